What follows belongs to an exercise in optimizing a design on an open flow for small area and a short achievable clock period; a production flow would make more cautious choices. At most, simulation tests tie the RTL to the original design; equivalence was not proved. Order is by start time. A run may have started before the one above it ended, and the first run may already hold edits. Not every run is shown, and edits may drop behaviour that the tests do not exercise. For runs 2, 3, 5 and 6, only the layout was checked, not whether the RTL still works.

[flow/config.mk]
export PLATFORM = sky130hd
export DESIGN_NAME = vga_top
export DESIGN_NICKNAME = vga_top
export VERILOG_FILES = /design/flow/design.v
export SDC_FILE = /design/flow/constraint.sdc
export NUM_CORES = 4
export LEC_CHECK = 0
export CAP_MARGIN = 20
export CORE_MARGIN = 2
export CORE_UTILIZATION = 40
export SLEW_MARGIN = 20
[flow/constraint.sdc]
create_clock -name core_clock -period 30.0 [get_ports {ClkPort}]
set_input_delay 6.0000 -clock core_clock [delete_from_list [all_inputs] [get_ports {ClkPort}]]
set_output_delay 6.0000 -clock core_clock [all_outputs]
set_load 0.01 [all_outputs]
[flow/design.v]
module ee201_debouncer(CLK, RESET, PB, DPB, SCEN, MCEN, CCEN);
input	CLK, RESET;
input PB;
output DPB;
output SCEN, MCEN, CCEN;
parameter N_dc = 5;
(* fsm_encoding = "user" *)
reg [5:0] state;
reg [N_dc-1:0] debounce_count;
reg [3:0] MCEN_count;
assign {DPB, SCEN, MCEN, CCEN} = state[5:2];
localparam
 INI        = 6'b000000,
 WQ         = 6'b000001,
 SCEN_st    = 6'b111100,
 WH         = 6'b100000,
 MCEN_st    = 6'b101100,
 CCEN_st    = 6'b100100,
 MCEN_cont  = 6'b101101,
 CCR        = 6'b100001,
 WFCR       = 6'b100010;
always @ (posedge CLK)
	begin : State_Machine
		if (RESET)
		   begin
		      state <= INI;
		      debounce_count <= 0;
		      MCEN_count <= 4'd0;
		   end
		else 
		   begin
			   case (state)
				   INI: begin					
					     debounce_count <= 0;
					     MCEN_count <= 0;  
					     if (PB)
						   begin
							   state <= WQ;
						   end
			            end
			       WQ: begin
					   debounce_count <= debounce_count + 1;
			           if (!PB)
			             begin
			                state <= INI;
			             end
				       else if (debounce_count[N_dc-2])  
				         begin
				             state <= SCEN_st;
				         end
				      end
				   SCEN_st: begin
					  debounce_count <= 0;
				      MCEN_count <= MCEN_count + 1;
				      state <= WH;
				      end
				   WH: begin
					  debounce_count <= debounce_count + 1;
				      if (!PB)
				         begin
								state <= CCR;
							end	
				      else if (debounce_count[N_dc-1])  
				         begin
								state <= MCEN_st;
							end
				      end
				   MCEN_st: begin
					  debounce_count <= 0;
				      MCEN_count <= MCEN_count + 1;
				      state <= CCEN_st;
				      end
				   CCEN_st: begin
					  debounce_count <= debounce_count + 1;
				      if (!PB)
				        begin
							state <= CCR;
						end
				      else if (debounce_count[N_dc-2])  
				        begin
				            if (MCEN_count == 50'd100000000)
				                begin
									state <= MCEN_cont;
								end
				            else
				                begin
									state <= MCEN_st;
								end
				        end
				      end
				   MCEN_cont: begin  
					  if (!PB)
				         begin
								state <= CCR;
						 end
				      end
				   CCR: begin
					  debounce_count <= 0;
				      MCEN_count <= 0;
				      state <= WFCR;
				      end
				   WFCR: begin
					  debounce_count <= debounce_count + 1;
				      if (PB)
				         begin
								state <= WH;
							end
				      else if (debounce_count[N_dc-2]) 
				         begin
								state <= INI;
							end
				      end
				endcase		    
	      end
	end  
endmodule  
`timescale 1ns / 1ps
module game_logic (
    input clk,
	input BtnR,
	input BtnL,
	input BtnC,
    input Reset,
    input rst,
	output reg[9:0]x_position_player,
	output reg[9:0]ben_v,
	output reg[9:0]ben_x,
	output reg collision,
	output reg [9:0] enemy1_x,
	output reg [9:0] enemy1_y,
	output reg [9:0] enemy1_bx,
	output reg [9:0] enemy1_by,
	output reg       enemy1_d,
	output reg       enemy1_c,
	output reg game_over,
    output reg [9:0] enemy2_by,
    output reg [9:0] enemy2_bx,
    output reg [9:0] enemy3_by,
    output reg [9:0] enemy3_bx,
    output reg [9:0] enemy4_by,
    output reg [9:0] enemy4_bx,
    output reg [9:0] enemy5_by,
    output reg [9:0] enemy5_bx,
    output reg [9:0] enemy6_by,
    output reg [9:0] enemy6_bx,
    output reg [9:0] enemy7_by,
    output reg [9:0] enemy7_bx,
    output reg [9:0] enemy8_by,
    output reg [9:0] enemy8_bx,
    output reg [9:0] enemy9_by,
    output reg [9:0] enemy9_bx,
    output reg       enemy_BL,
    output reg       enemy_BR,
    output reg       enemy_MM,
    output reg       enemy_ML,
    output reg       enemy_MR,
    output reg       enemy_TM,
    output reg       enemy_TL,
    output reg       enemy_TR,
    output reg       splash_screen);
    wire o_CCEN;
    wire L_MCEN;
    wire C_MCEN;
    reg[49:0] div_clk;  
    reg[49:0] div_clk2;  
    reg[49:0] div_clk3;  
    reg[49:0] div_clk4;  
    reg[49:0] div_clk5;  
    reg[49:0] movement_speed_wave_input;  
    reg[49:0] bullet_speed_wave_input;
    reg[4:0] enemy_movement_clock;
    reg ben;
    reg bounce;
    reg boundary;
    reg enable_enemybullet;
    reg enable_enemybullet2;
    reg enable_enemybullet3;
    reg enable_enemybullet4;
    reg enable_enemybullet5;
    reg enable_enemybullet6;
    reg enable_enemybullet7;
    reg enable_enemybullet8;
    reg enable_enemybullet9;
    reg[2:0] random_number;
    reg benflag;
ee201_debouncer #(.N_dc(12)) ee201_debouncer_1 
        (.CLK(clk), .RESET(Reset | rst), .PB(BtnR), .DPB( ), .SCEN( ), .MCEN(o_CCEN), .CCEN());
ee201_debouncer #(.N_dc(12)) ffee201_debouncer_2 
        (.CLK(clk), .RESET(Reset | rst), .PB(BtnL), .DPB( ), .SCEN( ), .MCEN(L_MCEN), .CCEN());
ee201_debouncer #(.N_dc(12)) ggee201_debouncer_3 
        (.CLK(clk), .RESET(Reset | rst), .PB(BtnC), .DPB( ), .SCEN( ), .MCEN(C_MCEN), .CCEN());
    always@ (posedge clk) begin
      if (rst) begin
		x_position_player = 10'd340;
		ben_v = 10'd0;
		ben_x = 10'd0;
		collision = 0;
		enemy1_x = 10'd340;
		enemy1_y = 10'd84;
		enemy1_bx = 10'd0;
		enemy1_by = 10'd0;
		enemy1_d = 0;
		enemy1_c = 0;
		game_over = 0;
		enemy2_bx = 10'd0; enemy2_by = 10'd0;
		enemy3_bx = 10'd0; enemy3_by = 10'd0;
		enemy4_bx = 10'd0; enemy4_by = 10'd0;
		enemy5_bx = 10'd0; enemy5_by = 10'd0;
		enemy6_bx = 10'd0; enemy6_by = 10'd0;
		enemy7_bx = 10'd0; enemy7_by = 10'd0;
		enemy8_bx = 10'd0; enemy8_by = 10'd0;
		enemy9_bx = 10'd0; enemy9_by = 10'd0;
		enemy_BL = 0;
		enemy_BR = 0;
		enemy_MM = 0;
		enemy_ML = 0;
		enemy_MR = 0;
		enemy_TM = 0;
		enemy_TL = 0;
		enemy_TR = 0;
		splash_screen = 0;
		div_clk = 50'd0;
		div_clk2 = 50'd0;
		div_clk3 = 50'd0;
		div_clk4 = 50'd0;
		div_clk5 = 50'd0;
		bullet_speed_wave_input = 50'd200000;     
		movement_speed_wave_input = 50'd200;      
		enemy_movement_clock = 5'd0;
		ben = 0;
		bounce = 1;
		boundary = 0;
		enable_enemybullet = 0;
		enable_enemybullet2 = 0;
		enable_enemybullet3 = 0;
		enable_enemybullet4 = 0;
		enable_enemybullet5 = 0;
		enable_enemybullet6 = 0;
		enable_enemybullet7 = 0;
		enable_enemybullet8 = 0;
		enable_enemybullet9 = 0;
		random_number = 1;
		benflag = 0;
      end
      else begin
        if (o_CCEN)begin
            if (x_position_player >= 10'd744)begin
                x_position_player = x_position_player; end
            else begin
                x_position_player = x_position_player + 10'd10; end
        end
        else if (L_MCEN)begin
            if (x_position_player <= 10'd144)begin                 
                x_position_player = x_position_player; end         
            else begin                                             
                x_position_player = x_position_player - 10'd10; end
        end
        else if (C_MCEN && (benflag == 0))begin
            ben = 1;
            benflag = 1;
            ben_v = 10'd400;
            ben_x = x_position_player + 10'd15;
        end           
        if (ben)begin
            div_clk = div_clk + 50'd1;
                if (div_clk >= 50'd50)begin
                    div_clk = 50'd0;
                    ben_v = ben_v - 10'd1; end
                if (ben_v <= 10'd34)begin
                    ben_v = 10'd400;
                    ben = 0;
                    benflag = 0;
                end
        end
        if ((ben_x >= enemy1_x) & (ben_x <= enemy1_x+ 10'd20) & (ben_v == enemy1_y + 10'd20) & ~enemy1_c)begin
            enemy1_c = 1;
            ben = 0;
            benflag = 0;
            ben_v = 10'd400;
            ben_x = x_position_player + 10'd15;
            end
            if ((ben_x >= enemy1_x -10'd25) & (ben_x <= enemy1_x - 10'd5) & (ben_v == enemy1_y + 10'd20) & ~enemy_BL)begin
            enemy_BL = 1;
            ben = 0;
            benflag = 0;
            ben_v = 10'd400;
            ben_x = x_position_player + 10'd15;
            end
            if ((ben_x >= enemy1_x + 10'd25) & (ben_x <= enemy1_x + 10'd45) & (ben_v == enemy1_y + 10'd20) & ~enemy_BR)begin
            enemy_BR = 1;
            ben = 0;
            benflag = 0;
            ben_v = 10'd400;
            ben_x = x_position_player + 10'd15;
            end
        if ((ben_x >= enemy1_x) & (ben_x <= enemy1_x+ 10'd20) & (ben_v == enemy1_y - 10'd25) & ~enemy_MM)begin
            enemy_MM = 1;
            ben = 0;
            benflag = 0;
            ben_v = 10'd400;
            ben_x = x_position_player + 10'd15;
            end
            if ((ben_x >= enemy1_x -10'd25) & (ben_x <= enemy1_x - 10'd5) & (ben_v == enemy1_y - 10'd25) & ~enemy_ML)begin
            enemy_ML = 1;
            ben = 0;
            benflag = 0;
            ben_v = 10'd400;
            ben_x = x_position_player + 10'd15;
            end
            if ((ben_x >= enemy1_x + 10'd25) & (ben_x <= enemy1_x + 10'd45) & (ben_v == enemy1_y - 10'd25) & ~enemy_MR)begin
            enemy_MR = 1;
            ben = 0;
            benflag = 0;
            ben_v = 10'd400;
            ben_x = x_position_player + 10'd15;
            end
        if ((ben_x >= enemy1_x) & (ben_x <= enemy1_x+ 10'd20) & (ben_v == enemy1_y - 10'd50) & ~enemy_TM)begin
            enemy_TM = 1;
            ben = 0;
            benflag = 0;
            ben_v = 10'd400;
            ben_x = x_position_player + 10'd15;
            end
            if ((ben_x >= enemy1_x -10'd25) & (ben_x <= enemy1_x - 10'd5) & (ben_v == enemy1_y - 10'd50) & ~enemy_TL)begin
            enemy_TL = 1;
            ben = 0;
            benflag = 0;
            ben_v = 10'd400;
            ben_x = x_position_player + 10'd15;
            end
            if ((ben_x >= enemy1_x + 10'd25) & (ben_x <= enemy1_x + 10'd45) & (ben_v == enemy1_y - 10'd50) & ~enemy_TR)begin
            enemy_TR = 1;
            ben = 0;
            benflag = 0;
            ben_v = 10'd400;
            ben_x = x_position_player + 10'd15;
            end
            div_clk2 = div_clk2+ 50'd1;
        if (div_clk2 >= movement_speed_wave_input)begin
            div_clk2 = 50'd0;
            enemy_movement_clock = enemy_movement_clock + 5'd1;
            if (bounce)begin
                enemy1_y = enemy1_y + 10'd10;
                bounce = 0;
                boundary = ~boundary;
                end
            if (boundary)begin
                enemy1_x = enemy1_x + 10'd1;
                if (enemy1_x >= 10'd764)begin
                    bounce = 1;
                    enemy1_x = enemy1_x;
                    end                    
            end
            if (boundary == 0)begin
                enemy1_x = enemy1_x - 10'd1;
                if (enemy1_x <= 10'd144)begin
                    bounce = 1;
                    enemy1_x = enemy1_x;
                    end
            end   
        end
    div_clk3 = div_clk3 + 50'd1;
    if (div_clk3 >= 50'd75)begin
        div_clk3 =0;
        if (enable_enemybullet) begin
            if(enemy1_by >=516)begin
                enemy1_by = enemy1_by;
                enable_enemybullet = 0;
            end
            else
                enemy1_by = enemy1_by + 10'd1;
        end
        if (enable_enemybullet2) begin
            if(enemy2_by >=516)begin
                enemy2_by = enemy2_by;
                enable_enemybullet2 = 0;
            end
            else
                enemy2_by = enemy2_by + 10'd1;
        end
        if (enable_enemybullet3) begin
            if(enemy3_by >=516)begin
                enemy3_by = enemy3_by;
                enable_enemybullet3 = 0;
            end
            else
                enemy3_by = enemy3_by + 10'd1;
        end
        if (enable_enemybullet4) begin
            if(enemy4_by >=516)begin
                enemy4_by = enemy4_by;
                enable_enemybullet4 = 0;
            end
            else
                enemy4_by = enemy4_by + 10'd1;
        end
        if (enable_enemybullet5) begin
            if(enemy5_by >=516)begin
                enemy5_by = enemy5_by;
                enable_enemybullet5 = 0;
            end
            else
                enemy5_by = enemy5_by + 10'd1;
        end
        if (enable_enemybullet6) begin
            if(enemy6_by >=516)begin
                enemy6_by = enemy6_by;
                enable_enemybullet6 = 0;
            end
            else
                enemy6_by = enemy6_by + 10'd1;
        end
        if (enable_enemybullet7) begin
            if(enemy7_by >=516)begin
                enemy7_by = enemy7_by;
                enable_enemybullet7 = 0;
            end
            else
                enemy7_by = enemy7_by + 10'd1;
        end
        if (enable_enemybullet8) begin
            if(enemy8_by >=516)begin
                enemy8_by = enemy8_by;
                enable_enemybullet8 = 0;
            end
            else
                enemy8_by = enemy8_by + 10'd1;
        end
        if (enable_enemybullet9) begin
            if(enemy9_by >=516)begin
                enemy9_by = enemy9_by;
                enable_enemybullet9 = 0;
            end
            else
                enemy9_by = enemy9_by + 10'd1;
        end
    end  
    div_clk4 = div_clk4 + 50'd1;
    if (div_clk4 >= bullet_speed_wave_input)begin
    random_number = {random_number[1:0], random_number[2] ^ random_number[1]};
    div_clk4 = 0;  
    if (~enemy1_c & (random_number == 1))begin
    enable_enemybullet = 1;
    enemy1_bx = enemy1_x + 10'd8;
    enemy1_by = enemy1_y;
    end
    if (~enemy_BL & (random_number == 1))begin
    enable_enemybullet2 = 1;
    enemy2_bx = enemy1_x -10'd13;
    enemy2_by = enemy1_y;
    end
    if (~enemy_BR & (random_number == 2))begin
    enable_enemybullet3 = 1;
    enemy3_bx = enemy1_x + 10'd33;
    enemy3_by = enemy1_y;
    end
    if (~enemy_MM & (random_number == 3))begin
    enable_enemybullet4 = 1;
    enemy4_bx = enemy1_x + 10'd8;
    enemy4_by = enemy1_y - 10'd25;
    end    
    if (~enemy_ML & (random_number == 4))begin
    enable_enemybullet5 = 1;
    enemy5_bx = enemy1_x - 10'd13;
    enemy5_by = enemy1_y - 10'd25;
    end
    if (~enemy_MR & (random_number == 5))begin
    enable_enemybullet6 = 1;
    enemy6_bx = enemy1_x + 10'd33;
    enemy6_by = enemy1_y - 10'd25;
    end
    if (~enemy_TM & (random_number == 6))begin
    enable_enemybullet7 = 1;
    enemy7_bx = enemy1_x + 10'd8;
    enemy7_by = enemy1_y - 10'd50;
    end   
    if (~enemy_TL & (random_number == 7))begin
    enable_enemybullet8 = 1;
    enemy8_bx = enemy1_x - 10'd13;
    enemy8_by = enemy1_y - 10'd50;
    end   
    if (~enemy_TR & (random_number == 7))begin
    enable_enemybullet9 = 1;
    enemy9_bx = enemy1_x + 10'd33;  
    enemy9_by = enemy1_y - 10'd50;
    end   
    end  
    if ((enemy1_bx >= x_position_player - 10'd5) & (enemy1_bx <= x_position_player + 10'd40) & (enemy1_by >= 10'd390) & (enemy1_by <= 10'd440)) begin
        game_over =1;
        enable_enemybullet = 0;
        end
    if ((enemy2_bx >= x_position_player - 10'd5) & (enemy2_bx <= x_position_player + 10'd40) & (enemy2_by >= 10'd390) & (enemy2_by <= 10'd440)) begin
        game_over =1;
        enable_enemybullet2 = 0;
        end
    if ((enemy3_bx >= x_position_player - 10'd5) & (enemy3_bx <= x_position_player + 10'd40) & (enemy3_by >= 10'd390) & (enemy3_by <= 10'd440)) begin
        game_over =1;
        enable_enemybullet3 = 0;
        end
    if ((enemy4_bx >= x_position_player - 10'd5) & (enemy4_bx <= x_position_player + 10'd40) & (enemy4_by >= 10'd390) & (enemy4_by <= 10'd440)) begin
        game_over =1;
        enable_enemybullet4 = 0;
        end
    if ((enemy5_bx >= x_position_player - 10'd5) & (enemy5_bx <= x_position_player + 10'd40) & (enemy5_by >= 10'd390) & (enemy5_by <= 10'd440)) begin
        game_over =1;
        enable_enemybullet5 = 0;
        end
    if ((enemy6_bx >= x_position_player - 10'd5) & (enemy6_bx <= x_position_player + 10'd40) & (enemy6_by >= 10'd390) & (enemy6_by <= 10'd440)) begin
        game_over =1;
        enable_enemybullet6 = 0;
        end    
    if ((enemy7_bx >= x_position_player - 10'd5) & (enemy7_bx <= x_position_player + 10'd40) & (enemy7_by >= 10'd390) & (enemy7_by <= 10'd440)) begin
        game_over =1;
        enable_enemybullet7 = 0;
        end
    if ((enemy8_bx >= x_position_player - 10'd5) & (enemy8_bx <= x_position_player + 10'd40) & (enemy8_by >= 10'd390) & (enemy8_by <= 10'd440)) begin
        game_over =1;
        enable_enemybullet8 = 0;
        end
    if ((enemy9_bx >= x_position_player - 10'd5) & (enemy9_bx <= x_position_player + 10'd40) & (enemy9_by >= 10'd390) & (enemy9_by <= 10'd440)) begin
        game_over =1;
        enable_enemybullet9 = 0;
        end    
if (enemy1_c & enemy_BL & enemy_BR & enemy_MM & enemy_ML & enemy_MR & enemy_TR & enemy_TM & enemy_TL)begin
    splash_screen =1;
    div_clk5 = div_clk5 + 50'd1;
    if (div_clk5 >= 5000)begin
    splash_screen =0;
    div_clk5 = 0;
    movement_speed_wave_input = movement_speed_wave_input - 50'd25;
    bullet_speed_wave_input = bullet_speed_wave_input - 50'd50000;
    enemy1_c = 0;
    enemy_BL = 0;
    enemy_BR = 0;
    enemy_MM = 0;
    enemy_ML = 0;
    enemy_MR = 0;
    enemy_TR = 0;
    enemy_TM = 0;
    enemy_TL = 0;
    x_position_player = 10'd340;
	enemy1_x = 10'd340;
	enemy1_y = 10'd84;
	bounce = 1;
	end 
    end  
    end  
    end  
endmodule
`timescale 1ns / 1ps
module display_controller(
	input clk,
	input rst,
	output hSync, vSync,
	output reg bright,
	output reg[9:0] hCount, 
	output reg [9:0] vCount  
	);
	reg [1:0] div;
	wire clk25_en = (div == 2'd0);
	always @(posedge clk)
		if (rst)
			div <= 2'd0;
		else
			div <= div + 2'd1;
	always @ (posedge clk)
		if (rst)
			begin
			hCount <= 0;
			vCount <= 0;
			end
		else if (clk25_en)
		begin
		if (hCount < 10'd799)
			begin
			hCount <= hCount + 1;
			end
		else if (vCount < 10'd524)
			begin
			hCount <= 0;
			vCount <= vCount + 1;
			end
		else
			begin
			hCount <= 0;
			vCount <= 0;
			end
		end
	assign hSync = (hCount < 96) ? 1:0;
	assign vSync = (vCount < 2) ? 1:0;
	always @(posedge clk)
		if (rst)
			bright <= 0;
		else if (clk25_en)
		begin
		if(hCount > 10'd143 && hCount < 10'd784 && vCount > 10'd34 && vCount < 10'd516)
			bright <= 1;
		else
			bright <= 0;
		end	
endmodule
`timescale 1ns / 1ps
module vga_bitchange(
	input clk,
	input rst,
	input bright,
	input BtnC,
	input button,
	input BtnR,
	input BtnL,
	input [9:0] hCount, vCount,
	output reg [11:0] rgb,
	output [15:0] score
   );
	parameter BLACK = 12'b0000_0000_0000;
	parameter WHITE = 12'b1111_1111_1111;
	parameter RED   = 12'b1111_0000_0000;
	parameter GREEN = 12'b0000_1111_0000;
	parameter BLUE = 12'b0000_0000_1111;
	parameter PINK = 12'b1111_1100_1101;
	wire whiteZone;
	reg reset;
    reg[9:0] ox_position_player;
    wire player;
    reg[49:0] x_clk;
    wire fenemy;
	wire [9:0] x_position_player;
	wire [9:0] ben_v;
    wire [9:0] ben_x;
    wire bullet;
    wire collision;
    wire stars;
    wire [9:0] enemy1_x;
    wire [9:0] enemy1_y;
    wire [9:0] enemy1_bx;
    wire [9:0] enemy1_by;
    wire       enemy1_d;
    wire       enemy1_c;
    wire game_over;
    wire enemy1bullet;  
	wire enemy2bullet;
	wire enemy3bullet;
	wire enemy4bullet;
	wire enemy5bullet;
	wire enemy6bullet;
	wire enemy7bullet;
	wire enemy8bullet;
	wire enemy9bullet;
	wire [9:0] enemy2_bx;
    wire [9:0] enemy2_by;
	wire [9:0] enemy3_bx;
    wire [9:0] enemy3_by;
	wire [9:0] enemy4_bx;
    wire [9:0] enemy4_by;
	wire [9:0] enemy5_bx;
    wire [9:0] enemy5_by;
	wire [9:0] enemy6_bx;
    wire [9:0] enemy6_by;		
	wire [9:0] enemy7_bx;
    wire [9:0] enemy7_by;
	wire [9:0] enemy8_bx;
    wire [9:0] enemy8_by;
	wire [9:0] enemy9_bx;
    wire [9:0] enemy9_by;
	wire enemy_BL;  
	wire enemy_BR;
	wire enemy2_d;  
	wire enemy3_d;
	wire enemy4_d;
	wire enemy5_d;
	wire enemy6_d;
	wire enemy7_d;
	wire enemy8_d;
	wire enemy9_d;
	wire splash_screen;
	wire enemy_MM, enemy_ML, enemy_MR, enemy_TM, enemy_TL, enemy_TR;
	assign score = 16'd0;
	game_logic gl(.clk(clk), .rst(rst), .BtnR(BtnR), .BtnL(BtnL), .BtnC(BtnC), .Reset(button), .x_position_player(x_position_player), .ben_v(ben_v), .ben_x(ben_x), .collision(collision),
	 .enemy1_x(enemy1_x), .enemy1_y(enemy1_y),
	  .enemy1_bx(enemy1_bx), .enemy1_by(enemy1_by),
	   .enemy1_d(), .enemy1_c(enemy1_c),
	    .game_over(game_over),
	 .enemy2_by(enemy2_by), .enemy2_bx(enemy2_bx),
	  .enemy3_by(enemy3_by), .enemy3_bx(enemy3_bx),
	  .enemy4_by(enemy4_by), .enemy4_bx(enemy4_bx),
	  .enemy5_by(enemy5_by), .enemy5_bx(enemy5_bx),
	  .enemy6_by(enemy6_by), .enemy6_bx(enemy6_bx),
	  .enemy7_by(enemy7_by), .enemy7_bx(enemy7_bx),
	  .enemy8_by(enemy8_by), .enemy8_bx(enemy8_bx),
	  .enemy9_by(enemy9_by), .enemy9_bx(enemy9_bx),
	   .enemy_BL(enemy_BL), .enemy_BR(enemy_BR),
	   .enemy_MM(enemy_MM), .enemy_ML(enemy_ML), .enemy_MR(enemy_MR),
	   .enemy_TM(enemy_TM), .enemy_TL(enemy_TL), .enemy_TR(enemy_TR), .splash_screen(splash_screen));
	always@ (*) begin 
    	if (~bright)
		rgb = BLACK;  
	 else if (game_over ==1)
	       rgb = PINK;
	 else if (splash_screen == 1)
	   rgb = GREEN;
	  else if (player == 1)
	   rgb = BLUE;
	 else if (bullet ==1)begin
	 	if (ben_v >=10'd399)
			rgb = BLACK;
	   	else
			rgb = RED;
	end
	else if (enemy1_d == 1)begin
	   if (enemy1_c)
	       rgb = BLACK;
	   else
	       rgb = GREEN;
	end
	else if (enemy2_d ==1)begin
		if (enemy_BL ==1)
			rgb = BLACK;
		else
			rgb = WHITE;
	end
	else if (enemy3_d ==1)begin
		if (enemy_BR ==1)
			rgb = BLACK;
		else
			rgb = WHITE;
	end
	else if (enemy4_d ==1)begin
		if (enemy_MM ==1)
			rgb = BLACK;
		else
			rgb = WHITE;
	end
	else if (enemy5_d ==1)begin
		if (enemy_ML ==1)
			rgb = BLACK;
		else
			rgb = WHITE;
	end
	else if (enemy6_d ==1)begin
		if (enemy_MR ==1)
			rgb = BLACK;
		else
			rgb = WHITE;
	end
	else if (enemy7_d ==1)begin
		if (enemy_TM ==1)
			rgb = BLACK;
		else
			rgb = WHITE;
	end
	else if (enemy8_d ==1)begin
		if (enemy_TL ==1)
			rgb = BLACK;
		else
			rgb = WHITE;
	end
	else if(enemy9_d ==1)begin
		if (enemy_TR ==1)
			rgb = BLACK;
		else
			rgb = WHITE;
	end
	else if (enemy1bullet == 1)begin
		if (enemy1_c)
			rgb = BLACK;
		else
			rgb = WHITE;
	end
	else if (enemy2bullet == 1)begin
		if(enemy_BL)
			rgb = BLACK;
		else
			rgb = WHITE;
	end
	else if (enemy3bullet == 1)begin
		if(enemy_BR)
			rgb =BLACK;
		else
			rgb = WHITE;
	end
	else if (enemy4bullet == 1)begin
		if(enemy_MM)
			rgb = BLACK;
		else
			rgb = WHITE;
	end
	else if (enemy5bullet == 1)begin
		if(enemy_ML)
			rgb = BLACK;
		else
			rgb = WHITE;
	end
	else if (enemy6bullet == 1)begin
		if(enemy_MR)
			rgb = BLACK;
		else
			rgb = WHITE;
	end
	else if (enemy7bullet == 1)begin
		if(enemy_TM)
			rgb = BLACK;
		else
			rgb = WHITE;
	end
	else if (enemy8bullet == 1)begin
		if(enemy_TL)
			rgb = BLACK;
		else
			rgb = WHITE;
	end
	else if (enemy9bullet == 1)begin
		if(enemy_TR)
			rgb = BLACK;
		else
			rgb = WHITE;
	end
    else if (stars == 1)
	   rgb = WHITE;
	 else if (whiteZone == 1)
		rgb = BLACK;  
	 else
		rgb = BLACK;  
	end
	assign whiteZone = ((hCount >= 10'd144) && (hCount <= 10'd784)) && ((vCount >= 10'd400) && (vCount <= 10'd475)) ? 1 : 0;
    assign stars = ((hCount + vCount)%17 == 0) && (vCount%13 == 0)? 1 : 0;
    assign player = (
                   ((hCount >= x_position_player) && (hCount < x_position_player + 10'd40)) &&
				   ((vCount >= 10'd420) && (vCount <= 10'd440)) 
				   || 
				   ((hCount >= x_position_player + + 10'd10) && (hCount < x_position_player + 10'd30)) &&
				   ((vCount >= 10'd400) && (vCount <= 10'd410))
				   ||
				   ((hCount >= x_position_player + + 10'd15) && (hCount < x_position_player + 10'd25)) &&
				   ((vCount >= 10'd410) && (vCount <= 10'd420))
				   )? 1 : 0;
	assign bullet = (
	               ((hCount >= ben_x + 10'd4) && (hCount < ben_x + 10'd6)) &&
				   ((vCount >= ben_v +10'd12) && (vCount <= ben_v + 10'd20))
				   ||
				   ((hCount >= ben_x + 10'd2) && (hCount < ben_x + 10'd8)) &&
				   ((vCount >= ben_v +10'd6) && (vCount <= ben_v + 10'd12))
				   ||
				   ((hCount >= ben_x) && (hCount < ben_x + 10'd10)) &&
				   ((vCount >= ben_v) && (vCount <= ben_v + 10'd6))
				   ||
				   ((hCount >= ben_x + 10'd2) && (hCount < ben_x + 10'd8)) &&
				   ((vCount >= ben_v - 10'd2) && (vCount <= ben_v))
				   )
				    ? 1 : 0;
	assign enemy1_d = (
	                  (((hCount >= enemy1_x) && (hCount <= enemy1_x + 10'd20)) &&
				      ((vCount >= enemy1_y) && (vCount <= enemy1_y + 10'd20)))
				   )
				    ? 1 : 0;
	assign enemy2_d = ((hCount >= (enemy1_x -10'd25)) && (hCount <= enemy1_x - 10'd5)) &&
				   ((vCount >= enemy1_y) && (vCount <= enemy1_y + 10'd20)) ? 1 : 0;
	assign enemy3_d = ((hCount >= (enemy1_x + 10'd25)) && (hCount <= enemy1_x + 10'd45)) &&
				   ((vCount >= enemy1_y) && (vCount <= enemy1_y + 10'd20)) ? 1 : 0;
	assign enemy4_d = ((hCount >= enemy1_x) && (hCount <= enemy1_x + 10'd20)) &&
				   ((vCount >= enemy1_y - 10'd25) && (vCount <= enemy1_y - 10'd5)) ? 1 : 0;
	assign enemy5_d = ((hCount >= (enemy1_x -10'd25)) && (hCount <= enemy1_x - 10'd5)) &&
				   ((vCount >= enemy1_y - 10'd25) && (vCount <= enemy1_y - 10'd5)) ? 1 : 0;
	assign enemy6_d = ((hCount >= (enemy1_x + 10'd25)) && (hCount <= enemy1_x + 10'd45)) &&
				   ((vCount >= enemy1_y - 10'd25) && (vCount <= enemy1_y - 10'd5)) ? 1 : 0;
	assign enemy7_d = ((hCount >= enemy1_x) && (hCount <= enemy1_x + 10'd20)) &&
				   ((vCount >= enemy1_y - 10'd50) && (vCount <= enemy1_y - 10'd30)) ? 1 : 0;
	assign enemy8_d = ((hCount >= (enemy1_x -10'd25)) && (hCount <= enemy1_x - 10'd5)) &&
				   ((vCount >= enemy1_y - 10'd50) && (vCount <= enemy1_y - 10'd30)) ? 1 : 0;
	assign enemy9_d = ((hCount >= (enemy1_x + 10'd25)) && (hCount <= enemy1_x + 10'd45)) &&
				   ((vCount >= enemy1_y - 10'd50) && (vCount <= enemy1_y - 10'd30)) ? 1 : 0;
	assign enemy1bullet = ((hCount >= enemy1_bx) && (hCount <= enemy1_bx + 10'd5)) &&
				   ((vCount >= enemy1_by) && (vCount <= enemy1_by + 10'd5)) ? 1 : 0;
	assign enemy2bullet = ((hCount >= enemy2_bx) && (hCount <= enemy2_bx + 10'd5)) &&
				   ((vCount >= enemy2_by) && (vCount <= enemy2_by + 10'd5)) ? 1 : 0;
	assign enemy3bullet = ((hCount >= enemy3_bx) && (hCount <= enemy3_bx + 10'd5)) &&
				   ((vCount >= enemy3_by) && (vCount <= enemy3_by + 10'd5)) ? 1 : 0;
	assign enemy4bullet = ((hCount >= enemy4_bx) && (hCount <= enemy4_bx + 10'd5)) &&
				   ((vCount >= enemy4_by) && (vCount <= enemy4_by + 10'd5)) ? 1 : 0;
	assign enemy5bullet = ((hCount >= enemy5_bx) && (hCount <= enemy5_bx + 10'd5)) &&
				   ((vCount >= enemy5_by) && (vCount <= enemy5_by + 10'd5)) ? 1 : 0;
	assign enemy6bullet = ((hCount >= enemy6_bx) && (hCount <= enemy6_bx + 10'd5)) &&
				   ((vCount >= enemy6_by) && (vCount <= enemy6_by + 10'd5)) ? 1 : 0;
	assign enemy7bullet = ((hCount >= enemy7_bx) && (hCount <= enemy7_bx + 10'd5)) &&
				   ((vCount >= enemy7_by) && (vCount <= enemy7_by + 10'd5)) ? 1 : 0;
	assign enemy8bullet = ((hCount >= enemy8_bx) && (hCount <= enemy8_bx + 10'd5)) &&
				   ((vCount >= enemy8_by) && (vCount <= enemy8_by + 10'd5)) ? 1 : 0;
	assign enemy9bullet = ((hCount >= enemy9_bx) && (hCount <= enemy9_bx + 10'd5)) &&
				   ((vCount >= enemy9_by) && (vCount <= enemy9_by + 10'd5)) ? 1 : 0;
endmodule
`timescale 1ns / 1ps
module counter(
	input clk,
	input rst,
	input[15:0] displayNumber,
	output reg [3:0] anode,
	output reg [6:0] ssdOut	
    );
	reg [10:0] refresh;  
	reg [3:0] LEDNumber;
	wire [1:0] LEDCounter;
	always @ (posedge clk)
	begin
		if (rst)
			refresh <= 11'd0;
		else
			refresh <= refresh + 11'd1;
	end
	assign LEDCounter = refresh[10:9];
	always @ (*)
	 begin
		case (LEDCounter)
		2'b00: begin
			anode = 4'b0111;
			LEDNumber = displayNumber/1000;
				end
		2'b01: begin
			anode = 4'b1011;
			LEDNumber = (displayNumber % 1000)/100;
				end
		2'b10: begin
			anode = 4'b1101;
			LEDNumber = ((displayNumber % 1000)%100)/10;
				end
		2'b11: begin
			anode = 4'b1110;
			LEDNumber = ((displayNumber % 1000)%100)%10;
				end		
		endcase
	end
	always @ (*)
    begin
        case (LEDNumber)
        4'b0000: ssdOut = 7'b0000001;     
        4'b0001: ssdOut = 7'b1001111; 
        4'b0010: ssdOut = 7'b0010010; 
        4'b0011: ssdOut = 7'b0000110;  
        4'b0100: ssdOut = 7'b1001100;  
        4'b0101: ssdOut = 7'b0100100; 
        4'b0110: ssdOut = 7'b0100000;  
        4'b0111: ssdOut = 7'b0001111;  
        4'b1000: ssdOut = 7'b0000000;     
        4'b1001: ssdOut = 7'b0000100; 
        default: ssdOut = 7'b0000001; 
        endcase
    end
endmodule
`timescale 1ns / 1ps
module vga_top(
	input ClkPort,
	input Reset,
	input BtnC,
	input BtnU,
	input BtnR,
	input BtnL,
	output hSync, vSync,
	output [3:0] vgaR, vgaG, vgaB,
	output An0, An1, An2, An3, An4, An5, An6, An7,
	output Ca, Cb, Cc, Cd, Ce, Cf, Cg, Dp,
	output QuadSpiFlashCS
	);
	wire bright;
	wire[9:0] hc, vc;
	wire[15:0] score;
	wire [6:0] ssdOut;
	wire [3:0] anode;
	wire [11:0] rgb;
	display_controller dc(.clk(ClkPort), .rst(Reset), .hSync(hSync), .vSync(vSync), .bright(bright), .hCount(hc), .vCount(vc));
	vga_bitchange vbc(.clk(ClkPort), .rst(Reset), .bright(bright), .BtnC(BtnC), .button(BtnU), .BtnR(BtnR), .BtnL(BtnL), .hCount(hc), .vCount(vc), .rgb(rgb), .score(score));
	counter cnt(.clk(ClkPort), .rst(Reset), .displayNumber(score), .anode(anode), .ssdOut(ssdOut));
	assign Dp = 1;
	assign {Ca, Cb, Cc, Cd, Ce, Cf, Cg} = ssdOut[6 : 0];
    assign {An7, An6, An5, An4, An3, An2, An1, An0} = {4'b1111, anode};
	assign vgaR = rgb[11 : 8];
	assign vgaG = rgb[7  : 4];
	assign vgaB = rgb[3  : 0];
	assign {QuadSpiFlashCS} = 1'b1;
endmodule
[flow/run.sh]
#!/bin/bash
# synth_recipe.tcl (not shown) runs the flow's synth.tcl, then flattens the netlist and writes it again
# the make line also repeats each setting of config.mk as NAME=value (left out here)
make -C /OpenROAD-flow-scripts/flow DESIGN_CONFIG=/design/flow/config.mk WORK_HOME=/design/flow/orfs CLKGATE_MAP_FILE= SYNTH_SCRIPT=/design/flow/synth_recipe.tcl finish
==> results.py, run 1 <==
metrics = {
    "clocking": {
        "clk_pin_slew_ns": 0.06,
        "clkSinkCount": 689,
        "clk_latency_ns": 0.73,
        "clock_path_buffers": 3,
        "h-tree-depth": 3,
        "ctsHoldBuffers": 0,
        "cts_tree": "done",
        "cts_buffers": 86,
        "cts_root_buffer": "clkbuf_16",
    },
    "placed_design": {
        "dp_hpwl_mm": 175,
        "gp_congestion": 0.995,
        "placed_cells": 11300,
        "post-place-ws_ns": -0.119,
        "io_buffer_count": 23,
    },
    "global_routing": {
        "antenna_found_initial": 5,
        "first_global_vias": 62200,
        "top_usage_layer": "met2",
        "grt_util_met2_pct": 41.7,
        "use_met1_pct": 34.9,
        "grtUsageMet3_pct": 3.40,
        "grt_pass1_wl_mm": 360,
        "grt_max_degree": 205,
        "grt_overflow": 0,
        "grt.total_usage_pct": 25.6,
    },
    "timing": {
        "drv_slew": 0,
        "relSlewSlack_pct": 25.4,
        "period_needed_ns": 28.29,
        "setup_ws_ns": 1.71,
        "setup_viol": 0,
        "fmax_mhz": 35.4,
        "finalHoldViolCount": 0,
        "fin_skew_ns": 0.0342,
        "tightest_slew_ns": 1.12,
        "finalCritPeriodShare_pct": 94.3,
    },
    "synth": {
        "ys_seq_elements": 689,
        "ys_warn_count": 5,
        "ys.flop_type": "dfxtp_1",
        "synth_seq_area_share_pct": 19.9,
        "synthArstFlopShare_pct": 0,
        "avgSynthCellArea_um2": 7.75,
        "syn_area_um2": 69500,
        "synth_edf_count": 0,
        "synth.distinct_cells": 111,
        "netlist_instances": 8965,
    },
    "routing": {
        "routed_via_density": 5.80,
        "dr.pass1.iters": 6,
        "wire_per_inst_um": 20.5,
        "drtIter0Drc": 5422,
        "drc": 0,
        "vias": 66500,
        "ant_nets": 0,
        "drt_wl_total_mm": 235,
    },
    "worst_setup_path": {
        "critPathSlowestCell": "or4_1",
        "path_class": "flip-flop to flip-flop",
        "arrival_ns": 28.92,
        "crit_path_end_kind": "flip-flop",
        "cp_slowest_stage_delay_ns": 0.57,
        "crit_required_ns": 30.63,
        "path_buf_inv": 9,
        "cp_max_fo": 15,
        "worstSetupStartpointType": "flip-flop",
        "worst_path_dominant_cell_family": "compound AO/OA/AOI/OAI gates",
        "crit_top_cell": "a21oi_1",
        "r2r_slack_ns": 1.71,
    },
    "finish": {
        "fin_util_pct": 44.8,
        "final_cell_mix": "1,139 x ha_1, 824 x nor2_1, 657 x a21oi_1",
        "drive_above_1_share_pct": 7.65,
        "fin_cells": 11500,
        "fillers": 17200,
        "area_delta_synth_final_pct": 11.0,
        "nNetsFinal": 10200,
        "final_common_cell": "ha_1",
    },
    "die": {
        "dieArea_um2": 177000,
        "start_util_pct": 40.4,
        "die_w_um": 421,
        "io_pins": 37,
        "core-area_um2": 172000,
        "rows": 152,
        "chipHeight_um": 421,
    },
    "hold_path": {
        "hold_class": "flip-flop to flip-flop",
    },
    "status": {
        "status": "complete, no violations",
    },
    "job": {
        "drv_cap": 0,
    },
}
## logic make-up (layout without fill, tap and decap cells)
family	after synthesis	in the layout	share of synthesized area (%)
xor+xnor	735	735	9.27
other cells	2	58	0.0108
flops	689	689	19.9
simple gates	3382	3383	25.2
mux	144	144	2.22
compound gates	2018	2018	18.1
fa+ha+maj	1146	1146	20.6
buf+inv	849	970	4.75
## layer usage
metal	vias up	wire [um]
met2	2049	105000
met5	-	27
li1	32400	-
met3	409	15500
met1	31600	107000
met4	4	7460
## final cells by class
type / instances / area, um^2 / share of cell area, %
Sequential cell: 689 / 13800 / 18.0
Clock buffer: 114 / 2370 / 3.07
Tap cell: 2310 / 2890 / 3.75
Clock inverter: 43 / 612 / 0.793
Timing Repair Buffer: 300 / 2370 / 3.07
Multi-Input combinational cell: 7482 / 53100 / 68.9
Antenna cell: 2 / 5.00 / 0.00649
Inverter: 513 / 1930 / 2.50
## synthesized netlist by cell type, types with 80 or more instances
library cell  count  area (um^2)
nor2_1          828         3110
inv_1           491         1840
a21o_1          182         1370
dfxtp_1         689        13800
nand4_1         274         1710
nand2_1         577         2170
xor2_1          138         1210
xnor2_1         597         5230
a21oi_1         665         3330
nor3_1          207         1040
nand2b_1        201         1260
o21ai_0         489         2450
ha_1           1141        14300
a31oi_1          80          500
nand3_1         262         1310
and2_1          142          888
and3_1          266         1660
or3_1            89          557
nor4_1           99          619
nor2b_1         227         1420
mux2_2           81          912
clkbuf_1        280         1050
## what timing repair did
| item | 4_1_cts | 5_1_grt |
|---|---|---|
| gates resized for setup | 7 | 111 |
| gates cloned | 0 | 2 |
| endpoints found under the setup margin | 2 | 229 |
| setup buffers | 0 | 31 |
| pin swaps | 1 | 28 |
## registers in the layout, summed over array words and instances, names as in the netlist, 11 cells and up
register,flops
vbc.gl.ee201_debouncer_1.debounce_count,12
vbc.gl.div_clk4,50
vbc.gl.ffee201_debouncer_2.debounce_count,12
vbc.gl.div_clk2,50
vbc.gl.movement_speed_wave_input,50
vbc.gl.div_clk3,50
vbc.gl.ggee201_debouncer_3.debounce_count,12
cnt.refresh,11
vbc.gl.bullet_speed_wave_input,46
vbc.gl.div_clk5,50
vbc.gl.div_clk,50
## worst paths after layout
kind / start / endpoint / depth (start not counted)
max: vbc.gl.div_clk[9]$_SDFFE_PP0N_ / vbc.gl.game_over$_SDFFE_PP0P_ / 158
min: dc.div[0]$_SDFF_PP0_ / dc.div[0]$_SDFF_PP0_ / 1
max reg2reg: vbc.gl.div_clk[9]$_SDFFE_PP0N_ / vbc.gl.game_over$_SDFFE_PP0P_ / 158
min reg2reg: dc.div[0]$_SDFF_PP0_ / dc.div[0]$_SDFF_PP0_ / 1
## stage by stage
stage	TNS, ns	cell area, um^2	hold WS, ns
floorplan	0	69700	0.393
global placement	0	73400	0.400
detailed placement	-0.218	73400	0.413
CTS	0	76400	0.421
global route	-0.318	77100	0.442
finish	0	77100	0.419
Power of run 1 is not shown: the default activity estimate is doubtful for this run.
==> inputs of run 2 (changes only) <==
==> flow/design.v (replaced) <==
module ee201_debouncer(CLK, RESET, PB, MCEN);
input CLK, RESET;
input PB;
output MCEN;
parameter N_dc = 5;
localparam
 INI     = 3'd0,
 WQ      = 3'd1,
 WH      = 3'd2,
 CCEN_st = 3'd3,
 CCR     = 3'd4,
 WFCR    = 3'd5,
 SCEN_st = 3'd6,
 MCEN_st = 3'd7;
reg [2:0] state;
reg [N_dc-1:0] debounce_count;
assign MCEN = state[2] & state[1];
always @(posedge CLK) begin
	case (state)
	INI, SCEN_st, MCEN_st, CCR: debounce_count <= 0;
	default: debounce_count <= debounce_count + 1;
	endcase
	if (RESET)
		state <= INI;
	else
		case (state)
		INI:     if (PB) state <= WQ;
		WQ:      if (!PB) state <= INI;
		         else if (debounce_count[N_dc-2]) state <= SCEN_st;
		SCEN_st: state <= WH;
		WH:      if (!PB) state <= CCR;
		         else if (debounce_count[N_dc-1]) state <= MCEN_st;
		MCEN_st: state <= CCEN_st;
		CCEN_st: if (!PB) state <= CCR;
		         else if (debounce_count[N_dc-2]) state <= MCEN_st;
		CCR:     state <= WFCR;
		WFCR:    if (PB) state <= WH;
		         else if (debounce_count[N_dc-2]) state <= INI;
		endcase
end
endmodule
`timescale 1ns / 1ps
module game_logic (
	input clk,
	input BtnR,
	input BtnL,
	input BtnC,
	input Reset,
	input rst,
	output reg [9:0] x_position_player,
	output reg [9:0] ben_v,
	output reg [9:0] ben_x,
	output reg [9:0] enemy1_x,
	output reg [9:0] enemy1_y,
	output reg [9:0] enemy1_bx, output reg [9:0] enemy1_by,
	output reg [9:0] enemy2_bx, output reg [9:0] enemy2_by,
	output reg [9:0] enemy3_bx, output reg [9:0] enemy3_by,
	output reg [9:0] enemy4_bx, output reg [9:0] enemy4_by,
	output reg [9:0] enemy5_bx, output reg [9:0] enemy5_by,
	output reg [9:0] enemy6_bx, output reg [9:0] enemy6_by,
	output reg [9:0] enemy7_bx, output reg [9:0] enemy7_by,
	output reg [9:0] enemy8_bx, output reg [9:0] enemy8_by,
	output reg [9:0] enemy9_bx, output reg [9:0] enemy9_by,
	output reg       enemy1_c,
	output reg       enemy_BL,
	output reg       enemy_BR,
	output reg       enemy_MM,
	output reg       enemy_ML,
	output reg       enemy_MR,
	output reg       enemy_TM,
	output reg       enemy_TL,
	output reg       enemy_TR,
	output reg       game_over,
	output reg       splash_screen);
	wire o_CCEN, L_MCEN, C_MCEN;
	reg [5:0]  div_clk;    
	reg [7:0]  div_clk2;   
	reg [6:0]  div_clk3;   
	reg [17:0] div_clk4;   
	reg [12:0] div_clk5;   
	reg [3:0]  wave;       
	reg ben;               
	reg bounce;
	reg boundary;
	reg [9:1] en;          
	reg [2:0] random_number;
	ee201_debouncer #(.N_dc(12)) ee201_debouncer_1
		(.CLK(clk), .RESET(Reset | rst), .PB(BtnR), .MCEN(o_CCEN));
	ee201_debouncer #(.N_dc(12)) ffee201_debouncer_2
		(.CLK(clk), .RESET(Reset | rst), .PB(BtnL), .MCEN(L_MCEN));
	ee201_debouncer #(.N_dc(12)) ggee201_debouncer_3
		(.CLK(clk), .RESET(Reset | rst), .PB(BtnC), .MCEN(C_MCEN));
	reg [7:0]  move_period;
	reg [17:0] fire_period;
	always @(*) begin
		case (wave)
		4'd0: move_period = 8'd200;
		4'd1: move_period = 8'd175;
		4'd2: move_period = 8'd150;
		4'd3: move_period = 8'd125;
		4'd4: move_period = 8'd100;
		4'd5: move_period = 8'd75;
		4'd6: move_period = 8'd50;
		4'd7: move_period = 8'd25;
		default: move_period = 8'd0;
		endcase
		case (wave)
		4'd0: fire_period = 18'd200000;
		4'd1: fire_period = 18'd150000;
		4'd2: fire_period = 18'd100000;
		4'd3: fire_period = 18'd50000;
		default: fire_period = 18'd0;
		endcase
	end
	wire move_live = (wave <= 4'd8);
	wire fire_live = (wave <= 4'd4);
	wire [7:0]  div_clk2_inc = div_clk2 + 8'd1;
	wire [17:0] div_clk4_inc = div_clk4 + 18'd1;
	reg [9:0] n_x_position_player;
	reg [9:0] n_ben_v;
	reg [9:0] n_ben_x;
	reg [9:0] n_enemy1_x;
	reg [9:0] n_enemy1_y;
	reg [9:0] n_enemy1_bx;
	reg [9:0] n_enemy1_by;
	reg [9:0] n_enemy2_bx;
	reg [9:0] n_enemy2_by;
	reg [9:0] n_enemy3_bx;
	reg [9:0] n_enemy3_by;
	reg [9:0] n_enemy4_bx;
	reg [9:0] n_enemy4_by;
	reg [9:0] n_enemy5_bx;
	reg [9:0] n_enemy5_by;
	reg [9:0] n_enemy6_bx;
	reg [9:0] n_enemy6_by;
	reg [9:0] n_enemy7_bx;
	reg [9:0] n_enemy7_by;
	reg [9:0] n_enemy8_bx;
	reg [9:0] n_enemy8_by;
	reg [9:0] n_enemy9_bx;
	reg [9:0] n_enemy9_by;
	reg n_enemy1_c;
	reg n_enemy_BL;
	reg n_enemy_BR;
	reg n_enemy_MM;
	reg n_enemy_ML;
	reg n_enemy_MR;
	reg n_enemy_TM;
	reg n_enemy_TL;
	reg n_enemy_TR;
	reg n_game_over;
	reg n_splash_screen;
	reg n_ben;
	reg n_bounce;
	reg n_boundary;
	reg [5:0] n_div_clk;
	reg [7:0] n_div_clk2;
	reg [6:0] n_div_clk3;
	reg [17:0] n_div_clk4;
	reg [12:0] n_div_clk5;
	reg [3:0] n_wave;
	reg [9:1] n_en;
	reg [2:0] n_random_number;
	always @(*) begin
		n_x_position_player = x_position_player;
		n_ben_v = ben_v;
		n_ben_x = ben_x;
		n_enemy1_x = enemy1_x;
		n_enemy1_y = enemy1_y;
		n_enemy1_bx = enemy1_bx;
		n_enemy1_by = enemy1_by;
		n_enemy2_bx = enemy2_bx;
		n_enemy2_by = enemy2_by;
		n_enemy3_bx = enemy3_bx;
		n_enemy3_by = enemy3_by;
		n_enemy4_bx = enemy4_bx;
		n_enemy4_by = enemy4_by;
		n_enemy5_bx = enemy5_bx;
		n_enemy5_by = enemy5_by;
		n_enemy6_bx = enemy6_bx;
		n_enemy6_by = enemy6_by;
		n_enemy7_bx = enemy7_bx;
		n_enemy7_by = enemy7_by;
		n_enemy8_bx = enemy8_bx;
		n_enemy8_by = enemy8_by;
		n_enemy9_bx = enemy9_bx;
		n_enemy9_by = enemy9_by;
		n_enemy1_c = enemy1_c;
		n_enemy_BL = enemy_BL;
		n_enemy_BR = enemy_BR;
		n_enemy_MM = enemy_MM;
		n_enemy_ML = enemy_ML;
		n_enemy_MR = enemy_MR;
		n_enemy_TM = enemy_TM;
		n_enemy_TL = enemy_TL;
		n_enemy_TR = enemy_TR;
		n_game_over = game_over;
		n_splash_screen = splash_screen;
		n_ben = ben;
		n_bounce = bounce;
		n_boundary = boundary;
		n_div_clk = div_clk;
		n_div_clk2 = div_clk2;
		n_div_clk3 = div_clk3;
		n_div_clk4 = div_clk4;
		n_div_clk5 = div_clk5;
		n_wave = wave;
		n_en = en;
		n_random_number = random_number;
			if (o_CCEN) begin
				if (n_x_position_player < 10'd744)
					n_x_position_player = n_x_position_player + 10'd10;
			end else if (L_MCEN) begin
				if (n_x_position_player > 10'd144)
					n_x_position_player = n_x_position_player - 10'd10;
			end else if (C_MCEN && !n_ben) begin
				n_ben = 1;
				n_ben_v = 10'd400;
				n_ben_x = n_x_position_player + 10'd15;
			end
			if (n_ben) begin
				n_div_clk = n_div_clk + 6'd1;
				if (n_div_clk >= 6'd50) begin
					n_div_clk = 0;
					n_ben_v = n_ben_v - 10'd1;
				end
				if (n_ben_v <= 10'd34) begin
					n_ben_v = 10'd400;
					n_ben = 0;
				end
			end
			if ((n_ben_x >= n_enemy1_x) & (n_ben_x <= n_enemy1_x + 10'd20) & (n_ben_v == n_enemy1_y + 10'd20) & ~n_enemy1_c) begin
				n_enemy1_c = 1; n_ben = 0; n_ben_v = 10'd400; n_ben_x = n_x_position_player + 10'd15;
			end
			if ((n_ben_x >= n_enemy1_x - 10'd25) & (n_ben_x <= n_enemy1_x - 10'd5) & (n_ben_v == n_enemy1_y + 10'd20) & ~n_enemy_BL) begin
				n_enemy_BL = 1; n_ben = 0; n_ben_v = 10'd400; n_ben_x = n_x_position_player + 10'd15;
			end
			if ((n_ben_x >= n_enemy1_x + 10'd25) & (n_ben_x <= n_enemy1_x + 10'd45) & (n_ben_v == n_enemy1_y + 10'd20) & ~n_enemy_BR) begin
				n_enemy_BR = 1; n_ben = 0; n_ben_v = 10'd400; n_ben_x = n_x_position_player + 10'd15;
			end
			if ((n_ben_x >= n_enemy1_x) & (n_ben_x <= n_enemy1_x + 10'd20) & (n_ben_v == n_enemy1_y - 10'd25) & ~n_enemy_MM) begin
				n_enemy_MM = 1; n_ben = 0; n_ben_v = 10'd400; n_ben_x = n_x_position_player + 10'd15;
			end
			if ((n_ben_x >= n_enemy1_x - 10'd25) & (n_ben_x <= n_enemy1_x - 10'd5) & (n_ben_v == n_enemy1_y - 10'd25) & ~n_enemy_ML) begin
				n_enemy_ML = 1; n_ben = 0; n_ben_v = 10'd400; n_ben_x = n_x_position_player + 10'd15;
			end
			if ((n_ben_x >= n_enemy1_x + 10'd25) & (n_ben_x <= n_enemy1_x + 10'd45) & (n_ben_v == n_enemy1_y - 10'd25) & ~n_enemy_MR) begin
				n_enemy_MR = 1; n_ben = 0; n_ben_v = 10'd400; n_ben_x = n_x_position_player + 10'd15;
			end
			if ((n_ben_x >= n_enemy1_x) & (n_ben_x <= n_enemy1_x + 10'd20) & (n_ben_v == n_enemy1_y - 10'd50) & ~n_enemy_TM) begin
				n_enemy_TM = 1; n_ben = 0; n_ben_v = 10'd400; n_ben_x = n_x_position_player + 10'd15;
			end
			if ((n_ben_x >= n_enemy1_x - 10'd25) & (n_ben_x <= n_enemy1_x - 10'd5) & (n_ben_v == n_enemy1_y - 10'd50) & ~n_enemy_TL) begin
				n_enemy_TL = 1; n_ben = 0; n_ben_v = 10'd400; n_ben_x = n_x_position_player + 10'd15;
			end
			if ((n_ben_x >= n_enemy1_x + 10'd25) & (n_ben_x <= n_enemy1_x + 10'd45) & (n_ben_v == n_enemy1_y - 10'd50) & ~n_enemy_TR) begin
				n_enemy_TR = 1; n_ben = 0; n_ben_v = 10'd400; n_ben_x = n_x_position_player + 10'd15;
			end
			if (move_live && div_clk2_inc >= move_period) begin
				n_div_clk2 = 0;
				if (n_bounce) begin
					n_enemy1_y = n_enemy1_y + 10'd10;
					n_bounce = 0;
					n_boundary = ~n_boundary;
				end
				if (n_boundary) begin
					n_enemy1_x = n_enemy1_x + 10'd1;
					if (n_enemy1_x >= 10'd764) n_bounce = 1;
				end else begin
					n_enemy1_x = n_enemy1_x - 10'd1;
					if (n_enemy1_x <= 10'd144) n_bounce = 1;
				end
			end else
				n_div_clk2 = div_clk2_inc;
			if (n_div_clk3 >= 7'd74) begin
				n_div_clk3 = 0;
				if (n_en[1]) begin if (n_enemy1_by >= 10'd516) n_en[1] = 0; else n_enemy1_by = n_enemy1_by + 10'd1; end
				if (n_en[2]) begin if (n_enemy2_by >= 10'd516) n_en[2] = 0; else n_enemy2_by = n_enemy2_by + 10'd1; end
				if (n_en[3]) begin if (n_enemy3_by >= 10'd516) n_en[3] = 0; else n_enemy3_by = n_enemy3_by + 10'd1; end
				if (n_en[4]) begin if (n_enemy4_by >= 10'd516) n_en[4] = 0; else n_enemy4_by = n_enemy4_by + 10'd1; end
				if (n_en[5]) begin if (n_enemy5_by >= 10'd516) n_en[5] = 0; else n_enemy5_by = n_enemy5_by + 10'd1; end
				if (n_en[6]) begin if (n_enemy6_by >= 10'd516) n_en[6] = 0; else n_enemy6_by = n_enemy6_by + 10'd1; end
				if (n_en[7]) begin if (n_enemy7_by >= 10'd516) n_en[7] = 0; else n_enemy7_by = n_enemy7_by + 10'd1; end
				if (n_en[8]) begin if (n_enemy8_by >= 10'd516) n_en[8] = 0; else n_enemy8_by = n_enemy8_by + 10'd1; end
				if (n_en[9]) begin if (n_enemy9_by >= 10'd516) n_en[9] = 0; else n_enemy9_by = n_enemy9_by + 10'd1; end
			end else
				n_div_clk3 = n_div_clk3 + 7'd1;
			if (fire_live && div_clk4_inc >= fire_period) begin
				n_div_clk4 = 0;
				n_random_number = {n_random_number[1:0], n_random_number[2] ^ n_random_number[1]};
				if (~n_enemy1_c & (n_random_number == 3'd1)) begin n_en[1] = 1; n_enemy1_bx = n_enemy1_x + 10'd8;  n_enemy1_by = n_enemy1_y; end
				if (~n_enemy_BL & (n_random_number == 3'd1)) begin n_en[2] = 1; n_enemy2_bx = n_enemy1_x - 10'd13; n_enemy2_by = n_enemy1_y; end
				if (~n_enemy_BR & (n_random_number == 3'd2)) begin n_en[3] = 1; n_enemy3_bx = n_enemy1_x + 10'd33; n_enemy3_by = n_enemy1_y; end
				if (~n_enemy_MM & (n_random_number == 3'd3)) begin n_en[4] = 1; n_enemy4_bx = n_enemy1_x + 10'd8;  n_enemy4_by = n_enemy1_y - 10'd25; end
				if (~n_enemy_ML & (n_random_number == 3'd4)) begin n_en[5] = 1; n_enemy5_bx = n_enemy1_x - 10'd13; n_enemy5_by = n_enemy1_y - 10'd25; end
				if (~n_enemy_MR & (n_random_number == 3'd5)) begin n_en[6] = 1; n_enemy6_bx = n_enemy1_x + 10'd33; n_enemy6_by = n_enemy1_y - 10'd25; end
				if (~n_enemy_TM & (n_random_number == 3'd6)) begin n_en[7] = 1; n_enemy7_bx = n_enemy1_x + 10'd8;  n_enemy7_by = n_enemy1_y - 10'd50; end
				if (~n_enemy_TL & (n_random_number == 3'd7)) begin n_en[8] = 1; n_enemy8_bx = n_enemy1_x - 10'd13; n_enemy8_by = n_enemy1_y - 10'd50; end
				if (~n_enemy_TR & (n_random_number == 3'd7)) begin n_en[9] = 1; n_enemy9_bx = n_enemy1_x + 10'd33; n_enemy9_by = n_enemy1_y - 10'd50; end
			end else
				n_div_clk4 = div_clk4_inc;
			if ((n_enemy1_bx >= n_x_position_player - 10'd5) & (n_enemy1_bx <= n_x_position_player + 10'd40) & (n_enemy1_by >= 10'd390) & (n_enemy1_by <= 10'd440)) n_game_over = 1;
			if ((n_enemy2_bx >= n_x_position_player - 10'd5) & (n_enemy2_bx <= n_x_position_player + 10'd40) & (n_enemy2_by >= 10'd390) & (n_enemy2_by <= 10'd440)) n_game_over = 1;
			if ((n_enemy3_bx >= n_x_position_player - 10'd5) & (n_enemy3_bx <= n_x_position_player + 10'd40) & (n_enemy3_by >= 10'd390) & (n_enemy3_by <= 10'd440)) n_game_over = 1;
			if ((n_enemy4_bx >= n_x_position_player - 10'd5) & (n_enemy4_bx <= n_x_position_player + 10'd40) & (n_enemy4_by >= 10'd390) & (n_enemy4_by <= 10'd440)) n_game_over = 1;
			if ((n_enemy5_bx >= n_x_position_player - 10'd5) & (n_enemy5_bx <= n_x_position_player + 10'd40) & (n_enemy5_by >= 10'd390) & (n_enemy5_by <= 10'd440)) n_game_over = 1;
			if ((n_enemy6_bx >= n_x_position_player - 10'd5) & (n_enemy6_bx <= n_x_position_player + 10'd40) & (n_enemy6_by >= 10'd390) & (n_enemy6_by <= 10'd440)) n_game_over = 1;
			if ((n_enemy7_bx >= n_x_position_player - 10'd5) & (n_enemy7_bx <= n_x_position_player + 10'd40) & (n_enemy7_by >= 10'd390) & (n_enemy7_by <= 10'd440)) n_game_over = 1;
			if ((n_enemy8_bx >= n_x_position_player - 10'd5) & (n_enemy8_bx <= n_x_position_player + 10'd40) & (n_enemy8_by >= 10'd390) & (n_enemy8_by <= 10'd440)) n_game_over = 1;
			if ((n_enemy9_bx >= n_x_position_player - 10'd5) & (n_enemy9_bx <= n_x_position_player + 10'd40) & (n_enemy9_by >= 10'd390) & (n_enemy9_by <= 10'd440)) n_game_over = 1;
			if (n_enemy1_c & n_enemy_BL & n_enemy_BR & n_enemy_MM & n_enemy_ML & n_enemy_MR & n_enemy_TR & n_enemy_TM & n_enemy_TL) begin
				n_splash_screen = 1;
				if (n_div_clk5 >= 13'd4999) begin
					n_splash_screen = 0;
					n_div_clk5 = 0;
					if (n_wave != 4'd9) n_wave = n_wave + 4'd1;
					n_enemy1_c = 0;
					n_enemy_BL = 0; n_enemy_BR = 0;
					n_enemy_MM = 0; n_enemy_ML = 0; n_enemy_MR = 0;
					n_enemy_TR = 0; n_enemy_TM = 0; n_enemy_TL = 0;
					n_x_position_player = 10'd340;
					n_enemy1_x = 10'd340;
					n_enemy1_y = 10'd84;
					n_bounce = 1;
				end else
					n_div_clk5 = n_div_clk5 + 13'd1;
			end
	end
	always @(posedge clk) begin
		if (rst) begin
			x_position_player <= 10'd340;
			ben_v <= 10'd0;
			ben_x <= 10'd0;
			enemy1_x <= 10'd340;
			enemy1_y <= 10'd84;
			enemy1_bx <= 10'd0; enemy1_by <= 10'd0;
			enemy2_bx <= 10'd0; enemy2_by <= 10'd0;
			enemy3_bx <= 10'd0; enemy3_by <= 10'd0;
			enemy4_bx <= 10'd0; enemy4_by <= 10'd0;
			enemy5_bx <= 10'd0; enemy5_by <= 10'd0;
			enemy6_bx <= 10'd0; enemy6_by <= 10'd0;
			enemy7_bx <= 10'd0; enemy7_by <= 10'd0;
			enemy8_bx <= 10'd0; enemy8_by <= 10'd0;
			enemy9_bx <= 10'd0; enemy9_by <= 10'd0;
			enemy1_c <= 0;
			enemy_BL <= 0; enemy_BR <= 0;
			enemy_MM <= 0; enemy_ML <= 0; enemy_MR <= 0;
			enemy_TM <= 0; enemy_TL <= 0; enemy_TR <= 0;
			game_over <= 0;
			splash_screen <= 0;
			div_clk <= 0;
			div_clk2 <= 0;
			div_clk3 <= 0;
			div_clk4 <= 0;
			div_clk5 <= 0;
			wave <= 0;
			ben <= 0;
			bounce <= 1;
			boundary <= 0;
			en <= 9'd0;
			random_number <= 3'd1;
		end else begin
			x_position_player <= n_x_position_player;
			ben_v <= n_ben_v;
			ben_x <= n_ben_x;
			enemy1_x <= n_enemy1_x;
			enemy1_y <= n_enemy1_y;
			enemy1_bx <= n_enemy1_bx;
			enemy1_by <= n_enemy1_by;
			enemy2_bx <= n_enemy2_bx;
			enemy2_by <= n_enemy2_by;
			enemy3_bx <= n_enemy3_bx;
			enemy3_by <= n_enemy3_by;
			enemy4_bx <= n_enemy4_bx;
			enemy4_by <= n_enemy4_by;
			enemy5_bx <= n_enemy5_bx;
			enemy5_by <= n_enemy5_by;
			enemy6_bx <= n_enemy6_bx;
			enemy6_by <= n_enemy6_by;
			enemy7_bx <= n_enemy7_bx;
			enemy7_by <= n_enemy7_by;
			enemy8_bx <= n_enemy8_bx;
			enemy8_by <= n_enemy8_by;
			enemy9_bx <= n_enemy9_bx;
			enemy9_by <= n_enemy9_by;
			enemy1_c <= n_enemy1_c;
			enemy_BL <= n_enemy_BL;
			enemy_BR <= n_enemy_BR;
			enemy_MM <= n_enemy_MM;
			enemy_ML <= n_enemy_ML;
			enemy_MR <= n_enemy_MR;
			enemy_TM <= n_enemy_TM;
			enemy_TL <= n_enemy_TL;
			enemy_TR <= n_enemy_TR;
			game_over <= n_game_over;
			splash_screen <= n_splash_screen;
			ben <= n_ben;
			bounce <= n_bounce;
			boundary <= n_boundary;
			div_clk <= n_div_clk;
			div_clk2 <= n_div_clk2;
			div_clk3 <= n_div_clk3;
			div_clk4 <= n_div_clk4;
			div_clk5 <= n_div_clk5;
			wave <= n_wave;
			en <= n_en;
			random_number <= n_random_number;
		end
	end
endmodule
module display_controller(
	input clk,
	input rst,
	output hSync, vSync,
	output reg bright,
	output reg [9:0] hCount,
	output reg [9:0] vCount,
	output [1:0] div_out,
	output stars
	);
	reg [1:0] div;
	wire clk25_en = (div == 2'd0);
	assign div_out = div;
	reg [4:0] s17, v17;
	reg [3:0] v13;
	always @(posedge clk)
		if (rst)
			div <= 2'd0;
		else
			div <= div + 2'd1;
	wire [4:0] v17_inc = (v17 == 5'd16) ? 5'd0 : v17 + 5'd1;
	always @(posedge clk)
		if (rst) begin
			hCount <= 0;
			vCount <= 0;
			s17 <= 0;
			v17 <= 0;
			v13 <= 0;
		end else if (clk25_en) begin
			if (hCount < 10'd799) begin
				hCount <= hCount + 1;
				s17 <= (s17 == 5'd16) ? 5'd0 : s17 + 5'd1;
			end else if (vCount < 10'd524) begin
				hCount <= 0;
				vCount <= vCount + 1;
				v17 <= v17_inc;
				s17 <= v17_inc;
				v13 <= (v13 == 4'd12) ? 4'd0 : v13 + 4'd1;
			end else begin
				hCount <= 0;
				vCount <= 0;
				s17 <= 0;
				v17 <= 0;
				v13 <= 0;
			end
		end
	assign hSync = (hCount < 96) ? 1 : 0;
	assign vSync = (vCount < 2) ? 1 : 0;
	assign stars = (s17 == 5'd0) && (v13 == 4'd0);
	always @(posedge clk)
		if (rst)
			bright <= 0;
		else if (clk25_en)
			bright <= (hCount > 10'd143 && hCount < 10'd784 && vCount > 10'd34 && vCount < 10'd516);
endmodule
`timescale 1ns / 1ps
module vga_bitchange(
	input clk,
	input rst,
	input bright,
	input BtnC,
	input button,
	input BtnR,
	input BtnL,
	input [9:0] hCount, vCount,
	input stars,
	output reg [11:0] rgb,
	output [15:0] score
	);
	parameter BLACK = 12'b0000_0000_0000;
	parameter WHITE = 12'b1111_1111_1111;
	parameter RED   = 12'b1111_0000_0000;
	parameter GREEN = 12'b0000_1111_0000;
	parameter BLUE  = 12'b0000_0000_1111;
	parameter PINK  = 12'b1111_1100_1101;
	wire [9:0] x_position_player, ben_v, ben_x, enemy1_x, enemy1_y;
	wire [9:0] enemy1_bx, enemy1_by, enemy2_bx, enemy2_by, enemy3_bx, enemy3_by;
	wire [9:0] enemy4_bx, enemy4_by, enemy5_bx, enemy5_by, enemy6_bx, enemy6_by;
	wire [9:0] enemy7_bx, enemy7_by, enemy8_bx, enemy8_by, enemy9_bx, enemy9_by;
	wire enemy1_c, enemy_BL, enemy_BR, enemy_MM, enemy_ML, enemy_MR, enemy_TM, enemy_TL, enemy_TR;
	wire game_over, splash_screen;
	assign score = 16'd0;
	game_logic gl(.clk(clk), .rst(rst), .BtnR(BtnR), .BtnL(BtnL), .BtnC(BtnC), .Reset(button),
		.x_position_player(x_position_player), .ben_v(ben_v), .ben_x(ben_x),
		.enemy1_x(enemy1_x), .enemy1_y(enemy1_y),
		.enemy1_bx(enemy1_bx), .enemy1_by(enemy1_by),
		.enemy2_bx(enemy2_bx), .enemy2_by(enemy2_by),
		.enemy3_bx(enemy3_bx), .enemy3_by(enemy3_by),
		.enemy4_bx(enemy4_bx), .enemy4_by(enemy4_by),
		.enemy5_bx(enemy5_bx), .enemy5_by(enemy5_by),
		.enemy6_bx(enemy6_bx), .enemy6_by(enemy6_by),
		.enemy7_bx(enemy7_bx), .enemy7_by(enemy7_by),
		.enemy8_bx(enemy8_bx), .enemy8_by(enemy8_by),
		.enemy9_bx(enemy9_bx), .enemy9_by(enemy9_by),
		.enemy1_c(enemy1_c), .enemy_BL(enemy_BL), .enemy_BR(enemy_BR),
		.enemy_MM(enemy_MM), .enemy_ML(enemy_ML), .enemy_MR(enemy_MR),
		.enemy_TM(enemy_TM), .enemy_TL(enemy_TL), .enemy_TR(enemy_TR),
		.game_over(game_over), .splash_screen(splash_screen));
	function inbox;
		input [9:0] pix, p;
		input [9:0] c;
		reg [10:0] d;
		begin
			d = {1'b0, pix} - {1'b0, p};
			inbox = ~d[10] & (d[9:0] <= c);
		end
	endfunction
	wire player =
		(inbox(hCount, x_position_player, 10'd39) && vCount >= 10'd420 && vCount <= 10'd440) ||
		(inbox(hCount, x_position_player + 10'd10, 10'd19) && vCount >= 10'd400 && vCount <= 10'd410) ||
		(inbox(hCount, x_position_player + 10'd15, 10'd9) && vCount >= 10'd410 && vCount <= 10'd420);
	wire bullet =
		((hCount >= ben_x + 10'd4) && (hCount < ben_x + 10'd6) && (vCount >= ben_v + 10'd12) && (vCount <= ben_v + 10'd20)) ||
		((hCount >= ben_x + 10'd2) && (hCount < ben_x + 10'd8) && (vCount >= ben_v + 10'd6) && (vCount <= ben_v + 10'd12)) ||
		((hCount >= ben_x) && (hCount < ben_x + 10'd10) && (vCount >= ben_v) && (vCount <= ben_v + 10'd6)) ||
		((hCount >= ben_x + 10'd2) && (hCount < ben_x + 10'd8) && (vCount >= ben_v - 10'd2) && (vCount <= ben_v));
	wire colL = inbox(hCount, enemy1_x - 10'd25, 10'd20);
	wire colM = inbox(hCount, enemy1_x, 10'd20);
	wire colR = inbox(hCount, enemy1_x + 10'd25, 10'd20);
	wire rowB = inbox(vCount, enemy1_y, 10'd20);
	wire rowM = inbox(vCount, enemy1_y - 10'd25, 10'd20);
	wire rowT = inbox(vCount, enemy1_y - 10'd50, 10'd20);
	wire e1 = colM & rowB, e2 = colL & rowB, e3 = colR & rowB;
	wire e4 = colM & rowM, e5 = colL & rowM, e6 = colR & rowM;
	wire e7 = colM & rowT, e8 = colL & rowT, e9 = colR & rowT;
	wire b1 = inbox(hCount, enemy1_bx, 10'd5) & inbox(vCount, enemy1_by, 10'd5);
	wire b2 = inbox(hCount, enemy2_bx, 10'd5) & inbox(vCount, enemy2_by, 10'd5);
	wire b3 = inbox(hCount, enemy3_bx, 10'd5) & inbox(vCount, enemy3_by, 10'd5);
	wire b4 = inbox(hCount, enemy4_bx, 10'd5) & inbox(vCount, enemy4_by, 10'd5);
	wire b5 = inbox(hCount, enemy5_bx, 10'd5) & inbox(vCount, enemy5_by, 10'd5);
	wire b6 = inbox(hCount, enemy6_bx, 10'd5) & inbox(vCount, enemy6_by, 10'd5);
	wire b7 = inbox(hCount, enemy7_bx, 10'd5) & inbox(vCount, enemy7_by, 10'd5);
	wire b8 = inbox(hCount, enemy8_bx, 10'd5) & inbox(vCount, enemy8_by, 10'd5);
	wire b9 = inbox(hCount, enemy9_bx, 10'd5) & inbox(vCount, enemy9_by, 10'd5);
	always @(*) begin
		if (~bright) rgb = BLACK;
		else if (game_over) rgb = PINK;
		else if (splash_screen) rgb = GREEN;
		else if (player) rgb = BLUE;
		else if (bullet) rgb = (ben_v >= 10'd399) ? BLACK : RED;
		else if (e1) rgb = enemy1_c ? BLACK : GREEN;
		else if (e2) rgb = enemy_BL ? BLACK : WHITE;
		else if (e3) rgb = enemy_BR ? BLACK : WHITE;
		else if (e4) rgb = enemy_MM ? BLACK : WHITE;
		else if (e5) rgb = enemy_ML ? BLACK : WHITE;
		else if (e6) rgb = enemy_MR ? BLACK : WHITE;
		else if (e7) rgb = enemy_TM ? BLACK : WHITE;
		else if (e8) rgb = enemy_TL ? BLACK : WHITE;
		else if (e9) rgb = enemy_TR ? BLACK : WHITE;
		else if (b1) rgb = enemy1_c ? BLACK : WHITE;
		else if (b2) rgb = enemy_BL ? BLACK : WHITE;
		else if (b3) rgb = enemy_BR ? BLACK : WHITE;
		else if (b4) rgb = enemy_MM ? BLACK : WHITE;
		else if (b5) rgb = enemy_ML ? BLACK : WHITE;
		else if (b6) rgb = enemy_MR ? BLACK : WHITE;
		else if (b7) rgb = enemy_TM ? BLACK : WHITE;
		else if (b8) rgb = enemy_TL ? BLACK : WHITE;
		else if (b9) rgb = enemy_TR ? BLACK : WHITE;
		else if (stars) rgb = WHITE;
		else rgb = BLACK;
	end
endmodule
module counter(
	input clk,
	input rst,
	input [15:0] displayNumber,
	input [1:0] low,             
	output reg [3:0] anode,
	output [6:0] ssdOut
	);
	reg [8:0] refresh_hi;        
	always @(posedge clk)
		if (rst)
			refresh_hi <= 9'd0;
		else if (low == 2'b11)
			refresh_hi <= refresh_hi + 9'd1;
	always @(*)
		case (refresh_hi[8:7])
		2'b00: anode = 4'b0111;
		2'b01: anode = 4'b1011;
		2'b10: anode = 4'b1101;
		2'b11: anode = 4'b1110;
		endcase
	assign ssdOut = 7'b0000001;
endmodule
`timescale 1ns / 1ps
module vga_top(
	input ClkPort,
	input Reset,
	input BtnC,
	input BtnU,
	input BtnR,
	input BtnL,
	output hSync, vSync,
	output [3:0] vgaR, vgaG, vgaB,
	output An0, An1, An2, An3, An4, An5, An6, An7,
	output Ca, Cb, Cc, Cd, Ce, Cf, Cg, Dp,
	output QuadSpiFlashCS
	);
	wire bright;
	wire [9:0] hc, vc;
	wire [15:0] score;
	wire [6:0] ssdOut;
	wire [3:0] anode;
	wire [11:0] rgb;
	wire [1:0] div;
	wire stars;
	display_controller dc(.clk(ClkPort), .rst(Reset), .hSync(hSync), .vSync(vSync), .bright(bright),
		.hCount(hc), .vCount(vc), .div_out(div), .stars(stars));
	vga_bitchange vbc(.clk(ClkPort), .rst(Reset), .bright(bright), .BtnC(BtnC), .button(BtnU), .BtnR(BtnR), .BtnL(BtnL),
		.hCount(hc), .vCount(vc), .stars(stars), .rgb(rgb), .score(score));
	counter cnt(.clk(ClkPort), .rst(Reset), .displayNumber(score), .low(div), .anode(anode), .ssdOut(ssdOut));
	assign Dp = 1;
	assign {Ca, Cb, Cc, Cd, Ce, Cf, Cg} = ssdOut[6:0];
	assign {An7, An6, An5, An4, An3, An2, An1, An0} = {4'b1111, anode};
	assign vgaR = rgb[11:8];
	assign vgaG = rgb[7:4];
	assign vgaB = rgb[3:0];
	assign QuadSpiFlashCS = 1'b1;
endmodule
==> run 2 against run 1 <==
  * Still clean on timing, DRC and antenna
  * Count of clock-buffer cells in the layout shrank 45
  * Utilization rose by 0.97 points
  * Synthesized cell count shrank 32%
  * Highest routed layer unchanged
==> results.py, run 2 <==
metrics = {
    "finish": {
        "final_cell_mix": "790 x ha_1, 589 x nor2_1, 414 x inv_1",
        "post-route-cell-area_um2": 53300,
        "area_delta_synth_final_pct": 13.3,
        "largest_reg_flops": 18,
        "top_register": "vbc.gl.div_clk4",
        "final_common_cell": "ha_1",
        "fillers": 11600,
        "drive_above_1_share_pct": 10.0,
        "fin_util_pct": 45.8,
        "nNetsFinal": 7164,
        "top_regs": "vbc.gl.div_clk4: 18 flops, vbc.gl.div_clk5: 13 flops",
    },
    "worst_setup_path": {
        "path_class": "flip-flop to flip-flop",
        "cp_slowest_stage_delay_ns": 0.54,
        "crit_top_cell": "a21o_1",
        "crit_required_ns": 30.55,
        "worstSetupStartpointType": "flip-flop",
        "cp_max_fo": 8,
        "crit_path_end_kind": "flip-flop",
        "critPathSlowestCell": "a2111o_1",
        "arrival_ns": 29.41,
    },
    "die": {
        "start_util_pct": 40.4,
        "dieArea_um2": 120000,
        "io_pins": 37,
        "chipHeight_um": 347,
        "die_w_um": 347,
        "rows": 125,
        "core-area_um2": 117000,
    },
    "synth": {
        "synth.distinct_cells": 113,
        "synth_edf_count": 0,
        "netlist_instances": 6103,
        "syn_area_um2": 47100,
        "synth_seq_area_share_pct": 17.4,
        "ys_seq_elements": 409,
        "avgSynthCellArea_um2": 7.71,
        "synth_common_cells": "793 x ha_1, 591 x nor2_1, 417 x a21oi_1",
        "ys_warn_count": 5,
        "ys.flop_type": "dfxtp_1",
        "netlist_top_cells_area": "ha_1 21%, dfxtp_1 17%, xnor2_1 6.4%, nor2_1 4.7%, a21oi_1 4.4%",
        "synthDominantCellAreaShare_pct": 21.1,
        "synth.most_common_cell": "ha_1",
        "synthArstFlopShare_pct": 0,
        "synth_top_area_cell": "ha_1",
    },
    "global_routing": {
        "first_global_vias": 43000,
        "antenna_found_initial": 4,
        "use_met1_pct": 39.8,
        "grt_util_met2_pct": 44.9,
        "top_usage_layer": "met2",
        "grt_overflow": 0,
        "grt_pass1_wl_mm": 267,
        "grtUsageMet3_pct": 3.51,
        "grt.total_usage_pct": 28.8,
        "grt_max_degree": 59,
    },
    "timing": {
        "period_needed_ns": 28.86,
        "relSlewSlack_pct": 11.9,
        "fin_skew_ns": 0.0439,
        "tightest_slew_ns": 1.31,
        "drv_slew": 0,
        "finalHoldViolCount": 0,
        "setup_viol": 0,
        "finalSetupTns_ns": 0,
        "fmax_mhz": 34.6,
        "finalCritPeriodShare_pct": 96.2,
    },
    "clocking": {
        "h-tree-depth": 2,
        "clkSinkCount": 409,
        "cts_buffers": 55,
        "clock_path_buffers": 3,
        "cts_tree": "done",
        "ctsHoldBuffers": 0,
        "cts_root_buffer": "clkbuf_16",
        "clk_pin_slew_ns": 0.07,
        "clk_latency_ns": 0.68,
    },
    "routing": {
        "vias": 46000,
        "dr.pass1.iters": 8,
        "routed_via_density": 5.81,
        "drc": 0,
        "wire_per_inst_um": 22.6,
        "ant_nets": 0,
        "drtIter0Drc": 4015,
        "drt_wl_total_mm": 179,
    },
    "placed_design": {
        "io_buffer_count": 23,
        "dp_hpwl_mm": 137,
        "gp_congestion": 1.03,
        "place_area_um2": 50900,
    },
    "status": {
        "status": "complete, no violations",
    },
    "hold_path": {
        "hold_class": "flip-flop to flip-flop",
    },
    "job": {
        "drv_cap": 0,
    },
}
-- run 2: final timing paths --
path	end	startpoint	slack (ns)	cells past startpoint
max	vbc.gl.game_over$_SDFFE_PP0P_	vbc.gl.x_position_player[1]$_SDFF_PP0_	1.14	167
min reg2reg	dc.div[0]$_SDFF_PP0_	dc.div[0]$_SDFF_PP0_	0.45	1
max reg2reg	vbc.gl.game_over$_SDFFE_PP0P_	vbc.gl.x_position_player[1]$_SDFF_PP0_	1.14	167
min	dc.div[0]$_SDFF_PP0_	dc.div[0]$_SDFF_PP0_	0.45	1
-- run 2: worst max-delay path, delay by kind of cell, from the launching register on --
| family | cells | cell delay (ns) |
|---|---|---|
| fa+ha+maj | 10 | 2.91 |
| compound gates | 87 | 14.82 |
| flops | 1 | 0.34 |
| buf+inv | 19 | 2.89 |
| mux | 5 | 1.49 |
| xor+xnor | 1 | 0.20 |
| simple gates | 45 | 6.02 |
-- run 2: area by class of cell --
class | instances | area (um^2) | share of cell area (%)
diodes | 3 | 7.51 | 0.0141
flip-flops and latches | 409 | 8200 | 15.4
repair buffers | 369 | 2860 | 5.36
clock buffers | 69 | 1460 | 2.74
inverters | 436 | 1640 | 3.07
multi-input cells | 5067 | 36800 | 69.1
clock inverters | 31 | 419 | 0.786
well taps | 1524 | 1910 | 3.58
-- run 2: logic make-up (layout without fill, tap and decap cells) --
logic type	after synthesis	after routing	share of synthesized area, %
AO/OA/AOI/OAI	1513	1513	20.7
XOR/XNOR	506	506	9.46
adder cells (fa/ha/maj)	820	820	22.2
buffers and inverters	642	905	5.34
flip-flops	409	409	17.4
multiplexers	108	108	2.44
other	2	20	0.0160
AND/OR/NAND/NOR	2103	2103	22.5
-- run 2: repair_timing --
item / CTS / global route
resized for setup: 2 / 93
buffers inserted: 0 / 26
cloned: 0 / 1
pin swaps: 0 / 29
setup endpoints to repair: 1 / 106
-- run 2: metrics by stage --
| step | worst slack [ns] | std cells | hold slack (ns) |
|---|---|---|---|
| 2_1_floorplan | 1.83 | 6118 | 0.417 |
| 3_3_place_gp | 0.419 | 7778 | 0.429 |
| 3_5_place_dp | -0.138 | 7778 | 0.443 |
| 4_1_cts | 0.0858 | 7878 | 0.450 |
| 5_1_grt | -0.285 | 7905 | 0.472 |
| 6_report | 1.14 | 7908 | 0.445 |
-- run 2: per-layer routing --
metal  vias up  wire length [um]
met1     21800             82000
met5         -                 7
li1      22200                 -
met4         2              7860
met3       344             12600
met2      1668             76500
Power of run 2 is not shown: the default activity estimate is doubtful for this run.
==> inputs of run 3 (changes only) <==
==> flow/design.v (replaced) <==
module ee201_debouncer(CLK, RESET, PB, MCEN);
input CLK, RESET;
input PB;
output MCEN;
parameter N_dc = 12;
localparam
 INI     = 3'd0,
 WQ      = 3'd1,
 WH      = 3'd2,
 CCEN_st = 3'd3,
 CCR     = 3'd4,
 WFCR    = 3'd5,
 SCEN_st = 3'd6,
 MCEN_st = 3'd7;
reg [2:0] state;
reg [11:0] debounce_count;
assign MCEN = state[2] & state[1];
wire t_quarter = (debounce_count == 12'h352);
wire t_half    = (debounce_count == 12'hc83);
always @(posedge CLK) begin
	case (state)
	INI, SCEN_st, MCEN_st, CCR: debounce_count <= 12'h001;
	default: debounce_count <= {debounce_count[10:0],
		debounce_count[11] ^ debounce_count[5] ^ debounce_count[3] ^ debounce_count[0]};
	endcase
	if (RESET)
		state <= INI;
	else
		case (state)
		INI:     if (PB) state <= WQ;
		WQ:      if (!PB) state <= INI;
		         else if (t_quarter) state <= SCEN_st;
		SCEN_st: state <= WH;
		WH:      if (!PB) state <= CCR;
		         else if (t_half) state <= MCEN_st;
		MCEN_st: state <= CCEN_st;
		CCEN_st: if (!PB) state <= CCR;
		         else if (t_quarter) state <= MCEN_st;
		CCR:     state <= WFCR;
		WFCR:    if (PB) state <= WH;
		         else if (t_quarter) state <= INI;
		endcase
end
endmodule
`timescale 1ns / 1ps
module game_logic (
	input clk,
	input BtnR,
	input BtnL,
	input BtnC,
	input Reset,
	input rst,
	output reg [5:0] k,           
	output reg [5:0] bk,          
	output reg bvalid,
	output reg [9:0] ben_v,
	output reg [6:0] eq,          
	output reg [3:0] er,
	output [9:0] enemy1_y,
	output [63:0] bq_all,         
	output [35:0] br_all,
	output [89:0] by_all,
	output [8:0] en_all,
	output [8:0] dead_all,        
	output reg game_over,
	output splash_screen);
	wire o_CCEN, L_MCEN, C_MCEN;
	ee201_debouncer #(.N_dc(12)) ee201_debouncer_1
		(.CLK(clk), .RESET(Reset | rst), .PB(BtnR), .MCEN(o_CCEN));
	ee201_debouncer #(.N_dc(12)) ffee201_debouncer_2
		(.CLK(clk), .RESET(Reset | rst), .PB(BtnL), .MCEN(L_MCEN));
	ee201_debouncer #(.N_dc(12)) ggee201_debouncer_3
		(.CLK(clk), .RESET(Reset | rst), .PB(BtnC), .MCEN(C_MCEN));
	reg [9:1] ey;
	reg [9:1] dead;
	reg [5:0]  div_clk;    
	reg [7:0]  div_clk2;   
	reg [6:0]  div_clk3;   
	reg [17:0] div_clk4;   
	reg g1, g2, g3;        
	reg [12:0] div_clk5;   
	reg [3:0]  wave;       
	reg ben;
	reg bounce;
	reg boundary;
	reg [9:1] en;
	reg [2:0] random_number;
	reg [6:0] bq [1:9];
	reg [3:0] br [1:9];
	reg [9:0] by [1:9];
	assign enemy1_y = {ey, 1'b0};
	assign dead_all = dead;
	assign en_all = en;
	assign splash_screen = &dead;
	genvar gi;
	generate for (gi = 1; gi <= 9; gi = gi + 1) begin : outs
		assign bq_all[7*gi-1 -: 7] = bq[gi];
		assign br_all[4*gi-1 -: 4] = br[gi];
		assign by_all[10*gi-1 -: 10] = by[gi];
	end endgenerate
	wire mvR = o_CCEN;
	wire mvL = ~o_CCEN & L_MCEN;
	wire fire = ~o_CCEN & ~L_MCEN & C_MCEN & ~ben;
	wire kup = mvR & (k <= 6'd60);         
	wire kdn = mvL & (k >= 6'd1);          
	wire [5:0] k1 = kup ? k + 6'd1 : kdn ? k - 6'd1 : k;
	wire ben1 = ben | fire;
	wire tick1 = ben1 & (div_clk == 6'h1a);           
	wire [5:0] div_clk_n = ~ben1 ? div_clk : tick1 ? 6'h01 : {div_clk[4:0], div_clk[5] ^ div_clk[4]};
	wire lost = tick1 & ~fire & (ben_v == 10'd35);
	wire [9:0] bv2 = (fire | lost) ? (tick1 & ~lost ? 10'd399 : 10'd400) :
	                 tick1 ? ben_v - 10'd1 : ben_v;
	wire ben2 = ben1 & ~lost;
	function [2:0] cols;   
		input [5:0] b;
		input [6:0] q;
		input [3:0] r;
		reg [7:0] dq;
		reg signed [7:0] d;
		begin
			dq = {2'b0, b} + 8'd15 - {1'b0, q};
			d = $signed({dq[3:0], 3'b0}) + $signed({dq[3:0], 1'b0}) + 8'sd5 - $signed({4'b0, r});
			if ($signed(dq) < -3 || $signed(dq) > 4) cols = 3'b000;
			else begin
				cols[0] = (d >= 0) && (d <= 20);
				cols[1] = (d >= -25) && (d <= -5);
				cols[2] = (d >= 25) && (d <= 45);
			end
		end
	endfunction
	function [2:0] rows;   
		input [9:0] d;     
		begin
			rows[0] = (d == 10'd20);
			rows[1] = (d == 10'd999);
			rows[2] = (d == 10'd974);
		end
	endfunction
	wire [2:0] oc = (fire | bvalid) ? cols(fire ? k : bk, eq, er) : 3'b000;
	wire [2:0] orw = rows(bv2 - enemy1_y);
	wire [2:0] ac = cols(k1, eq, er);
	wire [2:0] arw = rows(10'd400 - enemy1_y);
	wire [9:1] hit_o, hit_a;
	generate for (gi = 0; gi < 9; gi = gi + 1) begin : hits
		assign hit_o[gi+1] = oc[gi % 3] & orw[gi / 3] & ~dead[gi+1];
		assign hit_a[gi+1] = ac[gi % 3] & arw[gi / 3] & ~dead[gi+1];
	end endgenerate
	wire [9:1] prior;    
	assign prior[1] = 1'b0;
	generate for (gi = 2; gi <= 9; gi = gi + 1) begin : pre
		assign prior[gi] = prior[gi-1] | hit_o[gi-1];
	end endgenerate
	wire [9:1] killed = (prior & hit_a) | (~prior & hit_o);
	wire any_hit = |hit_o;
	wire [9:1] dead3 = dead | killed;
	reg move_due;
	always @(*)
		case (wave)
		4'd0: move_due = div_clk2 >= 8'd199;
		4'd1: move_due = div_clk2 >= 8'd174;
		4'd2: move_due = div_clk2 >= 8'd149;
		4'd3: move_due = div_clk2 >= 8'd124;
		4'd4: move_due = div_clk2 >= 8'd99;
		4'd5: move_due = div_clk2 >= 8'd74;
		4'd6: move_due = div_clk2 >= 8'd49;
		4'd7: move_due = div_clk2 >= 8'd24;
		4'd8: move_due = 1'b1;
		default: move_due = 1'b0;
		endcase
	wire [7:0] div_clk2_n = move_due ? 8'd0 : div_clk2 + 8'd1;
	wire turn = move_due & bounce;
	wire bnd4 = turn ? ~boundary : boundary;
	wire [9:1] ey4 = turn ? ey + 9'd5 : ey;
	wire [9:0] y4 = {ey4, 1'b0};
	wire at_right = (eq > 7'd76) || (eq == 7'd76 && er >= 4'd3);    
	wire at_left  = (eq < 7'd14) || (eq == 7'd14 && er <= 4'd5);    
	reg [6:0] eq4;
	reg [3:0] er4;
	always @(*)
		if (~move_due) begin
			eq4 = eq; er4 = er;
		end else if (bnd4) begin
			if (er == 4'd9) begin eq4 = eq + 7'd1; er4 = 4'd0; end
			else begin eq4 = eq; er4 = er + 4'd1; end
		end else begin
			if (er == 4'd0) begin eq4 = eq - 7'd1; er4 = 4'd9; end
			else begin eq4 = eq; er4 = er - 4'd1; end
		end
	wire bounce4 = ~move_due ? bounce : bnd4 ? at_right : at_left;
	wire tick3 = (div_clk3 == 7'h35);                  
	wire [6:0] div_clk3_n = tick3 ? 7'h01 : {div_clk3[5:0], div_clk3[6] ^ div_clk3[5]};
	wire c49 = (div_clk4 == 18'h0a1a4), c99 = (div_clk4 == 18'h3aa71);
	wire c149 = (div_clk4 == 18'h08d32), c199 = (div_clk4 == 18'h39925);
	reg fire_due;
	always @(*)
		case (wave)
		4'd0: fire_due = c199;
		4'd1: fire_due = c149 | g3;
		4'd2: fire_due = c99 | g2;
		4'd3: fire_due = c49 | g1;
		4'd4: fire_due = 1'b1;
		default: fire_due = 1'b0;
		endcase
	wire [17:0] div_clk4_n = fire_due ? 18'h00001 : {div_clk4[16:0], div_clk4[17] ^ div_clk4[10]};
	wire [2:0] rn = fire_due ? {random_number[1:0], random_number[2] ^ random_number[1]} : random_number;
	wire [9:1] sel = {rn == 3'd7, rn == 3'd7, rn == 3'd6, rn == 3'd5, rn == 3'd4, rn == 3'd3, rn == 3'd2, rn == 3'd1, rn == 3'd1};
	wire [9:1] shoot = {9{fire_due}} & ~dead3 & sel;
	wire [6:0] fq_M = (er4 >= 4'd2) ? eq4 + 7'd1 : eq4;
	wire [3:0] fr_M = (er4 >= 4'd2) ? er4 - 4'd2 : er4 + 4'd8;
	wire [6:0] fq_L = (er4 >= 4'd3) ? eq4 - 7'd1 : eq4 - 7'd2;
	wire [3:0] fr_L = (er4 >= 4'd3) ? er4 - 4'd3 : er4 + 4'd7;
	wire [6:0] fq_R = (er4 >= 4'd7) ? eq4 + 7'd4 : eq4 + 7'd3;
	wire [3:0] fr_R = (er4 >= 4'd7) ? er4 - 4'd7 : er4 + 4'd3;
	wire [9:0] fy_B = y4, fy_M = y4 - 10'd25, fy_T = y4 - 10'd50;
	wire [6:0] kp = {1'b0, k1} + 7'd14;
	function pwin;
		input [6:0] q;
		input [3:0] r;
		input [6:0] kp;
		reg [6:0] e;
		begin
			e = q - kp;
			pwin = (e <= 7'd3) || (e == 7'd4 && r == 4'd0) || (e == 7'h7f && r >= 4'd5);
		end
	endfunction
	function yhit;
		input [9:0] y;
		yhit = (y >= 10'd390) && (y <= 10'd440);
	endfunction
	wire [2:0] xf = {pwin(fq_R, fr_R, kp), pwin(fq_L, fr_L, kp), pwin(fq_M, fr_M, kp)};
	wire [2:0] yf = {yhit(fy_T), yhit(fy_M), yhit(fy_B)};
	wire [9:1] en_n, phit;
	wire [6:0] bq_n [1:9];
	wire [3:0] br_n [1:9];
	wire [9:0] by_n [1:9];
	generate for (gi = 1; gi <= 9; gi = gi + 1) begin : eb
		localparam C = (gi - 1) % 3, R = (gi - 1) / 3;
		wire step = tick3 & en[gi];
		wire stop = step & (by[gi] >= 10'd516);
		wire mv = step & ~stop;
		wire [9:0] by5 = mv ? by[gi] + 10'd1 : by[gi];
		assign bq_n[gi] = ~shoot[gi] ? bq[gi] : (C == 0) ? fq_M : (C == 1) ? fq_L : fq_R;
		assign br_n[gi] = ~shoot[gi] ? br[gi] : (C == 0) ? fr_M : (C == 1) ? fr_L : fr_R;
		assign by_n[gi] = ~shoot[gi] ? by5 : (R == 0) ? fy_B : (R == 1) ? fy_M : fy_T;
		assign en_n[gi] = shoot[gi] | (en[gi] & ~stop);
		wire vh = mv ? (by[gi] >= 10'd389) && (by[gi] <= 10'd439) : yhit(by[gi]);
		assign phit[gi] = shoot[gi] ? (xf[C] & yf[R]) : (en[gi] & vh & pwin(bq[gi], br[gi], kp));
	end endgenerate
	wire all_dead = &dead3;
	wire wave_end = (div_clk5 == 13'h0b43);
	wire [12:0] div_clk5_n = wave_end ? 13'h0001 : ~all_dead ? div_clk5 :
		{div_clk5[11:0], div_clk5[12] ^ div_clk5[3] ^ div_clk5[2] ^ div_clk5[0]};
	integer i;
	always @(posedge clk) begin
		for (i = 1; i <= 9; i = i + 1) begin
			bq[i] <= bq_n[i];
			br[i] <= br_n[i];
			by[i] <= by_n[i];
		end
		if (rst) begin
			k <= 6'd20;             
			bk <= 6'd0;
			bvalid <= 1'b0;
			ben_v <= 10'd0;
			eq <= 7'd34;            
			er <= 4'd0;
			ey <= 9'd42;            
			dead <= 9'd0;
			game_over <= 1'b0;
			div_clk <= 6'h01;
			div_clk2 <= 8'd0;
			div_clk3 <= 7'h01;
			div_clk4 <= 18'h00001;
			g1 <= 1'b0; g2 <= 1'b0; g3 <= 1'b0;
			div_clk5 <= 13'h0001;
			wave <= 4'd0;
			ben <= 1'b0;
			bounce <= 1'b1;
			boundary <= 1'b0;
			en <= 9'd0;
			random_number <= 3'd1;
		end else begin
			ben_v <= any_hit ? 10'd400 : bv2;
			if (any_hit) begin
				bk <= k1; bvalid <= 1'b1;
			end else if (fire) begin
				bk <= k; bvalid <= 1'b1;
			end
			ben <= ben2 & ~any_hit;
			div_clk <= div_clk_n;
			div_clk2 <= div_clk2_n;
			div_clk3 <= div_clk3_n;
			div_clk4 <= div_clk4_n;
			g1 <= ~fire_due & (g1 | c49);
			g2 <= ~fire_due & (g2 | c99);
			g3 <= ~fire_due & (g3 | c149);
			div_clk5 <= div_clk5_n;
			random_number <= rn;
			boundary <= bnd4;
			en <= en_n;
			game_over <= game_over | (|phit);
			if (wave_end) begin
				if (wave != 4'd9) wave <= wave + 4'd1;
				dead <= 9'd0;
				k <= 6'd20;
				eq <= 7'd34;
				er <= 4'd0;
				ey <= 9'd42;
				bounce <= 1'b1;
			end else begin
				dead <= dead3;
				k <= k1;
				eq <= eq4;
				er <= er4;
				ey <= ey4;
				bounce <= bounce4;
			end
		end
	end
endmodule
module display_controller(
	input clk,
	input rst,
	output hSync, vSync,
	output reg bright,
	output reg [6:0] hq,
	output reg [3:0] hr,
	output reg [9:0] vCount,
	output [1:0] div_out,
	output stars
	);
	reg [1:0] div;
	wire clk25_en = (div == 2'd0);
	assign div_out = div;
	reg [4:0] s17, v17;
	reg [3:0] v13;
	always @(posedge clk)
		if (rst)
			div <= 2'd0;
		else
			div <= div + 2'd1;
	wire h_end = (hq == 7'd79) && (hr == 4'd9);       
	wire [4:0] v17_inc = (v17 == 5'd16) ? 5'd0 : v17 + 5'd1;
	always @(posedge clk)
		if (rst) begin
			hq <= 0;
			hr <= 0;
			vCount <= 0;
			s17 <= 0;
			v17 <= 0;
			v13 <= 0;
		end else if (clk25_en) begin
			if (!h_end) begin
				if (hr == 4'd9) begin
					hr <= 0;
					hq <= hq + 7'd1;
				end else
					hr <= hr + 4'd1;
				s17 <= (s17 == 5'd16) ? 5'd0 : s17 + 5'd1;
			end else if (vCount < 10'd524) begin
				hq <= 0;
				hr <= 0;
				vCount <= vCount + 1;
				v17 <= v17_inc;
				s17 <= v17_inc;
				v13 <= (v13 == 4'd12) ? 4'd0 : v13 + 4'd1;
			end else begin
				hq <= 0;
				hr <= 0;
				vCount <= 0;
				s17 <= 0;
				v17 <= 0;
				v13 <= 0;
			end
		end
	assign hSync = (hq < 7'd9) || (hq == 7'd9 && hr < 4'd6);    
	assign vSync = (vCount < 2) ? 1 : 0;
	assign stars = (s17 == 5'd0) && (v13 == 4'd0);
	wire h_vis = ((hq > 7'd14) || (hq == 7'd14 && hr > 4'd3)) &&
	             ((hq < 7'd78) || (hq == 7'd78 && hr < 4'd4));
	always @(posedge clk)
		if (rst)
			bright <= 0;
		else if (clk25_en)
			bright <= h_vis && vCount > 10'd34 && vCount < 10'd516;
endmodule
`timescale 1ns / 1ps
module vga_bitchange(
	input clk,
	input rst,
	input bright,
	input BtnC,
	input button,
	input BtnR,
	input BtnL,
	input [6:0] hq,
	input [3:0] hr,
	input [9:0] vCount,
	input stars,
	output reg [11:0] rgb,
	output [15:0] score
	);
	parameter BLACK = 12'b0000_0000_0000;
	parameter WHITE = 12'b1111_1111_1111;
	parameter RED   = 12'b1111_0000_0000;
	parameter GREEN = 12'b0000_1111_0000;
	parameter BLUE  = 12'b0000_0000_1111;
	parameter PINK  = 12'b1111_1100_1101;
	wire [5:0] k, bk;
	wire bvalid;
	wire [9:0] ben_v, enemy1_y;
	wire [6:0] eq;
	wire [3:0] er;
	wire [63:0] bq_all;
	wire [35:0] br_all;
	wire [89:0] by_all;
	wire [8:0] en_all, dead;
	wire game_over, splash_screen;
	assign score = 16'd0;
	game_logic gl(.clk(clk), .rst(rst), .BtnR(BtnR), .BtnL(BtnL), .BtnC(BtnC), .Reset(button),
		.k(k), .bk(bk), .bvalid(bvalid), .ben_v(ben_v), .eq(eq), .er(er), .enemy1_y(enemy1_y),
		.bq_all(bq_all), .br_all(br_all), .by_all(by_all), .en_all(en_all), .dead_all(dead),
		.game_over(game_over), .splash_screen(splash_screen));
	wire [9:0] v = vCount;
	wire [7:0] dp = {1'b0, hq} - 8'd14 - {2'b0, k};
	wire player =
		((dp <= 8'd3) && v >= 10'd420 && v <= 10'd440) ||
		((dp == 8'd1 || dp == 8'd2) && v >= 10'd400 && v <= 10'd410) ||
		(((dp == 8'd1 && hr >= 4'd5) || (dp == 8'd2 && hr <= 4'd4)) && v >= 10'd410 && v <= 10'd420);
	wire [7:0] db = {1'b0, hq} - 8'd15 - {2'b0, bk};
	wire [4:0] dxb = (db == 8'd0) ? {1'b0, hr} - 5'd5 : (db == 8'd1) ? {1'b0, hr} + 5'd5 : 5'b11111;
	wire signed [10:0] dvb = {1'b0, v} - {1'b0, ben_v};
	wire bullet = bvalid && (
		((dxb >= 5'd4) && (dxb <= 5'd5) && (dvb >= 12) && (dvb <= 20)) ||
		((dxb >= 5'd2) && (dxb <= 5'd7) && (dvb >= 6) && (dvb <= 12)) ||
		((dxb <= 5'd9) && (dvb >= 0) && (dvb <= 6)) ||
		((dxb >= 5'd2) && (dxb <= 5'd7) && (dvb >= -2) && (dvb <= 0)));
	wire [7:0] de = {1'b0, hq} - {1'b0, eq};
	wire signed [7:0] dxe = $signed({de[3:0], 3'b0}) + $signed({de[3:0], 1'b0}) + $signed({4'b0, hr}) - $signed({4'b0, er});
	wire de_ok = ($signed(de) >= -3) && ($signed(de) <= 5);
	wire colM = de_ok && (dxe >= 0) && (dxe <= 20);
	wire colL = de_ok && (dxe >= -25) && (dxe <= -5);
	wire colR = de_ok && (dxe >= 25) && (dxe <= 45);
	wire signed [10:0] dye = {1'b0, v} - {1'b0, enemy1_y};
	wire rowB = (dye >= 0) && (dye <= 20);
	wire rowM = (dye >= -25) && (dye <= -5);
	wire rowT = (dye >= -50) && (dye <= -30);
	wire e1 = colM & rowB, e2 = colL & rowB, e3 = colR & rowB;
	wire e4 = colM & rowM, e5 = colL & rowM, e6 = colR & rowM;
	wire e7 = colM & rowT, e8 = colL & rowT, e9 = colR & rowT;
	wire [6:0] hq1 = hq - 7'd1;
	wire [6:0] va = v[9:3], va1 = v[9:3] - 7'd1;
	wire [2:0] vb = v[2:0];
	function ebox;
		input [6:0] hq, hq1;
		input [3:0] hr;
		input [6:0] va, va1;
		input [2:0] vb;
		input [6:0] q;
		input [3:0] r;
		input [9:0] y;
		reg hin, vin;
		begin
			hin = ((hq == q) && (hr >= r) && (hr <= r + 4'd5)) ||
			      ((hq1 == q) && (r >= hr + 4'd5));
			vin = ((va == y[9:3]) && (vb >= y[2:0]) && ({1'b0, vb} <= {1'b0, y[2:0]} + 4'd5)) ||
			      ((va1 == y[9:3]) && ({1'b0, y[2:0]} >= {1'b0, vb} + 4'd3));
			ebox = hin && vin;
		end
	endfunction
	wire [9:1] b;
	genvar gi;
	generate for (gi = 1; gi <= 9; gi = gi + 1) begin : eb
		assign b[gi] = en_all[gi-1] && ebox(hq, hq1, hr, va, va1, vb,
			bq_all[7*gi-1 -: 7], br_all[4*gi-1 -: 4], by_all[10*gi-1 -: 10]);
	end endgenerate
	always @(*) begin
		if (~bright) rgb = BLACK;
		else if (game_over) rgb = PINK;
		else if (splash_screen) rgb = GREEN;
		else if (player) rgb = BLUE;
		else if (bullet) rgb = (ben_v >= 10'd399) ? BLACK : RED;
		else if (e1) rgb = dead[0] ? BLACK : GREEN;
		else if (e2) rgb = dead[1] ? BLACK : WHITE;
		else if (e3) rgb = dead[2] ? BLACK : WHITE;
		else if (e4) rgb = dead[3] ? BLACK : WHITE;
		else if (e5) rgb = dead[4] ? BLACK : WHITE;
		else if (e6) rgb = dead[5] ? BLACK : WHITE;
		else if (e7) rgb = dead[6] ? BLACK : WHITE;
		else if (e8) rgb = dead[7] ? BLACK : WHITE;
		else if (e9) rgb = dead[8] ? BLACK : WHITE;
		else if (b[1]) rgb = dead[0] ? BLACK : WHITE;
		else if (b[2]) rgb = dead[1] ? BLACK : WHITE;
		else if (b[3]) rgb = dead[2] ? BLACK : WHITE;
		else if (b[4]) rgb = dead[3] ? BLACK : WHITE;
		else if (b[5]) rgb = dead[4] ? BLACK : WHITE;
		else if (b[6]) rgb = dead[5] ? BLACK : WHITE;
		else if (b[7]) rgb = dead[6] ? BLACK : WHITE;
		else if (b[8]) rgb = dead[7] ? BLACK : WHITE;
		else if (b[9]) rgb = dead[8] ? BLACK : WHITE;
		else if (stars) rgb = WHITE;
		else rgb = BLACK;
	end
endmodule
module counter(
	input clk,
	input rst,
	input [15:0] displayNumber,
	input [1:0] low,             
	output reg [3:0] anode,
	output [6:0] ssdOut
	);
	reg [8:0] refresh_hi;        
	always @(posedge clk)
		if (rst)
			refresh_hi <= 9'd0;
		else if (low == 2'b11)
			refresh_hi <= refresh_hi + 9'd1;
	always @(*)
		case (refresh_hi[8:7])
		2'b00: anode = 4'b0111;
		2'b01: anode = 4'b1011;
		2'b10: anode = 4'b1101;
		2'b11: anode = 4'b1110;
		endcase
	assign ssdOut = 7'b0000001;
endmodule
`timescale 1ns / 1ps
module vga_top(
	input ClkPort,
	input Reset,
	input BtnC,
	input BtnU,
	input BtnR,
	input BtnL,
	output hSync, vSync,
	output [3:0] vgaR, vgaG, vgaB,
	output An0, An1, An2, An3, An4, An5, An6, An7,
	output Ca, Cb, Cc, Cd, Ce, Cf, Cg, Dp,
	output QuadSpiFlashCS
	);
	wire bright;
	wire [6:0] hq;
	wire [3:0] hr;
	wire [9:0] vc;
	wire [15:0] score;
	wire [6:0] ssdOut;
	wire [3:0] anode;
	wire [11:0] rgb;
	wire [1:0] div;
	wire stars;
	display_controller dc(.clk(ClkPort), .rst(Reset), .hSync(hSync), .vSync(vSync), .bright(bright),
		.hq(hq), .hr(hr), .vCount(vc), .div_out(div), .stars(stars));
	vga_bitchange vbc(.clk(ClkPort), .rst(Reset), .bright(bright), .BtnC(BtnC), .button(BtnU), .BtnR(BtnR), .BtnL(BtnL),
		.hq(hq), .hr(hr), .vCount(vc), .stars(stars), .rgb(rgb), .score(score));
	counter cnt(.clk(ClkPort), .rst(Reset), .displayNumber(score), .low(div), .anode(anode), .ssdOut(ssdOut));
	assign Dp = 1;
	assign {Ca, Cb, Cc, Cd, Ce, Cf, Cg} = ssdOut[6:0];
	assign {An7, An6, An5, An4, An3, An2, An1, An0} = {4'b1111, anode};
	assign vgaR = rgb[11:8];
	assign vgaG = rgb[7:4];
	assign vgaB = rgb[3:0];
	assign QuadSpiFlashCS = 1'b1;
endmodule
==> run 3 against run 2 <==
  * Still clean
  * Setup slack better by 16 ns
  * Global-route usage fell by 5.3 points
  * Final cell count fell by 28%
==> results.py, run 3 <==
metrics = {
    "clocking": {
        "cts_resized": 0,
        "clock_path_buffers": 3,
        "clk_latency_ns": 0.64,
        "cts_tree": "done",
        "clk_pin_slew_ns": 0.07,
        "h-tree-depth": 2,
        "cts_buffers": 51,
        "cts_root_buffer": "clkbuf_16",
        "post_cts_buffers": 0,
        "clkSinkCount": 408,
        "ctsHoldBuffers": 0,
    },
    "global_routing": {
        "grt.total_usage_pct": 23.4,
        "first_global_vias": 30600,
        "antenna_found_initial": 3,
        "grt_overflow": 0,
        "grt_max_degree": 55,
        "grt_pass1_wl_mm": 181,
    },
    "die": {
        "io_pins": 37,
        "core-area_um2": 95000,
        "chipHeight_um": 314,
        "rows": 113,
        "die_w_um": 314,
        "start_util_pct": 40.4,
        "dieArea_um2": 98400,
    },
    "synth": {
        "synth_top_area_cell": "ha_1",
        "synth_common_cells": "498 x ha_1, 339 x xnor2_1, 324 x inv_1",
        "synth.most_common_cell": "ha_1",
        "synth_edf_count": 186,
        "muxShareOfSynthArea_pct": 1.40,
        "ys_seq_elements": 408,
        "ys_warn_count": 8,
        "synth_compound_area_share_pct": 16.7,
        "avgSynthCellArea_um2": 8.55,
        "yosys.area_share.simple_pct": 19.8,
        "synthDominantCellAreaShare_pct": 16.2,
        "netlist_instances": 4489,
        "synthXorXnorAreaFrac_pct": 12.5,
        "netlist_top_cells_area": "ha_1 16%, edfxtp_1 15%, dfxtp_1 12%, xnor2_1 7.7%, xor2_1 4.4%",
        "synthArstFlopShare_pct": 0,
        "synth_top_family_by_area": "simple AND/OR/NAND/NOR gates",
        "synthAdderAreaFrac_pct": 17.8,
        "synth_seq_area_share_pct": 26.1,
        "synth.distinct_cells": 117,
        "ys.flop_type": "dfxtp_1",
        "syn_area_um2": 38400,
    },
    "routing": {
        "wire_per_inst_um": 20.6,
        "drt_wl_total_mm": 118,
        "vias": 32900,
        "ant_nets": 0,
        "drtIter0Drc": 2779,
        "routed_via_density": 5.75,
        "dr.pass1.iters": 6,
        "drc": 0,
    },
    "finish": {
        "drive_above_1_share_pct": 5.44,
        "fin_util_pct": 43.7,
        "top_register": "vbc.gl.by",
        "nNetsFinal": 4953,
        "multi_input_area_um2": 26300,
        "final_common_cell": "ha_1",
        "fillers": 9419,
        "final_cell_mix": "498 x ha_1, 335 x xnor2_1, 324 x inv_1",
        "area_delta_synth_final_pct": 8.21,
        "largest_reg_flops": 90,
        "top_regs": "vbc.gl.by: 90 flops, vbc.gl.bq: 63 flops, vbc.gl.br: 36 flops",
        "regArea_um2": 10000,
    },
    "worst_setup_path": {
        "path_class": "flip-flop to output pin",
        "crit_required_ns": 24.00,
        "path_buf_inv": 3,
        "critPathSlowestCell": "clkdlybuf4s50_1",
        "cp_slowest_stage_delay_ns": 0.63,
        "crit_top_cell": "fa_1",
        "worst_path_dominant_cell_family": "adder cells",
        "r2r-start": "vbc.gl.ggee201_debouncer_3.state[2]$_SDFFE_PP0P_",
        "arrival_ns": 6.80,
        "worstSetupStartpointType": "flip-flop",
        "cp_max_fo": 6,
        "crit_start": "vbc.gl.eq[0]$_SDFF_PP0_",
        "cp_cell_sequence": "ha_1 -> inv_1 -> fa_1 -> fa_1 -> fa_1 -> inv_1 -> fa_1 -> nor2b_1 -> o21a_1 -> mux2_2 -> a31o_2 -> nand2_1 -> nand2_1 -> nor2b_1 -> nand3_1 -> a21boi_0 -> a211oi_1 -> o21ai_1 -> a21oi_1 -> o32ai_1 -> clkdlybuf4s50_1",
        "crit_path_end_kind": "output pin",
    },
    "timing": {
        "setup_viol": 0,
        "rsz0062_at_grt": "no",
        "tightest_slew_ns": 1.32,
        "fin_skew_ns": 0.0287,
        "finalCritPeriodShare_pct": 42.7,
        "fmax_mhz": 78.2,
        "period_needed_ns": 12.80,
        "setup_ws_ns": 17.20,
        "finalSetupTns_ns": 0,
        "finalHoldViolCount": 0,
        "relSlewSlack_pct": 11.5,
        "drv_slew": 0,
    },
    "placed_design": {
        "gp_congestion": 0.986,
        "post-place-ws_ns": 17.90,
        "dp_hpwl_mm": 89.9,
        "io_buffer_count": 23,
    },
    "hold_path": {
        "hp-start": "dc.div[0]$_SDFF_PP0_",
        "hold_class": "flip-flop to flip-flop",
    },
    "job": {
        "drv_cap": 0,
    },
    "status": {
        "status": "complete, no violations",
    },
}
==> run 3: cell types whose count changed after synthesis, sizes merged, moves of 72 or more <==
cell    change
a21o      -128
edfxtp    +186
nor2b      -72
nor2      -306
inv        -98
o21ai     -171
ha        -295
a21oi     -152
nand2     -109
dfxtp     -187
and2       -90
==> run 3: worst paths after layout <==
path	cells past startpoint	slack, ns	endpoint
setup / recovery	21	17.20	vgaR[2]
hold / removal	1	0.45	dc.div[0]$_SDFF_PP0_
hold reg to reg	1	0.45	dc.div[0]$_SDFF_PP0_
setup reg to reg	20	21.50	vbc.gl.bq[9][2]$_DFFE_PP_
==> run 3: cell type report <==
cell class	count	area share [%]
diodes	1	0.00603
clock buffers	60	3.21
clock inverters	36	0.916
inverters	333	3.02
multi-input cells	3545	63.3
flip-flops and latches	408	24.2
well taps	1265	3.81
repair buffers	81	1.60
==> run 3: through the flow <==
stage                     std cells  hold slack (ns)  cell area [um^2]
after detailed placement       5632            0.441             39800
after CTS                      5728            0.455             41500
after global routing           5728            0.469             41500
after floorplan                4500            0.417             38400
after global placement         5632            0.429             39800
final                          5729            0.450             41500
==> run 3: metal layers <==
| layer | vias to the layer above | share of wire [%] | track usage [%] |
|---|---|---|---|
| met2 | 1065 | 44 | 37.5 |
| met4 | 2 | 4.1 | 8.67 |
| li1 | 15900 | - | - |
| met5 | - | 0.011 | 0 |
| met1 | 15700 | 45 | 32.4 |
| met3 | 196 | 6.3 | 2.86 |
==> run 3: cells by family (layout without fill, tap and decap cells) <==
logic type,count (synthesis),after routing
AOI/OAI and AO/OA,975,975
xor gates and xnor gates,538,538
adders and majority gates,527,527
buffers and inverters,547,510
DFF,408,408
muxes,52,52
other,2,14
and+or+nand+nor,1440,1440
Power of run 3 is not shown: the default activity estimate is doubtful for this run.
==> inputs of run 4 (changes only) <==
--- a/flow/design.v
+++ b/flow/design.v
@@ -116,14 +116,14 @@
 		input [6:0] q;
 		input [3:0] r;
-		reg [7:0] dq;
-		reg signed [7:0] d;
+		reg [7:0] u;       
+		reg [6:0] t;       
 		begin
-			dq = {2'b0, b} + 8'd15 - {1'b0, q};
-			d = $signed({dq[3:0], 3'b0}) + $signed({dq[3:0], 1'b0}) + 8'sd5 - $signed({4'b0, r});
-			if ($signed(dq) < -3 || $signed(dq) > 4) cols = 3'b000;
+			u = {2'b0, b} + 8'd18 - {1'b0, q};
+			t = {u[2:0], 3'b0} + {u[2:0], 1'b0} + 7'd9 - {3'b0, r};
+			if (u > 8'd7) cols = 3'b000;
 			else begin
-				cols[0] = (d >= 0) && (d <= 20);
-				cols[1] = (d >= -25) && (d <= -5);
-				cols[2] = (d >= 25) && (d <= 45);
+				cols[0] = (t >= 7'd34) && (t <= 7'd54);
+				cols[1] = (t >= 7'd9) && (t <= 7'd29);
+				cols[2] = (t >= 7'd59) && (t <= 7'd79);
 			end
 		end
@@ -436,10 +436,10 @@
 		((dxb <= 5'd9) && (dvb >= 0) && (dvb <= 6)) ||
 		((dxb >= 5'd2) && (dxb <= 5'd7) && (dvb >= -2) && (dvb <= 0)));
-	wire [7:0] de = {1'b0, hq} - {1'b0, eq};
-	wire signed [7:0] dxe = $signed({de[3:0], 3'b0}) + $signed({de[3:0], 1'b0}) + $signed({4'b0, hr}) - $signed({4'b0, er});
-	wire de_ok = ($signed(de) >= -3) && ($signed(de) <= 5);
-	wire colM = de_ok && (dxe >= 0) && (dxe <= 20);
-	wire colL = de_ok && (dxe >= -25) && (dxe <= -5);
-	wire colR = de_ok && (dxe >= 25) && (dxe <= 45);
+	wire [7:0] u = {1'b0, hq} + 8'd3 - {1'b0, eq};
+	wire [6:0] te = {u[3:0], 3'b0} + {u[3:0], 1'b0} + {3'b0, hr} + 7'd9 - {3'b0, er};
+	wire de_ok = (u <= 8'd8);
+	wire colM = de_ok && (te >= 7'd39) && (te <= 7'd59);
+	wire colL = de_ok && (te >= 7'd14) && (te <= 7'd34);
+	wire colR = de_ok && (te >= 7'd64) && (te <= 7'd84);
 	wire signed [10:0] dye = {1'b0, v} - {1'b0, enemy1_y};
 	wire rowB = (dye >= 0) && (dye <= 20);
==> run 4 against run 3 <==
  * Still clean on timing, DRC and antenna
  * Synthesized cell count down 1.1%
  * Final area down 0.37%
  * Utilization down 0.096 points
==> results.py, run 4 <==
metrics = {
    "status": {
        "status": "complete, no violations",
    },
    "placed_design": {
        "gp_congestion": 0.946,
        "io_buffer_count": 23,
        "dp_hpwl_mm": 87.8,
    },
    "synth": {
        "synth.distinct_cells": 110,
        "ys.flop_type": "dfxtp_1",
        "synth_common_cells": "496 x ha_1, 341 x xnor2_1, 330 x inv_1",
        "ys_warn_count": 8,
        "netlist_instances": 4439,
        "synthArstFlopShare_pct": 0,
        "ys_seq_elements": 408,
        "synthDominantCellAreaShare_pct": 16.2,
        "synth_edf_count": 186,
        "synth.most_common_cell": "ha_1",
        "avgSynthCellArea_um2": 8.61,
        "synth_seq_area_share_pct": 26.3,
        "netlist_top_cells_area": "ha_1 16%, edfxtp_1 15%, dfxtp_1 12%, xnor2_1 7.8%, xor2_1 4.4%",
        "synth_top_area_cell": "ha_1",
        "syn_area_um2": 38200,
    },
    "clocking": {
        "ctsHoldBuffers": 0,
        "clk_latency_ns": 0.65,
        "clock_path_buffers": 3,
        "cts_root_buffer": "clkbuf_16",
        "cts_tree": "done",
        "cts_buffers": 50,
        "post_cts_buffers": 0,
        "h-tree-depth": 2,
        "cts_resized": 0,
        "clkSinkCount": 408,
        "clk_pin_slew_ns": 0.06,
    },
    "finish": {
        "insertedDiodeCount": 0,
        "fillers": 9364,
        "multi_input_area_um2": 26000,
        "top_register": "vbc.gl.by",
        "top_regs": "vbc.gl.by: 90 flops, vbc.gl.bq: 63 flops, vbc.gl.br: 36 flops",
        "regArea_um2": 10000,
        "final_cell_mix": "496 x ha_1, 339 x xnor2_1, 330 x inv_1",
        "nNetsFinal": 4897,
        "largest_reg_flops": 90,
        "area_delta_synth_final_pct": 8.30,
        "final_common_cell": "ha_1",
        "drive_above_1_share_pct": 5.47,
    },
    "global_routing": {
        "grt_pass1_wl_mm": 183,
        "antenna_found_initial": 4,
        "grt_overflow": 0,
        "grt_max_degree": 45,
        "first_global_vias": 30900,
        "grt.total_usage_pct": 23.7,
    },
    "die": {
        "start_util_pct": 40.3,
        "core-area_um2": 94900,
        "io_pins": 37,
        "rows": 113,
        "die_w_um": 313,
        "dieArea_um2": 98000,
        "chipHeight_um": 313,
    },
    "worst_setup_path": {
        "worst_path_dominant_cell_family": "adder cells",
        "cp_slowest_stage_delay_ns": 0.79,
        "path_buf_inv": 4,
        "cp_max_fo": 9,
        "cp_cell_sequence": "inv_1 -> ha_1 -> ha_1 -> fa_1 -> fa_1 -> inv_1 -> fa_1 -> inv_1 -> ha_1 -> fa_1 -> or4_1 -> o21ai_0 -> nand2_1 -> a2111oi_0 -> a311oi_1 -> a2bb2oi_1 -> o211ai_1 -> a21boi_0 -> o21ai_0 -> a21boi_0 -> clkdlybuf4s50_1",
        "crit_top_cell": "fa_1",
        "crit_required_ns": 24.00,
        "arrival_ns": 8.01,
        "critPathSlowestCell": "a2111oi_0",
        "path_class": "flip-flop to output pin",
        "crit_path_end_kind": "output pin",
        "worstSetupStartpointType": "flip-flop",
    },
    "hold_path": {
        "hold_class": "flip-flop to flip-flop",
    },
    "timing": {
        "setup_viol": 0,
        "finalCritPeriodShare_pct": 46.7,
        "relSlewSlack_pct": 18.5,
        "finalHoldViolCount": 0,
        "period_needed_ns": 14.01,
        "rsz0062_at_grt": "no",
        "finalSetupTns_ns": 0,
        "drv_slew": 0,
        "fmax_mhz": 71.4,
        "fin_skew_ns": 0.0536,
        "tightest_slew_ns": 1.21,
    },
    "routing": {
        "drt_wl_total_mm": 118,
        "drtIter0Drc": 2816,
        "routed_via_density": 5.74,
        "vias": 32600,
        "drc": 0,
        "wire_per_inst_um": 20.8,
        "dr.pass1.iters": 5,
        "ant_nets": 0,
    },
    "job": {
        "drv_cap": 0,
    },
}
[run 4: changes by cell type after synthesis, moves of 7 or more]
| cell | previous run | this run |
|---|---|---|
| nor4b_1 | 28 | 20 |
| o21ai_1 | 9 | 1 |
| nor2_1 | 283 | 276 |
| o21bai_1 | 21 | 14 |
| nand2_1 | 292 | 249 |
| clkbuf_1 | 147 | 167 |
| a211oi_1 | 27 | 34 |
| a21o_1 | 89 | 102 |
| a211o_1 | 5 | 15 |
| nor4_1 | 68 | 61 |
| o31ai_1 | 28 | 13 |
| nor3_1 | 95 | 110 |
[run 4: final timing paths]
path	startpoint	to	slack, ns	cells after the start
setup / recovery	vbc.gl.eq[1]$_SDFF_PP1_	vgaB[2]	15.99	21
hold / removal	dc.div[0]$_SDFF_PP0_	dc.div[0]$_SDFF_PP0_	0.44	1
setup reg to reg	vbc.gl.k[1]$_SDFF_PP0_	vbc.gl.by[3][1]$_DFFE_PP_	21.14	26
hold reg to reg	dc.div[0]$_SDFF_PP0_	dc.div[0]$_SDFF_PP0_	0.44	1
[run 4: layout make-up]
type | instances | area share [%]
Inverter | 338 | 3.07
Multi-Input combinational cell | 3476 | 62.8
Sequential cell | 408 | 24.3
Tap cell | 1265 | 3.83
Clock buffer | 65 | 3.39
Clock inverter | 29 | 0.865
Timing Repair Buffer | 92 | 1.80
[run 4: per-stage QoR]
stage	cells	cell area, um^2	hold slack, ns	setup WS, ns	utilization [%]
floorplan	4450	38200	0.417	17.49	-
global placement	5578	39600	0.432	16.80	41.7
detailed placement	5579	39600	0.438	16.86	41.7
CTS	5673	41400	0.446	16.11	43.6
global route	5673	41400	0.461	15.69	43.6
finish	5673	41400	0.442	15.99	43.6
[run 4: routing by layer]
metal / global-route usage (%) / share of wire, %
met5: 0 / 0.011
met4: 9.81 / 4.5
met3: 3.28 / 7.0
met2: 37.0 / 44
met1: 32.9 / 45
[run 4: cells by family (layout without fill, tap and decap cells)]
family,count (synthesis),after routing,share of synthesized area [%]
multiplexers,47,47,1.26
AND/OR/NAND/NOR,1364,1364,18.9
other,2,13,0.0197
AO/OA/AOI/OAI,985,985,17.1
adder cells (fa/ha/maj),525,525,17.8
buffers and inverters,566,524,5.93
flip-flops,408,408,26.3
XOR/XNOR,542,542,12.7
Power of run 4 is not shown: the default activity estimate is doubtful for this run.
==> inputs of run 5 (changes only) <==
--- a/flow/design.v
+++ b/flow/design.v
@@ -51,4 +51,13 @@
 	input Reset,
 	input rst,
+	input [6:0] hq_n,             
+	input [3:0] hr_n,
+	input [9:0] v_n,
+	output reg player_f,          
+	output reg bullet_f,
+	output reg bullet_black_f,    
+	output reg [2:0] col_f,       
+	output reg [2:0] row_f,       
+	output reg [9:1] eb_f,        
 	output reg [5:0] k,           
 	output reg [5:0] bk,          
@@ -137,8 +146,14 @@
 		end
 	endfunction
-	wire [2:0] oc = (fire | bvalid) ? cols(fire ? k : bk, eq, er) : 3'b000;
-	wire [2:0] orw = rows(bv2 - enemy1_y);
-	wire [2:0] ac = cols(k1, eq, er);
+	wire [2:0] oc_bk = bvalid ? cols(bk, eq, er) : 3'b000;
+	wire [2:0] oc_k = cols(k, eq, er);
+	wire [2:0] oc = fire ? oc_k : oc_bk;
+	wire [9:0] dvy = ben_v - enemy1_y;
+	wire [2:0] rw_0 = rows(dvy);                     
+	wire [2:0] rw_1 = rows(dvy - 10'd1);             
 	wire [2:0] arw = rows(10'd400 - enemy1_y);
+	wire [2:0] rw_399 = rows(10'd399 - enemy1_y);
+	wire [2:0] orw = (fire | lost) ? (tick1 & ~lost ? rw_399 : arw) : tick1 ? rw_1 : rw_0;
+	wire [2:0] ac = cols(k1, eq, er);
 	wire [9:1] hit_o, hit_a;
 	generate for (gi = 0; gi < 9; gi = gi + 1) begin : hits
@@ -205,5 +220,6 @@
 	wire [2:0] rn = fire_due ? {random_number[1:0], random_number[2] ^ random_number[1]} : random_number;
 	wire [9:1] sel = {rn == 3'd7, rn == 3'd7, rn == 3'd6, rn == 3'd5, rn == 3'd4, rn == 3'd3, rn == 3'd2, rn == 3'd1, rn == 3'd1};
-	wire [9:1] shoot = {9{fire_due}} & ~dead3 & sel;
+	wire [9:1] shootA = {9{fire_due}} & ~dead & sel;
+	wire [9:1] shoot = shootA & ~killed;
 	wire [6:0] fq_M = (er4 >= 4'd2) ? eq4 + 7'd1 : eq4;
 	wire [3:0] fr_M = (er4 >= 4'd2) ? er4 - 4'd2 : er4 + 4'd8;
@@ -230,5 +246,6 @@
 	wire [2:0] xf = {pwin(fq_R, fr_R, kp), pwin(fq_L, fr_L, kp), pwin(fq_M, fr_M, kp)};
 	wire [2:0] yf = {yhit(fy_T), yhit(fy_M), yhit(fy_B)};
-	wire [9:1] en_n, phit;
+	wire [9:1] en_n, phit, stop_v;
+	wire [9:0] by5_v [1:9];
 	wire [6:0] bq_n [1:9];
 	wire [3:0] br_n [1:9];
@@ -240,4 +257,6 @@
 		wire mv = step & ~stop;
 		wire [9:0] by5 = mv ? by[gi] + 10'd1 : by[gi];
+		assign stop_v[gi] = stop;
+		assign by5_v[gi] = by5;
 		assign bq_n[gi] = ~shoot[gi] ? bq[gi] : (C == 0) ? fq_M : (C == 1) ? fq_L : fq_R;
 		assign br_n[gi] = ~shoot[gi] ? br[gi] : (C == 0) ? fr_M : (C == 1) ? fr_L : fr_R;
@@ -251,4 +270,112 @@
 	wire [12:0] div_clk5_n = wave_end ? 13'h0001 : ~all_dead ? div_clk5 :
 		{div_clk5[11:0], div_clk5[12] ^ div_clk5[3] ^ div_clk5[2] ^ div_clk5[0]};
+	function t_player;    
+		input [6:0] hq;
+		input [3:0] hr;
+		input [9:0] v;
+		input [5:0] k;
+		reg [7:0] dp;
+		begin
+			dp = {1'b0, hq} - 8'd14 - {2'b0, k};
+			t_player =
+				((dp <= 8'd3) && v >= 10'd420 && v <= 10'd440) ||
+				((dp == 8'd1 || dp == 8'd2) && v >= 10'd400 && v <= 10'd410) ||
+				(((dp == 8'd1 && hr >= 4'd5) || (dp == 8'd2 && hr <= 4'd4)) && v >= 10'd410 && v <= 10'd420);
+		end
+	endfunction
+	function t_bullet;    
+		input [6:0] hq;
+		input [3:0] hr;
+		input [9:0] v;
+		input valid;
+		input [5:0] b;
+		input [9:0] bv;
+		reg [7:0] db;
+		reg [4:0] dx;
+		reg [10:0] dv;    
+		begin
+			db = {1'b0, hq} - 8'd15 - {2'b0, b};
+			dx = (db == 8'd0) ? {1'b0, hr} - 5'd5 : (db == 8'd1) ? {1'b0, hr} + 5'd5 : 5'b11111;
+			dv = {1'b0, v} - {1'b0, bv};
+			t_bullet = valid && (
+				((dx >= 5'd4) && (dx <= 5'd5) && (dv >= 11'd12) && (dv <= 11'd20) && ~dv[10]) ||
+				((dx >= 5'd2) && (dx <= 5'd7) && (dv >= 11'd6) && (dv <= 11'd12) && ~dv[10]) ||
+				((dx <= 5'd9) && (dv <= 11'd6)) ||
+				((dx >= 5'd2) && (dx <= 5'd7) && ((dv >= 11'h7fe) || (dv == 11'd0))));
+		end
+	endfunction
+	function [2:0] t_cols;    
+		input [6:0] hq;
+		input [3:0] hr;
+		input [6:0] q;
+		input [3:0] r;
+		reg [7:0] u;        
+		reg [6:0] t;        
+		begin
+			u = {1'b0, hq} + 8'd3 - {1'b0, q};
+			t = {u[3:0], 3'b0} + {u[3:0], 1'b0} + {3'b0, hr} + 7'd9 - {3'b0, r};
+			t_cols[0] = (u <= 8'd8) && (t >= 7'd39) && (t <= 7'd59);
+			t_cols[1] = (u <= 8'd8) && (t >= 7'd14) && (t <= 7'd34);
+			t_cols[2] = (u <= 8'd8) && (t >= 7'd64) && (t <= 7'd84);
+		end
+	endfunction
+	function [2:0] t_rows;    
+		input [9:0] v;        
+		input [9:0] y;
+		reg [10:0] d;
+		begin
+			d = {1'b0, v} - {1'b0, y};
+			t_rows[0] = ~d[10] && (d <= 11'd20);
+			t_rows[1] = (d >= 11'h7e7) && (d <= 11'h7fb);    
+			t_rows[2] = (d >= 11'h7ce) && (d <= 11'h7e2);    
+		end
+	endfunction
+	function t_hin;
+		input [6:0] hq, hq1;
+		input [3:0] hr;
+		input [6:0] q;
+		input [3:0] r;
+		reg [4:0] dh;
+		begin
+			dh = {1'b0, hr} - {1'b0, r};
+			t_hin = (~dh[4] & (dh[3:0] <= 4'd5) & (hq == q)) |
+			        (dh[4] & (dh[3:0] >= 4'd6) & (dh[3:0] <= 4'd11) & (hq1 == q));
+		end
+	endfunction
+	function t_vin;
+		input [6:0] va, va1;
+		input [2:0] vb;
+		input [9:0] y;
+		reg [3:0] dv;
+		begin
+			dv = {1'b0, vb} - {1'b0, y[2:0]};
+			t_vin = (dv[2:0] <= 3'd5) & (dv[3] ? (va1 == y[9:3]) : (va == y[9:3]));
+		end
+	endfunction
+	wire [6:0] hq1_n = hq_n - 7'd1;
+	wire [6:0] va_n = v_n[9:3], va1_n = v_n[9:3] - 7'd1;
+	wire [5:0] k_n = wave_end ? 6'd20 : k1;
+	wire [6:0] eq_n = wave_end ? 7'd34 : eq4;
+	wire [3:0] er_n = wave_end ? 4'd0 : er4;
+	wire [9:0] y_n = wave_end ? 10'd84 : y4;
+	wire bul_alt = t_bullet(hq_n, hr_n, v_n, 1'b1, k1, 10'd400);
+	wire bul_org = t_bullet(hq_n, hr_n, v_n, fire | bvalid, fire ? k : bk, bv2);
+	wire [2:0] xin_f = {t_hin(hq_n, hq1_n, hr_n, fq_R, fr_R), t_hin(hq_n, hq1_n, hr_n, fq_L, fr_L), t_hin(hq_n, hq1_n, hr_n, fq_M, fr_M)};
+	wire [2:0] yin_f = {t_vin(va_n, va1_n, v_n[2:0], fy_T), t_vin(va_n, va1_n, v_n[2:0], fy_M), t_vin(va_n, va1_n, v_n[2:0], fy_B)};
+	wire [9:1] eb_hold, eb_fire;
+	generate for (gi = 1; gi <= 9; gi = gi + 1) begin : ebf
+		localparam C = (gi - 1) % 3, R = (gi - 1) / 3;
+		assign eb_fire[gi] = xin_f[C] & yin_f[R];
+		assign eb_hold[gi] = en[gi] & ~stop_v[gi] & t_hin(hq_n, hq1_n, hr_n, bq[gi], br[gi]) &
+		                     t_vin(va_n, va1_n, v_n[2:0], by5_v[gi]);
+	end endgenerate
+	always @(posedge clk) begin
+		player_f <= t_player(hq_n, hr_n, v_n, k_n);
+		bullet_f <= any_hit ? bul_alt : bul_org;
+		bullet_black_f <= any_hit | (bv2 >= 10'd399);
+		col_f <= t_cols(hq_n, hr_n, eq_n, er_n);
+		row_f <= t_rows(v_n, y_n);
+		eb_f <= (shoot & eb_fire) | (~shoot & eb_hold);
+	end
 	integer i;
 	always @(posedge clk) begin
@@ -327,4 +454,7 @@
 	output reg [3:0] hr,
 	output reg [9:0] vCount,
+	output reg [6:0] hq_n,       
+	output reg [3:0] hr_n,
+	output reg [9:0] v_n,
 	output [1:0] div_out,
 	output stars
@@ -342,31 +472,20 @@
 	wire h_end = (hq == 7'd79) && (hr == 4'd9);       
 	wire [4:0] v17_inc = (v17 == 5'd16) ? 5'd0 : v17 + 5'd1;
-	always @(posedge clk)
+	always @(posedge clk) begin
+		hq <= hq_n;
+		hr <= hr_n;
+		vCount <= v_n;
 		if (rst) begin
-			hq <= 0;
-			hr <= 0;
-			vCount <= 0;
 			s17 <= 0;
 			v17 <= 0;
 			v13 <= 0;
 		end else if (clk25_en) begin
-			if (!h_end) begin
-				if (hr == 4'd9) begin
-					hr <= 0;
-					hq <= hq + 7'd1;
-				end else
-					hr <= hr + 4'd1;
+			if (!h_end)
 				s17 <= (s17 == 5'd16) ? 5'd0 : s17 + 5'd1;
-			end else if (vCount < 10'd524) begin
-				hq <= 0;
-				hr <= 0;
-				vCount <= vCount + 1;
+			else if (vCount < 10'd524) begin
 				v17 <= v17_inc;
 				s17 <= v17_inc;
 				v13 <= (v13 == 4'd12) ? 4'd0 : v13 + 4'd1;
 			end else begin
-				hq <= 0;
-				hr <= 0;
-				vCount <= 0;
 				s17 <= 0;
 				v17 <= 0;
@@ -374,4 +493,19 @@
 			end
 		end
+	end
+	always @(*) begin
+		hq_n = hq; hr_n = hr; v_n = vCount;
+		if (rst) begin
+			hq_n = 0; hr_n = 0; v_n = 0;
+		end else if (clk25_en) begin
+			if (!h_end) begin
+				if (hr == 4'd9) begin hr_n = 0; hq_n = hq + 7'd1; end
+				else hr_n = hr + 4'd1;
+			end else begin
+				hq_n = 0; hr_n = 0;
+				v_n = (vCount < 10'd524) ? vCount + 10'd1 : 10'd0;
+			end
+		end
+	end
 	assign hSync = (hq < 7'd9) || (hq == 7'd9 && hr < 4'd6);    
 	assign vSync = (vCount < 2) ? 1 : 0;
@@ -394,7 +528,7 @@
 	input BtnR,
 	input BtnL,
-	input [6:0] hq,
-	input [3:0] hr,
-	input [9:0] vCount,
+	input [6:0] hq_n,
+	input [3:0] hr_n,
+	input [9:0] v_n,
 	input stars,
 	output reg [11:0] rgb,
@@ -407,72 +541,23 @@
 	parameter BLUE  = 12'b0000_0000_1111;
 	parameter PINK  = 12'b1111_1100_1101;
-	wire [5:0] k, bk;
-	wire bvalid;
-	wire [9:0] ben_v, enemy1_y;
-	wire [6:0] eq;
-	wire [3:0] er;
-	wire [63:0] bq_all;
-	wire [35:0] br_all;
-	wire [89:0] by_all;
-	wire [8:0] en_all, dead;
+	wire player_f, bullet_f, bullet_black_f;
+	wire [2:0] col_f, row_f;
+	wire [9:1] b;
+	wire [8:0] dead;
 	wire game_over, splash_screen;
 	assign score = 16'd0;
 	game_logic gl(.clk(clk), .rst(rst), .BtnR(BtnR), .BtnL(BtnL), .BtnC(BtnC), .Reset(button),
-		.k(k), .bk(bk), .bvalid(bvalid), .ben_v(ben_v), .eq(eq), .er(er), .enemy1_y(enemy1_y),
-		.bq_all(bq_all), .br_all(br_all), .by_all(by_all), .en_all(en_all), .dead_all(dead),
+		.hq_n(hq_n), .hr_n(hr_n), .v_n(v_n),
+		.player_f(player_f), .bullet_f(bullet_f), .bullet_black_f(bullet_black_f),
+		.col_f(col_f), .row_f(row_f), .eb_f(b),
+		.k(), .bk(), .bvalid(), .ben_v(), .eq(), .er(), .enemy1_y(),
+		.bq_all(), .br_all(), .by_all(), .en_all(), .dead_all(dead),
 		.game_over(game_over), .splash_screen(splash_screen));
-	wire [9:0] v = vCount;
-	wire [7:0] dp = {1'b0, hq} - 8'd14 - {2'b0, k};
-	wire player =
-		((dp <= 8'd3) && v >= 10'd420 && v <= 10'd440) ||
-		((dp == 8'd1 || dp == 8'd2) && v >= 10'd400 && v <= 10'd410) ||
-		(((dp == 8'd1 && hr >= 4'd5) || (dp == 8'd2 && hr <= 4'd4)) && v >= 10'd410 && v <= 10'd420);
-	wire [7:0] db = {1'b0, hq} - 8'd15 - {2'b0, bk};
-	wire [4:0] dxb = (db == 8'd0) ? {1'b0, hr} - 5'd5 : (db == 8'd1) ? {1'b0, hr} + 5'd5 : 5'b11111;
-	wire signed [10:0] dvb = {1'b0, v} - {1'b0, ben_v};
-	wire bullet = bvalid && (
-		((dxb >= 5'd4) && (dxb <= 5'd5) && (dvb >= 12) && (dvb <= 20)) ||
-		((dxb >= 5'd2) && (dxb <= 5'd7) && (dvb >= 6) && (dvb <= 12)) ||
-		((dxb <= 5'd9) && (dvb >= 0) && (dvb <= 6)) ||
-		((dxb >= 5'd2) && (dxb <= 5'd7) && (dvb >= -2) && (dvb <= 0)));
-	wire [7:0] u = {1'b0, hq} + 8'd3 - {1'b0, eq};
-	wire [6:0] te = {u[3:0], 3'b0} + {u[3:0], 1'b0} + {3'b0, hr} + 7'd9 - {3'b0, er};
-	wire de_ok = (u <= 8'd8);
-	wire colM = de_ok && (te >= 7'd39) && (te <= 7'd59);
-	wire colL = de_ok && (te >= 7'd14) && (te <= 7'd34);
-	wire colR = de_ok && (te >= 7'd64) && (te <= 7'd84);
-	wire signed [10:0] dye = {1'b0, v} - {1'b0, enemy1_y};
-	wire rowB = (dye >= 0) && (dye <= 20);
-	wire rowM = (dye >= -25) && (dye <= -5);
-	wire rowT = (dye >= -50) && (dye <= -30);
+	wire player = player_f, bullet = bullet_f;
+	wire colM = col_f[0], colL = col_f[1], colR = col_f[2];
+	wire rowB = row_f[0], rowM = row_f[1], rowT = row_f[2];
 	wire e1 = colM & rowB, e2 = colL & rowB, e3 = colR & rowB;
 	wire e4 = colM & rowM, e5 = colL & rowM, e6 = colR & rowM;
 	wire e7 = colM & rowT, e8 = colL & rowT, e9 = colR & rowT;
-	wire [6:0] hq1 = hq - 7'd1;
-	wire [6:0] va = v[9:3], va1 = v[9:3] - 7'd1;
-	wire [2:0] vb = v[2:0];
-	function ebox;
-		input [6:0] hq, hq1;
-		input [3:0] hr;
-		input [6:0] va, va1;
-		input [2:0] vb;
-		input [6:0] q;
-		input [3:0] r;
-		input [9:0] y;
-		reg hin, vin;
-		begin
-			hin = ((hq == q) && (hr >= r) && (hr <= r + 4'd5)) ||
-			      ((hq1 == q) && (r >= hr + 4'd5));
-			vin = ((va == y[9:3]) && (vb >= y[2:0]) && ({1'b0, vb} <= {1'b0, y[2:0]} + 4'd5)) ||
-			      ((va1 == y[9:3]) && ({1'b0, y[2:0]} >= {1'b0, vb} + 4'd3));
-			ebox = hin && vin;
-		end
-	endfunction
-	wire [9:1] b;
-	genvar gi;
-	generate for (gi = 1; gi <= 9; gi = gi + 1) begin : eb
-		assign b[gi] = en_all[gi-1] && ebox(hq, hq1, hr, va, va1, vb,
-			bq_all[7*gi-1 -: 7], br_all[4*gi-1 -: 4], by_all[10*gi-1 -: 10]);
-	end endgenerate
 	always @(*) begin
 		if (~bright) rgb = BLACK;
@@ -480,5 +565,5 @@
 		else if (splash_screen) rgb = GREEN;
 		else if (player) rgb = BLUE;
-		else if (bullet) rgb = (ben_v >= 10'd399) ? BLACK : RED;
+		else if (bullet) rgb = bullet_black_f ? BLACK : RED;
 		else if (e1) rgb = dead[0] ? BLACK : GREEN;
 		else if (e2) rgb = dead[1] ? BLACK : WHITE;
@@ -541,7 +626,7 @@
 	);
 	wire bright;
-	wire [6:0] hq;
-	wire [3:0] hr;
-	wire [9:0] vc;
+	wire [6:0] hq, hq_n;
+	wire [3:0] hr, hr_n;
+	wire [9:0] vc, v_n;
 	wire [15:0] score;
 	wire [6:0] ssdOut;
@@ -551,7 +636,7 @@
 	wire stars;
 	display_controller dc(.clk(ClkPort), .rst(Reset), .hSync(hSync), .vSync(vSync), .bright(bright),
-		.hq(hq), .hr(hr), .vCount(vc), .div_out(div), .stars(stars));
+		.hq(hq), .hr(hr), .vCount(vc), .hq_n(hq_n), .hr_n(hr_n), .v_n(v_n), .div_out(div), .stars(stars));
 	vga_bitchange vbc(.clk(ClkPort), .rst(Reset), .bright(bright), .BtnC(BtnC), .button(BtnU), .BtnR(BtnR), .BtnL(BtnL),
-		.hq(hq), .hr(hr), .vCount(vc), .stars(stars), .rgb(rgb), .score(score));
+		.hq_n(hq_n), .hr_n(hr_n), .v_n(v_n), .stars(stars), .rgb(rgb), .score(score));
 	counter cnt(.clk(ClkPort), .rst(Reset), .displayNumber(score), .low(div), .anode(anode), .ssdOut(ssdOut));
 	assign Dp = 1;
==> run 5 against run 4 <==
  * Non-clock buffer count up 3
  * Sequential cell count up 18
  * Area after synthesis up 0.53%
  * Hold slack worse by 0.0063 ns
  * Critical path depth down 5
  * Final cell count up 1.4%
  * Utilization up 0.66 points
  * Still clean on timing, DRC and antenna
  * Routed wire length about the same
==> results.py, run 5 <==
metrics = {
    "routing": {
        "wire_per_inst_um": 20.5,
        "drc": 0,
        "dr.pass1.iters": 6,
        "vias": 32400,
        "drt_wl_total_mm": 118,
        "drtIter0Drc": 2511,
        "ant_nets": 0,
        "routed_via_density": 5.63,
    },
    "die": {
        "core-area_um2": 95000,
        "dieArea_um2": 98500,
        "die_w_um": 314,
        "io_pins": 37,
        "start_util_pct": 40.4,
        "rows": 113,
        "chipHeight_um": 314,
    },
    "synth": {
        "netlist_top_cells_area": "dfxtp_1 17%, ha_1 13%, xnor2_1 8.6%, edfxtp_1 7.7%, xor2_1 5.4%",
        "synthAdderAreaFrac_pct": 16.4,
        "ys.flop_type": "dfxtp_1",
        "syn_area_um2": 38400,
        "synth.distinct_cells": 116,
        "synth_edf_count": 99,
        "netlist_instances": 4459,
        "ys_warn_count": 8,
        "synth_common_cells": "408 x ha_1, 376 x xnor2_1, 333 x inv_1",
        "synth_seq_area_share_pct": 24.8,
        "yosys.area_share.simple_pct": 18.7,
        "synthArstFlopShare_pct": 0,
        "synth_compound_area_share_pct": 15.4,
        "synthXorXnorAreaFrac_pct": 14.9,
        "synthDominantCellAreaShare_pct": 17.0,
        "synth.most_common_cell": "ha_1",
        "avgSynthCellArea_um2": 8.61,
        "ys_seq_elements": 426,
        "synth_top_family_by_area": "simple AND/OR/NAND/NOR gates",
        "synth_top_area_cell": "dfxtp_1",
        "muxShareOfSynthArea_pct": 4.30,
    },
    "worst_setup_path": {
        "r2r-start": "vbc.gl.div_clk2[1]$_SDFF_PP0_",
        "crit_path_end_kind": "output pin",
        "endpoint": "vgaB[2]",
        "worstSetupStartpointType": "flip-flop",
        "path_class": "flip-flop to output pin",
        "cp_max_fo": 4,
        "reg2reg_depth": 25,
        "crit_required_ns": 24.00,
        "worstReg2RegEnd": "vbc.gl.game_over$_SDFF_PP0_",
        "r2r_slack_ns": 22.14,
        "arrival_ns": 5.05,
        "crit_start": "dc.v13[0]$_SDFFE_PP0P_",
    },
    "status": {
        "status": "complete, no violations",
    },
    "clocking": {
        "h-tree-depth": 2,
        "clk_pin_slew_ns": 0.06,
        "cts_buffers": 54,
        "clk_latency_ns": 0.66,
        "cts_root_buffer": "clkbuf_16",
        "cts_resized": 0,
        "clock_path_buffers": 3,
        "clkSinkCount": 426,
        "post_cts_buffers": 0,
        "ctsHoldBuffers": 0,
        "cts_tree": "done",
    },
    "global_routing": {
        "grt.total_usage_pct": 23.6,
        "grt_overflow": 0,
        "grt_max_degree": 54,
        "antenna_found_initial": 8,
        "grt_pass1_wl_mm": 182,
        "first_global_vias": 30600,
    },
    "timing": {
        "setup_viol": 0,
        "finalCritPeriodShare_pct": 36.8,
        "finalSetupTns_ns": 0,
        "tightest_slew_ns": 1.14,
        "period_needed_ns": 11.05,
        "relSlewSlack_pct": 23.6,
        "rsz0062_at_grt": "no",
        "finalHoldViolCount": 0,
        "fin_skew_ns": 0.0494,
        "drv_slew": 0,
        "fmax_mhz": 90.5,
    },
    "finish": {
        "largest_reg_flops": 90,
        "drive_above_1_share_pct": 6.51,
        "final_cell_mix": "408 x ha_1, 370 x xnor2_1, 333 x inv_1",
        "area_delta_synth_final_pct": 9.53,
        "nNetsFinal": 4911,
        "final_common_cell": "ha_1",
        "top_regs": "vbc.gl.by: 90 flops, vbc.gl.bq: 63 flops, vbc.gl.br: 36 flops",
        "post-route-cell-area_um2": 42100,
        "top_register": "vbc.gl.by",
        "fin_util_pct": 44.3,
        "fillers": 9411,
    },
    "placed_design": {
        "dp_hpwl_mm": 88.4,
        "place_area_um2": 40100,
        "io_buffer_count": 23,
        "gp_congestion": 0.935,
    },
    "job": {
        "drv_cap": 0,
    },
    "hold_path": {
        "hold_class": "flip-flop to flip-flop",
    },
}
## run 5: worst min-delay path by stage
stage | from | endpoint | slack (ns) | cells after the start
after floorplan | dc.div[0]$_SDFF_PP0_ | dc.div[0]$_SDFF_PP0_ | 0.40 | 1
after global placement | dc.div[0]$_SDFF_PP0_ | dc.div[0]$_SDFF_PP0_ | 0.42 | 1
after detailed placement | dc.div[0]$_SDFF_PP0_ | dc.div[0]$_SDFF_PP0_ | 0.43 | 1
after CTS | dc.div[0]$_SDFF_PP0_ | dc.div[0]$_SDFF_PP0_ | 0.44 | 1
after global routing | dc.div[0]$_SDFF_PP0_ | dc.div[0]$_SDFF_PP0_ | 0.45 | 1
final | dc.div[0]$_SDFF_PP0_ | dc.div[0]$_SDFF_PP0_ | 0.44 | 1
## run 5: cells by family after synthesis
logic type,after synthesis
AOI/OAI and AO/OA,900
buffers and inverters,529
DFF,426
adders and majority gates,468
muxes,160
other,2
and+or+nand+nor,1344
xor gates and xnor gates,630
## run 5: metal layers
layer	global-route usage [%]	up-vias	part of all wire, %
met2	37.5	1021	44
li1	-	15700	-
met3	3.65	268	6.7
met1	32.4	15400	46
met4	8.68	2	3.9
met5	0	-	0.011
## run 5: critical path, cell delays in order, from the launching register on
cell and delay [ns]:
dfxtp_1 0.34, inv_1 0.08, ha_1 0.17, nor4b_1 0.49, a311oi_1 0.30, a211oi_1 0.26, o31ai_1 0.09, o21ai_0 0.19
a221oi_1 0.10, a21oi_1 0.13, o211ai_1 0.09, nand3_1 0.07, nand2_1 0.07, a211oi_1 0.29, o21ai_0 0.16, o21ai_0 0.84
clkdlybuf4s50_1 0.71
## run 5: stage by stage
step	hold WS [ns]	cells	setup slack (ns)
floorplan	0.402	4470	18.97
finish	0.436	5751	18.95
global route	0.446	5748	18.68
global placement	0.418	5649	19.07
CTS	0.440	5748	19.01
detailed placement	0.426	5649	18.92
## run 5: area by class of cell
class	instances	area, um^2	share of cell area [%]
inverters	348	1310	3.11
clock buffers	76	1570	3.72
multi-input cells	3515	26900	64.1
well taps	1265	1580	3.76
flip-flops and latches	426	9520	22.6
diodes	3	7.51	0.0178
repair buffers	95	768	1.83
clock inverters	23	359	0.854
Power of run 5 is not shown: the default activity estimate is doubtful for this run.
==> inputs of run 6 (changes only) <==
--- a/flow/design.v
+++ b/flow/design.v
@@ -54,10 +54,7 @@
 	input [3:0] hr_n,
 	input [9:0] v_n,
-	output reg player_f,          
-	output reg bullet_f,
-	output reg bullet_black_f,    
-	output reg [2:0] col_f,       
-	output reg [2:0] row_f,       
-	output reg [9:1] eb_f,        
+	input bright_n,
+	input stars_n,
+	output reg [4:0] colour,      
 	output reg [5:0] k,           
 	output reg [5:0] bk,          
@@ -370,12 +367,38 @@
 		                     t_vin(va_n, va1_n, v_n[2:0], by5_v[gi]);
 	end endgenerate
-	always @(posedge clk) begin
-		player_f <= t_player(hq_n, hr_n, v_n, k_n);
-		bullet_f <= any_hit ? bul_alt : bul_org;
-		bullet_black_f <= any_hit | (bv2 >= 10'd399);
-		col_f <= t_cols(hq_n, hr_n, eq_n, er_n);
-		row_f <= t_rows(v_n, y_n);
-		eb_f <= (shoot & eb_fire) | (~shoot & eb_hold);
-	end
+	wire p_n = t_player(hq_n, hr_n, v_n, k_n);
+	wire bu_n = any_hit ? bul_alt : bul_org;
+	wire bb_n = any_hit | (bv2 >= 10'd399);
+	wire [2:0] c_n = t_cols(hq_n, hr_n, eq_n, er_n);
+	wire [2:0] r_n = t_rows(v_n, y_n);
+	wire [9:1] e_n = {c_n[2] & r_n[2], c_n[1] & r_n[2], c_n[0] & r_n[2],
+	                  c_n[2] & r_n[1], c_n[1] & r_n[1], c_n[0] & r_n[1],
+	                  c_n[2] & r_n[0], c_n[1] & r_n[0], c_n[0] & r_n[0]};
+	wire [9:1] b_n = (shoot & eb_fire) | (~shoot & eb_hold);
+	wire [9:1] dead_n = wave_end ? 9'd0 : dead3;
+	wire go_n = game_over | (|phit);
+	wire splash_n = &dead_n;
+	wire e_any = |e_n;
+	wire e_white = |(e_n & ~dead_n & 9'b111111110);
+	wire e_green = e_n[1] & ~dead_n[1];
+	wire [9:1] b_first;
+	assign b_first[1] = b_n[1];
+	generate for (gi = 2; gi <= 9; gi = gi + 1) begin : bf
+		assign b_first[gi] = b_n[gi] & ~|b_n[gi-1:1];
+	end endgenerate
+	wire b_any = |b_n;
+	wire b_white = |(b_first & ~dead_n);
+	wire low_white = e_any ? e_white : b_any ? b_white : stars_n;
+	wire low_green = e_any & e_green;
+	wire [4:0] col_n =
+		~bright_n ? 5'b00000 :
+		go_n ? 5'b11010 :
+		splash_n ? 5'b01100 :
+		p_n ? 5'b00011 :
+		bu_n ? (bb_n ? 5'b00000 : 5'b10000) :
+		low_green ? 5'b01100 :
+		low_white ? 5'b11111 : 5'b00000;
+	always @(posedge clk)
+		colour <= col_n;
 	integer i;
 	always @(posedge clk) begin
@@ -457,4 +480,6 @@
 	output reg [3:0] hr_n,
 	output reg [9:0] v_n,
+	output reg bright_n,         
+	output stars_n,              
 	output [1:0] div_out,
 	output stars
@@ -508,4 +533,22 @@
 		end
 	end
+	reg [4:0] s17_n;
+	reg [3:0] v13_n;
+	always @(*) begin
+		s17_n = s17; v13_n = v13;
+		if (rst) begin
+			s17_n = 0; v13_n = 0;
+		end else if (clk25_en) begin
+			if (!h_end)
+				s17_n = (s17 == 5'd16) ? 5'd0 : s17 + 5'd1;
+			else if (vCount < 10'd524) begin
+				s17_n = v17_inc;
+				v13_n = (v13 == 4'd12) ? 4'd0 : v13 + 4'd1;
+			end else begin
+				s17_n = 0; v13_n = 0;
+			end
+		end
+	end
+	assign stars_n = (s17_n == 5'd0) && (v13_n == 4'd0);
 	assign hSync = (hq < 7'd9) || (hq == 7'd9 && hr < 4'd6);    
 	assign vSync = (vCount < 2) ? 1 : 0;
@@ -513,9 +556,13 @@
 	wire h_vis = ((hq > 7'd14) || (hq == 7'd14 && hr > 4'd3)) &&
 	             ((hq < 7'd78) || (hq == 7'd78 && hr < 4'd4));
-	always @(posedge clk)
+	always @(*)
 		if (rst)
-			bright <= 0;
+			bright_n = 0;
 		else if (clk25_en)
-			bright <= h_vis && vCount > 10'd34 && vCount < 10'd516;
+			bright_n = h_vis && vCount > 10'd34 && vCount < 10'd516;
+		else
+			bright_n = bright;
+	always @(posedge clk)
+		bright <= bright_n;
 endmodule
 `timescale 1ns / 1ps
@@ -523,5 +570,5 @@
 	input clk,
 	input rst,
-	input bright,
+	input bright_n,
 	input BtnC,
 	input button,
@@ -531,5 +578,5 @@
 	input [3:0] hr_n,
 	input [9:0] v_n,
-	input stars,
+	input stars_n,
 	output reg [11:0] rgb,
 	output [15:0] score
@@ -541,50 +588,16 @@
 	parameter BLUE  = 12'b0000_0000_1111;
 	parameter PINK  = 12'b1111_1100_1101;
-	wire player_f, bullet_f, bullet_black_f;
-	wire [2:0] col_f, row_f;
-	wire [9:1] b;
-	wire [8:0] dead;
+	wire [4:0] colour;
 	wire game_over, splash_screen;
+	wire [8:0] dead;
 	assign score = 16'd0;
 	game_logic gl(.clk(clk), .rst(rst), .BtnR(BtnR), .BtnL(BtnL), .BtnC(BtnC), .Reset(button),
-		.hq_n(hq_n), .hr_n(hr_n), .v_n(v_n),
-		.player_f(player_f), .bullet_f(bullet_f), .bullet_black_f(bullet_black_f),
-		.col_f(col_f), .row_f(row_f), .eb_f(b),
+		.hq_n(hq_n), .hr_n(hr_n), .v_n(v_n), .bright_n(bright_n), .stars_n(stars_n),
+		.colour(colour),
 		.k(), .bk(), .bvalid(), .ben_v(), .eq(), .er(), .enemy1_y(),
 		.bq_all(), .br_all(), .by_all(), .en_all(), .dead_all(dead),
 		.game_over(game_over), .splash_screen(splash_screen));
-	wire player = player_f, bullet = bullet_f;
-	wire colM = col_f[0], colL = col_f[1], colR = col_f[2];
-	wire rowB = row_f[0], rowM = row_f[1], rowT = row_f[2];
-	wire e1 = colM & rowB, e2 = colL & rowB, e3 = colR & rowB;
-	wire e4 = colM & rowM, e5 = colL & rowM, e6 = colR & rowM;
-	wire e7 = colM & rowT, e8 = colL & rowT, e9 = colR & rowT;
-	always @(*) begin
-		if (~bright) rgb = BLACK;
-		else if (game_over) rgb = PINK;
-		else if (splash_screen) rgb = GREEN;
-		else if (player) rgb = BLUE;
-		else if (bullet) rgb = bullet_black_f ? BLACK : RED;
-		else if (e1) rgb = dead[0] ? BLACK : GREEN;
-		else if (e2) rgb = dead[1] ? BLACK : WHITE;
-		else if (e3) rgb = dead[2] ? BLACK : WHITE;
-		else if (e4) rgb = dead[3] ? BLACK : WHITE;
-		else if (e5) rgb = dead[4] ? BLACK : WHITE;
-		else if (e6) rgb = dead[5] ? BLACK : WHITE;
-		else if (e7) rgb = dead[6] ? BLACK : WHITE;
-		else if (e8) rgb = dead[7] ? BLACK : WHITE;
-		else if (e9) rgb = dead[8] ? BLACK : WHITE;
-		else if (b[1]) rgb = dead[0] ? BLACK : WHITE;
-		else if (b[2]) rgb = dead[1] ? BLACK : WHITE;
-		else if (b[3]) rgb = dead[2] ? BLACK : WHITE;
-		else if (b[4]) rgb = dead[3] ? BLACK : WHITE;
-		else if (b[5]) rgb = dead[4] ? BLACK : WHITE;
-		else if (b[6]) rgb = dead[5] ? BLACK : WHITE;
-		else if (b[7]) rgb = dead[6] ? BLACK : WHITE;
-		else if (b[8]) rgb = dead[7] ? BLACK : WHITE;
-		else if (b[9]) rgb = dead[8] ? BLACK : WHITE;
-		else if (stars) rgb = WHITE;
-		else rgb = BLACK;
-	end
+	always @(*)
+		rgb = {{4{colour[4]}}, {2{colour[3]}}, {2{colour[2]}}, {2{colour[1]}}, colour[0], colour[1]};
 endmodule
 module counter(
@@ -634,9 +647,9 @@
 	wire [11:0] rgb;
 	wire [1:0] div;
-	wire stars;
+	wire stars, bright_n, stars_n;
 	display_controller dc(.clk(ClkPort), .rst(Reset), .hSync(hSync), .vSync(vSync), .bright(bright),
-		.hq(hq), .hr(hr), .vCount(vc), .hq_n(hq_n), .hr_n(hr_n), .v_n(v_n), .div_out(div), .stars(stars));
-	vga_bitchange vbc(.clk(ClkPort), .rst(Reset), .bright(bright), .BtnC(BtnC), .button(BtnU), .BtnR(BtnR), .BtnL(BtnL),
-		.hq_n(hq_n), .hr_n(hr_n), .v_n(v_n), .stars(stars), .rgb(rgb), .score(score));
+		.hq(hq), .hr(hr), .vCount(vc), .hq_n(hq_n), .hr_n(hr_n), .v_n(v_n), .bright_n(bright_n), .stars_n(stars_n), .div_out(div), .stars(stars));
+	vga_bitchange vbc(.clk(ClkPort), .rst(Reset), .bright_n(bright_n), .BtnC(BtnC), .button(BtnU), .BtnR(BtnR), .BtnL(BtnL),
+		.hq_n(hq_n), .hr_n(hr_n), .v_n(v_n), .stars_n(stars_n), .rgb(rgb), .score(score));
 	counter cnt(.clk(ClkPort), .rst(Reset), .displayNumber(score), .low(div), .anode(anode), .ssdOut(ssdOut));
 	assign Dp = 1;
==> run 6 against run 5 <==
  * Still clean on timing, DRC and antenna
  * First-iteration DRC count is 33% higher
  * Final cell count is 6.2% higher
  * Synthesized cell count rose by 7.5%
  * Area after synthesis rose by 4.8%
  * Maximum frequency fell by 9.3%
  * Largest cell class unchanged
==> results.py, run 6 <==
metrics = {
    "status": {
        "status": "complete, no violations",
    },
    "global_routing": {
        "antenna_found_initial": 3,
        "grt.total_usage_pct": 25.5,
        "first_global_vias": 34300,
        "grt_max_degree": 52,
        "grt_overflow": 0,
        "grt_pass1_wl_mm": 205,
    },
    "finish": {
        "fillers": 9921,
        "area_delta_synth_final_pct": 8.87,
        "final_common_cell": "xnor2_1",
        "top_register": "vbc.gl.by",
        "nNetsFinal": 5241,
        "top_regs": "vbc.gl.by: 90 flops, vbc.gl.bq: 63 flops, vbc.gl.br: 36 flops",
        "final_cell_mix": "437 x xnor2_1, 410 x ha_1, 326 x inv_1",
        "regArea_um2": 9260,
        "post-route-cell-area_um2": 43800,
        "multi_input_area_um2": 28900,
        "largest_reg_flops": 90,
        "fin_util_pct": 43.9,
        "drive_above_1_share_pct": 5.99,
    },
    "timing": {
        "fmax_mhz": 82.1,
        "fin_skew_ns": 0.0477,
        "relSlewSlack_pct": 23.7,
        "drv_slew": 0,
        "setup_ws_ns": 17.82,
        "tightest_slew_ns": 1.14,
        "finalSetupTns_ns": 0,
        "rsz0062_at_grt": "no",
        "period_needed_ns": 12.18,
        "setup_viol": 0,
        "finalCritPeriodShare_pct": 40.6,
        "finalHoldViolCount": 0,
    },
    "job": {
        "drv_cap": 0,
    },
    "placed_design": {
        "dp_hpwl_mm": 101,
        "gp_congestion": 0.963,
        "place_area_um2": 42000,
        "io_buffer_count": 23,
        "post-place-ws_ns": 17.27,
    },
    "worst_setup_path": {
        "path_class": "input pin to flip-flop",
        "arrival_ns": 12.75,
        "crit_required_ns": 30.57,
        "worstSetupStartpointType": "input pin",
        "reg2reg_depth": 31,
        "crit_path_end_kind": "flip-flop",
        "cp_max_fo": 39,
    },
    "hold_path": {
        "hold_class": "flip-flop to flip-flop",
        "hold_depth": 1,
    },
    "routing": {
        "drt_wl_total_mm": 134,
        "wire_per_inst_um": 22.0,
        "ant_nets": 0,
        "drtIter0Drc": 3333,
        "vias": 36300,
        "drc": 0,
        "routed_via_density": 5.95,
        "dr.pass1.iters": 5,
    },
    "clocking": {
        "ctsHoldBuffers": 0,
        "clkSinkCount": 413,
        "clk_pin_slew_ns": 0.06,
        "clk_latency_ns": 0.65,
        "cts_root_buffer": "clkbuf_16",
        "cts_tree": "done",
        "cts_buffers": 52,
        "h-tree-depth": 2,
        "clock_path_buffers": 3,
        "post_cts_buffers": 0,
        "cts_resized": 0,
    },
    "synth": {
        "synth_edf_count": 99,
        "ys.flop_type": "dfxtp_1",
        "ys_seq_elements": 413,
        "syn_area_um2": 40200,
        "synth.distinct_cells": 120,
        "netlist_top_cells_area": "dfxtp_1 16%, ha_1 13%, xnor2_1 9.6%, edfxtp_1 7.4%, xor2_1 4.1%",
        "synth_seq_area_share_pct": 23.0,
        "netlist_instances": 4792,
        "synthDominantCellAreaShare_pct": 15.6,
        "avgSynthCellArea_um2": 8.40,
        "synthArstFlopShare_pct": 0,
        "synth.most_common_cell": "xnor2_1",
        "synth_top_area_cell": "dfxtp_1",
        "synth_common_cells": "440 x xnor2_1, 410 x ha_1, 326 x inv_1",
        "ys_warn_count": 8,
    },
    "die": {
        "die_w_um": 321,
        "dieArea_um2": 103000,
        "rows": 116,
        "io_pins": 37,
        "core-area_um2": 99900,
        "start_util_pct": 40.3,
        "chipHeight_um": 321,
    },
}
-- run 6: changes by cell type after synthesis, moves of 29 or more --
cell	delta
xnor2_1	+64
nor4_1	+34
nand3_1	+33
xor2_1	-48
nand2_1	+29
nor2_1	+29
-- run 6: through the flow --
stage / std cells / hold slack (ns)
3_3_place_gp: 6012 / 0.419
6_report: 6108 / 0.440
5_1_grt: 6107 / 0.479
4_1_cts: 6107 / 0.450
2_1_floorplan: 4803 / 0.402
3_5_place_dp: 6012 / 0.428
-- run 6: worst max-delay path: stages --
cell and delay (ns):
buf_4 0.53, a31oi_1 0.11, nand2_1 0.59, inv_1 0.13, ha_1 0.32, ha_1 0.17
inv_1 0.05, fa_1 0.55, inv_1 0.08, fa_1 0.53, inv_1 0.05, fa_1 0.50
inv_1 0.04, ha_1 0.22, fa_1 0.52, or4_1 0.54, o21ai_0 0.15, and4_1 0.30
nor2_1 0.08, a32o_1 0.26, o221a_2 0.14, o31ai_1 0.06, nor4_1 0.09, a21oi_1 0.19
nand4_1 0.14, a21boi_1 0.21, and3_1 0.17
-- run 6: final timing paths --
check | start | to | slack [ns]
worst max register to register | vbc.gl.k[0]$_SDFF_PP0_ | vbc.gl.colour[2]$_SDFF_PP0_ | 20.42
worst min-delay path | dc.div[0]$_SDFF_PP0_ | dc.div[0]$_SDFF_PP0_ | 0.44
worst max-delay path | Reset | vbc.gl.colour[0]$_SDFF_PP0_ | 17.82
worst min register to register | dc.div[0]$_SDFF_PP0_ | dc.div[0]$_SDFF_PP0_ | 0.44
-- run 6: layout make-up --
cell class	instances	share of cell area (%)
Antenna cell	1	0.00571
Clock buffer	62	3.12
Clock inverter	33	0.985
Inverter	343	2.94
Multi-Input combinational cell	3845	66.0
Sequential cell	413	21.1
Tap cell	1298	3.71
Timing Repair Buffer	113	2.06
-- run 6: cell families after synthesis --
family / Yosys count / synth area share [%]
and+or+nand+nor: 1521 / 20.2
AOI/OAI and AO/OA: 1065 / 18.0
xor gates and xnor gates: 637 / 14.2
buffers and inverters: 545 / 5.49
adders and majority gates: 467 / 15.6
DFF: 413 / 23.0
muxes: 142 / 3.55
other: 2 / 0.0187
-- run 6: routing by layer --
metal	global-route usage [%]	wire length, um	vias to the layer above
met5	0	13	-
met4	10.5	6210	2
met3	4.03	10400	334
met2	41.4	59800	1508
met1	33.5	57800	17300
li1	-	-	17200
Power of run 6 is not shown: the default activity estimate is doubtful for this run.
==> inputs of run 7 (changes only) <==
--- a/flow/design.v
+++ b/flow/design.v
@@ -367,9 +367,108 @@
 		                     t_vin(va_n, va1_n, v_n[2:0], by5_v[gi]);
 	end endgenerate
-	wire p_n = t_player(hq_n, hr_n, v_n, k_n);
-	wire bu_n = any_hit ? bul_alt : bul_org;
-	wire bb_n = any_hit | (bv2 >= 10'd399);
-	wire [2:0] c_n = t_cols(hq_n, hr_n, eq_n, er_n);
-	wire [2:0] r_n = t_rows(v_n, y_n);
+	function in8;           
+		input [7:0] x;
+		input integer off, lo, hi;
+		integer j;
+		begin
+			in8 = 1'b0;
+			for (j = lo; j <= hi; j = j + 1)
+				if (x == ((j + off) & 255)) in8 = 1'b1;
+		end
+	endfunction
+	function sin11;         
+		input [10:0] d;
+		input integer lo, hi;
+		reg [10:0] x;
+		begin
+			x = d ^ 11'h400;
+			sin11 = (x >= ((lo + 1024) & 2047)) && (x <= ((hi + 1024) & 2047));
+		end
+	endfunction
+	function t_pl;          
+		input [7:0] dp;
+		input integer off;
+		input [3:0] hr;
+		input [9:0] v;
+		t_pl = (in8(dp, off, 0, 3) && v >= 10'd420 && v <= 10'd440) ||
+		       (in8(dp, off, 1, 2) && v >= 10'd400 && v <= 10'd410) ||
+		       (((in8(dp, off, 1, 1) && hr >= 4'd5) || (in8(dp, off, 2, 2) && hr <= 4'd4)) && v >= 10'd410 && v <= 10'd420);
+	endfunction
+	wire [7:0] dp0 = {1'b0, hq_n} - 8'd14 - {2'b0, k};
+	wire [7:0] dpw = {1'b0, hq_n} - 8'd34;
+	wire p_n = wave_end ? t_pl(dpw, 0, hr_n, v_n) : kup ? t_pl(dp0, 1, hr_n, v_n) :
+	           kdn ? t_pl(dp0, -1, hr_n, v_n) : t_pl(dp0, 0, hr_n, v_n);
+	function [2:0] t_bx;
+		input [7:0] db;
+		input integer off;
+		input [3:0] hr;
+		begin
+			t_bx[2] = (in8(db, off, 0, 0) && hr >= 4'd5) || (in8(db, off, 1, 1) && hr <= 4'd4);
+			t_bx[1] = (in8(db, off, 0, 0) && hr >= 4'd7) || (in8(db, off, 1, 1) && hr <= 4'd2);
+			t_bx[0] = in8(db, off, 0, 0) && hr == 4'd9 || in8(db, off, 1, 1) && hr == 4'd0;
+		end
+	endfunction
+	function [3:0] t_by;
+		input [10:0] d;     
+		input integer adj;
+		begin
+			t_by[3] = sin11(d, 12 + adj, 20 + adj);
+			t_by[2] = sin11(d, 6 + adj, 12 + adj);
+			t_by[1] = sin11(d, 0 + adj, 6 + adj);
+			t_by[0] = sin11(d, -2 + adj, 0 + adj);
+		end
+	endfunction
+	function [3:0] t_byc;   
+		input [9:0] v;
+		input [9:0] y;
+		begin
+			t_byc[3] = v >= y + 10'd12 && v <= y + 10'd20;
+			t_byc[2] = v >= y + 10'd6 && v <= y + 10'd12;
+			t_byc[1] = v >= y && v <= y + 10'd6;
+			t_byc[0] = v >= y - 10'd2 && v <= y;
+		end
+	endfunction
+	function t_bul;
+		input [2:0] x;
+		input [3:0] y;
+		t_bul = (x[0] & y[3]) | (x[1] & y[2]) | (x[2] & y[1]) | (x[1] & y[0]);
+	endfunction
+	wire [7:0] dbk = {1'b0, hq_n} - 8'd15 - {2'b0, bk};
+	wire [7:0] dbs = {1'b0, hq_n} - 8'd15 - {2'b0, k};
+	wire [10:0] dvb = {1'b0, v_n} - {1'b0, ben_v};
+	wire [2:0] bx_bk = t_bx(dbk, 0, hr_n), bx_k = t_bx(dbs, 0, hr_n);
+	wire [2:0] bx_kp = t_bx(dbs, 1, hr_n), bx_km = t_bx(dbs, -1, hr_n);
+	wire [3:0] by_0 = t_by(dvb, 0), by_1 = t_by(dvb, -1);
+	wire [3:0] by_400 = t_byc(v_n, 10'd400), by_399 = t_byc(v_n, 10'd399);
+	wire [2:0] bx_o = fire ? bx_k : bx_bk;
+	wire [3:0] by_o = (fire | lost) ? (tick1 & ~lost ? by_399 : by_400) : tick1 ? by_1 : by_0;
+	wire [2:0] bx_a = kup ? bx_kp : kdn ? bx_km : bx_k;
+	wire bu_n = any_hit ? t_bul(bx_a, by_400) : ((fire | bvalid) & t_bul(bx_o, by_o));
+	wire bb_n = any_hit | fire | lost | (tick1 ? ben_v >= 10'd400 : ben_v >= 10'd399);
+	function [2:0] t_cl;
+		input [7:0] u;
+		input [6:0] te;
+		input integer s;    
+		begin
+			t_cl[0] = (u <= 8'd8) && (te >= 7'd39 + s) && (te <= 7'd59 + s);
+			t_cl[1] = (u <= 8'd8) && (te >= 7'd14 + s) && (te <= 7'd34 + s);
+			t_cl[2] = (u <= 8'd8) && (te >= 7'd64 + s) && (te <= 7'd84 + s);
+		end
+	endfunction
+	wire [7:0] ue = {1'b0, hq_n} + 8'd3 - {1'b0, eq};
+	wire [6:0] te = {ue[3:0], 3'b0} + {ue[3:0], 1'b0} + {3'b0, hr_n} + 7'd9 - {3'b0, er};
+	wire [2:0] c_n = wave_end ? t_cols(hq_n, hr_n, 7'd34, 4'd0) : ~move_due ? t_cl(ue, te, 0) :
+	                 bnd4 ? t_cl(ue, te, 1) : t_cl(ue, te, -1);
+	function [2:0] t_rw;
+		input [10:0] d;
+		input integer sh;
+		begin
+			t_rw[0] = sin11(d, 0 + sh, 20 + sh);
+			t_rw[1] = sin11(d, -25 + sh, -5 + sh);
+			t_rw[2] = sin11(d, -50 + sh, -30 + sh);
+		end
+	endfunction
+	wire [10:0] dye = {1'b0, v_n} - {1'b0, enemy1_y};
+	wire [2:0] r_n = wave_end ? t_rows(v_n, 10'd84) : turn ? t_rw(dye, 10) : t_rw(dye, 0);
 	wire [9:1] e_n = {c_n[2] & r_n[2], c_n[1] & r_n[2], c_n[0] & r_n[2],
 	                  c_n[2] & r_n[1], c_n[1] & r_n[1], c_n[0] & r_n[1],
@@ -472,9 +571,6 @@
 	input clk,
 	input rst,
-	output hSync, vSync,
+	output reg hSync, vSync,
 	output reg bright,
-	output reg [6:0] hq,
-	output reg [3:0] hr,
-	output reg [9:0] vCount,
 	output reg [6:0] hq_n,       
 	output reg [3:0] hr_n,
@@ -482,6 +578,5 @@
 	output reg bright_n,         
 	output stars_n,              
-	output [1:0] div_out,
-	output stars
+	output [1:0] div_out
 	);
 	reg [1:0] div;
@@ -490,4 +585,7 @@
 	reg [4:0] s17, v17;
 	reg [3:0] v13;
+	reg h_end;       
+	reg v_more;      
+	reg h_vis;       
 	always @(posedge clk)
 		if (rst)
@@ -495,42 +593,45 @@
 		else
 			div <= div + 2'd1;
-	wire h_end = (hq == 7'd79) && (hr == 4'd9);       
-	wire [4:0] v17_inc = (v17 == 5'd16) ? 5'd0 : v17 + 5'd1;
+	wire n_end = (hq_n == 7'd79) && (hr_n == 4'd9);
+	reg [6:0] hq_s;
+	reg [3:0] hr_s;
+	reg [9:0] v_s;
+	always @(*) begin
+		hq_s = hq_n; hr_s = hr_n; v_s = v_n;
+		if (!n_end) begin
+			if (hr_n == 4'd9) begin hr_s = 0; hq_s = hq_n + 7'd1; end
+			else hr_s = hr_n + 4'd1;
+		end else begin
+			hq_s = 0; hr_s = 0;
+			v_s = (v_n < 10'd524) ? v_n + 10'd1 : 10'd0;
+		end
+	end
 	always @(posedge clk) begin
-		hq <= hq_n;
-		hr <= hr_n;
-		vCount <= v_n;
 		if (rst) begin
-			s17 <= 0;
-			v17 <= 0;
-			v13 <= 0;
-		end else if (clk25_en) begin
-			if (!h_end)
-				s17 <= (s17 == 5'd16) ? 5'd0 : s17 + 5'd1;
-			else if (vCount < 10'd524) begin
-				v17 <= v17_inc;
-				s17 <= v17_inc;
-				v13 <= (v13 == 4'd12) ? 4'd0 : v13 + 4'd1;
-			end else begin
-				s17 <= 0;
-				v17 <= 0;
-				v13 <= 0;
-			end
+			hq_n <= 7'd0;
+			hr_n <= 4'd1;
+			v_n <= 10'd0;
+		end else if (div == 2'd3) begin
+			hq_n <= hq_s;
+			hr_n <= hr_s;
+			v_n <= v_s;
 		end
-	end
-	always @(*) begin
-		hq_n = hq; hr_n = hr; v_n = vCount;
 		if (rst) begin
-			hq_n = 0; hr_n = 0; v_n = 0;
-		end else if (clk25_en) begin
-			if (!h_end) begin
-				if (hr == 4'd9) begin hr_n = 0; hq_n = hq + 7'd1; end
-				else hr_n = hr + 4'd1;
-			end else begin
-				hq_n = 0; hr_n = 0;
-				v_n = (vCount < 10'd524) ? vCount + 10'd1 : 10'd0;
-			end
+			hSync <= 1'b1;
+			vSync <= 1'b1;
+			h_end <= 1'b0;
+			v_more <= 1'b1;
+			h_vis <= 1'b0;
+		end else if (div == 2'd0) begin
+			hSync <= (hq_n < 7'd9) || (hq_n == 7'd9 && hr_n < 4'd6);    
+			vSync <= v_n < 10'd2;
+			h_end <= n_end;
+			v_more <= v_n < 10'd524;
+			h_vis <= ((hq_n > 7'd14) || (hq_n == 7'd14 && hr_n > 4'd3)) &&
+			         ((hq_n < 7'd78) || (hq_n == 7'd78 && hr_n < 4'd4)) &&
+			         v_n > 10'd34 && v_n < 10'd516;
 		end
 	end
+	wire [4:0] v17_inc = (v17 == 5'd16) ? 5'd0 : v17 + 5'd1;
 	reg [4:0] s17_n;
 	reg [3:0] v13_n;
@@ -542,5 +643,5 @@
 			if (!h_end)
 				s17_n = (s17 == 5'd16) ? 5'd0 : s17 + 5'd1;
-			else if (vCount < 10'd524) begin
+			else if (v_more) begin
 				s17_n = v17_inc;
 				v13_n = (v13 == 4'd12) ? 4'd0 : v13 + 4'd1;
@@ -551,14 +652,17 @@
 	end
 	assign stars_n = (s17_n == 5'd0) && (v13_n == 4'd0);
-	assign hSync = (hq < 7'd9) || (hq == 7'd9 && hr < 4'd6);    
-	assign vSync = (vCount < 2) ? 1 : 0;
-	assign stars = (s17 == 5'd0) && (v13 == 4'd0);
-	wire h_vis = ((hq > 7'd14) || (hq == 7'd14 && hr > 4'd3)) &&
-	             ((hq < 7'd78) || (hq == 7'd78 && hr < 4'd4));
+	always @(posedge clk) begin
+		s17 <= s17_n;
+		v13 <= v13_n;
+		if (rst)
+			v17 <= 0;
+		else if (clk25_en && h_end)
+			v17 <= v_more ? v17_inc : 5'd0;
+	end
 	always @(*)
 		if (rst)
 			bright_n = 0;
 		else if (clk25_en)
-			bright_n = h_vis && vCount > 10'd34 && vCount < 10'd516;
+			bright_n = h_vis;
 		else
 			bright_n = bright;
@@ -639,7 +743,7 @@
 	);
 	wire bright;
-	wire [6:0] hq, hq_n;
-	wire [3:0] hr, hr_n;
-	wire [9:0] vc, v_n;
+	wire [6:0] hq_n;
+	wire [3:0] hr_n;
+	wire [9:0] v_n;
 	wire [15:0] score;
 	wire [6:0] ssdOut;
@@ -647,7 +751,7 @@
 	wire [11:0] rgb;
 	wire [1:0] div;
-	wire stars, bright_n, stars_n;
+	wire bright_n, stars_n;
 	display_controller dc(.clk(ClkPort), .rst(Reset), .hSync(hSync), .vSync(vSync), .bright(bright),
-		.hq(hq), .hr(hr), .vCount(vc), .hq_n(hq_n), .hr_n(hr_n), .v_n(v_n), .bright_n(bright_n), .stars_n(stars_n), .div_out(div), .stars(stars));
+		.hq_n(hq_n), .hr_n(hr_n), .v_n(v_n), .bright_n(bright_n), .stars_n(stars_n), .div_out(div));
 	vga_bitchange vbc(.clk(ClkPort), .rst(Reset), .bright_n(bright_n), .BtnC(BtnC), .button(BtnU), .BtnR(BtnR), .BtnL(BtnL),
 		.hq_n(hq_n), .hr_n(hr_n), .v_n(v_n), .stars_n(stars_n), .rgb(rgb), .score(score));
==> run 7 against run 6 <==
  * Global-route usage is 0.54 points lower
  * Via count is 1.4% higher
  * First-iteration DRC count is 6.5% lower
  * Setup slack better by 3.2 ns
  * Register-to-register slack better by 0.62 ns
  * Maximum frequency is 36% higher
  * Hold slack worse by 0.012 ns
  * Final area is 1.9% higher
  * Final cell count is 3.6% higher
  * Routed wire length is 1.1% higher
  * Area after synthesis is 2.0% higher
  * Clock skew is 0.0060 ns lower
  * Largest cell class unchanged
  * Highest routed layer is now met4
==> results.py, run 7 <==
metrics = {
    "clocking": {
        "cts_root_buffer": "clkbuf_16",
        "clk_pin_slew_ns": 0.06,
        "cts_tree": "done",
        "ctsHoldBuffers": 0,
        "clkSinkCount": 418,
        "h-tree-depth": 2,
        "cts_buffers": 51,
        "clock_path_buffers": 3,
        "post_cts_buffers": 0,
        "clk_latency_ns": 0.66,
        "cts_resized": 0,
    },
    "timing": {
        "finalHoldViolCount": 0,
        "rsz0062_at_grt": "no",
        "finalSetupTns_ns": 0,
        "fin_skew_ns": 0.0417,
        "setup_viol": 0,
        "period_needed_ns": 8.96,
        "tightest_slew_ns": 1.19,
        "fmax_mhz": 112,
        "relSlewSlack_pct": 20.6,
        "finalCritPeriodShare_pct": 29.9,
        "drv_slew": 0,
    },
    "worst_setup_path": {
        "path_class": "flip-flop to flip-flop",
        "worstSetupStartpointType": "flip-flop",
        "critPathSlowestCell": "nor4_2",
        "cp_max_fo": 24,
        "path_buf_inv": 8,
        "crit_required_ns": 30.56,
        "crit_path_end_kind": "flip-flop",
        "crit_top_cell": "inv_1",
        "worst_path_dominant_cell_family": "adder cells",
        "arrival_ns": 9.52,
        "cp_slowest_stage_delay_ns": 0.69,
    },
    "placed_design": {
        "gp_congestion": 0.960,
        "dp_hpwl_mm": 102,
        "io_buffer_count": 23,
        "placed_cells": 6234,
    },
    "finish": {
        "regArea_um2": 9370,
        "multi_input_area_um2": 29500,
        "final_cell_mix": "420 x xnor2_1, 418 x ha_1, 352 x nor2_1",
        "top_regs": "vbc.gl.by: 90 flops, vbc.gl.bq: 63 flops, vbc.gl.br: 36 flops",
        "top_register": "vbc.gl.by",
        "area_delta_synth_final_pct": 8.72,
        "largest_reg_flops": 90,
        "final_common_cell": "xnor2_1",
        "insertedDiodeCount": 0,
        "fillers": 10100,
        "drive_above_1_share_pct": 6.03,
        "nNetsFinal": 5401,
        "fin_cells": 6329,
    },
    "die": {
        "dieArea_um2": 105000,
        "rows": 117,
        "chipHeight_um": 324,
        "die_w_um": 324,
        "io_pins": 37,
        "start_util_pct": 40.4,
        "core-area_um2": 102000,
    },
    "synth": {
        "synth.distinct_cells": 123,
        "syn_area_um2": 41100,
        "synth_top_area_cell": "dfxtp_1",
        "ys_seq_elements": 418,
        "avgSynthCellArea_um2": 8.27,
        "synth_common_cells": "424 x xnor2_1, 418 x ha_1, 353 x nor2_1",
        "synthDominantCellAreaShare_pct": 15.6,
        "netlist_instances": 4964,
        "netlist_top_cells_area": "dfxtp_1 16%, ha_1 13%, xnor2_1 9.0%, edfxtp_1 7.2%, xor2_1 4.9%",
        "ys.flop_type": "dfxtp_1",
        "synth_edf_count": 99,
        "synth_seq_area_share_pct": 22.8,
        "synth.most_common_cell": "xnor2_1",
        "synthArstFlopShare_pct": 0,
        "ys_warn_count": 8,
    },
    "global_routing": {
        "grt_overflow": 0,
        "antenna_found_initial": 1,
        "first_global_vias": 34700,
        "grtUsageMet3_pct": 3.46,
        "use_met1_pct": 34.2,
        "grt.total_usage_pct": 24.9,
        "grt_max_degree": 53,
        "grt_util_met2_pct": 39.5,
        "grt_pass1_wl_mm": 207,
        "top_usage_layer": "met2",
    },
    "routing": {
        "drc": 0,
        "wire_per_inst_um": 21.4,
        "ant_nets": 0,
        "dr.pass1.iters": 7,
        "routed_via_density": 5.82,
        "drt_wl_total_mm": 136,
        "vias": 36800,
        "drtIter0Drc": 3116,
    },
    "status": {
        "status": "complete, no violations",
    },
    "hold_path": {
        "hold_class": "flip-flop to flip-flop",
    },
    "job": {
        "drv_cap": 0,
    },
}
run 7: layer usage:
metal	vias to the layer above	wire, um
met5	-	0
met2	1369	59800
li1	17700	-
met1	17500	60600
met3	264	9940
met4	0	5380
run 7: through the flow:
| step | hold slack, ns | cell area, um^2 | utilization, % | setup WS [ns] |
|---|---|---|---|---|
| finish | 0.428 | 44600 | 43.9 | 21.04 |
| detailed placement | 0.420 | 42800 | 42.1 | 21.10 |
| global route | 0.459 | 44600 | 43.9 | 20.27 |
| global placement | 0.415 | 42800 | 42.1 | 21.22 |
| floorplan | 0.402 | 41100 | - | 20.84 |
| CTS | 0.434 | 44600 | 43.9 | 21.10 |
run 7: kinds of logic after synthesis:
group | after synthesis | synth area share (%)
and+or+nand+nor | 1575 | 20.0
AOI/OAI and AO/OA | 1123 | 18.4
xor gates and xnor gates | 665 | 14.5
buffers and inverters | 580 | 5.67
adders and majority gates | 476 | 15.6
DFF | 418 | 22.8
muxes | 125 | 3.08
other | 2 | 0.0183
run 7: cell type report:
| class | instances | share of cell area [%] |
|---|---|---|
| clock inverter | 28 | 0.796 |
| inverter | 358 | 3.01 |
| timing repair buffer | 113 | 2.02 |
| multi-input combinational | 3977 | 66.1 |
| tap | 1368 | 3.83 |
| sequential | 418 | 21.0 |
| clock buffer | 67 | 3.25 |
run 7: worst paths after layout:
kind / from / depth (start not counted) / slack, ns / endpoint
max: vbc.gl.k[1]$_SDFF_PP0_ / 32 / 21.04 / vbc.gl.colour[0]$_SDFF_PP0_
min: dc.div[0]$_SDFF_PP0_ / 1 / 0.43 / dc.div[0]$_SDFF_PP0_
max reg2reg: vbc.gl.k[1]$_SDFF_PP0_ / 32 / 21.04 / vbc.gl.colour[0]$_SDFF_PP0_
min reg2reg: dc.div[0]$_SDFF_PP0_ / 1 / 0.43 / dc.div[0]$_SDFF_PP0_
Power of run 7 is not shown: the default activity estimate is doubtful for this run.
==> inputs of run 8 (changes only) <==
--- a/flow/design.v
+++ b/flow/design.v
@@ -54,5 +54,4 @@
 	input [3:0] hr_n,
 	input [9:0] v_n,
-	input bright_n,
 	input stars_n,
 	output reg [4:0] colour,      
@@ -122,14 +121,21 @@
 		input [6:0] q;
 		input [3:0] r;
+		cols = cols_c(b, 18, q, r);
+	endfunction
+	function [2:0] cols_c;   
+		input [5:0] b;
+		input integer c;
+		input [6:0] q;
+		input [3:0] r;
 		reg [7:0] u;       
 		reg [6:0] t;       
 		begin
-			u = {2'b0, b} + 8'd18 - {1'b0, q};
+			u = {2'b0, b} + c - {1'b0, q};
 			t = {u[2:0], 3'b0} + {u[2:0], 1'b0} + 7'd9 - {3'b0, r};
-			if (u > 8'd7) cols = 3'b000;
+			if (u > 8'd7) cols_c = 3'b000;
 			else begin
-				cols[0] = (t >= 7'd34) && (t <= 7'd54);
-				cols[1] = (t >= 7'd9) && (t <= 7'd29);
-				cols[2] = (t >= 7'd59) && (t <= 7'd79);
+				cols_c[0] = (t >= 7'd34) && (t <= 7'd54);
+				cols_c[1] = (t >= 7'd9) && (t <= 7'd29);
+				cols_c[2] = (t >= 7'd59) && (t <= 7'd79);
 			end
 		end
@@ -152,5 +158,5 @@
 	wire [2:0] rw_399 = rows(10'd399 - enemy1_y);
 	wire [2:0] orw = (fire | lost) ? (tick1 & ~lost ? rw_399 : arw) : tick1 ? rw_1 : rw_0;
-	wire [2:0] ac = cols(k1, eq, er);
+	wire [2:0] ac = kup ? cols_c(k, 19, eq, er) : kdn ? cols_c(k, 17, eq, er) : oc_k;
 	wire [9:1] hit_o, hit_a;
 	generate for (gi = 0; gi < 9; gi = gi + 1) begin : hits
@@ -226,13 +232,16 @@
 	wire [3:0] fr_R = (er4 >= 4'd7) ? er4 - 4'd7 : er4 + 4'd3;
 	wire [9:0] fy_B = y4, fy_M = y4 - 10'd25, fy_T = y4 - 10'd50;
-	wire [6:0] kp = {1'b0, k1} + 7'd14;
-	function pwin;
-		input [6:0] q;
+	function pw;
+		input [6:0] e0;     
+		input integer off;  
 		input [3:0] r;
-		input [6:0] kp;
-		reg [6:0] e;
+		integer j;
+		reg in03;
 		begin
-			e = q - kp;
-			pwin = (e <= 7'd3) || (e == 7'd4 && r == 4'd0) || (e == 7'h7f && r >= 4'd5);
+			in03 = 1'b0;
+			for (j = 0; j <= 3; j = j + 1)
+				if (e0 == ((j + off) & 127)) in03 = 1'b1;
+			pw = in03 || (e0 == ((4 + off) & 127) && r == 4'd0) ||
+			     (e0 == ((off - 1) & 127) && r >= 4'd5);
 		end
 	endfunction
@@ -241,5 +250,28 @@
 		yhit = (y >= 10'd390) && (y <= 10'd440);
 	endfunction
-	wire [2:0] xf = {pwin(fq_R, fr_R, kp), pwin(fq_L, fr_L, kp), pwin(fq_M, fr_M, kp)};
+	function pwin3;     
+		input [6:0] e0;
+		input [3:0] r;
+		input up, dn;
+		reg ok;
+		reg [2:0] l;        
+		begin
+			ok = (e0[6:3] == 4'b0000 && e0[2:0] <= 3'd5) || (e0[6:1] == 6'b111111);
+			l = e0[2:0];
+			if (up)         
+				pwin3 = ok && ((l >= 3'd1 && l <= 3'd4) || (l == 3'd5 && r == 4'd0) || (l == 3'd0 && r >= 4'd5));
+			else if (dn)    
+				pwin3 = ok && ((l == 3'd7 || l <= 3'd2) || (l == 3'd3 && r == 4'd0) || (l == 3'd6 && r >= 4'd5));
+			else
+				pwin3 = ok && ((l <= 3'd3) || (l == 3'd4 && r == 4'd0) || (l == 3'd7 && r >= 4'd5));
+		end
+	endfunction
+	wire [6:0] kb = {1'b0, k} + 7'd14;
+	wire [6:0] base_e = eq - kb;
+	wire signed [2:0] m_e = ~move_due ? 3'sd0 : (bnd4 ? ((er == 4'd9) ? 3'sd1 : 3'sd0) : ((er == 4'd0) ? -3'sd1 : 3'sd0));
+	wire [6:0] e_M = base_e + {{4{m_e[2]}}, m_e} + ((er4 >= 4'd2) ? 7'd1 : 7'd0);
+	wire [6:0] e_L = base_e + {{4{m_e[2]}}, m_e} - ((er4 >= 4'd3) ? 7'd1 : 7'd2);
+	wire [6:0] e_R = base_e + {{4{m_e[2]}}, m_e} + ((er4 >= 4'd7) ? 7'd4 : 7'd3);
+	wire [2:0] xf = {pwin3(e_R, fr_R, kup, kdn), pwin3(e_L, fr_L, kup, kdn), pwin3(e_M, fr_M, kup, kdn)};
 	wire [2:0] yf = {yhit(fy_T), yhit(fy_M), yhit(fy_B)};
 	wire [9:1] en_n, phit, stop_v;
@@ -261,5 +293,5 @@
 		assign en_n[gi] = shoot[gi] | (en[gi] & ~stop);
 		wire vh = mv ? (by[gi] >= 10'd389) && (by[gi] <= 10'd439) : yhit(by[gi]);
-		assign phit[gi] = shoot[gi] ? (xf[C] & yf[R]) : (en[gi] & vh & pwin(bq[gi], br[gi], kp));
+		assign phit[gi] = shoot[gi] ? (xf[C] & yf[R]) : (en[gi] & vh & pwin3(bq[gi] - kb, br[gi], kup, kdn));
 	end endgenerate
 	wire all_dead = &dead3;
@@ -358,6 +390,5 @@
 	wire bul_alt = t_bullet(hq_n, hr_n, v_n, 1'b1, k1, 10'd400);
 	wire bul_org = t_bullet(hq_n, hr_n, v_n, fire | bvalid, fire ? k : bk, bv2);
-	wire [2:0] xin_f = {t_hin(hq_n, hq1_n, hr_n, fq_R, fr_R), t_hin(hq_n, hq1_n, hr_n, fq_L, fr_L), t_hin(hq_n, hq1_n, hr_n, fq_M, fr_M)};
-	wire [2:0] yin_f = {t_vin(va_n, va1_n, v_n[2:0], fy_T), t_vin(va_n, va1_n, v_n[2:0], fy_M), t_vin(va_n, va1_n, v_n[2:0], fy_B)};
+	wire [2:0] xin_f, yin_f;     
 	wire [9:1] eb_hold, eb_fire;
 	generate for (gi = 1; gi <= 9; gi = gi + 1) begin : ebf
@@ -471,4 +502,25 @@
 	wire [10:0] dye = {1'b0, v_n} - {1'b0, enemy1_y};
 	wire [2:0] r_n = wave_end ? t_rows(v_n, 10'd84) : turn ? t_rw(dye, 10) : t_rw(dye, 0);
+	function [2:0] t_fx;    
+		input [7:0] u;
+		input [6:0] te;
+		input integer s;
+		begin
+			t_fx[0] = (u <= 8'd8) && (te >= 7'd47 + s) && (te <= 7'd52 + s);
+			t_fx[1] = (u <= 8'd8) && (te >= 7'd26 + s) && (te <= 7'd31 + s);
+			t_fx[2] = (u <= 8'd8) && (te >= 7'd72 + s) && (te <= 7'd77 + s);
+		end
+	endfunction
+	function [2:0] t_fy;    
+		input [10:0] d;
+		input integer sh;
+		begin
+			t_fy[0] = sin11(d, 0 + sh, 5 + sh);
+			t_fy[1] = sin11(d, -25 + sh, -20 + sh);
+			t_fy[2] = sin11(d, -50 + sh, -45 + sh);
+		end
+	endfunction
+	assign xin_f = ~move_due ? t_fx(ue, te, 0) : bnd4 ? t_fx(ue, te, 1) : t_fx(ue, te, -1);
+	assign yin_f = turn ? t_fy(dye, 10) : t_fy(dye, 0);
 	wire [9:1] e_n = {c_n[2] & r_n[2], c_n[1] & r_n[2], c_n[0] & r_n[2],
 	                  c_n[2] & r_n[1], c_n[1] & r_n[1], c_n[0] & r_n[1],
@@ -491,5 +543,4 @@
 	wire low_green = e_any & e_green;
 	wire [4:0] col_n =
-		~bright_n ? 5'b00000 :
 		go_n ? 5'b11010 :
 		splash_n ? 5'b01100 :
@@ -638,7 +689,5 @@
 	always @(*) begin
 		s17_n = s17; v13_n = v13;
-		if (rst) begin
-			s17_n = 0; v13_n = 0;
-		end else if (clk25_en) begin
+		if (clk25_en) begin
 			if (!h_end)
 				s17_n = (s17 == 5'd16) ? 5'd0 : s17 + 5'd1;
@@ -653,6 +702,6 @@
 	assign stars_n = (s17_n == 5'd0) && (v13_n == 4'd0);
 	always @(posedge clk) begin
-		s17 <= s17_n;
-		v13 <= v13_n;
+		s17 <= rst ? 5'd0 : s17_n;
+		v13 <= rst ? 4'd0 : v13_n;
 		if (rst)
 			v17 <= 0;
@@ -674,5 +723,5 @@
 	input clk,
 	input rst,
-	input bright_n,
+	input bright,
 	input BtnC,
 	input button,
@@ -697,5 +746,5 @@
 	assign score = 16'd0;
 	game_logic gl(.clk(clk), .rst(rst), .BtnR(BtnR), .BtnL(BtnL), .BtnC(BtnC), .Reset(button),
-		.hq_n(hq_n), .hr_n(hr_n), .v_n(v_n), .bright_n(bright_n), .stars_n(stars_n),
+		.hq_n(hq_n), .hr_n(hr_n), .v_n(v_n), .stars_n(stars_n),
 		.colour(colour),
 		.k(), .bk(), .bvalid(), .ben_v(), .eq(), .er(), .enemy1_y(),
@@ -703,5 +752,5 @@
 		.game_over(game_over), .splash_screen(splash_screen));
 	always @(*)
-		rgb = {{4{colour[4]}}, {2{colour[3]}}, {2{colour[2]}}, {2{colour[1]}}, colour[0], colour[1]};
+		rgb = {12{bright}} & {{4{colour[4]}}, {2{colour[3]}}, {2{colour[2]}}, {2{colour[1]}}, colour[0], colour[1]};
 endmodule
 module counter(
@@ -714,16 +763,14 @@
 	);
 	reg [8:0] refresh_hi;        
-	always @(posedge clk)
-		if (rst)
-			refresh_hi <= 9'd0;
-		else if (low == 2'b11)
-			refresh_hi <= refresh_hi + 9'd1;
-	always @(*)
-		case (refresh_hi[8:7])
-		2'b00: anode = 4'b0111;
-		2'b01: anode = 4'b1011;
-		2'b10: anode = 4'b1101;
-		2'b11: anode = 4'b1110;
+	wire [8:0] refresh_n = rst ? 9'd0 : (low == 2'b11) ? refresh_hi + 9'd1 : refresh_hi;
+	always @(posedge clk) begin
+		refresh_hi <= refresh_n;
+		case (refresh_n[8:7])
+		2'b00: anode <= 4'b0111;
+		2'b01: anode <= 4'b1011;
+		2'b10: anode <= 4'b1101;
+		2'b11: anode <= 4'b1110;
 		endcase
+	end
 	assign ssdOut = 7'b0000001;
 endmodule
@@ -754,5 +801,5 @@
 	display_controller dc(.clk(ClkPort), .rst(Reset), .hSync(hSync), .vSync(vSync), .bright(bright),
 		.hq_n(hq_n), .hr_n(hr_n), .v_n(v_n), .bright_n(bright_n), .stars_n(stars_n), .div_out(div));
-	vga_bitchange vbc(.clk(ClkPort), .rst(Reset), .bright_n(bright_n), .BtnC(BtnC), .button(BtnU), .BtnR(BtnR), .BtnL(BtnL),
+	vga_bitchange vbc(.clk(ClkPort), .rst(Reset), .bright(bright), .BtnC(BtnC), .button(BtnU), .BtnR(BtnR), .BtnL(BtnL),
 		.hq_n(hq_n), .hr_n(hr_n), .v_n(v_n), .stars_n(stars_n), .rgb(rgb), .score(score));
 	counter cnt(.clk(ClkPort), .rst(Reset), .displayNumber(score), .low(div), .anode(anode), .ssdOut(ssdOut));
==> run 8 against run 7 <==
  * Clock skew rose by 0.011 ns
  * Still clean on timing, DRC and antenna
  * Final cell count rose by 1.8%
  * Routed wire length rose by 0.42%
  * Final area rose by 0.65%
  * Hold slack improved by 0.0084 ns
  * Setup slack improved by 1.1 ns
  * Die area rose by 0.91%
  * Global-route usage barely moved
  * Synthesized cell count rose by 2.4%
  * Highest routed layer is now met5
==> results.py, run 8 <==
metrics = {
    "status": {
        "status": "complete, no violations",
    },
    "clocking": {
        "post_cts_buffers": 0,
        "cts_buffers": 50,
        "cts_root_buffer": "clkbuf_16",
        "clk_pin_slew_ns": 0.06,
        "cts_resized": 0,
        "clkSinkCount": 422,
        "ctsHoldBuffers": 0,
        "cts_tree": "done",
        "clk_latency_ns": 0.64,
        "clock_path_buffers": 3,
        "h-tree-depth": 2,
    },
    "die": {
        "core-area_um2": 103000,
        "io_pins": 37,
        "dieArea_um2": 106000,
        "chipHeight_um": 326,
        "rows": 118,
        "die_w_um": 326,
        "start_util_pct": 40.2,
    },
    "placed_design": {
        "post-place-ws_ns": 21.96,
        "place_area_um2": 43200,
        "gp_congestion": 0.958,
        "dp_hpwl_mm": 103,
        "io_buffer_count": 23,
    },
    "synth": {
        "synth_top_area_cell": "dfxtp_1",
        "synth_top_family_by_area": "simple AND/OR/NAND/NOR gates",
        "ys.flop_type": "dfxtp_1",
        "ys_warn_count": 8,
        "synthXorXnorAreaFrac_pct": 12.0,
        "synth_common_cells": "403 x ha_1, 398 x nor2_1, 383 x inv_1",
        "yosys.area_share.simple_pct": 22.0,
        "synth.most_common_cell": "ha_1",
        "ys_seq_elements": 422,
        "avgSynthCellArea_um2": 8.16,
        "synth_compound_area_share_pct": 18.5,
        "syn_area_um2": 41400,
        "synthDominantCellAreaShare_pct": 15.6,
        "synth_edf_count": 99,
        "synthAdderAreaFrac_pct": 15.2,
        "synth.distinct_cells": 131,
        "synthArstFlopShare_pct": 0,
        "muxShareOfSynthArea_pct": 3.74,
        "synth_seq_area_share_pct": 22.8,
        "netlist_top_cells_area": "dfxtp_1 16%, ha_1 12%, edfxtp_1 7.2%, xnor2_1 7.1%, xor2_1 4.4%",
        "netlist_instances": 5081,
    },
    "finish": {
        "top_regs": "vbc.gl.by: 90 flops, vbc.gl.bq: 63 flops, vbc.gl.br: 36 flops",
        "drive_above_1_share_pct": 6.14,
        "final_cell_mix": "403 x ha_1, 397 x nor2_1, 383 x inv_1",
        "final_common_cell": "ha_1",
        "top_register": "vbc.gl.by",
        "fin_util_pct": 43.5,
        "largest_reg_flops": 90,
        "insertedDiodeCount": 0,
        "area_delta_synth_final_pct": 8.43,
        "post-route-cell-area_um2": 44900,
        "fillers": 10300,
        "nNetsFinal": 5496,
    },
    "routing": {
        "wire_per_inst_um": 21.2,
        "drt_wl_total_mm": 136,
        "ant_nets": 0,
        "drc": 0,
        "dr.pass1.iters": 8,
        "vias": 37700,
        "drtIter0Drc": 3317,
        "routed_via_density": 5.86,
    },
    "worst_setup_path": {
        "r2r_slack_ns": 22.43,
        "cp_max_fo": 4,
        "worstReg2RegEnd": "vbc.gl.colour[4]$_SDFF_PP1_",
        "cp.depth": 2,
        "path_class": "flip-flop to output pin",
        "cp_slowest_stage_delay_ns": 0.56,
        "crit_start": "vbc.gl.colour[4]$_SDFF_PP1_",
        "reg2reg_depth": 23,
        "crit_required_ns": 24.00,
        "worst_path_dominant_cell_family": "buffers and inverters",
        "worstSetupStartpointType": "flip-flop",
        "crit_path_end_kind": "output pin",
        "r2r-start": "vbc.gl.k[0]$_SDFF_PP0_",
        "cp_cell_sequence": "and2_1 -> clkdlybuf4s50_1",
        "path_buf_inv": 1,
        "arrival_ns": 1.84,
        "critPathSlowestCell": "clkdlybuf4s50_1",
    },
    "timing": {
        "period_needed_ns": 7.84,
        "setup_viol": 0,
        "finalSetupTns_ns": 0,
        "finalCritPeriodShare_pct": 26.1,
        "fmax_mhz": 127,
        "drv_slew": 0,
        "fin_skew_ns": 0.0530,
        "setup_ws_ns": 22.16,
        "tightest_slew_ns": 1.19,
        "relSlewSlack_pct": 20.5,
        "finalHoldViolCount": 0,
        "rsz0062_at_grt": "no",
    },
    "global_routing": {
        "grt_max_degree": 52,
        "first_global_vias": 35600,
        "grt.total_usage_pct": 24.9,
        "antenna_found_initial": 5,
        "grt_overflow": 0,
        "grt_pass1_wl_mm": 208,
    },
    "job": {
        "drv_cap": 0,
    },
    "hold_path": {
        "hold_class": "flip-flop to flip-flop",
        "holdPathEnd": "dc.div[0]$_SDFF_PP0_",
        "hold_depth": 1,
        "hp-start": "dc.div[0]$_SDFF_PP0_",
    },
}
-- run 8: cell types whose count changed after synthesis, moves of 24 or more --
cell     delta
o21ai_0    +42
a21oi_1    -47
and2_1     +43
nor2_1     +45
xnor2_1    -88
nand3_1    +38
inv_1      +32
a21o_1     -50
nor3_1     +24
and3_1     -36
-- run 8: worst max-delay path by stage --
stage / to / slack, ns
after detailed placement: vbc.gl.dead[6]$_SDFF_PP0_ / 21.96
after global routing: vgaR[1] / 22.08
after global placement: vbc.gl.div_clk5[6]$_SDFFE_PP0P_ / 21.98
after CTS: vgaR[1] / 22.11
after floorplan: vbc.gl.colour[4]$_SDFF_PP1_ / 22.53
final: vgaR[1] / 22.16
-- run 8: cells by family after synthesis --
family | Yosys count
xor+xnor | 556
buf+inv | 608
compound gates | 1132
mux | 152
simple gates | 1741
flops | 422
fa+ha+maj | 468
other cells | 2
-- run 8: area by class of cell --
type / count / area [um^2] / share of cell area, %
multi-input cells: 4062 / 29700 / 66.2
flip-flops and latches: 422 / 9440 / 21.0
well taps: 1380 / 1730 / 3.84
inverters: 390 / 1470 / 3.27
clock buffers: 62 / 1340 / 2.97
repair buffers: 100 / 806 / 1.79
clock inverters: 29 / 410 / 0.913
-- run 8: per-stage QoR --
step                      instances  hold WS, ns
final                          6445        0.437
after global routing           6445        0.463
after CTS                      6445        0.442
after detailed placement       6354        0.428
after global placement         6354        0.419
after floorplan                5092        0.402
-- run 8: layer usage --
metal | vias up | GRT usage, % | routed length [um]
li1 | 18100 | - | -
met1 | 18000 | 33.1 | 59400
met2 | 1369 | 40.7 | 61100
met3 | 279 | 3.79 | 10100
met4 | 4 | 9.61 | 5700
met5 | - | 0 | 27
Power of run 8 is not shown: the default activity estimate is doubtful for this run.
==> inputs of run 9 (changes only) <==
--- a/flow/design.v
+++ b/flow/design.v
@@ -54,4 +54,5 @@
 	input [3:0] hr_n,
 	input [9:0] v_n,
+	input bright_n,              
 	input stars_n,
 	output reg [4:0] colour,      
@@ -543,4 +544,5 @@
 	wire low_green = e_any & e_green;
 	wire [4:0] col_n =
+		~bright_n ? 5'b00000 :
 		go_n ? 5'b11010 :
 		splash_n ? 5'b01100 :
@@ -550,5 +552,8 @@
 		low_white ? 5'b11111 : 5'b00000;
 	always @(posedge clk)
-		colour <= col_n;
+		if (rst)
+			colour <= 5'b00000;
+		else
+			colour <= col_n;
 	integer i;
 	always @(posedge clk) begin
@@ -710,12 +715,10 @@
 	end
 	always @(*)
-		if (rst)
-			bright_n = 0;
-		else if (clk25_en)
+		if (clk25_en)
 			bright_n = h_vis;
 		else
 			bright_n = bright;
 	always @(posedge clk)
-		bright <= bright_n;
+		bright <= rst ? 1'b0 : bright_n;
 endmodule
 `timescale 1ns / 1ps
@@ -723,5 +726,5 @@
 	input clk,
 	input rst,
-	input bright,
+	input bright_n,
 	input BtnC,
 	input button,
@@ -746,5 +749,5 @@
 	assign score = 16'd0;
 	game_logic gl(.clk(clk), .rst(rst), .BtnR(BtnR), .BtnL(BtnL), .BtnC(BtnC), .Reset(button),
-		.hq_n(hq_n), .hr_n(hr_n), .v_n(v_n), .stars_n(stars_n),
+		.hq_n(hq_n), .hr_n(hr_n), .v_n(v_n), .bright_n(bright_n), .stars_n(stars_n),
 		.colour(colour),
 		.k(), .bk(), .bvalid(), .ben_v(), .eq(), .er(), .enemy1_y(),
@@ -752,5 +755,5 @@
 		.game_over(game_over), .splash_screen(splash_screen));
 	always @(*)
-		rgb = {12{bright}} & {{4{colour[4]}}, {2{colour[3]}}, {2{colour[2]}}, {2{colour[1]}}, colour[0], colour[1]};
+		rgb = {{4{colour[4]}}, {2{colour[3]}}, {2{colour[2]}}, {2{colour[1]}}, colour[0], colour[1]};
 endmodule
 module counter(
@@ -801,5 +804,5 @@
 	display_controller dc(.clk(ClkPort), .rst(Reset), .hSync(hSync), .vSync(vSync), .bright(bright),
 		.hq_n(hq_n), .hr_n(hr_n), .v_n(v_n), .bright_n(bright_n), .stars_n(stars_n), .div_out(div));
-	vga_bitchange vbc(.clk(ClkPort), .rst(Reset), .bright(bright), .BtnC(BtnC), .button(BtnU), .BtnR(BtnR), .BtnL(BtnL),
+	vga_bitchange vbc(.clk(ClkPort), .rst(Reset), .bright_n(bright_n), .BtnC(BtnC), .button(BtnU), .BtnR(BtnR), .BtnL(BtnL),
 		.hq_n(hq_n), .hr_n(hr_n), .v_n(v_n), .stars_n(stars_n), .rgb(rgb), .score(score));
 	counter cnt(.clk(ClkPort), .rst(Reset), .displayNumber(score), .low(div), .anode(anode), .ssdOut(ssdOut));
==> run 9 against run 8 <==
  * Maximum frequency decreased by 3.4%
  * Non-clock buffer count increased by 6
  * Routed wire length increased by 0.43%
  * Via count decreased by 0.47%
  * Count of clock-buffer cells in the layout increased by 3
  * Sequential share of layout area increased by 0.31 points
  * Die area decreased by 1.8%
  * Global-route usage increased by 0.54 points
  * Critical path depth increased by 26
  * Synthesized cell count decreased by 1.6%
  * Sequential cell count unchanged
  * Critical path type is now flip-flop to flip-flop
  * Critical endpoint is now vbc.gl.colour[2]$_SDFF_PP0_
==> results.py, run 9 <==
metrics = {
    "global_routing": {
        "grt_max_degree": 58,
        "top_usage_layer": "met2",
        "grt.total_usage_pct": 25.5,
        "grt_overflow": 0,
        "grtUsageMet3_pct": 2.89,
        "grt_pass1_wl_mm": 207,
        "antenna_found_initial": 4,
        "first_global_vias": 34700,
        "use_met1_pct": 34.9,
        "grt_util_met2_pct": 40.4,
    },
    "placed_design": {
        "gp_congestion": 0.948,
        "dp_hpwl_mm": 103,
        "io_buffer_count": 23,
    },
    "timing": {
        "finalCritPeriodShare_pct": 27.1,
        "rsz0062_at_grt": "no",
        "setup_viol": 0,
        "finalSetupTns_ns": 0,
        "drv_slew": 0,
        "fin_skew_ns": 0.0406,
        "fmax_mhz": 123,
        "period_needed_ns": 8.12,
        "relSlewSlack_pct": 15.5,
        "tightest_slew_ns": 1.25,
        "finalHoldViolCount": 0,
    },
    "hold_path": {
        "hold_depth": 1,
        "hold_class": "flip-flop to flip-flop",
        "holdPathEnd": "vbc.gl.ggee201_debouncer_3.debounce_count[2]$_SDFF_PP0_",
        "hp-start": "vbc.gl.ggee201_debouncer_3.debounce_count[1]$_SDFF_PP0_",
    },
    "routing": {
        "drt_wl_total_mm": 137,
        "routed_via_density": 5.89,
        "drtIter0Drc": 3441,
        "dr.pass1.iters": 6,
        "ant_nets": 0,
        "drc": 0,
        "wire_per_inst_um": 21.5,
        "vias": 37600,
    },
    "clocking": {
        "ctsHoldBuffers": 0,
        "clkSinkCount": 422,
        "cts_root_buffer": "clkbuf_16",
        "cts_resized": 0,
        "clock_path_buffers": 3,
        "cts_tree": "done",
        "clk_latency_ns": 0.64,
        "h-tree-depth": 2,
        "clk_pin_slew_ns": 0.06,
        "post_cts_buffers": 0,
        "cts_buffers": 52,
    },
    "job": {
        "drv_cap": 0,
    },
    "die": {
        "core-area_um2": 101000,
        "die_w_um": 323,
        "io_pins": 37,
        "start_util_pct": 40.2,
        "dieArea_um2": 104000,
        "rows": 117,
        "chipHeight_um": 323,
    },
    "finish": {
        "drive_above_1_share_pct": 5.57,
        "fillers": 10300,
        "top_regs": "vbc.gl.by: 90 flops, vbc.gl.bq: 63 flops, vbc.gl.br: 36 flops",
        "insertedDiodeCount": 0,
        "area_delta_synth_final_pct": 8.78,
        "final_common_cell": "ha_1",
        "top_register": "vbc.gl.by",
        "largest_reg_flops": 90,
        "final_cell_mix": "403 x ha_1, 371 x nor2_1, 359 x inv_1",
        "nNetsFinal": 5441,
    },
    "synth": {
        "synth_top_area_cell": "dfxtp_1",
        "yosys.area_share.simple_pct": 21.7,
        "synth_compound_area_share_pct": 18.5,
        "synth_common_cells": "403 x ha_1, 372 x nor2_1, 359 x inv_1",
        "synth_top_family_by_area": "simple AND/OR/NAND/NOR gates",
        "ys_seq_elements": 422,
        "synth.distinct_cells": 117,
        "avgSynthCellArea_um2": 8.14,
        "synthArstFlopShare_pct": 0,
        "netlist_instances": 5000,
        "synth_edf_count": 99,
        "synth.most_common_cell": "ha_1",
        "ys.flop_type": "dfxtp_1",
        "ys_warn_count": 8,
        "synthXorXnorAreaFrac_pct": 12.6,
        "muxShareOfSynthArea_pct": 3.08,
        "synthDominantCellAreaShare_pct": 15.9,
        "syn_area_um2": 40700,
        "synth_seq_area_share_pct": 23.2,
        "synthAdderAreaFrac_pct": 15.4,
        "netlist_top_cells_area": "dfxtp_1 16%, ha_1 12%, xnor2_1 7.4%, edfxtp_1 7.3%, xor2_1 4.9%",
    },
    "worst_setup_path": {
        "cp_slowest_stage_delay_ns": 0.94,
        "arrival_ns": 8.67,
        "worst_path_dominant_cell_family": "adder cells",
        "path_class": "flip-flop to flip-flop",
        "cp_max_fo": 16,
        "worstReg2RegEnd": "vbc.gl.colour[2]$_SDFF_PP0_",
        "path_buf_inv": 3,
        "worstSetupStartpointType": "flip-flop",
        "crit_path_end_kind": "flip-flop",
        "crit_required_ns": 30.55,
        "reg2reg_depth": 28,
        "critPathSlowestCell": "dfxtp_1",
        "r2r_slack_ns": 21.88,
        "crit_top_cell": "ha_1",
        "r2r-start": "dc.hq_n[1]$_SDFFE_PP0P_",
    },
    "status": {
        "status": "complete, no violations",
    },
}
[run 9: changes by cell type after synthesis, moves of 8 or more]
| cell | previous run | this run |
|---|---|---|
| inv_1 | 383 | 359 |
| o31ai_1 | 35 | 22 |
| xnor2_1 | 336 | 346 |
| nor2_1 | 398 | 372 |
| mux2i_1 | 135 | 116 |
| a21oi_1 | 297 | 337 |
| and4b_1 | 3 | 11 |
| xor2_1 | 210 | 226 |
| or3_1 | 41 | 33 |
| a21o_1 | 66 | 88 |
| a41oi_1 | 13 | 4 |
| clkbuf_1 | 148 | 139 |
| nor3_1 | 154 | 162 |
[run 9: layout make-up]
type	instances	area, um^2	area share [%]
inverters	369	1390	3.13
repair buffers	106	851	1.92
multi-input cells	4020	29100	65.8
clock inverters	31	383	0.865
clock buffers	65	1380	3.12
flip-flops and latches	422	9440	21.3
well taps	1368	1710	3.87
[run 9: worst register-to-register path, delay by kind of cell (launching register included)]
family | cells | cell delay, ns
and+or+nand+nor | 8 | 1.92
adders and majority gates | 6 | 2.53
buffers and inverters | 3 | 0.49
DFF | 1 | 0.94
AOI/OAI and AO/OA | 9 | 1.36
xor gates and xnor gates | 2 | 0.83
[run 9: kinds of logic (layout without fill, tap and decap cells)]
kind of cell,after synthesis,after routing
buffers and inverters,569,571
xor gates and xnor gates,578,578
and+or+nand+nor,1694,1694
AOI/OAI and AO/OA,1145,1145
other,2,13
adders and majority gates,466,466
DFF,422,422
muxes,124,124
[run 9: through the flow]
step | std cells | hold WS, ns | setup slack (ns) | area [um^2] | util (%)
2_1_floorplan | 5011 | 0.402 | 22.89 | 40700 | -
3_3_place_gp | 6285 | 0.417 | 21.83 | 42500 | 42.0
3_5_place_dp | 6285 | 0.424 | 21.81 | 42500 | 42.0
4_1_cts | 6381 | 0.448 | 22.02 | 44300 | 43.7
5_1_grt | 6381 | 0.471 | 21.41 | 44300 | 43.7
6_report | 6381 | 0.446 | 21.88 | 44300 | 43.7
[run 9: routing by layer]
layer	vias to the layer above	share of wire, %	wire (um)
li1	17900	-	-
met1	18000	44	60200
met2	1479	44	60200
met3	246	7.4	10100
met4	2	4.6	6350
met5	-	0.030	41
[run 9: how the worst max path moves through the flow]
stage	start	depth (start not counted)	slack (ns)	to
after floorplan	Reset	4	22.89	cnt.anode[0]$_SDFF_PN1_
after global placement	Reset	6	21.83	cnt.anode[2]$_SDFF_PN1_
after detailed placement	Reset	6	21.81	cnt.anode[2]$_SDFF_PN1_
after CTS	dc.hq_n[1]$_SDFFE_PP0P_	28	22.02	vbc.gl.colour[2]$_SDFF_PP0_
after global routing	dc.hq_n[1]$_SDFFE_PP0P_	28	21.41	vbc.gl.colour[2]$_SDFF_PP0_
final	dc.hq_n[1]$_SDFFE_PP0P_	28	21.88	vbc.gl.colour[2]$_SDFF_PP0_
Power of run 9 is not shown: the default activity estimate is doubtful for this run.
==> inputs of run 10 (changes only) <==
==> flow/flow/run.sh (new file) <==
#!/bin/bash
# The standard layout, with plain buffers (sky130_fd_sc_hd__buf_2) on the
# ports instead of the delay cells ORFS's port buffering picks by default.
# Everything else is the standard flow's own flow (standard.sh) unchanged.
set -euo pipefail
export BUFFER_PORTS_ARGS="-buffer_cell sky130_fd_sc_hd__buf_2"
bash standard.sh "BUFFER_PORTS_ARGS=${BUFFER_PORTS_ARGS}" finish > standard_flow.log 2>&1
==> flow/standard.sh (new file) <==
#!/bin/bash
# synth_recipe.tcl (not shown) runs the flow's synth.tcl, then flattens the netlist and writes it again
# the make line also repeats each setting of config.mk as NAME=value (left out here)
make -C /OpenROAD-flow-scripts/flow DESIGN_CONFIG=/design/flow/config.mk WORK_HOME=/design/flow/orfs CLKGATE_MAP_FILE= SYNTH_SCRIPT=/design/flow/synth_recipe.tcl "${@:-finish}"
removed: flow/run.sh
==> run 10 against run 9 <==
  * Non-clock buffer count unchanged
  * Hold slack lost 0.0059 ns
  * Sequential share of layout area hardly changed
  * Still clean on timing, DRC and antenna
  * Global-route usage increased by 0.31 points
  * First-iteration DRC count increased by 0.38%
  * Die area unchanged
  * Sequential cell count did not move
  * Final cell count is essentially flat
  * Highest routed layer is now met4
  * Clock skew down 0.013 ns
  * Critical endpoint unchanged
  * Maximum frequency increased by 0.68%
==> results.py, run 10 <==
metrics = {
    "timing": {
        "fmax_mhz": 124,
        "drv_slew": 0,
        "worst_hold_slack_ns": 0.440,
        "tightest_slew_ns": 1.12,
        "finalHoldViolCount": 0,
        "period_needed_ns": 8.07,
        "fin_skew_ns": 0.0273,
        "finalCritPeriodShare_pct": 26.9,
        "relSlewSlack_pct": 25.0,
        "setup_viol": 0,
        "rsz0062_at_grt": "no",
        "finalSetupTns_ns": 0,
        "setup_ws_ns": 21.93,
    },
    "routing": {
        "routed_via_density": 5.84,
        "vias": 37300,
        "wire_per_inst_um": 21.5,
        "drt_wl_total_mm": 137,
        "drc": 0,
        "ant_nets": 0,
        "drtIter0Drc": 3454,
        "dr.pass1.iters": 8,
    },
    "finish": {
        "area_delta_synth_final_pct": 8.87,
        "drive_above_1_share_pct": 6.11,
        "top_regs": "vbc.gl.by: 90 flops, vbc.gl.bq: 63 flops, vbc.gl.br: 36 flops",
        "largest_reg_flops": 90,
        "final_common_cell": "ha_1",
        "final_cell_mix": "403 x ha_1, 371 x nor2_1, 359 x inv_1",
        "top_register": "vbc.gl.by",
        "nNetsFinal": 5441,
    },
    "synth": {
        "synthArstFlopShare_pct": 0,
        "ys.flop_type": "dfxtp_1",
        "synth_common_cells": "403 x ha_1, 372 x nor2_1, 359 x inv_1",
        "ys_warn_count": 8,
        "syn_area_um2": 40700,
        "synth.distinct_cells": 117,
        "synth.most_common_cell": "ha_1",
        "synth_seq_area_share_pct": 23.2,
        "netlist_instances": 5000,
        "synth_edf_count": 99,
        "synth_top_area_cell": "dfxtp_1",
        "ys_seq_elements": 422,
        "avgSynthCellArea_um2": 8.14,
        "synthDominantCellAreaShare_pct": 15.9,
        "netlist_top_cells_area": "dfxtp_1 16%, ha_1 12%, xnor2_1 7.4%, edfxtp_1 7.3%, xor2_1 4.9%",
    },
    "clocking": {
        "cts_root_buffer": "clkbuf_16",
        "ctsHoldBuffers": 0,
        "clk_pin_slew_ns": 0.07,
        "clock_path_buffers": 3,
        "cts_buffers": 52,
        "cts_tree": "done",
        "cts_resized": 0,
        "h-tree-depth": 2,
        "post_cts_buffers": 0,
        "clk_latency_ns": 0.63,
        "clkSinkCount": 422,
    },
    "die": {
        "io_pins": 37,
        "die_w_um": 323,
        "chipHeight_um": 323,
        "start_util_pct": 40.2,
        "core-area_um2": 101000,
        "dieArea_um2": 104000,
        "rows": 117,
    },
    "placed_design": {
        "io_buffer_count": 23,
        "gp_congestion": 0.953,
        "post-place-ws_ns": 21.83,
        "dp_hpwl_mm": 103,
    },
    "job": {
        "drv_cap": 0,
    },
    "global_routing": {
        "grt.total_usage_pct": 25.8,
        "grt_overflow": 0,
        "antenna_found_initial": 2,
        "grt_max_degree": 54,
        "first_global_vias": 35000,
        "grt_pass1_wl_mm": 209,
    },
    "worst_setup_path": {
        "crit_path_end_kind": "flip-flop",
        "cp.depth": 28,
        "arrival_ns": 8.61,
        "worstSetupStartpointType": "flip-flop",
        "crit_required_ns": 30.54,
        "reg2reg_depth": 28,
        "cp_slowest_stage_delay_ns": 0.94,
        "worst_path_dominant_cell_family": "adder cells",
        "cp_max_fo": 16,
        "path_class": "flip-flop to flip-flop",
        "path_buf_inv": 3,
        "r2r-start": "dc.hq_n[1]$_SDFFE_PP0P_",
        "critPathSlowestCell": "dfxtp_1",
        "worstReg2RegEnd": "vbc.gl.colour[2]$_SDFF_PP0_",
        "r2r_slack_ns": 21.93,
        "crit_top_cell": "ha_1",
    },
    "hold_path": {
        "hp-start": "vbc.gl.ggee201_debouncer_3.debounce_count[1]$_SDFF_PP0_",
        "hold_class": "flip-flop to flip-flop",
        "hold_depth": 1,
        "holdPathEnd": "vbc.gl.ggee201_debouncer_3.debounce_count[2]$_SDFF_PP0_",
    },
    "status": {
        "status": "complete, no violations",
    },
}
## run 10: cell counts after synthesis
Identical to the previous run, type by type.
## run 10: cells by family after synthesis
kind of cell	share of synthesized area, %
adder cells (fa/ha/maj)	15.4
XOR/XNOR	12.6
buffers and inverters	5.49
AO/OA/AOI/OAI	18.5
other	0.0185
flip-flops	23.2
multiplexers	3.08
AND/OR/NAND/NOR	21.7
## run 10: worst max path at each step
stage / startpoint / end / slack (ns)
6_report: dc.hq_n[1]$_SDFFE_PP0P_ / vbc.gl.colour[2]$_SDFF_PP0_ / 21.93
5_1_grt: dc.hq_n[1]$_SDFFE_PP0P_ / vbc.gl.colour[2]$_SDFF_PP0_ / 21.40
4_1_cts: dc.hq_n[1]$_SDFFE_PP0P_ / vbc.gl.colour[2]$_SDFF_PP0_ / 22.13
3_5_place_dp: Reset / cnt.anode[2]$_SDFF_PN1_ / 21.83
3_3_place_gp: Reset / cnt.anode[2]$_SDFF_PN1_ / 21.84
2_1_floorplan: Reset / cnt.anode[0]$_SDFF_PN1_ / 22.89
## run 10: per-stage QoR
step                util, %  cell area, um^2  instances
detailed placement     41.8            42400       6285
CTS                    43.7            44300       6380
finish                 43.7            44300       6382
floorplan                 -            40700       5011
global route           43.7            44300       6380
global placement       41.8            42400       6285
## run 10: metal layers
metal | GRT usage [%] | share of wire, %
met5 | 0 | 0
met4 | 11.1 | 4.7
met3 | 3.03 | 7.1
met2 | 40.3 | 43
met1 | 35.7 | 45
## run 10: final cells by class
type	count	area, um^2
repair buffers	106	741
clock inverters	36	514
inverters	369	1390
flip-flops and latches	422	9440
well taps	1368	1710
fillers	10100	57000
clock buffers	59	1400
multi-input cells	4020	29100
diodes	2	5.00
Power of run 10 is not shown: the default activity estimate is doubtful for this run.
==> inputs of run 11 (changes only) <==
--- a/flow/design.v
+++ b/flow/design.v
@@ -118,4 +118,40 @@
 	                 tick1 ? ben_v - 10'd1 : ben_v;
 	wire ben2 = ben1 & ~lost;
+	function s5in;          
+		input [4:0] x;
+		input integer lo, hi;
+		reg [4:0] y;
+		begin
+			y = x ^ 5'h10;
+			s5in = (lo <= hi) && (y >= ((lo + 16) & 31)) && (y <= ((hi + 16) & 31));
+		end
+	endfunction
+	function dwin;
+		input [7:0] dq;
+		input integer qoff;
+		input [4:0] dr;
+		input integer lo, hi;
+		integer a, l, h;
+		begin
+			dwin = 1'b0;
+			for (a = -6; a <= 7; a = a + 1) begin
+				l = lo - 10*a; h = hi - 10*a;
+				if (l < -16) l = -16;
+				if (h > 15) h = 15;
+				if (l <= h) dwin = dwin | ((dq == ((a + qoff) & 255)) && s5in(dr, l, h));
+			end
+		end
+	endfunction
+	function [2:0] colw;
+		input [7:0] dq;
+		input integer qoff;
+		input [4:0] dr;
+		input integer sh;
+		begin
+			colw[0] = dwin(dq, qoff, dr, 0 + sh, 20 + sh);
+			colw[1] = dwin(dq, qoff, dr, -25 + sh, -5 + sh);
+			colw[2] = dwin(dq, qoff, dr, 25 + sh, 45 + sh);
+		end
+	endfunction
 	function [2:0] cols;   
 		input [5:0] b;
@@ -150,6 +186,9 @@
 		end
 	endfunction
-	wire [2:0] oc_bk = bvalid ? cols(bk, eq, er) : 3'b000;
-	wire [2:0] oc_k = cols(k, eq, er);
+	wire [7:0] cq_bk = {2'b0, bk} - {1'b0, eq};
+	wire [7:0] cq_k = {2'b0, k} - {1'b0, eq};
+	wire [4:0] cr = 5'd5 - {1'b0, er};
+	wire [2:0] oc_bk = bvalid ? colw(cq_bk, -15, cr, 0) : 3'b000;
+	wire [2:0] oc_k = colw(cq_k, -15, cr, 0);
 	wire [2:0] oc = fire ? oc_k : oc_bk;
 	wire [9:0] dvy = ben_v - enemy1_y;
@@ -159,5 +198,5 @@
 	wire [2:0] rw_399 = rows(10'd399 - enemy1_y);
 	wire [2:0] orw = (fire | lost) ? (tick1 & ~lost ? rw_399 : arw) : tick1 ? rw_1 : rw_0;
-	wire [2:0] ac = kup ? cols_c(k, 19, eq, er) : kdn ? cols_c(k, 17, eq, er) : oc_k;
+	wire [2:0] ac = kup ? colw(cq_k, -16, cr, 0) : kdn ? colw(cq_k, -14, cr, 0) : oc_k;
 	wire [9:1] hit_o, hit_a;
 	generate for (gi = 0; gi < 9; gi = gi + 1) begin : hits
@@ -173,18 +212,21 @@
 	wire any_hit = |hit_o;
 	wire [9:1] dead3 = dead | killed;
-	reg move_due;
-	always @(*)
-		case (wave)
-		4'd0: move_due = div_clk2 >= 8'd199;
-		4'd1: move_due = div_clk2 >= 8'd174;
-		4'd2: move_due = div_clk2 >= 8'd149;
-		4'd3: move_due = div_clk2 >= 8'd124;
-		4'd4: move_due = div_clk2 >= 8'd99;
-		4'd5: move_due = div_clk2 >= 8'd74;
-		4'd6: move_due = div_clk2 >= 8'd49;
-		4'd7: move_due = div_clk2 >= 8'd24;
-		4'd8: move_due = 1'b1;
-		default: move_due = 1'b0;
+	function md_of;
+		input [3:0] w;
+		input [7:0] d;
+		case (w)
+		4'd0: md_of = d >= 8'd199;
+		4'd1: md_of = d >= 8'd174;
+		4'd2: md_of = d >= 8'd149;
+		4'd3: md_of = d >= 8'd124;
+		4'd4: md_of = d >= 8'd99;
+		4'd5: md_of = d >= 8'd74;
+		4'd6: md_of = d >= 8'd49;
+		4'd7: md_of = d >= 8'd24;
+		4'd8: md_of = 1'b1;
+		default: md_of = 1'b0;
 		endcase
+	endfunction
+	reg move_due;
 	wire [7:0] div_clk2_n = move_due ? 8'd0 : div_clk2 + 8'd1;
 	wire turn = move_due & bounce;
@@ -209,16 +251,24 @@
 	wire tick3 = (div_clk3 == 7'h35);                  
 	wire [6:0] div_clk3_n = tick3 ? 7'h01 : {div_clk3[5:0], div_clk3[6] ^ div_clk3[5]};
-	wire c49 = (div_clk4 == 18'h0a1a4), c99 = (div_clk4 == 18'h3aa71);
-	wire c149 = (div_clk4 == 18'h08d32), c199 = (div_clk4 == 18'h39925);
-	reg fire_due;
-	always @(*)
-		case (wave)
-		4'd0: fire_due = c199;
-		4'd1: fire_due = c149 | g3;
-		4'd2: fire_due = c99 | g2;
-		4'd3: fire_due = c49 | g1;
-		4'd4: fire_due = 1'b1;
-		default: fire_due = 1'b0;
+	function [3:0] c4_of;    
+		input [17:0] c;
+		c4_of = {c == 18'h39925, c == 18'h08d32, c == 18'h3aa71, c == 18'h0a1a4};
+	endfunction
+	function fd_of;
+		input [3:0] w;
+		input [3:0] c;
+		input [3:1] g;
+		case (w)
+		4'd0: fd_of = c[3];
+		4'd1: fd_of = c[2] | g[3];
+		4'd2: fd_of = c[1] | g[2];
+		4'd3: fd_of = c[0] | g[1];
+		4'd4: fd_of = 1'b1;
+		default: fd_of = 1'b0;
 		endcase
+	endfunction
+	wire [3:0] c4 = c4_of(div_clk4);
+	wire c49 = c4[0], c99 = c4[1], c149 = c4[2], c199 = c4[3];
+	reg fire_due;
 	wire [17:0] div_clk4_n = fire_due ? 18'h00001 : {div_clk4[16:0], div_clk4[17] ^ div_clk4[10]};
 	wire [2:0] rn = fire_due ? {random_number[1:0], random_number[2] ^ random_number[1]} : random_number;
@@ -275,5 +325,14 @@
 	wire [6:0] e_R = base_e + {{4{m_e[2]}}, m_e} + ((er4 >= 4'd7) ? 7'd4 : 7'd3);
 	wire [2:0] xf = {pwin3(e_R, fr_R, kup, kdn), pwin3(e_L, fr_L, kup, kdn), pwin3(e_M, fr_M, kup, kdn)};
-	wire [2:0] yf = {yhit(fy_T), yhit(fy_M), yhit(fy_B)};
+	function [2:0] yf_of;
+		input [9:0] y;
+		input integer sh;
+		begin
+			yf_of[0] = (y >= 10'd390 - sh) && (y <= 10'd440 - sh);
+			yf_of[1] = (y >= 10'd415 - sh) && (y <= 10'd465 - sh);
+			yf_of[2] = (y >= 10'd440 - sh) && (y <= 10'd490 - sh);
+		end
+	endfunction
+	wire [2:0] yf = turn ? yf_of(enemy1_y, 10) : yf_of(enemy1_y, 0);
 	wire [9:1] en_n, phit, stop_v;
 	wire [9:0] by5_v [1:9];
@@ -298,4 +357,6 @@
 	wire all_dead = &dead3;
 	wire wave_end = (div_clk5 == 13'h0b43);
+	wire [3:0] wave_n = (wave_end && wave != 4'd9) ? wave + 4'd1 : wave;
+	wire [3:1] g_n = {~fire_due & (g3 | c149), ~fire_due & (g2 | c99), ~fire_due & (g1 | c49)};
 	wire [12:0] div_clk5_n = wave_end ? 13'h0001 : ~all_dead ? div_clk5 :
 		{div_clk5[11:0], div_clk5[12] ^ div_clk5[3] ^ div_clk5[2] ^ div_clk5[0]};
@@ -427,8 +488,8 @@
 		       (((in8(dp, off, 1, 1) && hr >= 4'd5) || (in8(dp, off, 2, 2) && hr <= 4'd4)) && v >= 10'd410 && v <= 10'd420);
 	endfunction
-	wire [7:0] dp0 = {1'b0, hq_n} - 8'd14 - {2'b0, k};
-	wire [7:0] dpw = {1'b0, hq_n} - 8'd34;
-	wire p_n = wave_end ? t_pl(dpw, 0, hr_n, v_n) : kup ? t_pl(dp0, 1, hr_n, v_n) :
-	           kdn ? t_pl(dp0, -1, hr_n, v_n) : t_pl(dp0, 0, hr_n, v_n);
+	wire [7:0] dp0 = {1'b0, hq_n} - {2'b0, k};
+	wire [7:0] hq8 = {1'b0, hq_n};
+	wire p_n = wave_end ? t_pl(hq8, 34, hr_n, v_n) : kup ? t_pl(dp0, 15, hr_n, v_n) :
+	           kdn ? t_pl(dp0, 13, hr_n, v_n) : t_pl(dp0, 14, hr_n, v_n);
 	function [2:0] t_bx;
 		input [7:0] db;
@@ -466,9 +527,8 @@
 		t_bul = (x[0] & y[3]) | (x[1] & y[2]) | (x[2] & y[1]) | (x[1] & y[0]);
 	endfunction
-	wire [7:0] dbk = {1'b0, hq_n} - 8'd15 - {2'b0, bk};
-	wire [7:0] dbs = {1'b0, hq_n} - 8'd15 - {2'b0, k};
+	wire [7:0] dbk = {1'b0, hq_n} - {2'b0, bk};     
 	wire [10:0] dvb = {1'b0, v_n} - {1'b0, ben_v};
-	wire [2:0] bx_bk = t_bx(dbk, 0, hr_n), bx_k = t_bx(dbs, 0, hr_n);
-	wire [2:0] bx_kp = t_bx(dbs, 1, hr_n), bx_km = t_bx(dbs, -1, hr_n);
+	wire [2:0] bx_bk = t_bx(dbk, 15, hr_n), bx_k = t_bx(dp0, 15, hr_n);
+	wire [2:0] bx_kp = t_bx(dp0, 16, hr_n), bx_km = t_bx(dp0, 14, hr_n);
 	wire [3:0] by_0 = t_by(dvb, 0), by_1 = t_by(dvb, -1);
 	wire [3:0] by_400 = t_byc(v_n, 10'd400), by_399 = t_byc(v_n, 10'd399);
@@ -478,18 +538,8 @@
 	wire bu_n = any_hit ? t_bul(bx_a, by_400) : ((fire | bvalid) & t_bul(bx_o, by_o));
 	wire bb_n = any_hit | fire | lost | (tick1 ? ben_v >= 10'd400 : ben_v >= 10'd399);
-	function [2:0] t_cl;
-		input [7:0] u;
-		input [6:0] te;
-		input integer s;    
-		begin
-			t_cl[0] = (u <= 8'd8) && (te >= 7'd39 + s) && (te <= 7'd59 + s);
-			t_cl[1] = (u <= 8'd8) && (te >= 7'd14 + s) && (te <= 7'd34 + s);
-			t_cl[2] = (u <= 8'd8) && (te >= 7'd64 + s) && (te <= 7'd84 + s);
-		end
-	endfunction
-	wire [7:0] ue = {1'b0, hq_n} + 8'd3 - {1'b0, eq};
-	wire [6:0] te = {ue[3:0], 3'b0} + {ue[3:0], 1'b0} + {3'b0, hr_n} + 7'd9 - {3'b0, er};
-	wire [2:0] c_n = wave_end ? t_cols(hq_n, hr_n, 7'd34, 4'd0) : ~move_due ? t_cl(ue, te, 0) :
-	                 bnd4 ? t_cl(ue, te, 1) : t_cl(ue, te, -1);
+	wire [7:0] dqe = {1'b0, hq_n} - {1'b0, eq};
+	wire [4:0] dre = {1'b0, hr_n} - {1'b0, er};
+	wire [2:0] c_n = wave_end ? t_cols(hq_n, hr_n, 7'd34, 4'd0) : ~move_due ? colw(dqe, 0, dre, 0) :
+	                 bnd4 ? colw(dqe, 0, dre, 1) : colw(dqe, 0, dre, -1);
 	function [2:0] t_rw;
 		input [10:0] d;
@@ -504,11 +554,11 @@
 	wire [2:0] r_n = wave_end ? t_rows(v_n, 10'd84) : turn ? t_rw(dye, 10) : t_rw(dye, 0);
 	function [2:0] t_fx;    
-		input [7:0] u;
-		input [6:0] te;
+		input [7:0] dq;
+		input [4:0] dr;
 		input integer s;
 		begin
-			t_fx[0] = (u <= 8'd8) && (te >= 7'd47 + s) && (te <= 7'd52 + s);
-			t_fx[1] = (u <= 8'd8) && (te >= 7'd26 + s) && (te <= 7'd31 + s);
-			t_fx[2] = (u <= 8'd8) && (te >= 7'd72 + s) && (te <= 7'd77 + s);
+			t_fx[0] = dwin(dq, 0, dr, 8 + s, 13 + s);
+			t_fx[1] = dwin(dq, 0, dr, -13 + s, -8 + s);
+			t_fx[2] = dwin(dq, 0, dr, 33 + s, 38 + s);
 		end
 	endfunction
@@ -522,5 +572,5 @@
 		end
 	endfunction
-	assign xin_f = ~move_due ? t_fx(ue, te, 0) : bnd4 ? t_fx(ue, te, 1) : t_fx(ue, te, -1);
+	assign xin_f = ~move_due ? t_fx(dqe, dre, 0) : bnd4 ? t_fx(dqe, dre, 1) : t_fx(dqe, dre, -1);
 	assign yin_f = turn ? t_fy(dye, 10) : t_fy(dye, 0);
 	wire [9:1] e_n = {c_n[2] & r_n[2], c_n[1] & r_n[2], c_n[0] & r_n[2],
@@ -575,4 +625,6 @@
 			div_clk <= 6'h01;
 			div_clk2 <= 8'd0;
+			move_due <= 1'b0;
+			fire_due <= 1'b0;
 			div_clk3 <= 7'h01;
 			div_clk4 <= 18'h00001;
@@ -595,9 +647,9 @@
 			div_clk <= div_clk_n;
 			div_clk2 <= div_clk2_n;
+			move_due <= md_of(wave_n, div_clk2_n);
+			fire_due <= fd_of(wave_n, c4_of(div_clk4_n), g_n);
 			div_clk3 <= div_clk3_n;
 			div_clk4 <= div_clk4_n;
-			g1 <= ~fire_due & (g1 | c49);
-			g2 <= ~fire_due & (g2 | c99);
-			g3 <= ~fire_due & (g3 | c149);
+			{g3, g2, g1} <= g_n;
 			div_clk5 <= div_clk5_n;
 			random_number <= rn;
@@ -605,6 +657,6 @@
 			en <= en_n;
 			game_over <= game_over | (|phit);
+			wave <= wave_n;
 			if (wave_end) begin
-				if (wave != 4'd9) wave <= wave + 4'd1;
 				dead <= 9'd0;
 				k <= 6'd20;
@@ -766,14 +818,18 @@
 	);
 	reg [8:0] refresh_hi;        
-	wire [8:0] refresh_n = rst ? 9'd0 : (low == 2'b11) ? refresh_hi + 9'd1 : refresh_hi;
-	always @(posedge clk) begin
-		refresh_hi <= refresh_n;
-		case (refresh_n[8:7])
-		2'b00: anode <= 4'b0111;
-		2'b01: anode <= 4'b1011;
-		2'b10: anode <= 4'b1101;
-		2'b11: anode <= 4'b1110;
-		endcase
-	end
+	wire [8:0] refresh_n = (low == 2'b11) ? refresh_hi + 9'd1 : refresh_hi;
+	always @(posedge clk)
+		if (rst) begin
+			refresh_hi <= 9'd0;
+			anode <= 4'b0111;
+		end else begin
+			refresh_hi <= refresh_n;
+			case (refresh_n[8:7])
+			2'b00: anode <= 4'b0111;
+			2'b01: anode <= 4'b1011;
+			2'b10: anode <= 4'b1101;
+			2'b11: anode <= 4'b1110;
+			endcase
+		end
 	assign ssdOut = 7'b0000001;
 endmodule
==> flow/run.sh (new file) <==
#!/bin/bash
# synth_recipe.tcl (not shown) runs the flow's synth.tcl, then flattens the netlist and writes it again
# the make line also repeats each setting of config.mk as NAME=value (left out here)
make -C /OpenROAD-flow-scripts/flow DESIGN_CONFIG=/design/flow/config.mk WORK_HOME=/design/flow/orfs CLKGATE_MAP_FILE= SYNTH_SCRIPT=/design/flow/synth_recipe.tcl finish
removed: flow/flow/run.sh
removed: flow/standard.sh
==> run 11 against run 10 <==
  * Register-to-register slack better by 1.2 ns
  * Final area hardly changed
  * Non-clock buffer count is 3 higher
  * Count of clock-buffer cells in the layout is 2 higher
  * Highest routed layer is now met5
==> results.py, run 11 <==
metrics = {
    "worst_setup_path": {
        "path_buf_inv": 1,
        "arrival_ns": 1.87,
        "cp_cell_sequence": "clkdlybuf4s50_1",
        "worst_path_dominant_cell_family": "buffers and inverters",
        "cp_max_fo": 4,
        "cp_slowest_stage_delay_ns": 0.62,
        "worstSetupStartpointType": "flip-flop",
        "crit_required_ns": 24.00,
        "crit_path_end_kind": "output pin",
        "path_class": "flip-flop to output pin",
        "critPathSlowestCell": "clkdlybuf4s50_1",
    },
    "routing": {
        "drc": 0,
        "drt_wl_total_mm": 140,
        "dr.pass1.iters": 6,
        "ant_nets": 0,
        "wire_per_inst_um": 21.8,
        "routed_via_density": 6.01,
        "vias": 38600,
        "drtIter0Drc": 3958,
    },
    "timing": {
        "finalCritPeriodShare_pct": 26.2,
        "fin_skew_ns": 0.0633,
        "fmax_mhz": 127,
        "setup_viol": 0,
        "finalHoldViolCount": 0,
        "tightest_slew_ns": 1.17,
        "relSlewSlack_pct": 21.0,
        "drv_slew": 0,
        "rsz0062_at_grt": "no",
        "period_needed_ns": 7.87,
        "finalSetupTns_ns": 0,
    },
    "finish": {
        "drive_above_1_share_pct": 6.71,
        "top_regs": "vbc.gl.by: 90 flops, vbc.gl.bq: 63 flops, vbc.gl.br: 36 flops",
        "nNetsFinal": 5385,
        "regArea_um2": 9480,
        "multi_input_area_um2": 29400,
        "fillers": 10200,
        "final_common_cell": "nand2_1",
        "area_delta_synth_final_pct": 8.27,
        "final_cell_mix": "377 x nand2_1, 376 x nor2_1, 334 x xnor2_1",
        "top_register": "vbc.gl.by",
        "largest_reg_flops": 90,
        "insertedDiodeCount": 0,
    },
    "synth": {
        "synth_top_area_cell": "dfxtp_1",
        "ys.flop_type": "dfxtp_1",
        "synth_common_cells": "377 x nand2_1, 376 x nor2_1, 335 x xnor2_1",
        "synth.most_common_cell": "nand2_1",
        "netlist_instances": 5075,
        "avgSynthCellArea_um2": 8.07,
        "synth_seq_area_share_pct": 23.2,
        "synthDominantCellAreaShare_pct": 15.9,
        "synth_edf_count": 99,
        "ys_warn_count": 8,
        "ys_seq_elements": 424,
        "synthArstFlopShare_pct": 0,
        "syn_area_um2": 40900,
        "synth.distinct_cells": 145,
        "netlist_top_cells_area": "dfxtp_1 16%, ha_1 9.9%, edfxtp_1 7.3%, xnor2_1 7.2%, xor2_1 4.7%",
    },
    "status": {
        "status": "complete, no violations",
    },
    "clocking": {
        "cts_resized": 0,
        "clk_pin_slew_ns": 0.06,
        "cts_tree": "done",
        "ctsHoldBuffers": 0,
        "clock_path_buffers": 3,
        "h-tree-depth": 2,
        "clkSinkCount": 424,
        "post_cts_buffers": 0,
        "cts_root_buffer": "clkbuf_16",
        "cts_buffers": 53,
        "clk_latency_ns": 0.67,
    },
    "placed_design": {
        "dp_hpwl_mm": 104,
        "io_buffer_count": 23,
        "gp_congestion": 0.960,
    },
    "global_routing": {
        "grt_max_degree": 48,
        "grt.total_usage_pct": 26.1,
        "grt_util_met2_pct": 41.1,
        "first_global_vias": 35700,
        "grt_overflow": 0,
        "antenna_found_initial": 2,
        "top_usage_layer": "met2",
        "grt_pass1_wl_mm": 213,
        "grtUsageMet3_pct": 3.53,
        "use_met1_pct": 35.6,
    },
    "die": {
        "dieArea_um2": 105000,
        "chipHeight_um": 324,
        "start_util_pct": 40.3,
        "rows": 117,
        "die_w_um": 324,
        "io_pins": 37,
        "core-area_um2": 102000,
    },
    "hold_path": {
        "hold_class": "flip-flop to flip-flop",
    },
    "job": {
        "drv_cap": 0,
    },
}
## run 11: changes by cell type after synthesis, moves of 13 or more
| cell | delta |
|---|---|
| a31oi_1 | +16 |
| inv_1 | -77 |
| nand2b_1 | +15 |
| clkbuf_1 | +13 |
| nand2_1 | +40 |
| ha_1 | -79 |
| and2_1 | -17 |
| a211oi_1 | +17 |
| buf_2 | +14 |
| fa_1 | -15 |
| nor4_1 | -14 |
| nand3_1 | +28 |
## run 11: path summary, 6_finish.rpt
path                                from                           to  slack (ns)  cells past startpoint
max          vbc.gl.colour[4]$_SDFF_PP0_                      vgaR[2]       22.13                      1
min                 dc.div[0]$_SDFF_PP0_         dc.div[0]$_SDFF_PP0_        0.43                      1
max reg2reg   vbc.gl.move_due$_SDFF_PP0_  vbc.gl.colour[0]$_SDFF_PP0_       23.17                     24
min reg2reg         dc.div[0]$_SDFF_PP0_         dc.div[0]$_SDFF_PP0_        0.43                      1
## run 11: area by class of cell
type | instances | share of cell area, %
Clock inverter | 36 | 0.864
Sequential cell | 424 | 21.4
Timing Repair Buffer | 109 | 1.96
Clock buffer | 61 | 3.15
Multi-Input combinational cell | 4128 | 66.3
Inverter | 293 | 2.49
Tap cell | 1368 | 3.86
## run 11: cells by family after synthesis
family,Yosys count,synth area share (%)
other cells,2,0.0183
flops,424,23.2
xor+xnor,563,12.2
fa+ha+maj,370,12.2
mux,137,3.39
buf+inv,534,5.28
simple gates,1783,22.8
compound gates,1262,21.0
## run 11: through the flow
| stage | cell area [um^2] | setup WS (ns) | hold WS (ns) | std cells | utilization (%) |
|---|---|---|---|---|---|
| floorplan | 41000 | 22.99 | 0.402 | 5086 | - |
| global placement | 42500 | 22.34 | 0.413 | 6320 | 41.9 |
| detailed placement | 42500 | 22.30 | 0.428 | 6321 | 41.9 |
| CTS | 44300 | 22.14 | 0.440 | 6418 | 43.6 |
| global route | 44300 | 22.11 | 0.446 | 6419 | 43.6 |
| finish | 44300 | 22.13 | 0.432 | 6419 | 43.6 |
## run 11: layer usage
| layer | vias up | routed length, um |
|---|---|---|
| li1 | 18300 | - |
| met1 | 18400 | 61100 |
| met2 | 1569 | 61200 |
| met3 | 323 | 11300 |
| met4 | 6 | 6440 |
| met5 | - | 37 |
Power of run 11 is not shown: the default activity estimate is doubtful for this run.
==> inputs of run 12 (changes only) <==
==> flow/flow/run.sh (new file) <==
#!/bin/bash
# The standard layout, with plain buffers (sky130_fd_sc_hd__buf_2) on the
# ports instead of the delay cells ORFS's port buffering picks by default.
# Everything else is the standard flow's own flow (standard.sh) unchanged.
set -euo pipefail
export BUFFER_PORTS_ARGS="-buffer_cell sky130_fd_sc_hd__buf_2"
bash standard.sh "BUFFER_PORTS_ARGS=${BUFFER_PORTS_ARGS}" finish > standard_flow.log 2>&1
==> flow/standard.sh (new file) <==
#!/bin/bash
# synth_recipe.tcl (not shown) runs the flow's synth.tcl, then flattens the netlist and writes it again
# the make line also repeats each setting of config.mk as NAME=value (left out here)
make -C /OpenROAD-flow-scripts/flow DESIGN_CONFIG=/design/flow/config.mk WORK_HOME=/design/flow/orfs CLKGATE_MAP_FILE= SYNTH_SCRIPT=/design/flow/synth_recipe.tcl "${@:-finish}"
removed: flow/run.sh
==> run 12 against run 11 <==
  * Sequential cell count stayed put
  * Count of clock-buffer cells in the layout is 6 higher
  * Area after synthesis stayed put
  * Clock skew is 0.0070 ns lower
  * Critical endpoint is now vbc.gl.div_clk5[6]$_SDFFE_PP0P_
==> results.py, run 12 <==
metrics = {
    "synth": {
        "ys_warn_count": 8,
        "netlist_instances": 5075,
        "synth_top_area_cell": "dfxtp_1",
        "netlist_top_cells_area": "dfxtp_1 16%, ha_1 9.9%, edfxtp_1 7.3%, xnor2_1 7.2%, xor2_1 4.7%",
        "synth_seq_area_share_pct": 23.2,
        "synth_edf_count": 99,
        "syn_area_um2": 40900,
        "ys_seq_elements": 424,
        "synth.distinct_cells": 145,
        "synth_common_cells": "377 x nand2_1, 376 x nor2_1, 335 x xnor2_1",
        "synthDominantCellAreaShare_pct": 15.9,
        "synthArstFlopShare_pct": 0,
        "ys.flop_type": "dfxtp_1",
        "synth.most_common_cell": "nand2_1",
        "avgSynthCellArea_um2": 8.07,
    },
    "clocking": {
        "clkSinkCount": 424,
        "cts_tree": "done",
        "clk_latency_ns": 0.65,
        "cts_buffers": 53,
        "clock_path_buffers": 3,
        "ctsHoldBuffers": 0,
        "post_cts_buffers": 0,
        "cts_resized": 0,
        "cts_root_buffer": "clkbuf_16",
        "clk_pin_slew_ns": 0.06,
        "h-tree-depth": 2,
    },
    "worst_setup_path": {
        "crit_required_ns": 30.47,
        "cp_slowest_stage_delay_ns": 0.78,
        "crit_top_cell": "buf_4",
        "cp_max_fo": 63,
        "crit_start": "Reset",
        "crit_path_end_kind": "flip-flop",
        "cp_cell_sequence": "buf_4 -> buf_4 -> nand2b_1 -> buf_4 -> nor2_1",
        "worstSetupStartpointType": "input pin",
        "critPathSlowestCell": "buf_4",
        "arrival_ns": 7.93,
        "r2r-start": "vbc.gl.move_due$_SDFF_PP0_",
        "path_class": "input pin to flip-flop",
    },
    "die": {
        "chipHeight_um": 324,
        "die_w_um": 324,
        "rows": 117,
        "dieArea_um2": 105000,
        "start_util_pct": 40.3,
        "core-area_um2": 102000,
        "io_pins": 37,
    },
    "timing": {
        "setup_viol": 0,
        "tightest_slew_ns": 1.18,
        "fmax_mhz": 134,
        "relSlewSlack_pct": 20.9,
        "drv_slew": 0,
        "fin_skew_ns": 0.0562,
        "period_needed_ns": 7.46,
        "rsz0062_at_grt": "no",
        "finalCritPeriodShare_pct": 24.9,
        "finalHoldViolCount": 0,
        "finalSetupTns_ns": 0,
    },
    "finish": {
        "area_delta_synth_final_pct": 8.21,
        "final_common_cell": "nand2_1",
        "insertedDiodeCount": 0,
        "post-route-cell-area_um2": 44300,
        "fillers": 10300,
        "top_regs": "vbc.gl.by: 90 flops, vbc.gl.bq: 63 flops, vbc.gl.br: 36 flops",
        "top_register": "vbc.gl.by",
        "regArea_um2": 9480,
        "drive_above_1_share_pct": 7.26,
        "largest_reg_flops": 90,
        "multi_input_area_um2": 29400,
        "final_cell_mix": "377 x nand2_1, 376 x nor2_1, 335 x xnor2_1",
        "nNetsFinal": 5385,
    },
    "placed_design": {
        "gp_congestion": 0.986,
        "dp_hpwl_mm": 104,
        "io_buffer_count": 23,
        "place_area_um2": 42400,
    },
    "global_routing": {
        "grt_pass1_wl_mm": 211,
        "antenna_found_initial": 5,
        "grt_overflow": 0,
        "grt_max_degree": 64,
        "grt.total_usage_pct": 26.0,
        "first_global_vias": 35200,
    },
    "hold_path": {
        "hp-start": "dc.div[0]$_SDFF_PP0_",
        "hold_class": "flip-flop to flip-flop",
    },
    "routing": {
        "drc": 0,
        "wire_per_inst_um": 21.9,
        "ant_nets": 0,
        "vias": 38800,
        "dr.pass1.iters": 7,
        "drt_wl_total_mm": 140,
        "drtIter0Drc": 3959,
        "routed_via_density": 6.04,
    },
    "status": {
        "status": "complete, no violations",
    },
    "job": {
        "drv_cap": 0,
    },
}
## run 12: cell types whose count changed in the layout (fill, tap and decap cells not counted), sizes merged
cell,previous run,this run
buf,86,109
clkbuf,62,67
clkinvlp,3,2
bufinv,5,6
inv,293,290
clkinv,28,26
clkdlybuf4s50,22,0
## run 12: path summary, 6_finish.rpt
kind                            slack (ns)  cells after the start                         endpoint
worst max-delay path                 22.54                      5  vbc.gl.div_clk5[6]$_SDFFE_PP0P_
worst min-delay path                  0.44                      1             dc.div[0]$_SDFF_PP0_
worst max register to register       22.93                     24      vbc.gl.colour[0]$_SDFF_PP0_
worst min register to register        0.44                      1             dc.div[0]$_SDFF_PP0_
## run 12: layer usage
metal	routed length [um]	part of all wire [%]	global-route usage (%)	up-vias
met3	11100	7.9	2.91	261
met4	5440	3.9	9.30	4
li1	-	-	-	18300
met1	62100	44	36.3	18600
met2	61800	44	41.1	1614
met5	26	0.019	0	-
## run 12: final cells by class
type                            count  area share (%)
Multi-Input combinational cell   4128            66.3
Sequential cell                   424            21.4
Tap cell                         1368            3.86
Clock buffer                       67            3.38
Inverter                          293            2.49
Timing Repair Buffer              109            1.74
Clock inverter                     31           0.797
## run 12: metrics by stage
| step | hold slack, ns | cells | util (%) | setup slack [ns] |
|---|---|---|---|---|
| detailed placement | 0.432 | 6321 | 41.8 | 21.94 |
| finish | 0.437 | 6420 | 43.6 | 22.54 |
| CTS | 0.445 | 6419 | 43.6 | 22.57 |
| floorplan | 0.402 | 5086 | - | 22.99 |
| global placement | 0.414 | 6321 | 41.8 | 21.95 |
| global route | 0.469 | 6420 | 43.6 | 22.43 |
## run 12: critical path: cells and delay by family
kind,cells,cell delay (ns)
and+or+nand+nor,2,0.30
buffers and inverters,3,1.55
## run 12: cell families after synthesis
group,share of synthesized area (%)
buffers and inverters,5.28
other,0.0183
muxes,3.39
xor gates and xnor gates,12.2
DFF,23.2
AOI/OAI and AO/OA,21.0
adders and majority gates,12.2
and+or+nand+nor,22.8
Power of run 12 is not shown: the default activity estimate is doubtful for this run.
==> inputs of run 13 (changes only) <==
--- a/flow/config.mk
+++ b/flow/config.mk
@@ -8,4 +8,4 @@
 export CAP_MARGIN = 20
 export CORE_MARGIN = 2
-export CORE_UTILIZATION = 40
+export CORE_UTILIZATION = 60
 export SLEW_MARGIN = 20
==> run 13 against run 12 <==
  * Synthesized cell count did not move
  * Via count fell by 0.41%
  * Die area fell by 33%
  * Maximum frequency barely moved
  * Clock skew barely moved
  * Critical path type unchanged
  * Largest cell class unchanged
  * Highest routed layer is now met4
==> results.py, run 13 <==
metrics = {
    "status": {
        "status": "complete, no violations",
    },
    "finish": {
        "largest_reg_flops": 90,
        "drive_above_1_share_pct": 7.17,
        "top_register": "vbc.gl.by",
        "top_regs": "vbc.gl.by: 90 flops, vbc.gl.bq: 63 flops, vbc.gl.br: 36 flops",
        "final_cell_mix": "377 x nand2_1, 376 x nor2_1, 335 x xnor2_1",
        "nNetsFinal": 5383,
        "fin_cells": 5920,
        "insertedDiodeCount": 0,
        "final_common_cell": "nand2_1",
        "area_delta_synth_final_pct": 6.92,
    },
    "timing": {
        "period_needed_ns": 7.46,
        "finalSetupTns_ns": 0,
        "worst_hold_slack_ns": 0.435,
        "drv_slew": 0,
        "finalHoldViolCount": 0,
        "relSlewSlack_pct": 20.0,
        "rsz0062_at_grt": "no",
        "setup_viol": 0,
        "tightest_slew_ns": 1.19,
        "setup_ws_ns": 22.54,
        "fmax_mhz": 134,
        "finalCritPeriodShare_pct": 24.9,
        "fin_skew_ns": 0.0558,
    },
    "clocking": {
        "clk_latency_ns": 0.63,
        "ctsHoldBuffers": 0,
        "cts_root_buffer": "clkbuf_16",
        "cts_tree": "done",
        "clk_pin_slew_ns": 0.06,
        "post_cts_buffers": 0,
        "cts_resized": 0,
        "h-tree-depth": 2,
        "clkSinkCount": 424,
        "cts_buffers": 51,
        "clock_path_buffers": 3,
    },
    "synth": {
        "yosys.area_share.simple_pct": 22.8,
        "synthDominantCellAreaShare_pct": 15.9,
        "synth_seq_area_share_pct": 23.2,
        "synth_compound_area_share_pct": 21.0,
        "syn_area_um2": 40900,
        "synth.most_common_cell": "nand2_1",
        "muxShareOfSynthArea_pct": 3.39,
        "netlist_top_cells_area": "dfxtp_1 16%, ha_1 9.9%, edfxtp_1 7.3%, xnor2_1 7.2%, xor2_1 4.7%",
        "synth_top_family_by_area": "simple AND/OR/NAND/NOR gates",
        "ys_seq_elements": 424,
        "synth_common_cells": "377 x nand2_1, 376 x nor2_1, 335 x xnor2_1",
        "synth.distinct_cells": 145,
        "synthAdderAreaFrac_pct": 12.2,
        "synth_top_area_cell": "dfxtp_1",
        "ys.flop_type": "dfxtp_1",
        "avgSynthCellArea_um2": 8.07,
        "synthArstFlopShare_pct": 0,
        "netlist_instances": 5075,
        "synthXorXnorAreaFrac_pct": 12.2,
        "synth_edf_count": 99,
        "ys_warn_count": 8,
    },
    "die": {
        "start_util_pct": 60.7,
        "io_pins": 37,
        "rows": 95,
        "chipHeight_um": 265,
        "dieArea_um2": 70300,
        "core-area_um2": 67400,
        "die_w_um": 265,
    },
    "routing": {
        "drt_wl_total_mm": 135,
        "ant_nets": 0,
        "top_layer_used": "met4",
        "dr.pass1.iters": 6,
        "vias": 38600,
        "wl_met3_mm": 12.0,
        "drc": 0,
        "wl_met2_mm": 58.5,
        "m1WireLength_mm": 56.9,
        "drtIter0Drc": 4093,
        "wire_per_inst_um": 22.7,
        "routed_via_density": 6.52,
    },
    "global_routing": {
        "antenna_found_initial": 3,
        "grt.total_usage_pct": 37.3,
        "grt_pass1_wl_mm": 206,
        "grt_overflow": 0,
        "grt_max_degree": 67,
        "first_global_vias": 35600,
    },
    "job": {
        "drv_cap": 0,
    },
    "worst_setup_path": {
        "crit_path_end_kind": "flip-flop",
        "arrival_ns": 7.91,
        "path_class": "input pin to flip-flop",
        "crit_required_ns": 30.45,
        "cp_max_fo": 66,
        "worstSetupStartpointType": "input pin",
    },
    "placed_design": {
        "placed_cells": 5827,
        "dp_hpwl_mm": 100,
        "gp_congestion": 0.986,
        "io_buffer_count": 23,
        "post-place-ws_ns": 21.97,
    },
    "hold_path": {
        "hold_class": "flip-flop to flip-flop",
    },
}
## run 13: cell counts after synthesis
No cell type changed its count.
## run 13: worst max-delay path: stages
cell and delay [ns]:
buf_4 0.35, buf_4 0.76, nand2b_1 0.19, buf_4 0.39, nor2_1 0.11
## run 13: cells by family (layout without fill, tap and decap cells)
| kind of cell | after synthesis | after routing |
|---|---|---|
| simple gates | 1783 | 1783 |
| compound gates | 1262 | 1262 |
| xor+xnor | 563 | 563 |
| buf+inv | 534 | 495 |
| flops | 424 | 424 |
| fa+ha+maj | 370 | 370 |
| mux | 137 | 137 |
| other cells | 2 | 13 |
## run 13: metrics by stage
| stage | util, % | instance area [um^2] |
|---|---|---|
| after detailed placement | 62.0 | 41800 |
| final | 64.9 | 43800 |
| after global placement | 62.0 | 41800 |
| after global routing | 64.9 | 43800 |
| after CTS | 64.9 | 43800 |
| after floorplan | - | 41000 |
## run 13: final timing paths
check                                from                     endpoint  slack (ns)  cells after the start
setup reg to reg  vbc.gl.eq[0]$_SDFF_PP0_  vbc.gl.colour[2]$_SDFF_PP0_       23.35                     18
hold / removal       dc.div[0]$_SDFF_PP0_         dc.div[0]$_SDFF_PP0_        0.44                      1
setup / recovery                    Reset    vbc.gl.dead[5]$_SDFF_PP0_       22.54                      5
hold reg to reg      dc.div[0]$_SDFF_PP0_         dc.div[0]$_SDFF_PP0_        0.44                      1
## run 13: per-layer routing
| metal | global-route usage, % | vias to the layer above |
|---|---|---|
| li1 | - | 18300 |
| met1 | 50.1 | 18200 |
| met2 | 58.6 | 1757 |
| met3 | 5.98 | 358 |
| met4 | 17.6 | 0 |
| met5 | 0 | - |
## run 13: cell type report
| class | instances | area (um^2) |
|---|---|---|
| multi-input combinational | 4128 | 29400 |
| fill | 6022 | 23600 |
| sequential | 424 | 9480 |
| clock buffer | 65 | 1430 |
| inverter | 293 | 1100 |
| tap | 873 | 1090 |
| timing repair buffer | 109 | 763 |
| clock inverter | 28 | 515 |
Power of run 13 is not shown: the default activity estimate is doubtful for this run.

afterwards: timing with drivers on the ports:
The flow's constraints put no driver on any port. The routed layouts listed below were extracted and timed again, unchanged, in two steps. Step 1 assumes that a clkbuf_16 drives the clock port and a buf_2 every other input. Step 2 adds t to the input delays and takes it off the output delays; t is the mean of the earliest and latest rising clock arrival at the registers after step 1. Input paths then give back, and output paths get back, about the clock's delay inside the block. a / b / c = ideal ports / drivers / drivers and shift; a / b = the first two.
run	t, ns	setup slack, ns	worst hold slack (ns)	worst register clock-pin slew, ns
run 1	0.792	1.714 / 1.714 / 1.714	0.419 / 0.419 / 0.419	0.07 / 0.07
run 2	0.735	1.135 / 1.135 / 1.135	0.445 / 0.445 / 0.445	0.07 / 0.07
run 3	0.692	17.205 / 17.135 / 17.826	0.450 / 0.450 / 0.450	0.07 / 0.07
run 4	0.695	15.994 / 15.925 / 16.619	0.442 / 0.442 / 0.442	0.08 / 0.08
run 5	0.702	18.948 / 18.880 / 18.824	0.436 / 0.436 / 0.436	0.07 / 0.07
run 6	0.701	17.816 / 17.780 / 17.079	0.440 / 0.440 / 0.440	0.07 / 0.07
run 7	0.710	21.036 / 21.036 / 21.036	0.428 / 0.428 / 0.428	0.07 / 0.07
run 8	0.692	22.156 / 22.082 / 21.951	0.437 / 0.437 / 0.437	0.07 / 0.07
run 9	0.682	21.876 / 21.876 / 21.799	0.446 / 0.446 / 0.446	0.07 / 0.07
run 10	0.688	21.931 / 21.931 / 21.822	0.440 / 0.440 / 0.440	0.07 / 0.07
run 11	0.705	22.129 / 22.060 / 22.282	0.432 / 0.432 / 0.432	0.07 / 0.07
run 12	0.683	22.540 / 22.542 / 21.897	0.437 / 0.437 / 0.437	0.06 / 0.06
run 13	0.673	22.537 / 22.577 / 21.904	0.435 / 0.435 / 0.435	0.07 / 0.07
After both steps every run listed still meets setup and hold. For run 6, which loses most, drivers alone change the setup slack by -0.036 ns; drivers and shift together by -0.737 ns.
